What follows belongs to an exercise in optimizing a design on an open flow for small area; a production flow would make more cautious choices. The RTL was checked by simulation tests, not by an equivalence proof against the original design. Order is by start time. A run may have started before the one above it ended, and the first run may already hold edits. Not every run is shown, and edits may drop behaviour that the tests do not exercise.

### flow/constraint.sdc
create_clock -name core_clock -period 10.0 [get_ports {clk_50}]
set_input_delay 2.0000 -clock core_clock [delete_from_list [all_inputs] [get_ports {clk_50}]]
set_output_delay 2.0000 -clock core_clock [all_outputs]
set_load 0.01 [all_outputs]
### flow/config.mk
export PLATFORM = sky130hd
export DESIGN_NAME = BreakoutControl
export DESIGN_NICKNAME = BreakoutControl
export VERILOG_FILES = /design/flow/design.v
export SDC_FILE = /design/flow/constraint.sdc
export NUM_CORES = 4
export LEC_CHECK = 0
export CAP_MARGIN = 20
export CORE_MARGIN = 2
export CORE_UTILIZATION = 40
export SLEW_MARGIN = 20
### flow/design.v
module Block(clk, en, rst, start, ballx, bally, x, y, hitx, topbotcol, LRcol);
input clk, en, rst, start;
input [9:0] ballx, bally, x, y;
output reg hitx, topbotcol, LRcol;
reg [3:0] S, NS;
parameter
Start = 4'd0,
init = 4'd1,
display = 4'd2,
hit = 4'd3,
tb = 4'd4,
lr = 4'd5;
always@(posedge clk or negedge rst)
begin
    if(rst == 1'b0)
        S <= Start;
    else if(en)
        S <= NS;
end
always@(*)
case(S)
    Start:
        NS = init;
    init:
        NS = display;
    display:
        if((ballx > x && ballx < x + 40 && bally == y) || (ballx > x && ballx < x + 40 && bally == y + 20))
            NS = tb;
        else if((bally > y && bally < y + 20 && (ballx == x || ballx == x + 1)) || (bally > y && bally < y + 20 && (ballx == x + 40 || ballx == x + 39)))
            NS = lr;
		  else
			   NS = display;
	 lr:
		NS = hit;
	 tb:
	   NS = hit;
    hit:
        NS = hit;
    default:
        NS = S;
endcase
always@(posedge clk or negedge rst)
begin
    if(rst == 1'b0)
    begin
        hitx <= 1'b0;
        topbotcol <= 1'b0;
        LRcol <= 1'b0;
    end
    else if(en)
    begin
        case(S)
            init:
				begin
                hitx <= 1'b0;
                topbotcol <= 1'b0;
                LRcol <= 1'b0;
				end
            display:
				begin
					 begin
                    hitx <= 1'b0;
					 end
				end
				tb:
				begin
                   topbotcol <= 1'b1;
                   hitx <= 1'b1;
				end
				lr:
				begin
                   LRcol <= 1'b1;
                   hitx <= 1'b1;
				end
            hit:
				begin
                topbotcol <= 1'b0;
                LRcol <= 1'b0;
                hitx <= 1'd1;
				end
        endcase
    end
end
endmodule
module Ballmove(rst, clk, clk60, start, topbotcol, LRcol, topbotcol2, LRcol2, topbotcol3, LRcol3, topbotcol4, LRcol4, topbotcol5, LRcol5, topbotcol6, LRcol6, topbotcol7, LRcol7, topbotcol8, LRcol8, topbotcol9, LRcol9, topbotcol10, LRcol10, topbotcol11, LRcol11, topbotcol12, LRcol12, topbotcol13, LRcol13, topbotcol14, LRcol14, topbotcol15, LRcol15, topbotcol16, LRcol16, ceilingcol, walcol, padcol, padAng, ballx, bally, L);
input rst, clk, clk60, start,topbotcol, LRcol, topbotcol2, LRcol2, topbotcol3, LRcol3, topbotcol4, LRcol4, topbotcol5, LRcol5, topbotcol6, LRcol6, topbotcol7, LRcol7, topbotcol8, LRcol8, topbotcol9, LRcol9, topbotcol10, LRcol10, topbotcol11, LRcol11, topbotcol12, LRcol12, topbotcol13, LRcol13, topbotcol14, LRcol14, topbotcol15, LRcol15, topbotcol16, LRcol16, padcol, ceilingcol, walcol;
input [2:0] padAng;
output reg [9:0] ballx, bally;
output reg L;
reg [3:0] S, NS;
reg [2:0] movex, movey;
reg UD;
reg [2:0] LR;
parameter
Start = 4'd0,
Startpos = 4'd1,
Startmove = 4'd2,
Move = 4'd3,
SwitchL = 4'd4,
SwitchR = 4'd8,
Switchy = 4'd5,
Padcol = 4'd6,
Done = 4'd7,
Startx = 10'd160,
Starty = 10'd100;
always@(posedge clk or negedge rst)
begin
    if(rst == 1'b0)
        S <= Start;
    else if(clk60)
        S <= NS;
end
always@(*)
begin
    case(S)
        Start:
            NS = Startpos;
        Startpos:
         if(start == 1'b0)
				NS = Startmove;
			else
				NS = Startpos;
		Startmove:
			NS = Move;
		Move:
			if(topbotcol == 1'b1 || topbotcol2 == 1'b1 || topbotcol3 == 1'b1 || topbotcol4 == 1'b1 || topbotcol5 == 1'b1 || topbotcol6 == 1'b1 || topbotcol7 == 1'b1 || topbotcol8 == 1'b1 || topbotcol9 == 1'b1 || topbotcol10 == 1'b1 || topbotcol11 == 1'b1 || topbotcol12 == 1'b1 || topbotcol13 == 1'b1 || topbotcol14 == 1'b1 || topbotcol15 == 1'b1 || topbotcol16 == 1'b1)
				NS = Switchy;
			else
			if(bally == 10'd1)
				NS = Switchy;
			else
			if(ballx == 10'd2)
				NS = SwitchL;
			else
			if(ballx == 10'd1)
				NS = SwitchL;
			else
			if(ballx == 10'd318)
				NS = SwitchR;
			else
			if(ballx == 10'd319)
				NS = SwitchR;
			else
			if(LRcol == 1'b1 || LRcol2 == 1'b1 || LRcol3 == 1'b1 || LRcol4 == 1'b1 || LRcol5 == 1'b1 || LRcol6 == 1'b1 || LRcol7 == 1'b1 || LRcol8 == 1'b1 || LRcol9 == 1'b1 || LRcol10 == 1'b1 || LRcol11 == 1'b1 || LRcol12 == 1'b1 || LRcol13 == 1'b1 || LRcol14 == 1'b1 || LRcol15 == 1'b1 || LRcol16 == 1'b1)
				NS = SwitchL;
			else
			if(padcol == 1'b1)
				NS = Padcol;
			else
			if(bally == 240)
				NS = Done;
			else
				NS = Move;
		Switchy:
			NS = Move;
		SwitchL:
			NS = Move;
		SwitchR:
			NS = Move;
		Padcol:
			NS = Move;
		Done:
			NS = Done;
		default:
			NS = S;
	endcase
end
always@(posedge clk or negedge rst)
begin
	if(rst == 1'b0)
	begin
		ballx <= 10'd160;
		bally <= 10'd100;
		UD <= 1'b0;
		LR <= 3'd0;
		L <= 1'b0;
		movex <= 3'd0;
		movey <= 3'd0;
	end
	else if(clk60)
	begin
		case(S)
			Start: 
			begin
				ballx <= 10'd160;
				bally <= 10'd100;
			end
			Startmove:
			begin
				movex <= 3'd0;
				movey <= 3'd1;
			end
			Move:
			begin
			if(UD == 1'b0 && LR == 3'd0)
			begin
				ballx <= ballx;
				bally <= bally + 1;
			end
			else if(UD == 1'b0 && LR == 3'd1)
			begin
				ballx <= ballx - 1;
				bally <= bally + 1;
			end
			else if(UD == 1'b0 && LR == 3'd2)
			begin
				ballx <= ballx - 2;
				bally <= bally + 1;
			end
			else if(UD == 1'b0 && LR == 3'd3)
			begin
				ballx <= ballx + 1;
				bally <= bally + 1;
			end
			else if(UD == 1'b0 && LR == 3'd4)
			begin
				ballx <= ballx + 2;
				bally <= bally + 1;
			end
			else if(UD == 1'b1 && LR == 3'd0)
			begin
				ballx <= ballx;
				bally <= bally - 1;
			end
			else if(UD == 1'b1 && LR == 3'd1)
			begin
				ballx <= ballx - 1;
				bally <= bally - 1;
			end
			else if(UD == 1'b1 && LR == 3'd2)
			begin
				ballx <= ballx - 2;
				bally <= bally - 1;
			end
			else if(UD == 1'b1 && LR == 3'd3)
			begin
				ballx <= ballx + 1;
				bally <= bally - 1;
			end
			else if(UD == 1'b1 && LR == 3'd4)
			begin
				ballx <= ballx + 2;
				bally <= bally - 1;
			end
			else
			begin
				bally <= ballx;
				bally <= bally;
			end
			end
			Switchy:
			begin
				if(UD == 1'b1)
				begin
					bally <= bally + 2;
					UD <= 1'b0;
				end
				else
				begin
					bally <= bally - 2;
					UD <= 1'b1;
				end
			end
			SwitchL:
			begin
				if(LR == 3'd1)
				begin
					ballx <= ballx + 2;
					LR <= 3'd3;
				end
				else if(LR == 3'd2)
				begin
					ballx <= ballx + 3;
					LR <= 3'd4;
				end
				else
				begin
					LR <= LR;
				end
			end
			SwitchR:
			begin
				if(LR == 3'd3)
				begin
					ballx <= ballx - 2;
					LR <= 3'd1;
				end
				else if(LR == 3'd4)
				begin
					ballx <= ballx - 3;
					LR <= 3'd2;
				end
				else
				begin
					LR <= LR;
				end
			end
			Padcol:
			begin
				bally <= bally - 1;
				UD <= 1'b1;
				case(padAng)
					3'd0:
					begin
						LR <= 3'd2;
					end
					3'd1:
					begin
						LR <= 3'd1;
					end
					3'd2:
					begin
						LR <= 3'd0;
					end
					3'd3:
					begin
						LR <= 3'd3;
					end
					3'd4:
					begin
						LR <= 3'd4;
					end
				endcase
			end
			Done:
			begin
				L <= 1'b1;
			end
		endcase
	end
end
endmodule
module Paddlemove(rst, clk, clk60, L, R, start, ballx, bally, padx, pady, Padcol, PadAng);
input rst, clk, clk60, L, R, start;
input [9:0] ballx, bally;
output reg Padcol;
output reg [2:0] PadAng;
output reg [9:0] padx, pady;
reg [3:0] S,NS;
parameter
PadW = 8'd80,
PadH = 5'd20,
PadStartX = 10'd100,
PadStartY = 10'd200,
ScreenW = 10'd320,
ScreenH = 10'd240,
Start = 4'd0,
Wait = 4'd1,
MoveL = 4'd2,
MoveR = 4'd3;
always@(posedge clk or negedge rst)
begin
    if(rst == 1'b0)
        S <= Start;
    else if(clk60)
        S <= NS;
end
always@(*)
    case(S)
        Start:
            if(start == 1'b0)
                NS = Wait;
            else
                NS = Start;
        Wait:
            if(L == 1'b0)
                NS = MoveL;
            else
            if(R == 1'b0)
                NS = MoveR;
            else
            if(L^~R == 1'b0)
                NS = Wait;
            else
                NS = Wait;
        MoveL:
            if(L == 1'b0)
                NS = MoveL;
            else
                NS = Wait;
        MoveR:
            if(R == 1'b0)
                NS = MoveR;
            else
                NS = Wait;
        default:
            NS = S;
    endcase
always@(posedge clk or negedge rst)
begin
    if(rst == 1'b0)
    begin
        padx <= PadStartX;
        pady <= PadStartY;
        Padcol <= 1'b0;
        PadAng <= 3'd0;
    end
    else if(clk60)
    begin
        case(S)
            Wait:
				begin
                if(ballx > padx && ballx < padx + 17 && bally == pady)
					 begin
                    Padcol <= 1'b1;
                    PadAng <= 3'd0;
					 end
                else
                if(ballx > padx + 16 && ballx < padx + 33 && bally == pady)
					 begin
                    Padcol <= 1'b1;
                    PadAng <= 3'd1;
					 end
                else
                if(ballx > padx + 32 && ballx < padx + 49 && bally == pady)
					 begin
                    Padcol <= 1'b1;
                    PadAng <= 3'd2;
					 end
                else
                if(ballx > padx + 48 && ballx < padx + 65 && bally == pady)
					 begin
                    Padcol <= 1'b1;
                    PadAng <= 3'd3;
					 end
                else
                if(ballx > padx + 64 && ballx < padx + 80 && bally == pady)
					 begin
                    Padcol <= 1'b1;
                    PadAng <= 3'd4;
					 end
                else
					 begin
                    padx <= padx;
                    Padcol <= 1'b0;
					 end
            end
            MoveL:
				begin
                if(ballx > padx && ballx < padx + 17 && bally == pady)
					 begin
                    Padcol <= 1'b1;
                    PadAng <= 3'd0;
					 end
                else
                if(ballx > padx + 16 && ballx < padx + 33 && bally == pady)
					 begin
                    Padcol <= 1'b1;
                    PadAng <= 3'd1;
					 end
                else
                if(ballx > padx + 32 && ballx < padx + 49 && bally == pady)
					 begin
                    Padcol <= 1'b1;
                    PadAng <= 3'd2;
					 end
                else
                if(ballx > padx + 48 && ballx < padx + 65 && bally == pady)
					 begin
                    Padcol <= 1'b1;
                    PadAng <= 3'd3;
					 end
                else
                if(ballx > padx + 64 && ballx < padx + 80 && bally == pady)
					 begin
                    Padcol <= 1'b1;
                    PadAng <= 3'd4;
					 end
                else
                if(padx == 10'd0)
					 begin
                    padx <= padx;
					 end
                else
					 begin
                    padx <= padx - 1;
                    Padcol <= 1'b0;
					 end
				end
            MoveR:
				begin
                if(ballx > padx && ballx < padx + 17 && bally == pady)
					 begin
                    Padcol <= 1'b1;
                    PadAng <= 3'd0;
					 end
                else
                if(ballx > padx + 16 && ballx < padx + 33 && bally == pady)
					 begin
                    Padcol <= 1'b1;
                    PadAng <= 3'd1;
					 end
                else
                if(ballx > padx + 32 && ballx < padx + 49 && bally == pady)
					 begin
                    Padcol <= 1'b1;
                    PadAng <= 3'd2;
					 end
                else
                if(ballx > padx + 48 && ballx < padx + 65 && bally == pady)
					 begin
                    Padcol <= 1'b1;
                    PadAng <= 3'd3;
					 end
                else
                if(ballx > padx + 64 && ballx < padx + 80 && bally == pady)
					 begin
                    Padcol <= 1'b1;
                    PadAng <= 3'd4;
					 end
                else
                if(padx == 10'd240)
					 begin
                    padx <= padx;
					 end
                else
					 begin
                    padx <= padx + 1;
                    Padcol <= 1'b0;
					 end
				end
            endcase
		end
	end
endmodule
module Display(clk, rst, x, y, ballx, bally, paddlex, paddley, block1x, block1y, block2x, block2y, block3x, block3y, block4x, block4y, block5x, block5y, block6x, block6y, block7x, block7y, block8x, block8y, block9x, block9y, block10x, block10y, block11x, block11y, block12x, block12y, block13x, block13y, block14x, block14y, block15x, block15y, block16x, block16y, hit1, hit2, hit3, hit4, hit5, hit6, hit7, hit8, hit9, hit10, hit11, hit12, hit13, hit14, hit15, hit16, start, done, L, W, color);
input clk, rst, start, hit1, hit2, hit3, hit4, hit5, hit6, hit7, hit8, hit9, hit10, hit11, hit12, hit13, hit14, hit15, hit16, done, W, L;
input [9:0] x, y, ballx, bally, paddlex, paddley, block1x, block1y, block2x, block2y, block3x, block3y, block4x, block4y, block5x, block5y, block6x, block6y, block7x, block7y, block8x, block8y, block9x, block9y, block10x, block10y, block11x, block11y, block12x, block12y, block13x, block13y, block14x, block14y, block15x, block15y, block16x, block16y;
output reg [2:0] color;
reg [8:0] shift;
reg [7:0] S, NS;
parameter
Start = 8'd0,
xypos = 8'd1,
black = 8'd2,
colour = 8'd3,
white = 8'd4,
Begin = 8'd5,
Win = 8'd6,
Loss = 8'd7;
always@(posedge clk or negedge rst)
begin
	if(rst == 1'b0)
		S<= Start;
	else 
		S<= NS;
end
always@(*)
begin
case(S)
	Start:
		if(start == 1'b0)
			NS = xypos;
		else
			NS = Start;
	xypos:
		if((x > paddlex && x < paddlex + 80 && y < paddley + 10 && y > paddley) || (x > ballx - 2 && x < ballx + 2 && y > bally - 2 && y < bally + 2) && L == 1'b0 && W == 1'b0)
			NS = black;
		else if(x > block1x && x < block1x + 40 && y > block1y && y < block1y + 20 && hit1 == 1'b0 && L == 1'b0 && W == 1'b0)
			NS = colour;
		else if(x > block2x && x < block2x + 40 && y > block2y && y < block2y + 20 && hit2 == 1'b0 && L == 1'b0 && W == 1'b0)
			NS = colour;
		else if(x > block3x && x < block3x + 40 && y > block3y && y < block3y + 20 && hit3 == 1'b0 && L == 1'b0 && W == 1'b0)
			NS = colour;
		else if(x > block4x && x < block4x + 40 && y > block4y && y < block4y + 20 && hit4 == 1'b0 && L == 1'b0 && W == 1'b0)
			NS = colour;
		else if(x > block5x && x < block5x + 40 && y > block5y && y < block5y + 20 && hit5 == 1'b0 && L == 1'b0 && W == 1'b0)
			NS = colour;
		else if(x > block6x && x < block6x + 40 && y > block6y && y < block6y + 20 && hit6 == 1'b0 && L == 1'b0 && W == 1'b0)
			NS = colour;
		else if(x > block7x && x < block7x + 40 && y > block7y && y < block7y + 20 && hit7 == 1'b0 && L == 1'b0 && W == 1'b0)
			NS = colour;
		else if(x > block8x && x < block8x + 40 && y > block8y && y < block8y + 20 && hit8 == 1'b0 && L == 1'b0 && W == 1'b0)
			NS = colour;
		else if(x > block9x && x < block9x + 40 && y > block9y && y < block9y + 20 && hit9 == 1'b0 && L == 1'b0 && W == 1'b0)
			NS = colour;
		else if(x > block10x && x < block10x + 40 && y > block10y && y < block10y + 20 && hit10 == 1'b0 && L == 1'b0 && W == 1'b0)
			NS = colour;
		else if(x > block11x && x < block11x + 40 && y > block11y && y < block11y + 20 && hit11 == 1'b0 && L == 1'b0 && W == 1'b0)
			NS = colour;
		else if(x > block12x && x < block12x + 40 && y > block12y && y < block12y + 20 && hit12 == 1'b0 && L == 1'b0 && W == 1'b0)
			NS = colour;
		else if(x > block13x && x < block13x + 40 && y > block13y && y < block13y + 20 && hit13 == 1'b0 && L == 1'b0 && W == 1'b0)
			NS = colour;
		else if(x > block14x && x < block14x + 40 && y > block14y && y < block14y + 20 && hit14 == 1'b0 && L == 1'b0 && W == 1'b0)
			NS = colour;
		else if(x > block15x && x < block15x + 40 && y > block15y && y < block15y + 20 && hit15 == 1'b0 && L == 1'b0 && W == 1'b0)
			NS = colour;
		else if(x > block16x && x < block16x + 40 && y > block16y && y < block16y + 20 && hit16 == 1'b0 && L == 1'b0 && W == 1'b0)
			NS = colour;
		else if(L == 1'b1)
			NS = Loss;
		else if(W == 1'b1)
			NS = Win;
		else 
			NS = white;
	black:
		NS = xypos;
	colour:
		NS = xypos;
	white:
		NS = xypos;
	Win:
		NS = xypos;
	Loss:
		NS = xypos;
	default:
		NS = S;
endcase
end
always@(posedge clk or negedge rst)
begin
	if(rst == 1'b0)
	begin
		color <= 3'b111;
	end
	else
	begin
		case (S)
			Start:
			begin
			color <= 3'b000;
			end
			black:
			begin
			color <= 3'b001;
			end
			colour:
			begin
			color <= 3'b010;
			end
			white:
			begin
			color <= 3'b011;
			end
			Win:
			begin
			color <= 3'b100;
			end
			Loss:
			begin
			color <= 3'b101;
			end
			default:
			begin
			color <= 3'b111;
			end
		endcase
	end
end
endmodule
module BreakoutControl(clk_50, strt, rst, L, R, tick, color, pix_x, pix_y, ball_x, ball_y, pad_x, bricks, win, lose);
input clk_50;
input strt, rst, L, R;
input tick;
output [2:0] color;
output [8:0] pix_x;
output [7:0] pix_y;
output [9:0] ball_x;
output [9:0] ball_y;
output [9:0] pad_x;
output [15:0] bricks;
output win, lose;
parameter 
Start = 4'd0,
Play = 4'd1,
Win = 4'd2,
Lose = 4'd3,
block1x = 10'd1,
block1y = 10'd50,
block2x = 10'd41,
block2y = 10'd50,
block3x = 10'd81,
block3y = 10'd50,
block4x = 10'd121,
block4y = 10'd50,
block5x = 10'd161,
block5y = 10'd50,
block6x = 10'd201,
block6y = 10'd50,
block7x = 10'd241,
block7y = 10'd50,
block8x = 10'd281,
block8y = 10'd50,
block9x = 10'd1,
block9y = 10'd19,
block10x = 10'd41,
block10y = 10'd19,
block11x = 10'd81,
block11y = 10'd19,
block12x = 10'd121,
block12y = 10'd19,
block13x = 10'd161,
block13y = 10'd19,
block14x = 10'd201,
block14y = 10'd19,
block15x = 10'd241,
block15y = 10'd19,
block16x = 10'd281,
block16y = 10'd19;
wire [2:0] color;
reg [3:0] S,NS;
reg W, done, start_state, ph25; 
reg [9:0] x, y;
wire [9:0] ballx, bally, padx, pady;
wire [2:0] PadAng;
wire padcol, topbotcol, LRcol, topbotcol2, LRcol2, topbotcol3, LRcol3, topbotcol4, LRcol4, topbotcol5, LRcol5, topbotcol6, LRcol6, topbotcol7, LRcol7, topbotcol8, LRcol8, topbotcol9, LRcol9, topbotcol10, LRcol10, topbotcol11, LRcol11, topbotcol12, LRcol12, topbotcol13, LRcol13, topbotcol14, LRcol14, topbotcol15, LRcol15, topbotcol16, LRcol16, ceilingcol, walcol, Lo;
wire Hit1, Hit2, Hit3, Hit4, Hit5, Hit6, Hit7, Hit8, Hit9, Hit10, Hit11, Hit12, Hit13, Hit14, Hit15, Hit16;
wire clk60;
assign clk60 = tick;
Paddlemove pad(rst, clk_50, clk60, L, R, strt, ballx, bally, padx, pady, padcol, PadAng);
Block blk1(clk_50, clk60, rst, strt, ballx, bally, block1x, block1y, Hit1, topbotcol, LRcol);
Block blk2(clk_50, clk60, rst, strt, ballx, bally, block2x, block2y, Hit2, topbotcol2, LRcol2);
Block blk3(clk_50, clk60, rst, strt, ballx, bally, block3x, block3y, Hit3, topbotcol3, LRcol3);
Block blk4(clk_50, clk60, rst, strt, ballx, bally, block4x, block4y, Hit4, topbotcol4, LRcol4);
Block blk5(clk_50, clk60, rst, strt, ballx, bally, block5x, block5y, Hit5, topbotcol5, LRcol5);
Block blk6(clk_50, clk60, rst, strt, ballx, bally, block6x, block6y, Hit6, topbotcol6, LRcol6);
Block blk7(clk_50, clk60, rst, strt, ballx, bally, block7x, block7y, Hit7, topbotcol7, LRcol7);
Block blk8(clk_50, clk60, rst, strt, ballx, bally, block8x, block8y, Hit8, topbotcol8, LRcol8);
Block blk9(clk_50, clk60, rst, strt, ballx, bally, block9x, block9y, Hit9, topbotcol9, LRcol9);
Block blk10(clk_50, clk60, rst, strt, ballx, bally, block10x, block10y, Hit10, topbotcol10, LRcol10);
Block blk11(clk_50, clk60, rst, strt, ballx, bally, block11x, block11y, Hit11, topbotcol11, LRcol11);
Block blk12(clk_50, clk60, rst, strt, ballx, bally, block12x, block12y, Hit12, topbotcol12, LRcol12);
Block blk13(clk_50, clk60, rst, strt, ballx, bally, block13x, block13y, Hit13, topbotcol13, LRcol13);
Block blk14(clk_50, clk60, rst, strt, ballx, bally, block14x, block14y, Hit14, topbotcol14, LRcol14);
Block blk15(clk_50, clk60, rst, strt, ballx, bally, block15x, block15y, Hit15, topbotcol15, LRcol15);
Block blk16(clk_50, clk60, rst, strt, ballx, bally, block16x, block16y, Hit16, topbotcol16, LRcol16);
Ballmove ball(rst, clk_50, clk60, strt, topbotcol, LRcol, topbotcol2, LRcol2, topbotcol3, LRcol3, topbotcol4, LRcol4, topbotcol5, LRcol5, topbotcol6, LRcol6, topbotcol7, LRcol7, topbotcol8, LRcol8, topbotcol9, LRcol9, topbotcol10, LRcol10, topbotcol11, LRcol11, topbotcol12, LRcol12, topbotcol13, LRcol13, topbotcol14, LRcol14, topbotcol15, LRcol15, topbotcol16, LRcol16, ceilingcol, walcol, padcol, PadAng, ballx, bally, Lo);
Display dis(clk_50, rst, x, y, ballx, bally, padx, pady, block1x, block1y, block2x, block2y, block3x, block3y, block4x, block4y, block5x, block5y, block6x, block6y, block7x, block7y, block8x, block8y, block9x, block9y, block10x, block10y, block11x, block11y, block12x, block12y, block13x, block13y, block14x, block14y, block15x, block15y, block16x, block16y, Hit1, Hit2, Hit3, Hit4, Hit5, Hit6, Hit7, Hit8, Hit9, Hit10, Hit11, Hit12, Hit13, Hit14, Hit15, Hit16, strt, done, Lo, W, color);
assign pix_x = x[8:0];
assign pix_y = y[7:0];
assign ball_x = ballx;
assign ball_y = bally;
assign pad_x = padx;
assign bricks = {Hit16, Hit15, Hit14, Hit13, Hit12, Hit11, Hit10, Hit9, Hit8, Hit7, Hit6, Hit5, Hit4, Hit3, Hit2, Hit1};
assign win = W;
assign lose = Lo;
always @(posedge clk_50 or negedge rst) begin
	if (rst == 1'b0) begin
		ph25 <= 0;
	end else begin
		ph25 <= ~ph25;
	end
end
always @(posedge clk_50 or negedge rst) begin
	if (rst == 1'b0) begin
		x <= 0;
		y <= 0;
	end else if (ph25 == 1'b0) begin
		if (x == 10'd320) begin
			x <= 0;
			if (y == 10'd240) begin
				y <= 0;
			end else begin
				y <= y + 10'd1;
			end
		end else begin
			x <= x + 10'd1;
		end
	end
end
always@(posedge clk_50 or negedge rst)
begin
	if(rst == 1'b0)
		S<= Start;
	else 
		S<= NS;
end
always@(*)
begin
case(S)
	Start:
		if(strt == 1'b0)
			NS = Play;
		else 
			NS = Start;
	Play:
		if(Hit1 == 1'b1 && Hit2 == 1'b1 && Hit3 == 1'b1 && Hit4 == 1'b1 && Hit5 == 1'b1 && Hit6 == 1'b1 && Hit7 == 1'b1 && Hit8 == 1'b1 && Hit9 == 1'b1 && Hit10 == 1'b1 && Hit11 == 1'b1 && Hit12 == 1'b1 && Hit13 == 1'b1 && Hit14 == 1'b1 && Hit15 == 1'b1 && Hit16 == 1'b1)
			NS = Win;
		else 
			if(Lo == 1'b1)
				NS = Lose;
			else
			NS = Play;
	Win:
		NS = Win;
	Lose: 
		NS = Lose;
	default:
		NS = S;
endcase
end
always@(posedge clk_50 or negedge rst)
begin
	if(rst == 1'b0)
	begin 
		done <= 1'b0;
		W <= 1'b0;
		start_state <= 1'b1;
	end
	else 
	begin
		case (S)
			Start:
			begin
				done <= 1'b0;
				W <= 1'b0;
			end
			Win:
			begin
				W <= 1'b1;
			end
		endcase
	end
end
endmodule	
### flow/run.sh
#!/bin/bash
# synth_recipe.tcl (not shown) runs the flow's synth.tcl, then flattens the netlist and writes it again
# the make line also repeats each setting of config.mk as NAME=value (left out here)
make -C /OpenROAD-flow-scripts/flow DESIGN_CONFIG=/design/flow/config.mk WORK_HOME=/design/flow/orfs CLKGATE_MAP_FILE= SYNTH_SCRIPT=/design/flow/synth_recipe.tcl finish
==> results of run 1 <==
## worst min-delay path by stage
stage	to	cells past startpoint	start
finish	S[1]$_DFFE_PN0P_	2	S[1]$_DFFE_PN0P_
global route	S[1]$_DFFE_PN0P_	2	S[1]$_DFFE_PN0P_
CTS	S[1]$_DFFE_PN0P_	2	S[1]$_DFFE_PN0P_
detailed placement	S[1]$_DFFE_PN0P_	2	S[1]$_DFFE_PN0P_
global placement	S[1]$_DFFE_PN0P_	2	S[1]$_DFFE_PN0P_
floorplan	S[1]$_DFFE_PN0P_	2	S[1]$_DFFE_PN0P_
## flip-flops by register name, summed over array words and instances (netlist names), 4 cells and up
signal and count:
ball.S 4, ball.ballx 10, ball.bally 10, pad.padx 10, x 10, y 10
## per-layer routing
metal | vias to the layer above | track usage
met4 | 0 | 0.117
met5 | - | 0
li1 | 7471 | -
met3 | 121 | 0.0350
met1 | 7775 | 0.347
met2 | 671 | 0.417
## worst max-delay path: cells and delay by family, from the launching register on
kind | cells | cell delay (ns)
AOI/OAI and AO/OA | 4 | 0.65
xor gates and xnor gates | 1 | 0.26
adders and majority gates | 2 | 0.73
and+or+nand+nor | 5 | 1.55
buffers and inverters | 2 | 0.63
DFF | 1 | 0.68
## area by class of cell
| class | count | share of cell area |
|---|---|---|
| multi-input combinational | 1647 | 0.617 |
| sequential | 171 | 0.242 |
| clock inverter | 11 | 0.00833 |
| clock buffer | 21 | 0.0266 |
| inverter | 92 | 0.0195 |
| timing repair buffer | 91 | 0.0490 |
| tap | 525 | 0.0371 |
## placed cells by master (no fill, tap or decap), types with 23 or more instances in the layout
cell / count
nor4_1: 34
a22oi_1: 33
xor2_1: 28
nor2b_1: 31
o21ai_0: 156
inv_1: 87
o22ai_1: 23
nor3_1: 61
nand2b_1: 33
ha_1: 157
a31oi_1: 36
a21oi_1: 133
xnor2_1: 95
nand2_1: 196
nand4_1: 36
clkdlybuf4s50_1: 71
nand3_1: 57
nor2_1: 175
dfrtp_1: 160
## cell families (layout without fill, tap and decap cells)
family,after synthesis,in the layout
AOI/OAI and AO/OA,610,610
xor gates and xnor gates,123,123
adders and majority gates,158,158
buffers and inverters,232,215
DFF,171,171
muxes,16,16
and+or+nand+nor,740,740
## stage by stage
step           hold slack (ns)  utilization
3_5_place_dp             0.485        0.428
3_3_place_gp             0.458        0.428
2_1_floorplan            0.449            -
6_report                 0.497        0.444
4_1_cts                  0.502        0.444
5_1_grt                  0.525        0.444
==> results.yml, run 1 <==
synthesis:
  ys_warn_count: 5
  synth_edf_count: 0
  synth_cell_types: 89
  synthXorXnorAreaFrac: 0.0664
  synth_compound_gate_area_share: 0.245
  yosysMostFrequentCell: "nand2_1"
  synth_fa_ha_area_frac: 0.122
  seq_area_frac_synth: 0.265
  synth.cell_area_sq_um: 16200
  postSynthAreaPerCell_sq_um: 7.91
  synth_top_area_frac: 0.247
  synth-main-ff-cell: "dfrtp_1"
  synth.area.mux_share: 0.0101
  yosysTopAreaCell: "dfrtp_1"
  synth-simple-area-share: 0.229
  synth-seq-cells: 171
  async_flop_share: 1.00
  synth_top_family_by_area: "compound AO/OA/AOI/OAI gates"
  ys_top_cells_by_count: "nand2_1 (196), nor2_1 (175), dfrtp_1 (160)"
  synth.area.top_cells: "dfrtp_1 (25%), ha_1 (12%), xnor2_1 (5.1%), o21ai_0 (4.8%), nand2_1 (4.5%)"
  syn_inst: 2050
route:
  highest_layer: "met4"
  avgViaCountPerCell: 6.27
  route.met2.wl_microns: 24900
  firstDrtPassIters: 5
  ant_nets: 0
  route.met3.wl_microns: 3510
  met1_length_microns: 24200
  drc: 0
  routed_wl_microns: 54800
  vias: 16000
  drt_iter0_drc: 1308
  wl_per_cell_microns: 21.4
cts:
  worstSkewPairLatency_ns: 0.47
  hold_buffers: 0
  clockBufferDepth: 2
  cts_setup_buffers: 0
  clock-sinks: 171
  clkTransAtPathRegs_ns: 0.08
  cts-root-buf: "clkbuf_16"
  h-tree-depth: 4
  cts_tree: "done"
  ctsResizeCount: 0
  cts_made_buffers: 17
placement:
  gp_congestion: 0.973
  dp_cells: 2526
  io_buffers: 73
  place_area_sq_um: 17100
  dp_hpwl_microns: 39800
  place_ws_ns: 5.24
worst_setup_path:
  reg2regPathDepth: 14
  r2r_slack_ns: 5.35
  timing.rr.start: "ball.ballx[1]$_DFFE_PN0P_"
  max_stage_delay_ns: 0.68
  cp.required_ns: 10.33
  r2r-end: "dis.S[1]$_DFFE_PN0P_"
  cp_slowest_cell: "dfrtp_1"
  crit_chain: "inv_1, ha_1, nor3b_1, nand3_1, xnor2_1, inv_1, ha_1, a211oi_1, a22oi_1, o2111ai_1, nor4_1, and4_1, nor4b_1, a211oi_1"
  critPathLaunchType: "register"
  critical_path_class: "reg2reg"
  startpoint: "ball.ballx[1]$_DFFE_PN0P_"
  worstPathMaxFanout: 16
  cp.arrival_ns: 4.98
  critPathCapture: "dis.S[1]$_DFFE_PN0P_"
  cp-end-kind: "register"
die:
  num_rows: 73
  design.core.area_sq_um: 39900
  die_h_microns: 205
  io_pins: 74
  start_util: 0.406
  die-area_sq_um: 42200
  die_x_microns: 205
global_route:
  grt_max_degree: 126
  grt_first_pass_wirelength_microns: 85400
  track_usage: 0.259
  antenna_found_initial: 0
  grt-ovfl-total: 0
  grt_pass1_vias: 15000
worst_hold_path:
  hold_path.class: "reg2reg"
timing:
  maxSlewViolCount: 0
  final-hold-violation-count: 0
  tightest_slew_ns: 1.11
  period_share: 0.465
  fin_tns_setup_ns: 0
  relSlewSlack: 0.263
  clock_skew_ns: 0.0177
  rsz0062_at_grt: "no"
  fmax_ghz: 0.215
  setup_ws_ns: 5.35
  post-route-min-period_ns: 4.65
  setup_viol: 0
final_layout:
  final_nets: 2184
  antenna_cells: 0
  nFillCells: 3960
  final_area_sq_um: 17700
  regArea_sq_um: 4290
  layout.cells.non_filler: 2558
  multiInputGateArea_sq_um: 10900
  drive_above_1_share: 0.0482
  areaGrowthSynthToFinish_pct: 9.21
outcome:
  status: "no timing/DRC/antenna violations"
run:
  drv_cap: 0
Power of run 1 is not shown: the default activity estimate is doubtful for this run.
==> run 2, diff against run 1 <==
==> flow/design.v (replaced) <==
module BreakoutControl(clk_50, strt, rst, L, R, tick, color, pix_x, pix_y, ball_x, ball_y, pad_x, bricks, win, lose);
input clk_50;
input strt, rst, L, R;
input tick;
output reg [2:0] color;
output [8:0] pix_x;
output [7:0] pix_y;
output [9:0] ball_x;
output [9:0] ball_y;
output [9:0] pad_x;
output [15:0] bricks;
output win, lose;
reg ph25;
reg [8:0] x;    
reg [7:0] y;    
always @(posedge clk_50 or negedge rst)
	if (!rst) begin
		ph25 <= 1'b0;
		x <= 9'd0;
		y <= 8'd0;
	end else begin
		ph25 <= ~ph25;
		if (!ph25) begin
			if (x[8] & x[6]) begin             
				x <= 9'd0;
				y <= (&y[7:4]) ? 8'd0 : y + 8'd1;  
			end else
				x <= x + 9'd1;
		end
	end
localparam BS_START = 4'd0, BS_POS = 4'd1, BS_SMOVE = 4'd2, BS_MOVE = 4'd3,
           BS_SWY = 4'd4, BS_SWL = 4'd5, BS_SWR = 4'd6, BS_PAD = 4'd7, BS_DONE = 4'd8;
reg [3:0] bs;
reg [9:0] bx, by;
reg ud;            
reg [2:0] dx;      
reg lo;
reg [15:0] hit, pend;
reg tbp, lrp, tbc, lrc;
reg [1:0] ps;
reg [7:0] px;      
reg pcol;
reg [2:0] pang;
always @(posedge clk_50 or negedge rst)
	if (!rst) bs <= BS_START;
	else if (tick)
		case (bs)
			BS_START: bs <= BS_POS;
			BS_POS:   if (!strt) bs <= BS_SMOVE;
			BS_SMOVE: bs <= BS_MOVE;
			BS_MOVE:
				if (tbc || by == 10'd1) bs <= BS_SWY;
				else if (bx == 10'd2 || bx == 10'd1) bs <= BS_SWL;
				else if (bx == 10'd318 || bx == 10'd319) bs <= BS_SWR;
				else if (lrc) bs <= BS_SWL;
				else if (pcol) bs <= BS_PAD;
				else if (by == 10'd240) bs <= BS_DONE;
			BS_SWY, BS_SWL, BS_SWR, BS_PAD: bs <= BS_MOVE;
			default: bs <= bs;
		endcase
wire mv  = bs == BS_MOVE;
wire swl = bs == BS_SWL && dx[2];
wire swr = bs == BS_SWR && !dx[2] && dx != 3'd0;
wire [3:0] xd = mv ? {dx[2], dx} : swl ? 4'd1 - {dx[2], dx} : swr ? 4'hf - {dx[2], dx} : 4'd0;
wire [2:0] yd = mv ? (ud ? 3'b111 : 3'b001) : bs == BS_SWY ? (ud ? 3'b010 : 3'b110) : bs == BS_PAD ? 3'b111 : 3'b000;
always @(posedge clk_50 or negedge rst)
	if (!rst) begin
		bx <= 10'd160;
		by <= 10'd100;
		ud <= 1'b0;
		dx <= 3'd0;
		lo <= 1'b0;
	end else if (tick) begin
		bx <= bx + {{6{xd[3]}}, xd};
		by <= by + {{7{yd[2]}}, yd};
		if (bs == BS_SWY) ud <= ~ud;
		if (bs == BS_PAD) ud <= 1'b1;
		if (swl || swr) dx <= -dx;
		if (bs == BS_PAD) dx <= pang - 3'd2;
		if (bs == BS_DONE) lo <= 1'b1;
	end
wire [10:0] pe = {1'b0, bx} + {3'b111, ~px};         
wire coll = by == 10'd200 && !pe[10] && pe[9:0] <= 10'd78;
always @(posedge clk_50 or negedge rst)
	if (!rst) ps <= 2'd0;
	else if (tick)
		case (ps)
			2'd0: if (!strt) ps <= 2'd1;
			2'd1: if (!L) ps <= 2'd2; else if (!R) ps <= 2'd3;
			2'd2: if (L) ps <= 2'd1;
			2'd3: if (R) ps <= 2'd1;
		endcase
always @(posedge clk_50 or negedge rst)
	if (!rst) begin
		px <= 8'd100;
		pcol <= 1'b0;
		pang <= 3'd0;
	end else if (tick && ps != 2'd0) begin
		if (coll) begin
			pcol <= 1'b1;
			pang <= pe[6:4];
		end else if (ps == 2'd1)
			pcol <= 1'b0;
		else if (ps == 2'd2 && px != 8'd0) begin
			px <= px - 8'd1;
			pcol <= 1'b0;
		end else if (ps == 2'd3 && px != 8'd240) begin
			px <= px + 8'd1;
			pcol <= 1'b0;
		end
	end
wire row1tb = by == 10'd50 || by == 10'd70;
wire row1lr = by > 10'd50 && by < 10'd70;
wire row2tb = by == 10'd19 || by == 10'd39;
wire row2lr = by > 10'd19 && by < 10'd39;
reg [7:0] coltb, collr;
integer k;
always @(*)
	for (k = 0; k < 8; k = k + 1) begin
		coltb[k] = bx > 1 + 40 * k && bx < 41 + 40 * k;
		collr[k] = bx == 1 + 40 * k || bx == 2 + 40 * k || bx == 40 + 40 * k || bx == 41 + 40 * k;
	end
wire [15:0] tbdet = {coltb & {8{row2tb}}, coltb & {8{row1tb}}};
wire [15:0] lrdet = {collr & {8{row2lr}}, collr & {8{row1lr}}};
wire [15:0] live = ~hit & ~pend;
always @(posedge clk_50 or negedge rst)
	if (!rst) begin
		hit <= 16'd0;
		pend <= 16'd0;
		tbp <= 1'b0;
		lrp <= 1'b0;
		tbc <= 1'b0;
		lrc <= 1'b0;
	end else if (tick) begin
		hit <= hit | pend;
		pend <= (tbdet | lrdet) & live;
		tbp <= |(tbdet & live);
		lrp <= |(lrdet & live);
		tbc <= tbp;
		lrc <= lrp;
	end
reg [2:0] ds;      
reg wst, lst, W;
wire started = ds != 3'd0;
always @(posedge clk_50 or negedge rst)
	if (!rst) begin
		wst <= 1'b0;
		lst <= 1'b0;
		W <= 1'b0;
	end else begin
		if (started && !wst && !lst) begin
			if (&hit) wst <= 1'b1;
			else if (lo) lst <= 1'b1;
		end
		W <= wst;
	end
wire over = lo | W;
wire [10:0] qe = {2'b0, x} + {3'b111, ~px};          
wire padpix = !qe[10] && qe[9:0] <= 10'd78 && y > 8'd200 && y < 8'd210;
wire [10:0] bxd = {2'b0, x} + 11'd1 - {1'b0, bx};
wire [10:0] byd = {3'b0, y} + 11'd1 - {1'b0, by};
wire ballpix = bx[9:1] != 9'd0 && by[9:1] != 9'd0 && bxd <= 11'd2 && byd <= 11'd2;
reg [7:0] colx;
always @(*)
	for (k = 0; k < 8; k = k + 1)
		colx[k] = x > 1 + 40 * k && x < 41 + 40 * k;
wire r1 = y > 8'd50 && y < 8'd70;
wire r2 = y > 8'd19 && y < 8'd39;
wire blkpix = (r1 && |(colx & ~hit[7:0])) || (r2 && |(colx & ~hit[15:8]));
wire [2:0] cls = (padpix || (ballpix && !over)) ? 3'd1 :
                 (blkpix && !over) ? 3'd2 :
                 lo ? 3'd5 : W ? 3'd4 : 3'd3;
always @(posedge clk_50 or negedge rst)
	if (!rst) begin
		ds <= 3'd0;
		color <= 3'b111;
	end else begin
		color <= ds;
		case (ds)
			3'd0: if (!strt) ds <= 3'd7;
			3'd7: ds <= cls;
			3'd6: ds <= ds;
			default: ds <= 3'd7;
		endcase
	end
assign pix_x = x;
assign pix_y = y;
assign ball_x = bx;
assign ball_y = by;
assign pad_x = {2'b00, px};
assign bricks = hit;
assign win = W;
assign lose = lo;
endmodule
==> results.yml, run 2 <==
route:
  wl_per_cell_microns: 18.4
  vias: 8200
  drt_iter0_drc: 524
  ant_nets: 0
  firstDrtPassIters: 5
  routed_wl_microns: 25700
  avgViaCountPerCell: 5.85
  drc: 0
timing:
  setup_viol: 0
  maxSlewViolCount: 0
  clock_skew_ns: 0.0100
  tightest_slew_ns: 1.01
  rsz0062_at_grt: "no"
  period_share: 0.424
  post-route-min-period_ns: 4.24
  fin_tns_setup_ns: 0
  relSlewSlack: 0.326
  final-hold-violation-count: 0
  fmax_ghz: 0.236
final_layout:
  reg_top3: "hit: 16 flops, pend: 16 flops"
  drive_above_1_share: 0.0491
  areaGrowthSynthToFinish_pct: 13.8
  final_cell_mix: "nor2_1 (103), dfrtp_1 (95), ha_1 (85), nand2_1 (75)"
  regArea_sq_um: 2670
  antenna_cells: 0
  multiInputGateArea_sq_um: 5780
  layout_commonest_cell: "nor2_1"
  final_nets: 1214
  nFillCells: 2183
placement:
  gp_congestion: 0.881
  dp_hpwl_microns: 19300
  io_buffers: 71
cts:
  cts-root-buf: "clkbuf_16"
  cts_made_buffers: 9
  h-tree-depth: 3
  clock-sinks: 106
  cts_setup_buffers: 0
  worstSkewPairLatency_ns: 0.36
  hold_buffers: 0
  ctsResizeCount: 0
  clockBufferDepth: 2
  cts_tree: "done"
  clkTransAtPathRegs_ns: 0.07
worst_hold_path:
  hold_path_end: "W$_DFF_PN0_"
  whs_path_depth: 0
  hold_start: "wst$_DFFE_PN0P_"
  hold_path.class: "reg2reg"
die:
  num_rows: 54
  die_x_microns: 153
  start_util: 0.408
  io_pins: 74
  die_h_microns: 153
  die-area_sq_um: 23500
  design.core.area_sq_um: 21800
global_route:
  grt-ovfl-total: 0
  antenna_found_initial: 0
  grtUsageMet2: 0.352
  grt_pass1_vias: 7748
  met3_usage: 0.0360
  grt_first_pass_wirelength_microns: 41900
  met1_usage: 0.315
  grt_max_degree: 61
  track_usage: 0.221
  top_usage_layer: "met2"
synthesis:
  syn_inst: 1070
  ys_top_cells_by_count: "nor2_1 (103), dfrtp_1 (95), ha_1 (85)"
  postSynthAreaPerCell_sq_um: 8.32
  synth-seq-cells: 106
  synth_cell_types: 83
  synth_edf_count: 0
  synth.cell_area_sq_um: 8900
  synth_top_area_frac: 0.267
  async_flop_share: 1.00
  synth-main-ff-cell: "dfrtp_1"
  seq_area_frac_synth: 0.299
  ys_warn_count: 1
  yosysTopAreaCell: "dfrtp_1"
  synth.area.top_cells: "dfrtp_1 (27%), ha_1 (12%), nor2_1 (4.3%), a21oi_1 (3.9%), o21ai_0 (3.5%)"
  yosysMostFrequentCell: "nor2_1"
worst_setup_path:
  cp-end-kind: "register"
  cp.arrival_ns: 4.48
  critical_path_class: "reg2reg"
  reg2regPathDepth: 15
  timing.rr.start: "dx[1]$_DFFE_PN0P_"
  critPathLaunchType: "register"
  worstPathMaxFanout: 7
  r2r_slack_ns: 5.76
  cp.required_ns: 10.23
  r2r-end: "bx[9]$_DFFE_PN0P_"
run:
  drv_cap: 0
outcome:
  status: "no timing/DRC/antenna violations"
## run 2: cell types whose count changed in the layout (fill, tap and decap cells not counted), moves of 22 or more
cell	before	now
xnor2_1	95	35
nand3_1	57	31
nor2_1	175	103
a31oi_1	36	12
nor2b_1	31	9
ha_1	157	85
a22oi_1	33	1
a21oi_1	133	69
nand2_1	196	75
dfrtp_1	160	95
nor4_1	34	12
o21ai_0	156	62
## run 2: cell families after synthesis
kind of cell             after synthesis  synth area share
AO/OA/AOI/OAI                        312             0.232
XOR/XNOR                              51            0.0502
adder cells (fa/ha/maj)               92             0.135
buffers and inverters                116            0.0517
flip-flops                           106             0.299
multiplexers                          13            0.0159
other                                  1          0.000421
AND/OR/NAND/NOR                      379             0.215
## run 2: stage by stage
step / cells / setup slack, ns / instance area (sq um) / util / hold WS, ns
after floorplan: 1071 / 6.23 / 8910 / - / 0.376
after global placement: 1385 / 5.86 / 9820 / 0.450 / 0.410
after detailed placement: 1385 / 5.73 / 9820 / 0.450 / 0.406
after CTS: 1401 / 5.72 / 10100 / 0.464 / 0.432
after global routing: 1401 / 5.39 / 10100 / 0.464 / 0.449
final: 1401 / 5.76 / 10100 / 0.464 / 0.431
## run 2: worst max path at each step
stage / start / end / slack, ns / cells after the start
after floorplan: dx[1]$_DFFE_PN0P_ / bx[9]$_DFFE_PN0P_ / 6.23 / 15
after global placement: dx[1]$_DFFE_PN0P_ / bx[9]$_DFFE_PN0P_ / 5.86 / 15
after detailed placement: dx[1]$_DFFE_PN0P_ / bx[9]$_DFFE_PN0P_ / 5.73 / 15
after CTS: dx[1]$_DFFE_PN0P_ / bx[9]$_DFFE_PN0P_ / 5.72 / 15
after global routing: dx[1]$_DFFE_PN0P_ / bx[9]$_DFFE_PN0P_ / 5.39 / 15
final: dx[1]$_DFFE_PN0P_ / bx[9]$_DFFE_PN0P_ / 5.76 / 15
## run 2: layer usage
| layer | routed length, microns | vias to the layer above |
|---|---|---|
| met1 | 12100 | 3935 |
| li1 | - | 4037 |
| met5 | 0 | - |
| met2 | 11900 | 201 |
| met3 | 1280 | 27 |
| met4 | 384 | 0 |
## run 2: layout make-up
type,instances,area share
repair buffers,78,0.0746
well taps,280,0.0346
inverters,72,0.0267
clock inverters,6,0.00815
flip-flops and latches,106,0.263
clock buffers,10,0.0226
multi-input cells,849,0.570
## run 2: worst max-delay path: stages, from the launching register on
cell	delay, ns
dfrtp_1	0.41
inv_1	0.06
ha_1	0.18
ha_1	0.18
nor3_1	0.25
a21oi_1	0.14
o32ai_1	0.84
ha_1	0.44
and3_1	0.20
a221o_1	0.34
o41a_1	0.35
a21o_1	0.18
a21oi_1	0.17
xnor2_1	0.13
nand2_1	0.08
xnor2_1	0.16
Power of run 2 is not shown: the default activity estimate is doubtful for this run.
==> run 3, diff against run 2 <==
--- a/flow/design.v
+++ b/flow/design.v
@@ -10,9 +10,37 @@
 output [9:0] pad_x;
 output [15:0] bricks;
 output win, lose;
+function [10:0] radd;
+	input [10:0] a;
+	input [10:0] b;
+	input cin;
+	integer i;
+	reg c;
+	begin
+		c = cin;
+		for (i = 0; i < 11; i = i + 1) begin
+			radd[i] = a[i] ^ b[i] ^ c;
+			c = (a[i] & b[i]) | (c & (a[i] | b[i]));
+		end
+	end
+endfunction
+function ge;
+	input [10:0] v;
+	input [10:0] c;
+	integer i;
+	reg r;
+	begin
+		r = 1'b1;
+		for (i = 0; i < 11; i = i + 1)
+			r = c[i] ? (v[i] & r) : (v[i] | r);
+		ge = r;
+	end
+endfunction
 reg ph25;
 reg [8:0] x;    
 reg [7:0] y;    
+wire [10:0] xinc = radd({2'b0, x}, 11'd0, 1'b1);
+wire [10:0] yinc = radd({3'b0, y}, 11'd0, 1'b1);
 always @(posedge clk_50 or negedge rst)
 	if (!rst) begin
 		ph25 <= 1'b0;
@@ -23,9 +51,9 @@
 		if (!ph25) begin
 			if (x[8] & x[6]) begin             
 				x <= 9'd0;
-				y <= (&y[7:4]) ? 8'd0 : y + 8'd1;  
+				y <= (&y[7:4]) ? 8'd0 : yinc[7:0];  
 			end else
-				x <= x + 9'd1;
+				x <= xinc[8:0];
 		end
 	end
 localparam BS_START = 4'd0, BS_POS = 4'd1, BS_SMOVE = 4'd2, BS_MOVE = 4'd3,
@@ -61,8 +89,10 @@
 wire mv  = bs == BS_MOVE;
 wire swl = bs == BS_SWL && dx[2];
 wire swr = bs == BS_SWR && !dx[2] && dx != 3'd0;
-wire [3:0] xd = mv ? {dx[2], dx} : swl ? 4'd1 - {dx[2], dx} : swr ? 4'hf - {dx[2], dx} : 4'd0;
+wire [3:0] xd = mv ? {dx[2], dx} : swl ? {3'b001, ~dx[0]} : swr ? {2'b11, dx[0], ~dx[0]} : 4'd0;
 wire [2:0] yd = mv ? (ud ? 3'b111 : 3'b001) : bs == BS_SWY ? (ud ? 3'b010 : 3'b110) : bs == BS_PAD ? 3'b111 : 3'b000;
+wire [10:0] bxn = radd({1'b0, bx}, {{7{xd[3]}}, xd}, 1'b0);
+wire [10:0] byn = radd({1'b0, by}, {{8{yd[2]}}, yd}, 1'b0);
 always @(posedge clk_50 or negedge rst)
 	if (!rst) begin
 		bx <= 10'd160;
@@ -71,16 +101,17 @@
 		dx <= 3'd0;
 		lo <= 1'b0;
 	end else if (tick) begin
-		bx <= bx + {{6{xd[3]}}, xd};
-		by <= by + {{7{yd[2]}}, yd};
+		bx <= bxn[9:0];
+		by <= byn[9:0];
 		if (bs == BS_SWY) ud <= ~ud;
 		if (bs == BS_PAD) ud <= 1'b1;
-		if (swl || swr) dx <= -dx;
+		if (swl || swr) dx <= {~dx[2], dx[1] ^ dx[0], dx[0]};  
 		if (bs == BS_PAD) dx <= pang - 3'd2;
 		if (bs == BS_DONE) lo <= 1'b1;
 	end
-wire [10:0] pe = {1'b0, bx} + {3'b111, ~px};         
-wire coll = by == 10'd200 && !pe[10] && pe[9:0] <= 10'd78;
+wire [10:0] pe = radd({1'b0, bx}, {3'b111, ~px}, 1'b0);    
+wire coll = by == 10'd200 && !pe[10] && !ge(pe, 11'd79);
+wire [10:0] pxn = radd({3'b0, px}, {3'b0, {7{~ps[0]}}, 1'b1}, 1'b0);  
 always @(posedge clk_50 or negedge rst)
 	if (!rst) ps <= 2'd0;
 	else if (tick)
@@ -101,23 +132,22 @@
 			pang <= pe[6:4];
 		end else if (ps == 2'd1)
 			pcol <= 1'b0;
-		else if (ps == 2'd2 && px != 8'd0) begin
-			px <= px - 8'd1;
+		else if (ps == 2'd2 ? px != 8'd0 : px != 8'd240) begin
+			px <= pxn[7:0];
 			pcol <= 1'b0;
-		end else if (ps == 2'd3 && px != 8'd240) begin
-			px <= px + 8'd1;
-			pcol <= 1'b0;
-		end
-	end
+		end
+	end
+wire [10:0] bx11 = {1'b0, bx};
+wire [10:0] by11 = {1'b0, by};
 wire row1tb = by == 10'd50 || by == 10'd70;
-wire row1lr = by > 10'd50 && by < 10'd70;
+wire row1lr = ge(by11, 51) && !ge(by11, 70);
 wire row2tb = by == 10'd19 || by == 10'd39;
-wire row2lr = by > 10'd19 && by < 10'd39;
+wire row2lr = ge(by11, 20) && !ge(by11, 39);
 reg [7:0] coltb, collr;
 integer k;
 always @(*)
 	for (k = 0; k < 8; k = k + 1) begin
-		coltb[k] = bx > 1 + 40 * k && bx < 41 + 40 * k;
+		coltb[k] = ge(bx11, 2 + 40 * k) && !ge(bx11, 41 + 40 * k);
 		collr[k] = bx == 1 + 40 * k || bx == 2 + 40 * k || bx == 40 + 40 * k || bx == 41 + 40 * k;
 	end
 wire [15:0] tbdet = {coltb & {8{row2tb}}, coltb & {8{row1tb}}};
@@ -155,17 +185,21 @@
 		W <= wst;
 	end
 wire over = lo | W;
-wire [10:0] qe = {2'b0, x} + {3'b111, ~px};          
-wire padpix = !qe[10] && qe[9:0] <= 10'd78 && y > 8'd200 && y < 8'd210;
-wire [10:0] bxd = {2'b0, x} + 11'd1 - {1'b0, bx};
-wire [10:0] byd = {3'b0, y} + 11'd1 - {1'b0, by};
-wire ballpix = bx[9:1] != 9'd0 && by[9:1] != 9'd0 && bxd <= 11'd2 && byd <= 11'd2;
+wire [10:0] x11 = {2'b0, x};
+wire [10:0] qe = radd(x11, {3'b111, ~px}, 1'b0);           
+wire padpix = !qe[10] && !ge(qe, 11'd79) && ge({3'b0, y}, 201) && !ge({3'b0, y}, 210);
+wire [10:0] bxd = radd(bx11, ~x11, 1'b1);                  
+wire [10:0] byd = radd(by11, ~{3'b0, y}, 1'b1);            
+wire ballpix = bx[9:1] != 9'd0 && by[9:1] != 9'd0 &&
+               (bxd == 11'd0 || bxd == 11'd1 || bxd == 11'h7ff) &&
+               (byd == 11'd0 || byd == 11'd1 || byd == 11'h7ff);
 reg [7:0] colx;
 always @(*)
 	for (k = 0; k < 8; k = k + 1)
-		colx[k] = x > 1 + 40 * k && x < 41 + 40 * k;
-wire r1 = y > 8'd50 && y < 8'd70;
-wire r2 = y > 8'd19 && y < 8'd39;
+		colx[k] = ge(x11, 2 + 40 * k) && !ge(x11, 41 + 40 * k);
+wire [10:0] y11 = {3'b0, y};
+wire r1 = ge(y11, 51) && !ge(y11, 70);
+wire r2 = ge(y11, 20) && !ge(y11, 39);
 wire blkpix = (r1 && |(colx & ~hit[7:0])) || (r2 && |(colx & ~hit[15:8]));
 wire [2:0] cls = (padpix || (ballpix && !over)) ? 3'd1 :
                  (blkpix && !over) ? 3'd2 :
==> results.yml, run 3 <==
outcome:
  status: "no timing/DRC/antenna violations"
route:
  drt_iter0_drc: 689
  firstDrtPassIters: 6
  ant_nets: 0
  avgViaCountPerCell: 5.70
  wl_per_cell_microns: 19.2
  drc: 0
  vias: 6738
  routed_wl_microns: 22700
cts:
  hold_buffers: 0
  clock-sinks: 106
  cts_setup_buffers: 0
  clockBufferDepth: 2
  cts-root-buf: "clkbuf_16"
  h-tree-depth: 3
  worstSkewPairLatency_ns: 0.36
  cts_tree: "done"
  clkTransAtPathRegs_ns: 0.07
  cts_made_buffers: 9
  ctsResizeCount: 0
worst_setup_path:
  worstPathMaxFanout: 8
  startpoint: "bx[0]$_DFFE_PN0P_"
  critical_path_class: "reg2reg"
  critPathLaunchType: "register"
  cp.required_ns: 10.26
  timing.rr.start: "bx[0]$_DFFE_PN0P_"
  cp-end-kind: "register"
  cp.arrival_ns: 5.55
global_route:
  grt_max_degree: 67
  grt-ovfl-total: 0
  antenna_found_initial: 0
  grt_pass1_vias: 6432
  track_usage: 0.220
  grt_first_pass_wirelength_microns: 36800
synthesis:
  ys_warn_count: 1
  synth_cell_types: 92
  yosysMostFrequentCell: "dfrtp_1"
  ys_top_cells_by_count: "dfrtp_1 (95), inv_1 (92), nand2_1 (80)"
  syn_inst: 866
  synth-main-ff-cell: "dfrtp_1"
  synth.cell_area_sq_um: 8000
  synth_edf_count: 0
  synth.area.top_cells: "dfrtp_1 (30%), fa_1 (13%), ha_1 (5.3%), inv_1 (4.3%), nand2_1 (3.8%)"
  postSynthAreaPerCell_sq_um: 9.23
  yosysTopAreaCell: "dfrtp_1"
  seq_area_frac_synth: 0.333
  synth_top_area_frac: 0.297
  synth-seq-cells: 106
  async_flop_share: 1.00
die:
  io_pins: 74
  num_rows: 51
  design.core.area_sq_um: 19500
  die-area_sq_um: 21100
  die_h_microns: 145
  start_util: 0.409
  die_x_microns: 145
final_layout:
  layout.cells.non_filler: 1182
  final_cell_mix: "dfrtp_1 (95), inv_1 (92), nand2_1 (80), clkdlybuf4s50_1 (69), nor2_1 (59)"
  antenna_cells: 0
  layout_commonest_cell: "dfrtp_1"
  areaGrowthSynthToFinish_pct: 14.7
  final_nets: 1003
  reg_top3: "hit: 16 flops, pend: 16 flops"
  drive_above_1_share: 0.0720
  nFillCells: 1873
timing:
  rsz0062_at_grt: "no"
  post-route-min-period_ns: 5.29
  hold_ws_ns: 0.418
  relSlewSlack: 0.280
  period_share: 0.529
  maxSlewViolCount: 0
  setup_viol: 0
  final-hold-violation-count: 0
  fin_tns_setup_ns: 0
  tightest_slew_ns: 1.07
  fmax_ghz: 0.189
  clock_skew_ns: 0.0122
worst_hold_path:
  hold_path.class: "reg2reg"
  hold_start: "wst$_DFFE_PN0P_"
placement:
  io_buffers: 71
  dp_cells: 1166
  gp_congestion: 0.904
  dp_hpwl_microns: 17000
run:
  drv_cap: 0
==> run 3: final timing paths <==
kind | slack, ns | end | cells past startpoint
max | 4.71 | ds[0]$_DFFE_PN0P_ | 19
min | 0.42 | W$_DFF_PN0_ | 0
max reg2reg | 4.71 | ds[0]$_DFFE_PN0P_ | 19
min reg2reg | 0.42 | W$_DFF_PN0_ | 0
max in group asynchronous | 7.10 | px[3]$_DFFE_PN0P_ | 2
min in group asynchronous | 1.62 | y[6]$_DFFE_PN0P_ | 1
==> run 3: final cells by class <==
type                       count  area [sq um]  area share
multi-input combinational    625          4780       0.521
sequential                   106          2670       0.291
timing repair buffer          77           748      0.0816
inverter                      93           349      0.0381
tap                          265           332      0.0361
clock buffer                  10           229      0.0250
clock inverter                 6          66.3     0.00723
==> run 3: metal layers <==
layer | routed length, microns | global-route usage
met4 | 421 | 0.0632
met3 | 1570 | 0.0411
met2 | 10400 | 0.343
met1 | 10300 | 0.316
met5 | 0 | 0
==> run 3: per-stage QoR <==
step                area, sq um   util  setup slack (ns)
finish                     9170  0.470              4.71
global route               9170  0.470              4.45
CTS                        9170  0.470              4.84
detailed placement         8880  0.455              4.87
global placement           8880  0.455              4.88
floorplan                  8000      -              5.37
==> run 3: kinds of logic after synthesis <==
logic type | synth area share
AOI/OAI and AO/OA | 0.183
xor gates and xnor gates | 0.00986
adders and majority gates | 0.181
buffers and inverters | 0.0695
DFF | 0.333
muxes | 0.0150
other | 0.000469
and+or+nand+nor | 0.207
==> run 3: critical path: stages (launching register included) <==
cell	delay (ns)
dfrtp_1	0.50
inv_1	0.16
ha_1	0.17
fa_1	0.16
inv_1	0.05
fa_1	0.38
fa_1	0.39
fa_1	0.39
fa_1	0.39
fa_1	0.37
inv_1	0.08
fa_1	0.18
fa_1	0.16
ha_1	0.11
or4b_1	0.42
nor4_1	0.70
o22ai_1	0.21
o211ai_1	0.23
a21oi_1	0.09
o41ai_1	0.06
Power of run 3 is not shown: the default activity estimate is doubtful for this run.
==> run 4, diff against run 3 <==
--- a/flow/design.v
+++ b/flow/design.v
@@ -63,7 +63,7 @@
 reg ud;            
 reg [2:0] dx;      
 reg lo;
-reg [15:0] hit, pend;
+reg [15:0] hit;
 reg tbp, lrp, tbc, lrc;
 reg [1:0] ps;
 reg [7:0] px;      
@@ -86,11 +86,13 @@
 			BS_SWY, BS_SWL, BS_SWR, BS_PAD: bs <= BS_MOVE;
 			default: bs <= bs;
 		endcase
-wire mv  = bs == BS_MOVE;
-wire swl = bs == BS_SWL && dx[2];
-wire swr = bs == BS_SWR && !dx[2] && dx != 3'd0;
+wire mv  = tick && bs == BS_MOVE;
+wire swy = tick && bs == BS_SWY;
+wire bpad = tick && bs == BS_PAD;
+wire swl = tick && bs == BS_SWL && dx[2];
+wire swr = tick && bs == BS_SWR && !dx[2] && dx != 3'd0;
 wire [3:0] xd = mv ? {dx[2], dx} : swl ? {3'b001, ~dx[0]} : swr ? {2'b11, dx[0], ~dx[0]} : 4'd0;
-wire [2:0] yd = mv ? (ud ? 3'b111 : 3'b001) : bs == BS_SWY ? (ud ? 3'b010 : 3'b110) : bs == BS_PAD ? 3'b111 : 3'b000;
+wire [2:0] yd = mv ? (ud ? 3'b111 : 3'b001) : swy ? (ud ? 3'b010 : 3'b110) : bpad ? 3'b111 : 3'b000;
 wire [10:0] bxn = radd({1'b0, bx}, {{7{xd[3]}}, xd}, 1'b0);
 wire [10:0] byn = radd({1'b0, by}, {{8{yd[2]}}, yd}, 1'b0);
 always @(posedge clk_50 or negedge rst)
@@ -100,18 +102,19 @@
 		ud <= 1'b0;
 		dx <= 3'd0;
 		lo <= 1'b0;
-	end else if (tick) begin
+	end else begin
 		bx <= bxn[9:0];
 		by <= byn[9:0];
-		if (bs == BS_SWY) ud <= ~ud;
-		if (bs == BS_PAD) ud <= 1'b1;
+		if (swy) ud <= ~ud;
+		if (bpad) ud <= 1'b1;
 		if (swl || swr) dx <= {~dx[2], dx[1] ^ dx[0], dx[0]};  
-		if (bs == BS_PAD) dx <= pang - 3'd2;
-		if (bs == BS_DONE) lo <= 1'b1;
+		if (bpad) dx <= pang - 3'd2;
+		if (tick && bs == BS_DONE) lo <= 1'b1;
 	end
 wire [10:0] pe = radd({1'b0, bx}, {3'b111, ~px}, 1'b0);    
 wire coll = by == 10'd200 && !pe[10] && !ge(pe, 11'd79);
-wire [10:0] pxn = radd({3'b0, px}, {3'b0, {7{~ps[0]}}, 1'b1}, 1'b0);  
+wire pmv = tick && ps[1] && !coll && (ps[0] ? px != 8'd240 : px != 8'd0);
+wire [10:0] pxn = radd({3'b0, px}, {3'b0, {7{pmv & ~ps[0]}}, pmv}, 1'b0);  
 always @(posedge clk_50 or negedge rst)
 	if (!rst) ps <= 2'd0;
 	else if (tick)
@@ -123,7 +126,6 @@
 		endcase
 always @(posedge clk_50 or negedge rst)
 	if (!rst) begin
-		px <= 8'd100;
 		pcol <= 1'b0;
 		pang <= 3'd0;
 	end else if (tick && ps != 2'd0) begin
@@ -132,40 +134,61 @@
 			pang <= pe[6:4];
 		end else if (ps == 2'd1)
 			pcol <= 1'b0;
-		else if (ps == 2'd2 ? px != 8'd0 : px != 8'd240) begin
-			px <= pxn[7:0];
+		else if (pmv)
 			pcol <= 1'b0;
-		end
-	end
+	end
+always @(posedge clk_50 or negedge rst)
+	if (!rst)
+		px <= 8'd100;
+	else
+		px <= pxn[7:0];
+reg pv, prow, ptwo;
+reg [2:0] pk;
 wire [10:0] bx11 = {1'b0, bx};
 wire [10:0] by11 = {1'b0, by};
 wire row1tb = by == 10'd50 || by == 10'd70;
 wire row1lr = ge(by11, 51) && !ge(by11, 70);
 wire row2tb = by == 10'd19 || by == 10'd39;
 wire row2lr = ge(by11, 20) && !ge(by11, 39);
-reg [7:0] coltb, collr;
+wire rowtb = row1tb | row2tb;
+wire rowlr = row1lr | row2lr;
+wire row = row2tb | row2lr;            
+wire g41 = ge(bx11, 41), g81 = ge(bx11, 81), g121 = ge(bx11, 121), g161 = ge(bx11, 161),
+     g201 = ge(bx11, 201), g241 = ge(bx11, 241), g281 = ge(bx11, 281);
+wire [2:0] K = {g161, (g81 & ~g161) | g241, (g41 & ~g81) | (g121 & ~g161) | (g201 & ~g241) | g281};
+wire two = bx == 10'd41 || bx == 10'd81 || bx == 10'd121 || bx == 10'd161 || bx == 10'd201 || bx == 10'd241 || bx == 10'd281;
+wire e2 = bx == 10'd2 || bx == 10'd42 || bx == 10'd82 || bx == 10'd122 || bx == 10'd162 || bx == 10'd202 || bx == 10'd242 || bx == 10'd282;
+wire e40 = bx == 10'd40 || bx == 10'd80 || bx == 10'd120 || bx == 10'd160 || bx == 10'd200 || bx == 10'd240 || bx == 10'd280 || bx == 10'd320;
+wire tbd = rowtb && ge(bx11, 2) && !ge(bx11, 321) && !two;
+wire lrd = rowlr && (bx == 10'd1 || bx == 10'd321 || two || e2 || e40);
+reg [15:0] pdec;
 integer k;
 always @(*)
-	for (k = 0; k < 8; k = k + 1) begin
-		coltb[k] = ge(bx11, 2 + 40 * k) && !ge(bx11, 41 + 40 * k);
-		collr[k] = bx == 1 + 40 * k || bx == 2 + 40 * k || bx == 40 + 40 * k || bx == 41 + 40 * k;
-	end
-wire [15:0] tbdet = {coltb & {8{row2tb}}, coltb & {8{row1tb}}};
-wire [15:0] lrdet = {collr & {8{row2lr}}, collr & {8{row1lr}}};
-wire [15:0] live = ~hit & ~pend;
+	for (k = 0; k < 16; k = k + 1)
+		pdec[k] = pv && prow == k[3] && (pk == k[2:0] || (ptwo && pk == k[2:0] + 3'd1));
+wire [15:0] live = ~hit & ~pdec;
+wire [7:0] lrow = row ? live[15:8] : live[7:0];
+wire liveA = lrow[K];
+wire liveB = lrow[K - 3'd1];
 always @(posedge clk_50 or negedge rst)
 	if (!rst) begin
 		hit <= 16'd0;
-		pend <= 16'd0;
+		pv <= 1'b0;
+		prow <= 1'b0;
+		ptwo <= 1'b0;
+		pk <= 3'd0;
 		tbp <= 1'b0;
 		lrp <= 1'b0;
 		tbc <= 1'b0;
 		lrc <= 1'b0;
 	end else if (tick) begin
-		hit <= hit | pend;
-		pend <= (tbdet | lrdet) & live;
-		tbp <= |(tbdet & live);
-		lrp <= |(lrdet & live);
+		hit <= hit | pdec;
+		pv <= tbd | lrd;
+		prow <= row;
+		pk <= K;
+		ptwo <= lrd & two;
+		tbp <= tbd & liveA;
+		lrp <= lrd & (liveA | (two & liveB));
 		tbc <= tbp;
 		lrc <= lrp;
 	end
==> results.yml, run 4 <==
final_layout:
  layout_commonest_cell: "dfrtp_1"
  final_cell_mix: "dfrtp_1 (85), clkdlybuf4s50_1 (70), inv_1 (67), nor2_1 (55)"
  regMostFlops: "hit"
  final_nets: 855
  areaGrowthSynthToFinish_pct: 16.5
  reg_top3: "hit: 16 flops, bx: 10 flops, by: 10 flops"
  nFillCells: 1650
  antenna_cells: 0
  largest_reg_flops: 16
  final_area_sq_um: 8130
  drive_above_1_share: 0.0753
  fin_util: 0.473
global_route:
  antenna_found_initial: 0
  track_usage: 0.210
  grt_pass1_vias: 5627
  grt_max_degree: 66
  grt-ovfl-total: 0
  grt_first_pass_wirelength_microns: 30000
synthesis:
  yosysMostFrequentCell: "dfrtp_1"
  postSynthAreaPerCell_sq_um: 9.86
  synth.area.top_cells: "dfrtp_1 (30%), fa_1 (15%), ha_1 (5.9%), dfstp_2 (4.1%), inv_1 (3.6%)"
  async_flop_share: 1.00
  syn_inst: 708
  synth_edf_count: 0
  ys_warn_count: 1
  yosysTopAreaCell: "dfrtp_1"
  synth.cell_area_sq_um: 6980
  synth-seq-cells: 96
  synth_cell_types: 79
  seq_area_frac_synth: 0.346
  synth_top_area_frac: 0.305
  ys_top_cells_by_count: "dfrtp_1 (85), inv_1 (67), nor2_1 (55)"
  synth-main-ff-cell: "dfrtp_1"
timing:
  period_share: 0.737
  relSlewSlack: 0.438
  post-route-min-period_ns: 7.37
  tightest_slew_ns: 0.843
  fmax_ghz: 0.136
  clock_skew_ns: 0.0107
  setup_viol: 0
  final-hold-violation-count: 0
  setup_ws_ns: 2.63
  maxSlewViolCount: 0
  fin_tns_setup_ns: 0
  rsz0062_at_grt: "no"
route:
  drt_iter0_drc: 493
  avgViaCountPerCell: 5.74
  wl_per_cell_microns: 18.6
  vias: 5711
  drc: 0
  routed_wl_microns: 18500
  ant_nets: 0
  firstDrtPassIters: 5
die:
  die-area_sq_um: 18500
  die_x_microns: 136
  die_h_microns: 136
  design.core.area_sq_um: 17200
  num_rows: 48
  start_util: 0.406
  io_pins: 74
cts:
  hold_buffers: 0
  cts-root-buf: "clkbuf_16"
  worstSkewPairLatency_ns: 0.35
  cts_setup_buffers: 0
  cts_tree: "done"
  clock-sinks: 96
  ctsResizeCount: 0
  clockBufferDepth: 2
  cts_made_buffers: 9
  clkTransAtPathRegs_ns: 0.07
  h-tree-depth: 3
worst_setup_path:
  path_buf_inv: 5
  cp.required_ns: 10.22
  cp_slowest_cell: "dfrtp_1"
  cpLargestDelayFamily: "adder cells"
  critPathLaunchType: "register"
  critical_path_class: "reg2reg"
  worstPathMaxFanout: 11
  critPathMostFrequentCell: "fa_1"
  max_stage_delay_ns: 0.54
  cp.arrival_ns: 7.59
  cp-end-kind: "register"
placement:
  gp_congestion: 0.863
  dp_hpwl_microns: 13900
  place_ws_ns: 2.60
  io_buffers: 71
  place_area_sq_um: 7860
run:
  drv_cap: 0
worst_hold_path:
  hold_path.class: "reg2reg"
outcome:
  status: "no timing/DRC/antenna violations"
[run 4: changes by cell type after synthesis, sizes merged, moves of 10 or more]
cell / before / now
nand2: 80 / 52
a21oi: 41 / 25
a21o: 13 / 2
o21bai: 3 / 18
nor3: 27 / 13
dfrtp: 95 / 85
inv: 93 / 68
buf: 22 / 8
[run 4: cell type report]
type,instances,area [sq um],area share
flip-flops and latches,96,2420,0.297
repair buffers,73,723,0.0889
inverters,68,255,0.0314
well taps,225,282,0.0346
clock inverters,6,46.3,0.00569
multi-input cells,517,4180,0.514
clock buffers,10,229,0.0282
[run 4: cell families after synthesis]
logic type      synth area share
simple gates               0.184
compound gates             0.164
flops                      0.346
buf+inv                   0.0556
fa+ha+maj                  0.205
mux                       0.0319
xor+xnor                  0.0125
other cells             0.000537
[run 4: final timing paths]
check / from / to / slack [ns] / cells past startpoint
min in group asynchronous: rst / y[5]$_DFFE_PN0P_ / 1.57 / 1
worst max-delay path: bx[0]$_DFF_PN0_ / px[7]$_DFF_PN0_ / 2.63 / 26
worst min register to register: wst$_DFFE_PN0P_ / W$_DFF_PN0_ / 0.42 / 0
max in group asynchronous: rst / pang[2]$_DFFE_PN0P_ / 7.24 / 2
worst max register to register: bx[0]$_DFF_PN0_ / px[7]$_DFF_PN0_ / 2.63 / 26
worst min-delay path: wst$_DFFE_PN0P_ / W$_DFF_PN0_ / 0.42 / 0
[run 4: per-layer routing]
metal | track usage | vias to the layer above | wire (microns)
li1 | - | 2648 | -
met3 | 0.0332 | 21 | 944
met1 | 0.289 | 2875 | 8330
met2 | 0.344 | 167 | 9010
met5 | 0 | - | 0
met4 | 0.0584 | 0 | 232
[run 4: worst register-to-register path: stages (launching register included)]
cell and delay, ns:
dfrtp_1 0.54, ha_1 0.30, fa_1 0.38, fa_1 0.40
fa_1 0.40, fa_1 0.37, inv_1 0.07, fa_1 0.18
fa_1 0.16, inv_1 0.05, fa_1 0.36, inv_1 0.07
ha_1 0.14, ha_1 0.23, nand4b_1 0.11, nor4_1 0.12
nor4_1 0.53, inv_1 0.34, fa_1 0.48, fa_1 0.39
fa_1 0.40, fa_1 0.41, fa_1 0.37, inv_1 0.08
fa_1 0.18, xnor2_1 0.13, xnor2_1 0.08
[run 4: stage by stage]
stage          hold WS, ns  std cells
2_1_floorplan        0.376        709
3_3_place_gp         0.391        979
3_5_place_dp         0.398        979
4_1_cts              0.414        995
5_1_grt              0.435        995
6_report             0.417        995
Power of run 4 is not shown: the default activity estimate is doubtful for this run.
==> run 5, diff against run 4 <==
--- a/flow/config.mk
+++ b/flow/config.mk
@@ -8,4 +8,5 @@
 export CAP_MARGIN = 20
 export CORE_MARGIN = 2
 export CORE_UTILIZATION = 40
+export CTS_BUF_LIST = sky130_fd_sc_hd__clkbuf_8
 export SLEW_MARGIN = 20
==> results.yml, run 5 <==
synthesis:
  async_flop_share: 1.00
  synth_cell_types: 79
  yosysTopAreaCell: "dfrtp_1"
  ys_top_cells_by_count: "dfrtp_1 (85), inv_1 (67), nor2_1 (55)"
  synth.area.top_cells: "dfrtp_1 (30%), fa_1 (15%), ha_1 (5.9%), dfstp_2 (4.1%), inv_1 (3.6%)"
  synth_edf_count: 0
  synth_top_area_frac: 0.305
  seq_area_frac_synth: 0.346
  postSynthAreaPerCell_sq_um: 9.86
  synth.cell_area_sq_um: 6980
  yosysMostFrequentCell: "dfrtp_1"
  ys_warn_count: 1
  synth-seq-cells: 96
  syn_inst: 708
  synth-main-ff-cell: "dfrtp_1"
run:
  drv_cap: 0
worst_hold_path:
  hold_start: "wst$_DFFE_PN0P_"
  hold_path_end: "W$_DFF_PN0_"
  whs_path_depth: 0
  hold_path.class: "reg2reg"
die:
  start_util: 0.406
  die_x_microns: 136
  io_pins: 74
  design.core.area_sq_um: 17200
  die-area_sq_um: 18500
  num_rows: 48
  die_h_microns: 136
worst_setup_path:
  r2r-end: "px[7]$_DFF_PN0_"
  cp.required_ns: 10.27
  r2r_slack_ns: 2.64
  worstPathMaxFanout: 11
  cp.arrival_ns: 7.62
  startpoint: "bx[0]$_DFF_PN0_"
  reg2regPathDepth: 26
  critPathLaunchType: "register"
  cp-end-kind: "register"
  critical_path_class: "reg2reg"
  timing.rr.start: "bx[0]$_DFF_PN0_"
timing:
  period_share: 0.736
  fin_tns_setup_ns: 0
  fmax_ghz: 0.136
  tightest_slew_ns: 0.851
  maxSlewViolCount: 0
  clock_skew_ns: 0.0156
  rsz0062_at_grt: "no"
  final-hold-violation-count: 0
  relSlewSlack: 0.433
  post-route-min-period_ns: 7.36
  setup_viol: 0
cts:
  h-tree-depth: 3
  clkTransAtPathRegs_ns: 0.11
  cts_tree: "done"
  clock-sinks: 96
  cts_made_buffers: 9
  ctsResizeCount: 0
  hold_buffers: 0
  worstSkewPairLatency_ns: 0.39
  clockBufferDepth: 2
  cts_setup_buffers: 0
  cts-root-buf: "clkbuf_8"
final_layout:
  layout_commonest_cell: "dfrtp_1"
  largest_reg_flops: 16
  final_nets: 855
  nFillCells: 1667
  regMostFlops: "hit"
  drive_above_1_share: 0.0753
  areaGrowthSynthToFinish_pct: 15.0
  antenna_cells: 0
  reg_top3: "hit: 16 flops, bx: 10 flops, by: 10 flops"
  final_cell_mix: "dfrtp_1 (85), clkdlybuf4s50_1 (70), inv_1 (68), nor2_1 (55)"
route:
  ant_nets: 0
  avgViaCountPerCell: 5.74
  drc: 0
  wl_per_cell_microns: 18.6
  routed_wl_microns: 18500
  vias: 5716
  firstDrtPassIters: 6
  drt_iter0_drc: 487
global_route:
  grt_first_pass_wirelength_microns: 30100
  grt-ovfl-total: 0
  met1_usage: 0.292
  grt_pass1_vias: 5632
  grt_max_degree: 66
  met3_usage: 0.0276
  grtUsageMet2: 0.343
  top_usage_layer: "met2"
  track_usage: 0.210
  antenna_found_initial: 0
placement:
  dp_hpwl_microns: 13900
  io_buffers: 71
  gp_congestion: 0.863
outcome:
  status: "no timing/DRC/antenna violations"
-- run 5: critical path: stages, from the launching register on --
cell and delay, ns:
dfrtp_1 0.55, ha_1 0.29, fa_1 0.38, fa_1 0.39
fa_1 0.39, fa_1 0.37, inv_1 0.07, fa_1 0.18
fa_1 0.16, inv_1 0.05, fa_1 0.36, inv_1 0.07
ha_1 0.14, ha_1 0.22, nand4b_1 0.11, nor4_1 0.12
nor4_1 0.53, inv_1 0.33, fa_1 0.48, fa_1 0.39
fa_1 0.40, fa_1 0.41, fa_1 0.37, inv_1 0.08
fa_1 0.18, xnor2_1 0.13, xnor2_1 0.08
-- run 5: metrics by stage --
stage	setup slack, ns	util	std cells	cell area [sq um]	hold slack (ns)
final	2.64	0.468	995	8030	0.424
after CTS	2.61	0.468	995	8030	0.422
after detailed placement	2.60	0.457	979	7860	0.398
after floorplan	3.22	-	709	6990	0.376
after global placement	2.82	0.457	979	7860	0.391
after global routing	2.23	0.468	995	8030	0.441
-- run 5: worst max-delay path by stage --
stage,end,cells after the start
detailed placement,px[7]$_DFF_PN0_,26
global placement,px[7]$_DFF_PN0_,26
finish,px[7]$_DFF_PN0_,26
floorplan,px[7]$_DFF_PN0_,27
CTS,px[7]$_DFF_PN0_,26
global route,px[7]$_DFF_PN0_,26
-- run 5: logic make-up (layout without fill, tap and decap cells) --
| family | count (synthesis) | after routing | synth area share |
|---|---|---|---|
| buf+inv | 96 | 157 | 0.0556 |
| other cells | 1 | 2 | 0.000537 |
| xor+xnor | 10 | 10 | 0.0125 |
| compound gates | 165 | 165 | 0.164 |
| mux | 19 | 19 | 0.0319 |
| fa+ha+maj | 84 | 84 | 0.205 |
| flops | 96 | 96 | 0.346 |
| simple gates | 237 | 237 | 0.184 |
-- run 5: routing by layer --
layer | share of wire | up-vias
met5 | 0 | -
met4 | 0.015 | 0
met3 | 0.054 | 23
met2 | 0.48 | 180
met1 | 0.45 | 2861
li1 | - | 2652
-- run 5: final cells by class --
class                      instances  area [sq um]  area share
inverter                          68           255      0.0318
tap                              225           282      0.0351
clock inverter                     7          50.0     0.00623
timing repair buffer              73           723      0.0900
sequential                        96          2420       0.301
multi-input combinational        517          4180       0.521
clock buffer                       9           124      0.0154
Power of run 5 is not shown: the default activity estimate is doubtful for this run.
==> run 6, diff against run 5 <==
==> flow/flow/run.sh (new file) <==
#!/bin/bash
set -euo pipefail
export BUFFER_PORTS_ARGS="-buffer_cell sky130_fd_sc_hd__buf_1"
bash standard.sh > standard.log 2>&1
==> flow/standard.sh (new file) <==
#!/bin/bash
# synth_recipe.tcl (not shown) runs the flow's synth.tcl, then flattens the netlist and writes it again
# the make line also repeats each setting of config.mk as NAME=value (left out here)
make -C /OpenROAD-flow-scripts/flow DESIGN_CONFIG=/design/flow/config.mk WORK_HOME=/design/flow/orfs CLKGATE_MAP_FILE= SYNTH_SCRIPT=/design/flow/synth_recipe.tcl "${@:-finish}"
--- a/flow/config.mk
+++ b/flow/config.mk
@@ -8,5 +8,4 @@
 export CAP_MARGIN = 20
 export CORE_MARGIN = 2
 export CORE_UTILIZATION = 40
-export CTS_BUF_LIST = sky130_fd_sc_hd__clkbuf_8
 export SLEW_MARGIN = 20
removed: flow/run.sh
==> results.yml, run 6 <==
worst_setup_path:
  cpLargestDelayFamily: "adder cells"
  critPathLaunchType: "register"
  path_buf_inv: 5
  critPathMostFrequentCell: "fa_1"
  cp-end-kind: "register"
  worstPathMaxFanout: 11
  cp.arrival_ns: 7.65
  cp_slowest_cell: "nor4_1"
  max_stage_delay_ns: 0.58
  critical_path_class: "reg2reg"
  cp.required_ns: 10.21
die:
  num_rows: 48
  start_util: 0.406
  io_pins: 74
  die_x_microns: 136
  design.core.area_sq_um: 17200
  die-area_sq_um: 18500
  die_h_microns: 136
route:
  vias: 5684
  drt_iter0_drc: 387
  avgViaCountPerCell: 5.71
  wl_per_cell_microns: 18.0
  ant_nets: 0
  routed_wl_microns: 17900
  firstDrtPassIters: 6
  drc: 0
final_layout:
  final_nets: 855
  multiInputGateArea_sq_um: 4180
  reg_top3: "hit: 16 flops, bx: 10 flops, by: 10 flops"
  layout.cells.non_filler: 996
  final_cell_mix: "dfrtp_1 (85), buf_1 (70), inv_1 (67), nor2_1 (55)"
  regMostFlops: "hit"
  regArea_sq_um: 2420
  nFillCells: 1669
  areaGrowthSynthToFinish_pct: 11.1
  layout_commonest_cell: "dfrtp_1"
  drive_above_1_share: 0.0766
  largest_reg_flops: 16
cts:
  h-tree-depth: 3
  cts-root-buf: "clkbuf_16"
  clock-sinks: 96
  worstSkewPairLatency_ns: 0.35
  hold_buffers: 0
  ctsResizeCount: 0
  cts_tree: "done"
  cts_made_buffers: 9
  clkTransAtPathRegs_ns: 0.07
  cts_setup_buffers: 0
  clockBufferDepth: 2
synthesis:
  yosysTopAreaCell: "dfrtp_1"
  synth_cell_types: 79
  ys_top_cells_by_count: "dfrtp_1 (85), inv_1 (67), nor2_1 (55)"
  synth_edf_count: 0
  synth-main-ff-cell: "dfrtp_1"
  synth_top_area_frac: 0.305
  synth-seq-cells: 96
  synth.area.top_cells: "dfrtp_1 (30%), fa_1 (15%), ha_1 (5.9%), dfstp_2 (4.1%), inv_1 (3.6%)"
  yosysMostFrequentCell: "dfrtp_1"
  synth.cell_area_sq_um: 6980
  seq_area_frac_synth: 0.346
  postSynthAreaPerCell_sq_um: 9.86
  async_flop_share: 1.00
  syn_inst: 708
  ys_warn_count: 1
timing:
  fin_tns_setup_ns: 0
  relSlewSlack: 0.495
  post-route-min-period_ns: 7.44
  tightest_slew_ns: 0.758
  period_share: 0.744
  setup_viol: 0
  maxSlewViolCount: 0
  clock_skew_ns: 0.00747
  rsz0062_at_grt: "no"
  final-hold-violation-count: 0
  fmax_ghz: 0.134
placement:
  gp_congestion: 0.873
  dp_hpwl_microns: 13600
  io_buffers: 71
  dp_cells: 979
global_route:
  grt_pass1_vias: 5658
  grt_max_degree: 79
  grtUsageMet2: 0.329
  grt-ovfl-total: 0
  top_usage_layer: "met2"
  track_usage: 0.203
  antenna_found_initial: 1
  met1_usage: 0.281
  grt_first_pass_wirelength_microns: 29400
  met3_usage: 0.0324
worst_hold_path:
  hold_path.class: "reg2reg"
outcome:
  status: "no timing/DRC/antenna violations"
run:
  drv_cap: 0
run 6: per-stage QoR:
| step | hold slack (ns) | setup WS [ns] | cell area [sq um] | util |
|---|---|---|---|---|
| final | 0.414 | 2.56 | 7750 | 0.451 |
| after global routing | 0.442 | 2.04 | 7750 | 0.451 |
| after CTS | 0.419 | 2.56 | 7750 | 0.451 |
| after detailed placement | 0.403 | 2.57 | 7420 | 0.432 |
| after global placement | 0.388 | 2.81 | 7420 | 0.432 |
| after floorplan | 0.376 | 3.22 | 6990 | - |
run 6: worst paths after layout:
kind,depth (start not counted),from,to,slack (ns)
setup / recovery,26,bx[0]$_DFF_PN0_,px[7]$_DFF_PN0_,2.56
hold / removal,0,wst$_DFFE_PN0P_,W$_DFF_PN0_,0.41
setup reg to reg,26,bx[0]$_DFF_PN0_,px[7]$_DFF_PN0_,2.56
hold reg to reg,0,wst$_DFFE_PN0P_,W$_DFF_PN0_,0.41
max in group asynchronous,2,rst,pang[0]$_DFFE_PN0P_,7.47
min in group asynchronous,1,rst,y[2]$_DFFE_PN0P_,1.54
run 6: worst register-to-register path, delay by kind of cell, from the launching register on:
family                   cells  cell delay, ns
XOR/XNOR                     2            0.21
buffers and inverters        5            0.63
AND/OR/NAND/NOR              3            0.78
flip-flops                   1            0.54
adder cells (fa/ha/maj)     16            5.12
run 6: cell type report:
type                            count  share of cell area
Timing Repair Buffer               73              0.0373
Tap cell                          225              0.0363
Inverter                           68              0.0329
Clock buffer                       10              0.0308
Antenna cell                        1            0.000323
Sequential cell                    96               0.312
Clock inverter                      6              0.0116
Multi-Input combinational cell    517               0.539
run 6: cell families (layout without fill, tap and decap cells):
family | count (synthesis) | in the layout | synth area share
fa+ha+maj | 84 | 84 | 0.205
buf+inv | 96 | 157 | 0.0556
xor+xnor | 10 | 10 | 0.0125
compound gates | 165 | 165 | 0.164
flops | 96 | 96 | 0.346
other cells | 1 | 3 | 0.000537
mux | 19 | 19 | 0.0319
simple gates | 237 | 237 | 0.184
run 6: metal layers:
layer,vias up,share of wire
li1,2645,-
met4,0,0.013
met1,2847,0.46
met5,-,0
met2,169,0.47
met3,23,0.053
Power of run 6 is not shown: the default activity estimate is doubtful for this run.
==> run 7, diff against run 6 <==
==> flow/flow/run.sh (replaced) <==
#!/bin/bash
set -euo pipefail
export BUFFER_PORTS_ARGS="-buffer_cell sky130_fd_sc_hd__buf_1"
export CTS_ARGS="-sink_clustering_enable -repair_clock_nets -dont_use_dummy_load -buf_list sky130_fd_sc_hd__clkbuf_8"
bash standard.sh > standard.log 2>&1
==> results.yml, run 7 <==
synthesis:
  synth_fa_ha_area_frac: 0.205
  seq_area_frac_synth: 0.346
  synth_compound_gate_area_share: 0.164
  synth_top_area_frac: 0.305
  syn_inst: 708
  yosysTopAreaCell: "dfrtp_1"
  synth_top_family_by_area: "adder cells"
  synth-main-ff-cell: "dfrtp_1"
  synth_edf_count: 0
  postSynthAreaPerCell_sq_um: 9.86
  async_flop_share: 1.00
  ys_warn_count: 1
  synth-seq-cells: 96
  synth_cell_types: 79
  synth.cell_area_sq_um: 6980
  synth.area.top_cells: "dfrtp_1 (30%), fa_1 (15%), ha_1 (5.9%), dfstp_2 (4.1%), inv_1 (3.6%)"
  synthXorXnorAreaFrac: 0.0125
  yosysMostFrequentCell: "dfrtp_1"
  synth-simple-area-share: 0.184
  ys_top_cells_by_count: "dfrtp_1 (85), inv_1 (67), nor2_1 (55)"
  synth.area.mux_share: 0.0319
final_layout:
  final_cell_mix: "dfrtp_1 (85), buf_1 (70), inv_1 (67), nor2_1 (55)"
  regMostFlops: "hit"
  areaGrowthSynthToFinish_pct: 8.14
  reg_top3: "hit: 16 flops, bx: 10 flops, by: 10 flops"
  layout_commonest_cell: "dfrtp_1"
  largest_reg_flops: 16
  nFillCells: 1693
  drive_above_1_share: 0.0682
  final_nets: 855
cts:
  hold_buffers: 0
  cts_tree: "done"
  worstSkewPairLatency_ns: 0.39
  ctsResizeCount: 0
  cts_setup_buffers: 0
  cts-root-buf: "clkbuf_8"
  clkTransAtPathRegs_ns: 0.09
  clock-sinks: 96
  clockBufferDepth: 2
  h-tree-depth: 3
  cts_made_buffers: 9
route:
  routed_wl_microns: 17900
  drc: 0
  avgViaCountPerCell: 5.75
  firstDrtPassIters: 5
  drt_iter0_drc: 464
  vias: 5685
  wl_per_cell_microns: 18.1
  ant_nets: 0
timing:
  maxSlewViolCount: 0
  clock_skew_ns: 0.0264
  relSlewSlack: 0.476
  setup_ws_ns: 2.57
  final-hold-violation-count: 0
  period_share: 0.743
  rsz0062_at_grt: "no"
  fin_tns_setup_ns: 0
  post-route-min-period_ns: 7.43
  tightest_slew_ns: 0.785
  setup_viol: 0
  fmax_ghz: 0.135
placement:
  gp_congestion: 0.873
  io_buffers: 71
  place_ws_ns: 2.57
  dp_hpwl_microns: 13600
global_route:
  grt_pass1_vias: 5636
  track_usage: 0.204
  grt-ovfl-total: 0
  grt_first_pass_wirelength_microns: 29300
  antenna_found_initial: 1
  grt_max_degree: 79
die:
  die_x_microns: 136
  die-area_sq_um: 18500
  design.core.area_sq_um: 17200
  num_rows: 48
  io_pins: 74
  die_h_microns: 136
  start_util: 0.406
run:
  drv_cap: 0
worst_setup_path:
  critPathMostFrequentCell: "fa_1"
  cp.arrival_ns: 7.66
  cp.required_ns: 10.23
  reg2regPathDepth: 26
  cp_slowest_cell: "nor4_1"
  r2r-end: "px[7]$_DFF_PN0_"
  r2r_slack_ns: 2.57
  cp-end-kind: "register"
  critPathLaunchType: "register"
  max_stage_delay_ns: 0.57
  worstPathMaxFanout: 11
  timing.rr.start: "bx[0]$_DFF_PN0_"
  critical_path_class: "reg2reg"
worst_hold_path:
  whs_path_depth: 0
  hold_path_end: "W$_DFF_PN0_"
  hold_path.class: "reg2reg"
  hold_start: "wst$_DFFE_PN0P_"
outcome:
  status: "no timing/DRC/antenna violations"
-- run 7: layout make-up --
cell class | count | area, sq um | share of cell area
multi-input cells | 517 | 4180 | 0.554
flip-flops and latches | 96 | 2420 | 0.320
repair buffers | 73 | 289 | 0.0383
well taps | 225 | 282 | 0.0373
inverters | 68 | 255 | 0.0338
clock buffers | 9 | 124 | 0.0164
diodes | 1 | 2.50 | 0.000331
-- run 7: layer usage --
| layer | vias up | wire length [microns] | global-route usage | part of all wire |
|---|---|---|---|---|
| li1 | 2634 | - | - | - |
| met1 | 2846 | 8140 | 0.281 | 0.45 |
| met2 | 178 | 8420 | 0.325 | 0.47 |
| met3 | 27 | 1040 | 0.0328 | 0.058 |
| met4 | 0 | 330 | 0.0718 | 0.018 |
| met5 | - | 0 | 0 | 0 |
-- run 7: kinds of logic after synthesis --
group / count (synthesis)
AO/OA/AOI/OAI: 165
XOR/XNOR: 10
adder cells (fa/ha/maj): 84
buffers and inverters: 96
flip-flops: 96
multiplexers: 19
other: 1
AND/OR/NAND/NOR: 237
-- run 7: worst max-delay path: cells and delay by family (launching register included) --
| family | cells | cell delay (ns) |
|---|---|---|
| xor gates and xnor gates | 2 | 0.21 |
| adders and majority gates | 16 | 5.11 |
| buffers and inverters | 5 | 0.63 |
| DFF | 1 | 0.55 |
| and+or+nand+nor | 3 | 0.77 |
-- run 7: worst max path at each step --
stage / cells after the start / slack, ns / endpoint / from
after floorplan: 27 / 3.22 / px[7]$_DFF_PN0_ / px[0]$_DFF_PN0_
after global placement: 26 / 2.81 / px[7]$_DFF_PN0_ / bx[0]$_DFF_PN0_
after detailed placement: 26 / 2.57 / px[7]$_DFF_PN0_ / bx[0]$_DFF_PN0_
after CTS: 26 / 2.56 / px[7]$_DFF_PN0_ / bx[0]$_DFF_PN0_
after global routing: 26 / 2.03 / px[7]$_DFF_PN0_ / bx[0]$_DFF_PN0_
final: 26 / 2.57 / px[7]$_DFF_PN0_ / bx[0]$_DFF_PN0_
-- run 7: stage by stage --
| stage | area, sq um | util | instances | hold WS [ns] |
|---|---|---|---|---|
| 3_5_place_dp | 7420 | 0.432 | 979 | 0.403 |
| 5_1_grt | 7550 | 0.439 | 988 | 0.449 |
| 6_report | 7550 | 0.440 | 989 | 0.422 |
| 3_3_place_gp | 7420 | 0.432 | 979 | 0.388 |
| 2_1_floorplan | 6990 | - | 709 | 0.376 |
| 4_1_cts | 7540 | 0.439 | 988 | 0.425 |
Power of run 7 is not shown: the default activity estimate is doubtful for this run.
==> run 8, diff against run 7 <==
==> flow/flow/run.sh (replaced) <==
#!/bin/bash
set -euo pipefail
export BUFFER_PORTS_ARGS="-buffer_cell sky130_fd_sc_hd__buf_1"
export CTS_ARGS="-sink_clustering_enable -repair_clock_nets -dont_use_dummy_load -buf_list sky130_fd_sc_hd__clkbuf_8 -sink_clustering_size 20 -sink_clustering_max_diameter 100"
bash standard.sh > standard.log 2>&1
==> results.yml, run 8 <==
die:
  io_pins: 74
  die_x_microns: 136
  die-area_sq_um: 18500
  design.core.area_sq_um: 17200
  start_util: 0.406
  num_rows: 48
  die_h_microns: 136
timing:
  relSlewSlack: 0.476
  maxSlewViolCount: 0
  fin_tns_setup_ns: 0
  period_share: 0.743
  fmax_ghz: 0.135
  post-route-min-period_ns: 7.43
  rsz0062_at_grt: "no"
  tightest_slew_ns: 0.785
  final-hold-violation-count: 0
  setup_viol: 0
  clock_skew_ns: 0.0264
worst_hold_path:
  whs_path_depth: 0
  hold_start: "wst$_DFFE_PN0P_"
  hold_path_end: "W$_DFF_PN0_"
  hold_path.class: "reg2reg"
worst_setup_path:
  critical_path_class: "reg2reg"
  cp.required_ns: 10.23
  worstPathMaxFanout: 11
  cp-end-kind: "register"
  critPathLaunchType: "register"
  cp.arrival_ns: 7.66
  r2r-end: "px[7]$_DFF_PN0_"
  timing.rr.start: "bx[0]$_DFF_PN0_"
  r2r_slack_ns: 2.57
  reg2regPathDepth: 26
  startpoint: "bx[0]$_DFF_PN0_"
final_layout:
  drive_above_1_share: 0.0682
  nFillCells: 1693
  layout_commonest_cell: "dfrtp_1"
  final_nets: 855
  regMostFlops: "hit"
  areaGrowthSynthToFinish_pct: 8.14
  fin_util: 0.440
  largest_reg_flops: 16
  reg_top3: "hit: 16 flops, bx: 10 flops, by: 10 flops"
  final_cell_mix: "dfrtp_1 (85), buf_1 (70), inv_1 (67), nor2_1 (55)"
global_route:
  grt-ovfl-total: 0
  grt_first_pass_wirelength_microns: 29300
  track_usage: 0.204
  antenna_found_initial: 1
  grt_max_degree: 79
  grt_pass1_vias: 5636
cts:
  worstSkewPairLatency_ns: 0.39
  clock-sinks: 96
  hold_buffers: 0
  ctsResizeCount: 0
  clkTransAtPathRegs_ns: 0.09
  cts_tree: "done"
  h-tree-depth: 3
  cts_made_buffers: 9
  cts_setup_buffers: 0
  clockBufferDepth: 2
  cts-root-buf: "clkbuf_8"
synthesis:
  postSynthAreaPerCell_sq_um: 9.86
  synth_cell_types: 79
  yosysTopAreaCell: "dfrtp_1"
  synth-simple-area-share: 0.184
  synthXorXnorAreaFrac: 0.0125
  synth.area.mux_share: 0.0319
  synth-main-ff-cell: "dfrtp_1"
  synth_compound_gate_area_share: 0.164
  syn_inst: 708
  ys_top_cells_by_count: "dfrtp_1 (85), inv_1 (67), nor2_1 (55)"
  synth_top_family_by_area: "adder cells"
  synth_top_area_frac: 0.305
  synth.area.top_cells: "dfrtp_1 (30%), fa_1 (15%), ha_1 (5.9%), dfstp_2 (4.1%), inv_1 (3.6%)"
  synth-seq-cells: 96
  ys_warn_count: 1
  synth_fa_ha_area_frac: 0.205
  synth_edf_count: 0
  yosysMostFrequentCell: "dfrtp_1"
  seq_area_frac_synth: 0.346
  synth.cell_area_sq_um: 6980
  async_flop_share: 1.00
route:
  firstDrtPassIters: 5
  wl_per_cell_microns: 18.1
  vias: 5685
  avgViaCountPerCell: 5.75
  drt_iter0_drc: 464
  drc: 0
  ant_nets: 0
  routed_wl_microns: 17900
placement:
  gp_congestion: 0.873
  dp_hpwl_microns: 13600
  io_buffers: 71
outcome:
  status: "no timing/DRC/antenna violations"
run:
  drv_cap: 0
## run 8: worst max-delay path by stage
stage,to,slack [ns],cells after the start
after floorplan,px[7]$_DFF_PN0_,3.22,27
after global placement,px[7]$_DFF_PN0_,2.81,26
after detailed placement,px[7]$_DFF_PN0_,2.57,26
after CTS,px[7]$_DFF_PN0_,2.56,26
after global routing,px[7]$_DFF_PN0_,2.03,26
final,px[7]$_DFF_PN0_,2.57,26
## run 8: layout make-up
| class | instances | area [sq um] | area share |
|---|---|---|---|
| inverters | 68 | 255 | 0.0338 |
| diodes | 1 | 2.50 | 0.000331 |
| flip-flops and latches | 96 | 2420 | 0.320 |
| clock buffers | 9 | 124 | 0.0164 |
| multi-input cells | 517 | 4180 | 0.554 |
| well taps | 225 | 282 | 0.0373 |
| repair buffers | 73 | 289 | 0.0383 |
## run 8: worst max-delay path: stages (launching register included)
cell      delay [ns]
dfrtp_1         0.55
ha_1            0.29
fa_1            0.38
fa_1            0.39
fa_1            0.40
fa_1            0.39
inv_1           0.08
fa_1            0.18
fa_1            0.16
inv_1           0.05
fa_1            0.36
inv_1           0.07
ha_1            0.13
ha_1            0.22
nand4b_1        0.09
nor4_1          0.11
nor4_1          0.57
inv_1           0.34
fa_1            0.49
fa_1            0.39
fa_1            0.39
fa_1            0.39
fa_1            0.37
inv_1           0.09
fa_1            0.18
xnor2_1         0.13
xnor2_1         0.08
## run 8: through the flow
stage          setup slack, ns  cell area (sq um)  hold slack, ns  cells
2_1_floorplan             3.22               6990           0.376    709
3_3_place_gp              2.81               7420           0.388    979
3_5_place_dp              2.57               7420           0.403    979
4_1_cts                   2.56               7540           0.425    988
5_1_grt                   2.03               7550           0.449    988
6_report                  2.57               7550           0.422    989
## run 8: per-layer routing
layer | global-route usage | vias to the layer above | share of wire
met5 | 0 | - | 0
met4 | 0.0718 | 0 | 0.018
met3 | 0.0328 | 27 | 0.058
met2 | 0.325 | 178 | 0.47
met1 | 0.281 | 2846 | 0.45
li1 | - | 2634 | -
## run 8: logic make-up (layout without fill, tap and decap cells)
group | count (synthesis) | after routing
AO/OA/AOI/OAI | 165 | 165
multiplexers | 19 | 19
buffers and inverters | 96 | 150
other | 1 | 3
AND/OR/NAND/NOR | 237 | 237
flip-flops | 96 | 96
adder cells (fa/ha/maj) | 84 | 84
XOR/XNOR | 10 | 10
Power of run 8 is not shown: the default activity estimate is doubtful for this run.
==> run 9, diff against run 8 <==
--- a/flow/design.v
+++ b/flow/design.v
@@ -57,12 +57,12 @@
 		end
 	end
 localparam BS_START = 4'd0, BS_POS = 4'd1, BS_SMOVE = 4'd2, BS_MOVE = 4'd3,
-           BS_SWY = 4'd4, BS_SWL = 4'd5, BS_SWR = 4'd6, BS_PAD = 4'd7, BS_DONE = 4'd8;
+           BS_SWY = 4'd4, BS_SWL = 4'd5, BS_SWR = 4'd6, BS_PAD = 4'd7, BS_DONE = 4'd8,
+           BS_LOST = 4'd9;    
 reg [3:0] bs;
 reg [9:0] bx, by;
 reg ud;            
 reg [2:0] dx;      
-reg lo;
 reg [15:0] hit;
 reg tbp, lrp, tbc, lrc;
 reg [1:0] ps;
@@ -84,8 +84,10 @@
 				else if (pcol) bs <= BS_PAD;
 				else if (by == 10'd240) bs <= BS_DONE;
 			BS_SWY, BS_SWL, BS_SWR, BS_PAD: bs <= BS_MOVE;
+			BS_DONE: bs <= BS_LOST;
 			default: bs <= bs;
 		endcase
+wire lo = bs == BS_LOST;
 wire mv  = tick && bs == BS_MOVE;
 wire swy = tick && bs == BS_SWY;
 wire bpad = tick && bs == BS_PAD;
@@ -101,7 +103,6 @@
 		by <= 10'd100;
 		ud <= 1'b0;
 		dx <= 3'd0;
-		lo <= 1'b0;
 	end else begin
 		bx <= bxn[9:0];
 		by <= byn[9:0];
@@ -109,10 +110,9 @@
 		if (bpad) ud <= 1'b1;
 		if (swl || swr) dx <= {~dx[2], dx[1] ^ dx[0], dx[0]};  
 		if (bpad) dx <= pang - 3'd2;
-		if (tick && bs == BS_DONE) lo <= 1'b1;
-	end
-wire [10:0] pe = radd({1'b0, bx}, {3'b111, ~px}, 1'b0);    
-wire coll = by == 10'd200 && !pe[10] && !ge(pe, 11'd79);
+	end
+wire [10:0] pe = radd({2'b0, bx[8:0]}, {2'b11, 1'b1, ~px}, 1'b0);
+wire coll = by == 10'd200 && !bx[9] && !pe[9] && !ge({2'b0, pe[8:0]}, 11'd79);
 wire pmv = tick && ps[1] && !coll && (ps[0] ? px != 8'd240 : px != 8'd0);
 wire [10:0] pxn = radd({3'b0, px}, {3'b0, {7{pmv & ~ps[0]}}, pmv}, 1'b0);  
 always @(posedge clk_50 or negedge rst)
@@ -142,7 +142,7 @@
 		px <= 8'd100;
 	else
 		px <= pxn[7:0];
-reg pv, prow, ptwo;
+reg prow, ptwo;
 reg [2:0] pk;
 wire [10:0] bx11 = {1'b0, bx};
 wire [10:0] by11 = {1'b0, by};
@@ -165,7 +165,7 @@
 integer k;
 always @(*)
 	for (k = 0; k < 16; k = k + 1)
-		pdec[k] = pv && prow == k[3] && (pk == k[2:0] || (ptwo && pk == k[2:0] + 3'd1));
+		pdec[k] = (tbp | lrp) && prow == k[3] && (pk == k[2:0] || (ptwo && pk == k[2:0] + 3'd1));
 wire [15:0] live = ~hit & ~pdec;
 wire [7:0] lrow = row ? live[15:8] : live[7:0];
 wire liveA = lrow[K];
@@ -173,7 +173,6 @@
 always @(posedge clk_50 or negedge rst)
 	if (!rst) begin
 		hit <= 16'd0;
-		pv <= 1'b0;
 		prow <= 1'b0;
 		ptwo <= 1'b0;
 		pk <= 3'd0;
@@ -183,7 +182,6 @@
 		lrc <= 1'b0;
 	end else if (tick) begin
 		hit <= hit | pdec;
-		pv <= tbd | lrd;
 		prow <= row;
 		pk <= K;
 		ptwo <= lrd & two;
@@ -193,19 +191,18 @@
 		lrc <= lrp;
 	end
 reg [2:0] ds;      
-reg wst, lst, W;
+reg [1:0] gs;      
+wire W = gs == 2'd3;
 wire started = ds != 3'd0;
 always @(posedge clk_50 or negedge rst)
 	if (!rst) begin
-		wst <= 1'b0;
-		lst <= 1'b0;
-		W <= 1'b0;
-	end else begin
-		if (started && !wst && !lst) begin
-			if (&hit) wst <= 1'b1;
-			else if (lo) lst <= 1'b1;
-		end
-		W <= wst;
+		gs <= 2'd0;
+	end else begin
+		if (started && gs == 2'd0) begin
+			if (&hit) gs <= 2'd1;
+			else if (lo) gs <= 2'd2;
+		end else if (gs == 2'd1)
+			gs <= 2'd3;
 	end
 wire over = lo | W;
 wire [10:0] x11 = {2'b0, x};
==> flow/flow/run.sh (replaced) <==
#!/bin/bash
set -euo pipefail
export BUFFER_PORTS_ARGS="-buffer_cell sky130_fd_sc_hd__buf_1"
export CTS_ARGS="-sink_clustering_enable -repair_clock_nets -dont_use_dummy_load -buf_list sky130_fd_sc_hd__clkbuf_8"
bash standard.sh > standard.log 2>&1
==> results.yml, run 9 <==
outcome:
  status: "no timing/DRC/antenna violations"
worst_setup_path:
  r2r_slack_ns: 3.15
  cp-end-kind: "register"
  critPathLaunchType: "register"
  worstPathMaxFanout: 11
  critical_path_class: "reg2reg"
  cp.required_ns: 10.25
  reg2regPathDepth: 24
  cp.arrival_ns: 7.10
  r2r-end: "px[7]$_DFF_PN0_"
  timing.rr.start: "bx[0]$_DFF_PN0_"
cts:
  cts_made_buffers: 9
  hold_buffers: 0
  clock-sinks: 93
  cts_setup_buffers: 0
  clockBufferDepth: 2
  cts_tree: "done"
  cts-root-buf: "clkbuf_8"
  clkTransAtPathRegs_ns: 0.10
  ctsResizeCount: 0
  h-tree-depth: 3
  worstSkewPairLatency_ns: 0.39
route:
  wl_per_cell_microns: 18.0
  routed_wl_microns: 17300
  vias: 5514
  drc: 0
  drt_iter0_drc: 465
  avgViaCountPerCell: 5.73
  ant_nets: 0
  firstDrtPassIters: 6
synthesis:
  synth.cell_area_sq_um: 6750
  yosysMostFrequentCell: "dfrtp_1"
  synth.area.top_cells: "dfrtp_1 (30%), fa_1 (15%), ha_1 (5.9%), dfstp_2 (4.3%), inv_1 (3.8%)"
  synth_cell_types: 72
  synth_edf_count: 0
  ys_top_cells_by_count: "dfrtp_1 (82), inv_1 (69), nand2_1 (62)"
  seq_area_frac_synth: 0.347
  yosysTopAreaCell: "dfrtp_1"
  synth_top_area_frac: 0.304
  async_flop_share: 1.00
  synth-main-ff-cell: "dfrtp_1"
  ys_warn_count: 1
  synth-seq-cells: 93
  postSynthAreaPerCell_sq_um: 9.86
  syn_inst: 685
die:
  die-area_sq_um: 17900
  num_rows: 47
  design.core.area_sq_um: 16500
  die_h_microns: 134
  io_pins: 74
  die_x_microns: 134
  start_util: 0.409
final_layout:
  regMostFlops: "hit"
  final_nets: 833
  areaGrowthSynthToFinish_pct: 8.49
  layout_commonest_cell: "dfrtp_1"
  antenna_cells: 0
  final_cell_mix: "dfrtp_1 (82), buf_1 (70), inv_1 (69), nand2_1 (62), fa_1 (51)"
  reg_top3: "hit: 16 flops, bx: 10 flops, by: 10 flops"
  drive_above_1_share: 0.0606
  largest_reg_flops: 16
global_route:
  track_usage: 0.203
  grt_first_pass_wirelength_microns: 28500
  grt-ovfl-total: 0
  antenna_found_initial: 0
  grt_max_degree: 53
  grt_pass1_vias: 5348
worst_hold_path:
  hold_start: "ds[0]$_DFFE_PN0P_"
  hold_path.class: "reg2reg"
  hold_path_end: "color[0]$_DFF_PN1_"
  whs_path_depth: 0
timing:
  final-hold-violation-count: 0
  rsz0062_at_grt: "no"
  fmax_ghz: 0.146
  tightest_slew_ns: 0.832
  setup_viol: 0
  fin_tns_setup_ns: 0
  relSlewSlack: 0.446
  period_share: 0.685
  post-route-min-period_ns: 6.85
  clock_skew_ns: 0.0302
  maxSlewViolCount: 0
placement:
  gp_congestion: 0.905
  dp_hpwl_microns: 13400
  io_buffers: 71
run:
  drv_cap: 0
## run 9: cell count changes after synthesis, sizes merged, moves of 4 or more
cell,delta
nor2,-17
nand2,+10
nand3,-9
o31ai,+8
nand4,-7
clkbuf,-5
nor2b,-5
o211ai,-5
nor3,+4
o21ai,-4
or4,+4
## run 9: stage by stage
step	std cells	hold slack [ns]	instance area, sq um	worst slack, ns	util
2_1_floorplan	686	0.396	6760	3.69	-
3_3_place_gp	953	0.415	7200	3.38	0.436
3_5_place_dp	953	0.420	7200	3.18	0.436
4_1_cts	962	0.434	7330	3.15	0.443
5_1_grt	962	0.460	7330	2.81	0.443
6_report	962	0.436	7330	3.15	0.443
## run 9: cells by family (layout without fill, tap and decap cells)
group                    count (synthesis)  in the layout  synth area share
flip-flops                              93             93             0.347
other                                    1              2          0.000555
AO/OA/AOI/OAI                          165            165             0.170
XOR/XNOR                                12             12            0.0183
multiplexers                            17             17            0.0298
buffers and inverters                   95            151            0.0565
AND/OR/NAND/NOR                        219            219             0.168
adder cells (fa/ha/maj)                 83             83             0.210
## run 9: how the worst max path moves through the flow
stage,start,to,slack [ns],cells after the start
after CTS,bx[0]$_DFF_PN0_,px[7]$_DFF_PN0_,3.15,24
after floorplan,px[0]$_DFF_PN0_,px[7]$_DFF_PN0_,3.69,25
after detailed placement,bx[0]$_DFF_PN0_,px[7]$_DFF_PN0_,3.18,24
final,bx[0]$_DFF_PN0_,px[7]$_DFF_PN0_,3.15,24
after global routing,bx[0]$_DFF_PN0_,px[7]$_DFF_PN0_,2.81,24
after global placement,bx[0]$_DFF_PN0_,px[7]$_DFF_PN0_,3.38,24
## run 9: worst max-delay path, stage by stage, from the launching register on
cell	delay, ns
dfrtp_1	0.51
ha_1	0.27
fa_1	0.38
fa_1	0.40
fa_1	0.40
fa_1	0.36
inv_1	0.08
fa_1	0.18
fa_1	0.18
fa_1	0.41
nand2_1	0.08
nor3_1	0.04
nand3_1	0.12
nor3_1	0.07
nor3_1	0.41
inv_1	0.29
fa_1	0.48
fa_1	0.41
fa_1	0.40
fa_1	0.40
fa_1	0.38
inv_1	0.08
fa_1	0.18
xnor2_1	0.13
xnor2_1	0.08
## run 9: area by class of cell
class	count	area (sq um)
Inverter	69	259
Multi-Input combinational cell	498	4040
Fill cell	1583	9200
Clock buffer	9	124
Tap cell	220	275
Sequential cell	93	2340
Timing Repair Buffer	73	285
## run 9: metal layers
metal	vias up	part of all wire	GRT usage
met5	-	0	0
li1	2557	-	-
met2	209	0.47	0.324
met1	2718	0.45	0.283
met3	30	0.061	0.0389
met4	0	0.019	0.0567
Power of run 9 is not shown: the default activity estimate is doubtful for this run.
==> run 10, diff against run 9 <==
==> flow/run.sh (new file) <==
#!/bin/bash
# synth_recipe.tcl (not shown) runs the flow's synth.tcl, then flattens the netlist and writes it again
# the make line also repeats each setting of config.mk as NAME=value (left out here)
make -C /OpenROAD-flow-scripts/flow DESIGN_CONFIG=/design/flow/config.mk WORK_HOME=/design/flow/orfs CLKGATE_MAP_FILE= SYNTH_SCRIPT=/design/flow/synth_recipe.tcl finish
removed: flow/flow/run.sh
removed: flow/standard.sh
==> results.yml, run 10 <==
synthesis:
  synth_top_family_by_area: "adder cells"
  synth_compound_gate_area_share: 0.170
  ys_top_cells_by_count: "dfrtp_1 (82), inv_1 (69), nand2_1 (62)"
  synth-seq-cells: 93
  ys_warn_count: 1
  synth.area.mux_share: 0.0298
  synth_edf_count: 0
  synth-main-ff-cell: "dfrtp_1"
  synth.area.top_cells: "dfrtp_1 (30%), fa_1 (15%), ha_1 (5.9%), dfstp_2 (4.3%), inv_1 (3.8%)"
  synth.cell_area_sq_um: 6750
  synthXorXnorAreaFrac: 0.0183
  seq_area_frac_synth: 0.347
  synth_top_area_frac: 0.304
  synth_fa_ha_area_frac: 0.210
  postSynthAreaPerCell_sq_um: 9.86
  yosysMostFrequentCell: "dfrtp_1"
  synth_cell_types: 72
  syn_inst: 685
  yosysTopAreaCell: "dfrtp_1"
  async_flop_share: 1.00
  synth-simple-area-share: 0.168
cts:
  clockBufferDepth: 2
  ctsResizeCount: 0
  h-tree-depth: 3
  cts_made_buffers: 9
  cts-root-buf: "clkbuf_16"
  clkTransAtPathRegs_ns: 0.07
  cts_setup_buffers: 0
  worstSkewPairLatency_ns: 0.35
  hold_buffers: 0
  cts_tree: "done"
  clock-sinks: 93
placement:
  dp_hpwl_microns: 13400
  gp_congestion: 0.907
  place_area_sq_um: 7640
  io_buffers: 71
route:
  drt_iter0_drc: 526
  firstDrtPassIters: 5
  vias: 5462
  wl_per_cell_microns: 18.3
  drc: 0
  ant_nets: 0
  routed_wl_microns: 17800
  avgViaCountPerCell: 5.64
worst_setup_path:
  max_stage_delay_ns: 0.53
  crit_chain: "ha_1, fa_1, fa_1, fa_1, fa_1, inv_1, fa_1, fa_1, fa_1, nand2_1, nor3_1, nand3_1, nor3_1, nor3_1, inv_1, fa_1, fa_1, fa_1, fa_1, fa_1, inv_1, fa_1, xnor2_1, xnor2_1"
  cp-end-kind: "register"
  worstPathMaxFanout: 11
  cp.arrival_ns: 7.08
  critPathMostFrequentCell: "fa_1"
  path_buf_inv: 3
  cp.required_ns: 10.23
  cpLargestDelayFamily: "adder cells"
  critPathLaunchType: "register"
  cp_slowest_cell: "dfrtp_1"
  critical_path_class: "reg2reg"
timing:
  tightest_slew_ns: 0.947
  rsz0062_at_grt: "no"
  relSlewSlack: 0.368
  fin_tns_setup_ns: 0
  final-hold-violation-count: 0
  period_share: 0.685
  post-route-min-period_ns: 6.85
  fmax_ghz: 0.146
  setup_viol: 0
  maxSlewViolCount: 0
  clock_skew_ns: 0.00574
global_route:
  grt_pass1_vias: 5417
  antenna_found_initial: 0
  grt-ovfl-total: 0
  grt_first_pass_wirelength_microns: 29200
  grt_max_degree: 75
  track_usage: 0.207
final_layout:
  final_nets: 833
  regMostFlops: "hit"
  nFillCells: 1561
  antenna_cells: 0
  final_area_sq_um: 7920
  largest_reg_flops: 16
  final_cell_mix: "dfrtp_1 (82), clkdlybuf4s50_1 (70), inv_1 (69), nand2_1 (62), fa_1 (51)"
  layout_commonest_cell: "dfrtp_1"
  reg_top3: "hit: 16 flops, bx: 10 flops, by: 10 flops"
  drive_above_1_share: 0.0681
  areaGrowthSynthToFinish_pct: 17.3
die:
  start_util: 0.409
  die-area_sq_um: 17900
  io_pins: 74
  num_rows: 47
  die_x_microns: 134
  design.core.area_sq_um: 16500
  die_h_microns: 134
outcome:
  status: "no timing/DRC/antenna violations"
run:
  drv_cap: 0
worst_hold_path:
  hold_path.class: "reg2reg"
[run 10: cell count changes in the layout (fill, tap and decap cells not counted), moves of 2 or more]
| cell | delta |
|---|---|
| buf_1 | -70 |
| clkdlybuf4s50_1 | +70 |
| clkbuf_16 | +9 |
| clkbuf_8 | -8 |
| clkinv_2 | +2 |
[run 10: per-layer routing]
layer  vias to the layer above  track usage  wire length (microns)
met3                        29       0.0287                    901
met1                      2685        0.293                   8230
met5                         -            0                      0
met4                         0       0.0727                    307
li1                       2574            -                      -
met2                       174        0.329                   8330
[run 10: kinds of logic (layout without fill, tap and decap cells)]
logic type / after synthesis / count (layout)
buffers and inverters: 95 / 158
adder cells (fa/ha/maj): 83 / 83
other: 1 / 2
multiplexers: 17 / 17
AND/OR/NAND/NOR: 219 / 219
flip-flops: 93 / 93
XOR/XNOR: 12 / 12
AO/OA/AOI/OAI: 165 / 165
[run 10: area by class of cell]
cell class	instances	area [sq um]	share of cell area
repair buffers	73	723	0.0913
flip-flops and latches	93	2340	0.296
clock buffers	11	243	0.0307
multi-input cells	498	4040	0.510
well taps	220	275	0.0348
clock inverters	5	35.0	0.00442
inverters	69	259	0.0327
[run 10: per-stage QoR]
step | worst slack, ns | cells | hold WS [ns] | util
floorplan | 3.69 | 686 | 0.396 | -
global placement | 2.97 | 953 | 0.415 | 0.462
detailed placement | 2.81 | 953 | 0.415 | 0.462
CTS | 3.11 | 969 | 0.425 | 0.479
global route | 2.74 | 969 | 0.449 | 0.479
finish | 3.15 | 969 | 0.429 | 0.479
[run 10: worst paths after layout]
| kind | start | to | slack [ns] | cells past startpoint |
|---|---|---|---|---|
| min in group asynchronous | rst | y[2]$_DFFE_PN0P_ | 1.52 | 1 |
| setup / recovery | bx[0]$_DFF_PN0_ | px[7]$_DFF_PN0_ | 3.15 | 24 |
| max in group asynchronous | rst | bs[1]$_DFFE_PN0P_ | 7.25 | 2 |
| setup reg to reg | bx[0]$_DFF_PN0_ | px[7]$_DFF_PN0_ | 3.15 | 24 |
| hold reg to reg | ds[0]$_DFFE_PN0P_ | color[0]$_DFF_PN1_ | 0.43 | 0 |
| hold / removal | ds[0]$_DFFE_PN0P_ | color[0]$_DFF_PN1_ | 0.43 | 0 |
Power of run 10 is not shown: the default activity estimate is doubtful for this run.
==> run 11, diff against run 10 <==
==> flow/flow/run.sh (new file) <==
#!/bin/bash
# The standard layout (standard.sh) with three changes:
#  - after the standard synthesis, ABC maps the logic between the registers
#    again, for area; the registers and tie cells stay exactly as synthesised
#    (same cells, same instance names);
#  - every port gets the smallest buffer;
#  - the clock tree is built from clkbuf_8 without dummy loads.
# Each tool writes its full output to a log file here.
set -euo pipefail
here=$(pwd)
export BUFFER_PORTS_ARGS="-buffer_cell sky130_fd_sc_hd__buf_1"
export CTS_ARGS="-sink_clustering_enable -repair_clock_nets -dont_use_dummy_load -buf_list sky130_fd_sc_hd__clkbuf_8"

bash standard.sh synth > synth.log 2>&1

res=orfs/results/$FLOW_PLATFORM/BreakoutControl/base
pv() { make -s -C "$FLOW_HOME" DESIGN_CONFIG="$here/config.mk" WORK_HOME="$here/orfs" "print-$1" | sed "s/^$1: //"; }
lib=$(pv LIB_FILES)
du=""
for c in $(pv DONT_USE_CELLS); do du="$du -dont_use $c"; done
cp "$res/1_2_yosys.v" "$here/synth_standard.v"

# black-box models of the flip-flops and tie cells, so that they stay as they are
cat > stubs.ys <<EOS
read_liberty -lib -ignore_miss_func $lib
write_verilog -blackboxes $here/cells_bb.v
EOS
yosys -s stubs.ys > stubs.log 2>&1
awk '/^module /{keep=($2 ~ /^sky130_fd_sc_hd__(df|conb_1)/)} keep{print} /^endmodule/{keep=0}' cells_bb.v > keep_bb.v

# every other cell is read as its logic function, flattened and mapped again
cat > remap.ys <<EOS
read_verilog -lib $here/keep_bb.v
read_liberty -ignore_miss_func -ignore_redef $lib
read_verilog $here/synth_standard.v
hierarchy -top $FLOW_TOP
flatten
rename -hide w:*.*
delete t:\$scopeinfo
opt -purge
abc -liberty $lib $du -script $here/flow/remap.abc
opt_clean -purge
hilomap -singleton -hicell sky130_fd_sc_hd__conb_1 HI -locell sky130_fd_sc_hd__conb_1 LO
splitnets
opt_clean -purge
write_verilog -noattr -noexpr -nohex -nodec $here/synth_remap0.v
EOS
yosys -s remap.ys > remap.log 2>&1

python3 flow/fixnets.py synth_remap0.v synth_remap1.v > fixnets.log 2>&1

cat > finish.ys <<EOS
read_liberty -lib -ignore_miss_func $lib
read_verilog $here/synth_remap1.v
hierarchy -top $FLOW_TOP
opt_clean -purge
insbuf -buf sky130_fd_sc_hd__buf_4 A X
check -assert
tee -o $here/remap_stat.txt stat -liberty $lib
write_verilog -noattr -noexpr -nohex -nodec $here/synth_remap.v
EOS
yosys -s finish.ys > finish.log 2>&1

cp "$here/synth_remap.v" "$res/1_2_yosys.v"
rm -f "$res/1_synth.odb" "$res/1_synth.sdc"
bash standard.sh > layout.log 2>&1
==> flow/flow/fixnets.py (new file) <==
#!/usr/bin/env python3
"""Join output ports to the nets that drive them in a flat gate netlist.

Yosys leaves assigns such as  assign {y[2], y[0]} = {_12_, _40_};  when a port
bit is driven through an internal net. For each assigned port bit whose net is
a private 1-bit net used by no other assigned port bit, the net is renamed to
the port bit everywhere and the assign is dropped. Assigns left over are
written one bit per line (insbuf then buffers them).
usage: fixnets.py in.v out.v
"""
import re
import sys

src = open(sys.argv[1]).read()

def bits(expr):
    expr = expr.strip()
    if expr.startswith('{'):
        expr = expr[1:-1]
    out = []
    for item in [t.strip() for t in expr.split(',')]:
        m = re.fullmatch(r'(\\?\S+?)\s*\[(\d+):(\d+)\]', item)
        if m:
            hi, lo = int(m.group(2)), int(m.group(3))
            step = -1 if hi >= lo else 1
            out += ['%s[%d]' % (m.group(1), i) for i in range(hi, lo + step, step)]
        else:
            out.append(item)
    return out

pairs = []
def grab(m):
    l, r = bits(m.group(1)), bits(m.group(2))
    assert len(l) == len(r), m.group(0)
    pairs.extend(zip(l, r))
    return ''
body = re.sub(r'^\s*assign\s+(.*?)\s*=\s*(.*?);\s*$', grab, src, flags=re.M)

use = {}
for l, r in pairs:
    use[r] = use.get(r, 0) + 1
rename = {}
left = []
for l, r in pairs:
    if re.fullmatch(r'_\d+_', r) and use[r] == 1 and re.fullmatch(r'\w+\[\d+\]', l):
        rename[r] = l
    else:
        left.append((l, r))

def sub(m):
    n = m.group(0)
    return rename.get(n, n)
body = re.sub(r'(?<![\w$\\])_\d+_(?![\w$])', sub, body)
# drop the declarations of the renamed nets (they now read "wire port[i];")
body = re.sub(r'^\s*wire\s+\w+\[\d+\]\s*;\s*\n', '', body, flags=re.M)
extra = ''.join('  assign %s = %s;\n' % (l, r) for l, r in left)
body = re.sub(r'^endmodule', extra + 'endmodule', body, count=1, flags=re.M)
open(sys.argv[2], 'w').write(body)
print('joined %d port bits, left %d assigns' % (len(rename), len(left)))
==> flow/flow/remap.abc (new file) <==
strash
dc2
dch -f
map -a
topo
strash
dc2
dch -f
map -a
topo
==> flow/standard.sh (new file) <==
#!/bin/bash
# synth_recipe.tcl (not shown) runs the flow's synth.tcl, then flattens the netlist and writes it again
# the make line also repeats each setting of config.mk as NAME=value (left out here)
make -C /OpenROAD-flow-scripts/flow DESIGN_CONFIG=/design/flow/config.mk WORK_HOME=/design/flow/orfs CLKGATE_MAP_FILE= SYNTH_SCRIPT=/design/flow/synth_recipe.tcl "${@:-finish}"
removed: flow/run.sh
==> results.yml, run 11 <==
cts:
  clkTransAtPathRegs_ns: 0.09
  h-tree-depth: 3
  clock-sinks: 93
  hold_buffers: 0
  ctsResizeCount: 0
  cts_tree: "done"
  clockBufferDepth: 2
  cts_setup_buffers: 0
  cts_made_buffers: 9
  worstSkewPairLatency_ns: 0.38
  cts-root-buf: "clkbuf_8"
run:
  drv_cap: 0
worst_hold_path:
  whs_path_depth: 0
  hold_path_end: "color[2]$_DFF_PN1_"
  hold_path.class: "reg2reg"
  hold_start: "ds[2]$_DFFE_PN0P_"
final_layout:
  layout.cells.non_filler: 1250
  regMostFlops: "hit"
  antenna_cells: 0
  reg_top3: "hit: 16 flops, bx: 10 flops, by: 10 flops"
  layout_commonest_cell: "nor2_1"
  drive_above_1_share: 0.0290
  multiInputGateArea_sq_um: 3600
  final_area_sq_um: 7130
  final_nets: 1042
  final_cell_mix: "nor2_1 (190), nand2_1 (183), clkinv_1 (133), o21ai_0 (84), dfrtp_1 (82)"
  nFillCells: 1694
  regArea_sq_um: 2340
  largest_reg_flops: 16
  areaGrowthSynthToFinish_pct: 10.6
placement:
  gp_congestion: 0.911
  dp_hpwl_microns: 15500
  io_buffers: 71
  place_area_sq_um: 7010
  dp_cells: 1241
timing:
  tightest_slew_ns: 0.825
  final-hold-violation-count: 0
  fin_tns_setup_ns: 0
  maxSlewViolCount: 0
  relSlewSlack: 0.450
  rsz0062_at_grt: "no"
  fmax_ghz: 0.176
  period_share: 0.570
  setup_viol: 0
  clock_skew_ns: 0.0313
  post-route-min-period_ns: 5.70
route:
  avgViaCountPerCell: 5.48
  wl_per_cell_microns: 15.8
  drc: 0
  drt_iter0_drc: 462
  vias: 6853
  ant_nets: 0
  routed_wl_microns: 19700
  firstDrtPassIters: 6
synthesis:
  synth.cell_area_sq_um: 6450
  syn_inst: 952
  ys_warn_count: 1
  postSynthAreaPerCell_sq_um: 6.77
global_route:
  track_usage: 0.240
  grt_first_pass_wirelength_microns: 32100
  grt-ovfl-total: 0
  antenna_found_initial: 0
  grt_pass1_vias: 6379
  grt_max_degree: 69
worst_setup_path:
  reg2regPathDepth: 27
  cp-end-kind: "register"
  critPathLaunchType: "input pin"
  r2r_slack_ns: 5.07
  cp.required_ns: 10.26
  r2r-end: "px[7]$_DFF_PN0_"
  cp.arrival_ns: 5.96
  timing.rr.start: "bx[0]$_DFF_PN0_"
  worstPathMaxFanout: 14
  critical_path_class: "in2reg"
die:
  die_x_microns: 131
  start_util: 0.407
  die-area_sq_um: 17200
  die_h_microns: 131
  num_rows: 46
  design.core.area_sq_um: 15800
  io_pins: 74
outcome:
  status: "no timing/DRC/antenna violations"
[run 11: critical path, stage by stage]
cell and delay (ns):
buf_1 0.07, buf_4 0.20, clkinv_1 0.30, nor2_1 0.18
clkinv_1 0.10, nor2_1 0.19, nand2_1 0.17, nand3_1 0.14
nand2_1 0.09, a21oi_1 0.46, clkinv_1 0.36, nor2_1 0.22
clkinv_1 0.09, a21oi_1 0.26, o21ai_0 0.15, nor2_1 0.13
nor2_1 0.08, nor2_1 0.19, nand2_1 0.07, nand2_1 0.09
nand2_1 0.07, a21oi_1 0.12, nand2_1 0.08, xnor2_1 0.12
[run 11: cell type report]
type                            count  share of cell area
Multi-Input combinational cell    725               0.505
Sequential cell                    93               0.328
Inverter                          133              0.0700
Timing Repair Buffer               74              0.0411
Tap cell                          216              0.0379
Clock buffer                        9              0.0174
[run 11: per-layer routing]
metal  track usage  part of all wire  vias to the layer above
li1              -                 -                     3392
met3        0.0403             0.057                       37
met2         0.383              0.45                      251
met5             0                 0                        -
met4        0.0932             0.024                        0
met1         0.326              0.47                     3173
[run 11: worst max-delay path by stage]
stage                     startpoint         endpoint  slack (ns)  cells past startpoint
after global placement          tick  by[9]$_DFF_PN0_        4.08                     24
final                           tick  by[9]$_DFF_PN0_        4.30                     24
after floorplan                 tick  by[9]$_DFF_PN0_        4.93                     22
after global routing            tick  by[9]$_DFF_PN0_        3.61                     24
after CTS                       tick  by[9]$_DFF_PN0_        4.37                     24
after detailed placement        tick  by[9]$_DFF_PN0_        3.99                     24
[run 11: per-stage QoR]
step	hold WS (ns)	setup WS, ns	util
final	0.413	4.30	0.450
after global routing	0.437	3.61	0.450
after CTS	0.417	4.37	0.450
after detailed placement	0.404	3.99	0.443
after global placement	0.400	4.08	0.443
after floorplan	0.375	4.93	-
Power of run 11 is not shown: the default activity estimate is doubtful for this run.
==> run 12, diff against run 11 <==
--- a/flow/flow/run.sh
+++ b/flow/flow/run.sh
@@ -1,8 +1,9 @@
 #!/bin/bash
 # The standard layout (standard.sh) with three changes:
-#  - after the standard synthesis, ABC maps the logic between the registers
-#    again, for area; the registers and tie cells stay exactly as synthesised
-#    (same cells, same instance names);
+#  - after the standard synthesis, ABC optimises the logic between the
+#    registers again (deepsyn) and maps it for area (amap); the registers and
+#    tie cells stay exactly as synthesised (same cells, same instance names).
+#    If that step fails, the standard netlist is laid out instead;
 #  - every port gets the smallest buffer;
 #  - the clock tree is built from clkbuf_8 without dummy loads.
 # Each tool writes its full output to a log file here.
@@ -45,9 +46,9 @@
 opt_clean -purge
 write_verilog -noattr -noexpr -nohex -nodec $here/synth_remap0.v
 EOS
-yosys -s remap.ys > remap.log 2>&1
+yosys -s remap.ys > remap.log 2>&1 || true
 
-python3 flow/fixnets.py synth_remap0.v synth_remap1.v > fixnets.log 2>&1
+python3 flow/fixnets.py synth_remap0.v synth_remap1.v > fixnets.log 2>&1 || true
 
 cat > finish.ys <<EOS
 read_liberty -lib -ignore_miss_func $lib
@@ -59,8 +60,16 @@
 tee -o $here/remap_stat.txt stat -liberty $lib
 write_verilog -noattr -noexpr -nohex -nodec $here/synth_remap.v
 EOS
-yosys -s finish.ys > finish.log 2>&1
+rm -f synth_remap.v
+yosys -s finish.ys > finish.log 2>&1 || rm -f synth_remap.v
 
-cp "$here/synth_remap.v" "$res/1_2_yosys.v"
+# use the new netlist only if it has exactly the standard netlist's registers
+regs() { grep -oE '^ *sky130_fd_sc_hd__df[a-z0-9_]+ +[^ ]+' "$1" | sed 's/^ *//' | sort; }
+if [[ -s synth_remap.v ]] && [[ "$(regs synth_remap.v)" == "$(regs synth_standard.v)" ]]; then
+  cp "$here/synth_remap.v" "$res/1_2_yosys.v"
+  echo "laying out the remapped netlist" > choice.log
+else
+  echo "remap failed; laying out the standard netlist" > choice.log
+fi
 rm -f "$res/1_synth.odb" "$res/1_synth.sdc"
 bash standard.sh > layout.log 2>&1
==> flow/flow/remap.abc (replaced) <==
strash
&get -n
&deepsyn -T 120
&put
strash
dc2
dch -f
amap
topo
strash
dc2
dch -f
amap
topo
strash
dc2
dch -f
amap
topo
==> results.yml, run 12 <==
outcome:
  status: "no timing/DRC/antenna violations"
cts:
  hold_buffers: 0
  worstSkewPairLatency_ns: 0.38
  cts_tree: "done"
  cts_made_buffers: 9
  cts_setup_buffers: 0
  clkTransAtPathRegs_ns: 0.09
  cts-root-buf: "clkbuf_8"
  clockBufferDepth: 2
  h-tree-depth: 3
  clock-sinks: 93
  ctsResizeCount: 0
placement:
  gp_congestion: 0.936
  io_buffers: 71
  dp_hpwl_microns: 14200
worst_setup_path:
  r2r-end: "tbp$_DFFE_PN0P_"
  cpLargestDelayFamily: "compound AO/OA/AOI/OAI gates"
  cp.depth: 22
  max_stage_delay_ns: 0.44
  path_buf_inv: 4
  critical_path_class: "in2reg"
  cp_slowest_cell: "clkinv_1"
  cp-end-kind: "register"
  reg2regPathDepth: 16
  critPathLaunchType: "input pin"
  crit_chain: "buf_1, clkinv_1, nor2_1, nand2_1, clkinv_1, o211ai_1, a22oi_1, o21a_1, a21oi_1, nor2_1, nor2_1, o21ai_0, a21oi_1, nand2_1, o21ai_0, nand2_1, nor2_1, o22ai_1, clkinv_1, o21ai_0, nor2_1, o21ai_0"
  timing.rr.start: "by[8]$_DFF_PN0_"
  startpoint: "tick"
  worstPathMaxFanout: 12
  cp.arrival_ns: 5.73
  critPathCapture: "bx[7]$_DFF_PN1_"
  cp.required_ns: 10.30
  critPathMostFrequentCell: "nor2_1"
  r2r_slack_ns: 5.33
global_route:
  grt_first_pass_wirelength_microns: 31000
  grt-ovfl-total: 0
  grt_pass1_vias: 5841
  antenna_found_initial: 0
  track_usage: 0.243
  grt_max_degree: 65
route:
  firstDrtPassIters: 5
  avgViaCountPerCell: 5.90
  drt_iter0_drc: 614
  wl_per_cell_microns: 17.4
  drc: 0
  vias: 6300
  routed_wl_microns: 18600
  ant_nets: 0
final_layout:
  areaGrowthSynthToFinish_pct: 10.9
  antenna_cells: 0
  regMostFlops: "hit"
  final_cell_mix: "nor2_1 (155), clkinv_1 (120), dfrtp_1 (82), o21ai_0 (81), buf_1 (70)"
  drive_above_1_share: 0.0283
  layout_commonest_cell: "nor2_1"
  final_nets: 891
  reg_top3: "hit: 16 flops, bx: 10 flops, by: 10 flops"
  largest_reg_flops: 16
synthesis:
  ys_warn_count: 1
  synth.cell_area_sq_um: 5900
  syn_inst: 801
  postSynthAreaPerCell_sq_um: 7.37
timing:
  hold_ws_ns: 0.414
  final-hold-violation-count: 0
  period_share: 0.544
  rsz0062_at_grt: "no"
  tightest_slew_ns: 1.04
  setup_viol: 0
  fmax_ghz: 0.184
  relSlewSlack: 0.289
  post-route-min-period_ns: 5.44
  maxSlewViolCount: 0
  clock_skew_ns: 0.0200
  fin_tns_setup_ns: 0
die:
  die_h_microns: 125
  design.core.area_sq_um: 14500
  start_util: 0.407
  die-area_sq_um: 15700
  io_pins: 74
  num_rows: 44
  die_x_microns: 125
worst_hold_path:
  whs_path_depth: 0
  hold_path.class: "reg2reg"
run:
  drv_cap: 0
-- run 12: cell types whose count changed in the layout (fill, tap and decap cells not counted), moves of 11 or more --
cell      delta
xnor2_1     -13
clkinv_1    -13
xor2_1      -30
nand3_1     -17
nor2_1      -35
o221ai_1    +11
nand2_1    -116
o22ai_1     +30
-- run 12: how the worst min path moves through the flow --
stage                      startpoint                  to  slack [ns]
floorplan           ds[2]$_DFFE_PN0P_  color[2]$_DFF_PN1_        0.37
global placement    ds[2]$_DFFE_PN0P_  color[2]$_DFF_PN1_        0.40
detailed placement  ds[2]$_DFFE_PN0P_  color[2]$_DFF_PN1_        0.38
CTS                 ds[2]$_DFFE_PN0P_  color[2]$_DFF_PN1_        0.41
global route        ds[1]$_DFFE_PN0P_  color[1]$_DFF_PN1_        0.44
finish              ds[2]$_DFFE_PN0P_  color[2]$_DFF_PN1_        0.41
-- run 12: worst register-to-register path, delay by kind of cell, from the launching register on --
kind / cells / cell delay [ns]
flops: 1 / 0.44
simple gates: 5 / 1.38
compound gates: 8 / 1.76
buf+inv: 3 / 0.96
-- run 12: stage by stage --
stage / setup WS [ns] / cell area (sq um) / std cells / utilization
floorplan: 5.36 / 5900 / 802 / -
global placement: 4.33 / 6410 / 1058 / 0.443
detailed placement: 4.18 / 6410 / 1058 / 0.443
CTS: 4.58 / 6540 / 1067 / 0.451
global route: 4.00 / 6540 / 1067 / 0.452
finish: 4.56 / 6540 / 1067 / 0.452
-- run 12: cell type report --
cell class | instances | area [sq um]
sequential | 93 | 2340
inverter | 120 | 450
timing repair buffer | 74 | 293
fill | 1511 | 7940
tap | 184 | 230
clock buffer | 9 | 124
multi-input combinational | 587 | 3100
-- run 12: layer usage --
layer | global-route usage | wire length [microns] | share of wire
met5 | 0 | 0 | 0
met4 | 0.0654 | 489 | 0.026
met1 | 0.359 | 8860 | 0.48
met3 | 0.0608 | 1230 | 0.066
met2 | 0.355 | 8030 | 0.43
Power of run 12 is not shown: the default activity estimate is doubtful for this run.
==> run 13, diff against run 12 <==
==> flow/flow/run.sh (replaced) <==
#!/bin/bash
set -euo pipefail
export BUFFER_PORTS_ARGS="-buffer_cell sky130_fd_sc_hd__buf_1"
export CTS_ARGS="-sink_clustering_enable -repair_clock_nets -dont_use_dummy_load -buf_list sky130_fd_sc_hd__clkbuf_8 -sink_clustering_size 30 -sink_clustering_max_diameter 400"
bash standard.sh > standard.log 2>&1
removed: flow/flow/fixnets.py
removed: flow/flow/remap.abc
==> results.yml, run 13 <==
placement:
  dp_hpwl_microns: 13400
  io_buffers: 71
  gp_congestion: 0.905
worst_setup_path:
  worstPathMaxFanout: 11
  cp-end-kind: "register"
  cp.required_ns: 10.25
  critical_path_class: "reg2reg"
  critPathLaunchType: "register"
  cp.arrival_ns: 7.10
route:
  firstDrtPassIters: 6
  wl_per_cell_microns: 18.0
  drc: 0
  routed_wl_microns: 17300
  vias: 5514
  avgViaCountPerCell: 5.73
  drt_iter0_drc: 465
  ant_nets: 0
final_layout:
  final_nets: 833
  layout_commonest_cell: "dfrtp_1"
  drive_above_1_share: 0.0606
  antenna_cells: 0
  regMostFlops: "hit"
  nFillCells: 1583
  regArea_sq_um: 2340
  largest_reg_flops: 16
  areaGrowthSynthToFinish_pct: 8.49
  reg_top3: "hit: 16 flops, bx: 10 flops, by: 10 flops"
  fin_util: 0.443
  multiInputGateArea_sq_um: 4040
  final_cell_mix: "dfrtp_1 (82), buf_1 (70), inv_1 (69), nand2_1 (62), fa_1 (51)"
cts:
  cts-root-buf: "clkbuf_8"
  cts_made_buffers: 9
  clkTransAtPathRegs_ns: 0.10
  cts_tree: "done"
  hold_buffers: 0
  worstSkewPairLatency_ns: 0.39
  cts_setup_buffers: 0
  h-tree-depth: 3
  ctsResizeCount: 0
  clock-sinks: 93
  clockBufferDepth: 2
timing:
  relSlewSlack: 0.446
  fin_tns_setup_ns: 0
  rsz0062_at_grt: "no"
  post-route-min-period_ns: 6.85
  period_share: 0.685
  maxSlewViolCount: 0
  final-hold-violation-count: 0
  tightest_slew_ns: 0.832
  clock_skew_ns: 0.0302
  hold_ws_ns: 0.436
  setup_viol: 0
  fmax_ghz: 0.146
die:
  die-area_sq_um: 17900
  die_h_microns: 134
  design.core.area_sq_um: 16500
  io_pins: 74
  die_x_microns: 134
  start_util: 0.409
  num_rows: 47
synthesis:
  synth-seq-cells: 93
  postSynthAreaPerCell_sq_um: 9.86
  synth_edf_count: 0
  ys_top_cells_by_count: "dfrtp_1 (82), inv_1 (69), nand2_1 (62)"
  synth_cell_types: 72
  syn_inst: 685
  synth.cell_area_sq_um: 6750
  synth-main-ff-cell: "dfrtp_1"
  async_flop_share: 1.00
  synth_top_area_frac: 0.304
  synth.area.top_cells: "dfrtp_1 (30%), fa_1 (15%), ha_1 (5.9%), dfstp_2 (4.3%), inv_1 (3.8%)"
  yosysTopAreaCell: "dfrtp_1"
  ys_warn_count: 1
  seq_area_frac_synth: 0.347
  yosysMostFrequentCell: "dfrtp_1"
global_route:
  antenna_found_initial: 0
  grt-ovfl-total: 0
  grt_first_pass_wirelength_microns: 28500
  grt_pass1_vias: 5348
  grt_max_degree: 53
  track_usage: 0.203
outcome:
  status: "no timing/DRC/antenna violations"
worst_hold_path:
  hold_path.class: "reg2reg"
run:
  drv_cap: 0
-- run 13: metal layers --
layer / routed length, microns / share of wire / global-route usage
met5: 0 / 0 / 0
met4: 327 / 0.019 / 0.0567
met1: 7730 / 0.45 / 0.283
met2: 8230 / 0.47 / 0.324
met3: 1060 / 0.061 / 0.0389
-- run 13: worst paths after layout --
kind                       slack [ns]            endpoint  cells after the start              start
setup / recovery                 3.15     px[7]$_DFF_PN0_                     24    bx[0]$_DFF_PN0_
hold / removal                   0.44  color[0]$_DFF_PN1_                      0  ds[0]$_DFFE_PN0P_
setup reg to reg                 3.15     px[7]$_DFF_PN0_                     24    bx[0]$_DFF_PN0_
hold reg to reg                  0.44  color[0]$_DFF_PN1_                      0  ds[0]$_DFFE_PN0P_
max in group asynchronous        7.27   bs[2]$_DFFE_PN0P_                      2                rst
min in group asynchronous        1.62    y[7]$_DFFE_PN0P_                      1                rst
-- run 13: stage by stage --
step	area, sq um	instances	worst slack (ns)
3_3_place_gp	7200	953	3.38
5_1_grt	7330	962	2.81
6_report	7330	962	3.15
2_1_floorplan	6760	686	3.69
3_5_place_dp	7200	953	3.18
4_1_cts	7330	962	3.15
-- run 13: final cells by class --
class                           instances  area share
Timing Repair Buffer                   73      0.0389
Inverter                               69      0.0354
Multi-Input combinational cell        498       0.552
Clock buffer                            9      0.0169
Tap cell                              220      0.0376
Sequential cell                        93       0.320
-- run 13: kinds of logic (layout without fill, tap and decap cells) --
| group | count (synthesis) | count (layout) | share of synthesized area |
|---|---|---|---|
| and+or+nand+nor | 219 | 219 | 0.168 |
| AOI/OAI and AO/OA | 165 | 165 | 0.170 |
| buffers and inverters | 95 | 151 | 0.0565 |
| DFF | 93 | 93 | 0.347 |
| adders and majority gates | 83 | 83 | 0.210 |
| muxes | 17 | 17 | 0.0298 |
| xor gates and xnor gates | 12 | 12 | 0.0183 |
| other | 1 | 2 | 0.000555 |
-- run 13: critical path, stage by stage, from the launching register on --
cell and delay, ns:
dfrtp_1 0.51, ha_1 0.27, fa_1 0.38, fa_1 0.40
fa_1 0.40, fa_1 0.36, inv_1 0.08, fa_1 0.18
fa_1 0.18, fa_1 0.41, nand2_1 0.08, nor3_1 0.04
nand3_1 0.12, nor3_1 0.07, nor3_1 0.41, inv_1 0.29
fa_1 0.48, fa_1 0.41, fa_1 0.40, fa_1 0.40
fa_1 0.38, inv_1 0.08, fa_1 0.18, xnor2_1 0.13
xnor2_1 0.08
Power of run 13 is not shown: the default activity estimate is doubtful for this run.
==> run 14, diff against run 13 <==
--- a/flow/design.v
+++ b/flow/design.v
@@ -2,7 +2,7 @@
 input clk_50;
 input strt, rst, L, R;
 input tick;
-output reg [2:0] color;
+output [2:0] color;
 output [8:0] pix_x;
 output [7:0] pix_y;
 output [9:0] ball_x;
@@ -190,10 +190,11 @@
 		tbc <= tbp;
 		lrc <= lrp;
 	end
-reg [2:0] ds;      
+reg st, dp;
+reg [2:0] dc;
 reg [1:0] gs;      
 wire W = gs == 2'd3;
-wire started = ds != 3'd0;
+wire started = st;
 always @(posedge clk_50 or negedge rst)
 	if (!rst) begin
 		gs <= 2'd0;
@@ -226,17 +227,20 @@
                  lo ? 3'd5 : W ? 3'd4 : 3'd3;
 always @(posedge clk_50 or negedge rst)
 	if (!rst) begin
-		ds <= 3'd0;
-		color <= 3'b111;
-	end else begin
-		color <= ds;
-		case (ds)
-			3'd0: if (!strt) ds <= 3'd7;
-			3'd7: ds <= cls;
-			3'd6: ds <= ds;
-			default: ds <= 3'd7;
-		endcase
-	end
+		st <= 1'b0;
+		dp <= 1'b0;
+		dc <= 3'b111;
+	end else if (!st) begin
+		dc <= 3'd0;
+		if (!strt) begin
+			st <= 1'b1;
+			dp <= 1'b1;
+		end
+	end else begin
+		dp <= ~dp;
+		if (dp) dc <= cls;
+	end
+assign color = (st && !dp) ? 3'b111 : dc;
 assign pix_x = x;
 assign pix_y = y;
 assign ball_x = bx;
==> flow/flow/run.sh: back to that of run 12 <==
==> flow/flow/fixnets.py (new file) <==
#!/usr/bin/env python3
"""Join output ports to the nets that drive them in a flat gate netlist.

Yosys leaves assigns such as  assign {y[2], y[0]} = {_12_, _40_};  when a port
bit is driven through an internal net. For each assigned port bit whose net is
a private 1-bit net used by no other assigned port bit, the net is renamed to
the port bit everywhere and the assign is dropped. Assigns left over are
written one bit per line (insbuf then buffers them).
usage: fixnets.py in.v out.v
"""
import re
import sys

src = open(sys.argv[1]).read()

def bits(expr):
    expr = expr.strip()
    if expr.startswith('{'):
        expr = expr[1:-1]
    out = []
    for item in [t.strip() for t in expr.split(',')]:
        m = re.fullmatch(r'(\\?\S+?)\s*\[(\d+):(\d+)\]', item)
        if m:
            hi, lo = int(m.group(2)), int(m.group(3))
            step = -1 if hi >= lo else 1
            out += ['%s[%d]' % (m.group(1), i) for i in range(hi, lo + step, step)]
        else:
            out.append(item)
    return out

pairs = []
def grab(m):
    l, r = bits(m.group(1)), bits(m.group(2))
    assert len(l) == len(r), m.group(0)
    pairs.extend(zip(l, r))
    return ''
body = re.sub(r'^\s*assign\s+(.*?)\s*=\s*(.*?);\s*$', grab, src, flags=re.M)

use = {}
for l, r in pairs:
    use[r] = use.get(r, 0) + 1
rename = {}
left = []
for l, r in pairs:
    if re.fullmatch(r'_\d+_', r) and use[r] == 1 and re.fullmatch(r'\w+\[\d+\]', l):
        rename[r] = l
    else:
        left.append((l, r))

def sub(m):
    n = m.group(0)
    return rename.get(n, n)
body = re.sub(r'(?<![\w$\\])_\d+_(?![\w$])', sub, body)
# drop the declarations of the renamed nets (they now read "wire port[i];")
body = re.sub(r'^\s*wire\s+\w+\[\d+\]\s*;\s*\n', '', body, flags=re.M)
extra = ''.join('  assign %s = %s;\n' % (l, r) for l, r in left)
body = re.sub(r'^endmodule', extra + 'endmodule', body, count=1, flags=re.M)
open(sys.argv[2], 'w').write(body)
print('joined %d port bits, left %d assigns' % (len(rename), len(left)))
==> flow/flow/remap.abc (new file) <==
strash
&get -n
&deepsyn -T 120
&put
strash
dc2
dch -f
amap
topo
strash
dc2
dch -f
amap
topo
strash
dc2
dch -f
amap
topo
==> results.yml, run 14 <==
final_layout:
  final_cell_mix: "nor2_1 (178), clkinv_1 (121), dfrtp_1 (81), o21ai_0 (70), buf_1 (70)"
  layout_commonest_cell: "nor2_1"
  nFillCells: 1566
  regArea_sq_um: 2320
  drive_above_1_share: 0.0291
  areaGrowthSynthToFinish_pct: 11.0
  regMostFlops: "hit"
  final_nets: 900
  fin_util: 0.453
  largest_reg_flops: 16
  reg_top3: "hit: 16 flops, bx: 10 flops, by: 10 flops"
  multiInputGateArea_sq_um: 3120
  antenna_cells: 0
global_route:
  grt_max_degree: 51
  grt-ovfl-total: 0
  antenna_found_initial: 0
  grt_first_pass_wirelength_microns: 29400
  grt_pass1_vias: 5610
  track_usage: 0.233
timing:
  clock_skew_ns: 0.0262
  period_share: 0.639
  setup_viol: 0
  rsz0062_at_grt: "no"
  fmax_ghz: 0.157
  fin_tns_setup_ns: 0
  tightest_slew_ns: 0.802
  post-route-min-period_ns: 6.39
  relSlewSlack: 0.461
  final-hold-violation-count: 0
  maxSlewViolCount: 0
die:
  die_x_microns: 126
  die_h_microns: 126
  design.core.area_sq_um: 14500
  start_util: 0.408
  num_rows: 44
  io_pins: 74
  die-area_sq_um: 15800
worst_setup_path:
  cp-end-kind: "register"
  cp.arrival_ns: 6.65
  worstPathMaxFanout: 12
  critical_path_class: "in2reg"
  cp.required_ns: 10.26
  critPathLaunchType: "input pin"
route:
  routed_wl_microns: 18300
  vias: 6267
  firstDrtPassIters: 5
  wl_per_cell_microns: 17.0
  ant_nets: 0
  drc: 0
  avgViaCountPerCell: 5.82
  drt_iter0_drc: 734
cts:
  cts_made_buffers: 9
  hold_buffers: 0
  worstSkewPairLatency_ns: 0.39
  cts-root-buf: "clkbuf_8"
  cts_tree: "done"
  cts_setup_buffers: 0
  clock-sinks: 92
  h-tree-depth: 3
  clockBufferDepth: 2
  clkTransAtPathRegs_ns: 0.08
  ctsResizeCount: 0
synthesis:
  postSynthAreaPerCell_sq_um: 7.31
  synth.cell_area_sq_um: 5910
  syn_inst: 808
  ys_warn_count: 1
run:
  drv_cap: 0
worst_hold_path:
  hold_path.class: "reg2reg"
placement:
  dp_hpwl_microns: 14000
  io_buffers: 71
  gp_congestion: 0.957
outcome:
  status: "no timing/DRC/antenna violations"
## run 14: per-stage QoR
stage	setup slack (ns)	hold WS, ns	area [sq um]	std cells
floorplan	4.63	0.451	5910	809
global placement	3.37	0.473	6430	1067
detailed placement	3.23	0.480	6430	1067
CTS	3.63	0.499	6560	1076
global route	2.83	0.518	6560	1076
finish	3.61	0.498	6560	1076
## run 14: per-layer routing
metal  track usage  part of all wire  vias to the layer above
met4        0.0680             0.013                        0
met5             0                 0                        -
li1              -                 -                     3080
met1         0.335              0.46                     2945
met2         0.360              0.46                      225
met3        0.0402             0.068                       17
## run 14: critical path, cell delays in order
cell,delay [ns]
buf_1,0.45
clkinv_1,0.50
nor2_1,0.27
clkinv_1,0.11
nor2_1,0.22
clkinv_1,0.13
nor3_1,0.31
nor2_1,0.11
nor2_1,0.17
nor2_1,0.08
o21ai_0,0.28
a22oi_1,0.17
nor2_1,0.19
nor2_1,0.09
a21oi_1,0.24
and3_1,0.22
o22ai_1,0.09
clkinv_1,0.09
o21ai_0,0.11
clkinv_1,0.08
nand2_1,0.07
clkinv_1,0.07
o21ai_0,0.12
nor2_1,0.18
o221ai_1,0.16
nor2_1,0.12
a21oi_1,0.05
## run 14: worst paths after layout
| check | from | endpoint | slack, ns | depth (start not counted) |
|---|---|---|---|---|
| setup / recovery | tick | bx[9]$_DFF_PN0_ | 3.61 | 27 |
| setup reg to reg | bx[4]$_DFF_PN0_ | lrp$_DFFE_PN0P_ | 5.43 | 19 |
| hold reg to reg | ph25$_DFF_PN0_ | ph25$_DFF_PN0_ | 0.50 | 1 |
| max in group asynchronous | rst | bx[6]$_DFF_PN0_ | 7.25 | 2 |
| hold / removal | ph25$_DFF_PN0_ | ph25$_DFF_PN0_ | 0.50 | 1 |
| min in group asynchronous | rst | dp$_DFFE_PN0P_ | 1.64 | 1 |
## run 14: cell type report
cell class | count | share of cell area
flip-flops and latches | 92 | 0.353
repair buffers | 76 | 0.0469
inverters | 121 | 0.0693
clock buffers | 9 | 0.0189
multi-input cells | 594 | 0.477
well taps | 184 | 0.0351
Power of run 14 is not shown: the default activity estimate is doubtful for this run.
==> run 15, diff against run 14 <==
==> flow/flow/run.sh (replaced) <==
#!/bin/bash
# The standard layout (standard.sh) with three changes:
#  - after the standard synthesis, ABC optimises the logic between the
#    registers again (deepsyn, four seeds in parallel) and maps it for area
#    (amap); the smallest result is laid out. The registers and tie cells stay
#    exactly as synthesised (same cells, same instance names). If that step
#    fails, the standard netlist is laid out instead;
#  - every port gets the smallest buffer;
#  - the clock tree is built from clkbuf_8 without dummy loads.
# Each tool writes its full output to a log file here.
set -euo pipefail
here=$(pwd)
export BUFFER_PORTS_ARGS="-buffer_cell sky130_fd_sc_hd__buf_1"
export CTS_ARGS="-sink_clustering_enable -repair_clock_nets -dont_use_dummy_load -buf_list sky130_fd_sc_hd__clkbuf_8"
DEEPSYN_SECONDS=240

bash standard.sh synth > synth.log 2>&1

res=orfs/results/$FLOW_PLATFORM/BreakoutControl/base
pv() { make -s -C "$FLOW_HOME" DESIGN_CONFIG="$here/config.mk" WORK_HOME="$here/orfs" "print-$1" | sed "s/^$1: //"; }
lib=$(pv LIB_FILES)
du=""
for c in $(pv DONT_USE_CELLS); do du="$du -dont_use $c"; done
cp "$res/1_2_yosys.v" "$here/synth_standard.v"

# black-box models of the flip-flops and tie cells, so that they stay as they are
cat > stubs.ys <<EOS
read_liberty -lib -ignore_miss_func $lib
write_verilog -blackboxes $here/cells_bb.v
EOS
yosys -s stubs.ys > stubs.log 2>&1
awk '/^module /{keep=($2 ~ /^sky130_fd_sc_hd__(df|conb_1)/)} keep{print} /^endmodule/{keep=0}' cells_bb.v > keep_bb.v

remap() {
  local s=$1
  sed "s/@T@/$DEEPSYN_SECONDS/; s/@S@/$s/" flow/remap.abc > remap_$s.abc
  # every other cell is read as its logic function, flattened and mapped again
  cat > remap_$s.ys <<EOS
read_verilog -lib $here/keep_bb.v
read_liberty -ignore_miss_func -ignore_redef $lib
read_verilog $here/synth_standard.v
hierarchy -top $FLOW_TOP
flatten
rename -hide w:*.*
delete t:\$scopeinfo
opt -purge
abc -liberty $lib $du -script $here/remap_$s.abc
opt_clean -purge
hilomap -singleton -hicell sky130_fd_sc_hd__conb_1 HI -locell sky130_fd_sc_hd__conb_1 LO
splitnets
opt_clean -purge
write_verilog -noattr -noexpr -nohex -nodec $here/remap0_$s.v
EOS
  yosys -s remap_$s.ys > remap_$s.log 2>&1 || return 0
  python3 flow/fixnets.py remap0_$s.v remap1_$s.v > fixnets_$s.log 2>&1 || return 0
  cat > finish_$s.ys <<EOS
read_liberty -lib -ignore_miss_func $lib
read_verilog $here/remap1_$s.v
hierarchy -top $FLOW_TOP
opt_clean -purge
insbuf -buf sky130_fd_sc_hd__buf_4 A X
check -assert
tee -o $here/remap_stat_$s.txt stat -liberty $lib
write_verilog -noattr -noexpr -nohex -nodec $here/remap_$s.v
EOS
  yosys -s finish_$s.ys > finish_$s.log 2>&1 || rm -f remap_$s.v
}
for s in 1 2 3 4; do remap $s & done
wait

# lay out the smallest new netlist that has exactly the standard netlist's registers
regs() { grep -oE '^ *sky130_fd_sc_hd__df[a-z0-9_]+ +[^ ]+' "$1" | sed 's/^ *//' | sort; }
best=""
bestarea=""
for s in 1 2 3 4; do
  [[ -s remap_$s.v && -s remap_stat_$s.txt ]] || continue
  [[ "$(regs remap_$s.v)" == "$(regs synth_standard.v)" ]] || continue
  a=$(grep "Chip area" remap_stat_$s.txt | awk '{print $NF}')
  if [[ -z "$best" ]] || awk "BEGIN{exit !($a < $bestarea)}"; then best=$s; bestarea=$a; fi
done
if [[ -n "$best" ]]; then
  cp "$here/remap_$best.v" "$here/synth_remap.v"
  cp "$here/synth_remap.v" "$res/1_2_yosys.v"
  echo "laying out the remapped netlist of seed $best (area $bestarea)" > choice.log
else
  echo "remap failed; laying out the standard netlist" > choice.log
fi
rm -f "$res/1_synth.odb" "$res/1_synth.sdc"
bash standard.sh > layout.log 2>&1
==> flow/flow/remap.abc (replaced) <==
strash
&get -n
&deepsyn -T @T@ -S @S@
&put
strash
dc2
dch -f
amap
topo
strash
dc2
dch -f
amap
topo
strash
dc2
dch -f
amap
topo
==> results.yml, run 15 <==
worst_setup_path:
  max_stage_delay_ns: 0.53
  cpLargestDelayFamily: "buffers and inverters"
  crit_chain: "buf_1, clkinv_1, nor2_1, nand2_1, nor2_1, clkinv_1, nor2_1, clkinv_1, o22ai_1, nand2_1, o21ai_0, a21oi_1, nor2_1, o22ai_1, a21oi_1, clkinv_1, nor2_1, o21ai_0, clkinv_1, o21ai_0, nand2_1, o21ai_0"
  critical_path_class: "in2reg"
  timing.rr.start: "bx[5]$_DFF_PN1_"
  cp_slowest_cell: "buf_1"
  path_buf_inv: 6
  cp-end-kind: "register"
  startpoint: "tick"
  cp.arrival_ns: 5.87
  critPathLaunchType: "input pin"
  worstPathMaxFanout: 15
  cp.required_ns: 10.24
die:
  die-area_sq_um: 15500
  design.core.area_sq_um: 14400
  die_x_microns: 125
  num_rows: 44
  io_pins: 74
  die_h_microns: 125
  start_util: 0.405
run:
  drv_cap: 0
final_layout:
  nFillCells: 1503
  final_nets: 885
  antenna_cells: 0
  reg_top3: "hit: 16 flops, bx: 10 flops, by: 10 flops"
  final_cell_mix: "nor2_1 (183), clkinv_1 (113), dfrtp_1 (81), buf_1 (70), o21ai_0 (69)"
  regMostFlops: "hit"
  largest_reg_flops: 16
  final_area_sq_um: 6460
  areaGrowthSynthToFinish_pct: 11.2
  fin_util: 0.450
  layout_commonest_cell: "nor2_1"
  drive_above_1_share: 0.0296
cts:
  clockBufferDepth: 2
  cts_made_buffers: 9
  cts-root-buf: "clkbuf_8"
  cts_tree: "done"
  h-tree-depth: 3
  cts_setup_buffers: 0
  ctsResizeCount: 0
  hold_buffers: 0
  worstSkewPairLatency_ns: 0.38
  clkTransAtPathRegs_ns: 0.09
  clock-sinks: 92
synthesis:
  postSynthAreaPerCell_sq_um: 7.33
  synth.cell_area_sq_um: 5810
  ys_warn_count: 1
  syn_inst: 793
timing:
  fin_tns_setup_ns: 0
  post-route-min-period_ns: 5.63
  relSlewSlack: 0.265
  final-hold-violation-count: 0
  clock_skew_ns: 0.0303
  period_share: 0.563
  setup_viol: 0
  rsz0062_at_grt: "no"
  tightest_slew_ns: 1.07
  maxSlewViolCount: 0
  hold_ws_ns: 0.493
  fmax_ghz: 0.178
global_route:
  grt_max_degree: 49
  met1_usage: 0.344
  grt_first_pass_wirelength_microns: 29900
  grt_pass1_vias: 5636
  grtUsageMet2: 0.368
  grt-ovfl-total: 0
  top_usage_layer: "met2"
  antenna_found_initial: 0
  met3_usage: 0.0305
  track_usage: 0.237
worst_hold_path:
  hold_start: "dc[2]$_DFFE_PN1N_"
  hold_path.class: "reg2reg"
route:
  vias: 6074
  drc: 0
  wl_per_cell_microns: 17.0
  firstDrtPassIters: 6
  drt_iter0_drc: 523
  avgViaCountPerCell: 5.72
  routed_wl_microns: 18100
  ant_nets: 0
placement:
  dp_hpwl_microns: 13900
  place_area_sq_um: 6340
  gp_congestion: 0.933
  io_buffers: 71
outcome:
  status: "no timing/DRC/antenna violations"
[run 15: metrics by stage]
stage | setup WS (ns) | cells
after CTS | 4.44 | 1061
after global placement | 4.17 | 1052
after global routing | 3.87 | 1061
after floorplan | 5.23 | 794
final | 4.37 | 1061
after detailed placement | 4.07 | 1052
[run 15: path summary, 6_finish.rpt]
check | to | slack (ns) | cells past startpoint
max in group asynchronous | by[3]$_DFF_PN0_ | 7.28 | 2
min in group asynchronous | hit[5]$_DFFE_PN0P_ | 1.67 | 1
worst max-delay path | bx[9]$_DFF_PN0_ | 4.37 | 22
worst min-delay path | dc[2]$_DFFE_PN1N_ | 0.49 | 2
worst min register to register | dc[2]$_DFFE_PN1N_ | 0.49 | 2
worst max register to register | lrp$_DFFE_PN0P_ | 5.10 | 18
[run 15: cell type report]
cell class              count  area, sq um  area share
clock buffers               9          124      0.0192
inverters                 113          424      0.0656
multi-input cells         587         3060       0.474
flip-flops and latches     92         2320       0.358
well taps                 184          230      0.0356
repair buffers             76          308      0.0476
[run 15: per-layer routing]
layer	share of wire	wire [microns]	vias to the layer above
li1	-	-	3022
met5	0	0	-
met4	0.019	348	0
met1	0.47	8520	2820
met3	0.053	964	31
met2	0.46	8260	201
[run 15: worst min-delay path, cell delays in order (launching register included)]
cell	delay [ns]
dfstp_2	0.37
clkinv_1	0.05
o32ai_1	0.07
Power of run 15 is not shown: the default activity estimate is doubtful for this run.
==> run 16, diff against run 15 <==
--- a/flow/design.v
+++ b/flow/design.v
@@ -161,11 +161,16 @@
 wire e40 = bx == 10'd40 || bx == 10'd80 || bx == 10'd120 || bx == 10'd160 || bx == 10'd200 || bx == 10'd240 || bx == 10'd280 || bx == 10'd320;
 wire tbd = rowtb && ge(bx11, 2) && !ge(bx11, 321) && !two;
 wire lrd = rowlr && (bx == 10'd1 || bx == 10'd321 || two || e2 || e40);
-reg [15:0] pdec;
-integer k;
-always @(*)
-	for (k = 0; k < 16; k = k + 1)
-		pdec[k] = (tbp | lrp) && prow == k[3] && (pk == k[2:0] || (ptwo && pk == k[2:0] + 3'd1));
+wire [15:0] pdec;
+genvar k;
+generate
+	for (k = 0; k < 16; k = k + 1) begin : g_pdec
+		localparam [0:0] KR = k / 8;
+		localparam [2:0] KC = k % 8;
+		localparam [2:0] KN = (k + 1) % 8;
+		assign pdec[k] = (tbp | lrp) && prow == KR && (pk == KC || (ptwo && pk == KN));
+	end
+endgenerate
 wire [15:0] live = ~hit & ~pdec;
 wire [7:0] lrow = row ? live[15:8] : live[7:0];
 wire liveA = lrow[K];
@@ -214,10 +219,12 @@
 wire ballpix = bx[9:1] != 9'd0 && by[9:1] != 9'd0 &&
                (bxd == 11'd0 || bxd == 11'd1 || bxd == 11'h7ff) &&
                (byd == 11'd0 || byd == 11'd1 || byd == 11'h7ff);
-reg [7:0] colx;
-always @(*)
-	for (k = 0; k < 8; k = k + 1)
-		colx[k] = ge(x11, 2 + 40 * k) && !ge(x11, 41 + 40 * k);
+wire [7:0] colx;
+generate
+	for (k = 0; k < 8; k = k + 1) begin : g_colx
+		assign colx[k] = ge(x11, 2 + 40 * k) && !ge(x11, 41 + 40 * k);
+	end
+endgenerate
 wire [10:0] y11 = {3'b0, y};
 wire r1 = ge(y11, 51) && !ge(y11, 70);
 wire r2 = ge(y11, 20) && !ge(y11, 39);
==> results.yml, run 16 <==
outcome:
  status: "no timing/DRC/antenna violations"
synthesis:
  synth.cell_area_sq_um: 5820
  ys_warn_count: 1
  syn_inst: 796
  postSynthAreaPerCell_sq_um: 7.31
timing:
  period_share: 0.638
  tightest_slew_ns: 0.903
  post-route-min-period_ns: 6.38
  clock_skew_ns: 0.0167
  final-hold-violation-count: 0
  maxSlewViolCount: 0
  setup_viol: 0
  setup_ws_ns: 3.62
  relSlewSlack: 0.392
  fmax_ghz: 0.157
  rsz0062_at_grt: "no"
  fin_tns_setup_ns: 0
final_layout:
  final_nets: 887
  reg_top3: "hit: 16 flops, bx: 10 flops, by: 10 flops"
  areaGrowthSynthToFinish_pct: 11.1
  layout_commonest_cell: "nor2_1"
  multiInputGateArea_sq_um: 3050
  regArea_sq_um: 2320
  drive_above_1_share: 0.0284
  fin_util: 0.450
  antenna_cells: 0
  final_cell_mix: "nor2_1 (175), clkinv_1 (117), o21ai_0 (84), dfrtp_1 (81), buf_1 (70)"
  final_area_sq_um: 6460
  nFillCells: 1486
  largest_reg_flops: 16
  regMostFlops: "hit"
route:
  drt_iter0_drc: 495
  vias: 6181
  drc: 0
  wl_per_cell_microns: 17.8
  ant_nets: 0
  routed_wl_microns: 18900
  firstDrtPassIters: 5
  avgViaCountPerCell: 5.81
worst_setup_path:
  r2r_slack_ns: 5.77
  cp_slowest_cell: "clkinv_1"
  cp.depth: 22
  cp.arrival_ns: 6.64
  path_buf_inv: 5
  crit_chain: "buf_1, clkinv_1, nor3_1, nand3_1, o21ai_0, o22ai_1, nor2_1, clkinv_1, a22oi_1, nand2_1, o21ai_0, clkinv_1, nor3_1, o22ai_1, nor2_1, o21ai_0, nor2_1, clkinv_1, nor3_1, o221ai_1, nor2_1, a21oi_1"
  timing.rr.start: "bs[2]$_DFFE_PN0P_"
  max_stage_delay_ns: 0.53
  critPathLaunchType: "input pin"
  reg2regPathDepth: 21
  cp-end-kind: "register"
  startpoint: "tick"
  cp.required_ns: 10.27
  worstPathMaxFanout: 14
  critical_path_class: "in2reg"
  r2r-end: "bx[9]$_DFF_PN0_"
  cpLargestDelayFamily: "simple AND/OR/NAND/NOR gates"
cts:
  cts_tree: "done"
  cts_made_buffers: 9
  cts_setup_buffers: 0
  clockBufferDepth: 2
  worstSkewPairLatency_ns: 0.38
  h-tree-depth: 3
  clkTransAtPathRegs_ns: 0.09
  cts-root-buf: "clkbuf_8"
  hold_buffers: 0
  clock-sinks: 92
  ctsResizeCount: 0
die:
  design.core.area_sq_um: 14400
  io_pins: 74
  start_util: 0.405
  die_x_microns: 125
  die-area_sq_um: 15500
  die_h_microns: 125
  num_rows: 44
global_route:
  track_usage: 0.245
  grt-ovfl-total: 0
  grt_pass1_vias: 5848
  antenna_found_initial: 0
  grt_first_pass_wirelength_microns: 30600
  grt_max_degree: 50
worst_hold_path:
  hold_path.class: "reg2reg"
  hold_start: "dc[2]$_DFFE_PN1N_"
  whs_path_depth: 2
  hold_path_end: "dc[2]$_DFFE_PN1N_"
placement:
  place_area_sq_um: 6340
  dp_hpwl_microns: 14200
  place_ws_ns: 3.32
  io_buffers: 71
  gp_congestion: 0.936
run:
  drv_cap: 0
-- run 16: worst register-to-register path, cell delays in order (launching register included) --
cell and delay [ns]:
dfrtp_1 0.41, clkinv_1 0.15, nor3_1 0.28, nand3_1 0.15, o21ai_0 0.35, o22ai_1 0.16, nor2_1 0.20, clkinv_1 0.12
a22oi_1 0.22, nand2_1 0.10, o21ai_0 0.18, clkinv_1 0.18, nor3_1 0.23, o22ai_1 0.14, nor2_1 0.18, o21ai_0 0.17
nor2_1 0.18, clkinv_1 0.10, nor3_1 0.25, o221ai_1 0.21, nor2_1 0.12, a21oi_1 0.05
-- run 16: how the worst max path moves through the flow --
stage | end | slack (ns)
2_1_floorplan | bx[9]$_DFF_PN0_ | 4.60
5_1_grt | bx[9]$_DFF_PN0_ | 3.00
3_5_place_dp | bx[9]$_DFF_PN0_ | 3.32
6_report | bx[9]$_DFF_PN0_ | 3.62
4_1_cts | bx[9]$_DFF_PN0_ | 3.72
3_3_place_gp | bx[9]$_DFF_PN0_ | 3.46
-- run 16: through the flow --
stage | hold slack, ns | cells
6_report | 0.484 | 1063
5_1_grt | 0.500 | 1063
2_1_floorplan | 0.450 | 797
3_5_place_dp | 0.474 | 1054
3_3_place_gp | 0.473 | 1054
4_1_cts | 0.489 | 1063
-- run 16: cell type report --
class | count | area share
clock buffer | 9 | 0.0192
tap | 184 | 0.0356
timing repair buffer | 75 | 0.0465
inverter | 117 | 0.0680
multi-input combinational | 586 | 0.472
sequential | 92 | 0.358
-- run 16: metal layers --
layer	up-vias	part of all wire	track usage	wire (microns)
met5	-	0	0	0
met4	0	0.016	0.0780	303
met3	21	0.067	0.0296	1260
met2	257	0.46	0.392	8660
met1	2884	0.46	0.345	8660
li1	3019	-	-	-
Power of run 16 is not shown: the default activity estimate is doubtful for this run.
==> run 17, diff against run 16 <==
--- a/flow/design.v
+++ b/flow/design.v
@@ -197,18 +197,14 @@
 	end
 reg st, dp;
 reg [2:0] dc;
-reg [1:0] gs;      
-wire W = gs == 2'd3;
-wire started = st;
-always @(posedge clk_50 or negedge rst)
-	if (!rst) begin
-		gs <= 2'd0;
-	end else begin
-		if (started && gs == 2'd0) begin
-			if (&hit) gs <= 2'd1;
-			else if (lo) gs <= 2'd2;
-		end else if (gs == 2'd1)
-			gs <= 2'd3;
+reg wst, W;
+always @(posedge clk_50 or negedge rst)
+	if (!rst) begin
+		wst <= 1'b0;
+		W <= 1'b0;
+	end else begin
+		wst <= &hit;
+		W <= wst;
 	end
 wire over = lo | W;
 wire [10:0] x11 = {2'b0, x};
--- a/flow/flow/run.sh
+++ b/flow/flow/run.sh
@@ -65,14 +65,14 @@
 EOS
   yosys -s finish_$s.ys > finish_$s.log 2>&1 || rm -f remap_$s.v
 }
-for s in 1 2 3 4; do remap $s & done
+for s in 1 6 7 8; do remap $s & done
 wait
 
 # lay out the smallest new netlist that has exactly the standard netlist's registers
 regs() { grep -oE '^ *sky130_fd_sc_hd__df[a-z0-9_]+ +[^ ]+' "$1" | sed 's/^ *//' | sort; }
 best=""
 bestarea=""
-for s in 1 2 3 4; do
+for s in 1 6 7 8; do
   [[ -s remap_$s.v && -s remap_stat_$s.txt ]] || continue
   [[ "$(regs remap_$s.v)" == "$(regs synth_standard.v)" ]] || continue
   a=$(grep "Chip area" remap_stat_$s.txt | awk '{print $NF}')
--- a/flow/flow/fixnets.py
+++ b/flow/flow/fixnets.py
@@ -13,6 +13,12 @@
 
 src = open(sys.argv[1]).read()
 
+# declared vector ranges, to expand a whole vector named without a range
+ranges = {}
+for m in re.finditer(r'^\s*(?:input|output|inout|wire|reg)\s*\[(\d+):(\d+)\]\s*([^;]+);', src, re.M):
+    for name in m.group(3).split(','):
+        ranges[name.strip()] = (int(m.group(1)), int(m.group(2)))
+
 def bits(expr):
     expr = expr.strip()
     if expr.startswith('{'):
@@ -21,11 +27,14 @@
     for item in [t.strip() for t in expr.split(',')]:
         m = re.fullmatch(r'(\\?\S+?)\s*\[(\d+):(\d+)\]', item)
         if m:
-            hi, lo = int(m.group(2)), int(m.group(3))
-            step = -1 if hi >= lo else 1
-            out += ['%s[%d]' % (m.group(1), i) for i in range(hi, lo + step, step)]
+            name, hi, lo = m.group(1), int(m.group(2)), int(m.group(3))
+        elif item in ranges:
+            name, (hi, lo) = item, ranges[item]
         else:
             out.append(item)
+            continue
+        step = -1 if hi >= lo else 1
+        out += ['%s[%d]' % (name, i) for i in range(hi, lo + step, step)]
     return out
 
 pairs = []
==> results.yml, run 17 <==
outcome:
  status: "no timing/DRC/antenna violations"
die:
  die_x_microns: 125
  io_pins: 74
  start_util: 0.406
  die-area_sq_um: 15500
  num_rows: 44
  die_h_microns: 125
  design.core.area_sq_um: 14400
route:
  highest_layer: "met4"
  avgViaCountPerCell: 5.83
  routed_wl_microns: 18800
  drt_iter0_drc: 551
  firstDrtPassIters: 5
  route.met2.wl_microns: 8440
  drc: 0
  met1_length_microns: 8600
  vias: 6152
  route.met3.wl_microns: 1170
  ant_nets: 0
  wl_per_cell_microns: 17.8
timing:
  period_share: 0.594
  fmax_ghz: 0.168
  fin_tns_setup_ns: 0
  setup_viol: 0
  final-hold-violation-count: 0
  relSlewSlack: 0.445
  clock_skew_ns: 0.0346
  rsz0062_at_grt: "no"
  maxSlewViolCount: 0
  post-route-min-period_ns: 5.94
  tightest_slew_ns: 0.830
cts:
  cts_setup_buffers: 0
  cts_tree: "done"
  ctsResizeCount: 0
  cts-root-buf: "clkbuf_8"
  cts_made_buffers: 9
  h-tree-depth: 3
  hold_buffers: 0
  worstSkewPairLatency_ns: 0.39
  clock-sinks: 92
  clockBufferDepth: 2
  clkTransAtPathRegs_ns: 0.08
final_layout:
  largest_reg_flops: 16
  layout_commonest_cell: "nor2_1"
  reg_top3: "hit: 16 flops, bx: 10 flops, by: 10 flops"
  antenna_cells: 0
  final_area_sq_um: 6470
  final_cell_mix: "nor2_1 (167), clkinv_1 (109), dfrtp_1 (81), buf_1 (70), o21ai_0 (69)"
  nFillCells: 1512
  areaGrowthSynthToFinish_pct: 11.1
  regMostFlops: "hit"
  final_nets: 880
  drive_above_1_share: 0.0287
global_route:
  antenna_found_initial: 0
  grt_max_degree: 79
  grt_pass1_vias: 5709
  grt-ovfl-total: 0
  grt_first_pass_wirelength_microns: 30700
  track_usage: 0.246
worst_setup_path:
  timing.rr.start: "bx[2]$_DFF_PN0_"
  cp-end-kind: "register"
  r2r_slack_ns: 5.89
  critical_path_class: "in2reg"
  worstPathMaxFanout: 13
  cp.arrival_ns: 6.23
  startpoint: "tick"
  critPathLaunchType: "input pin"
  cp.required_ns: 10.29
placement:
  gp_congestion: 0.948
  place_area_sq_um: 6350
  io_buffers: 71
  dp_hpwl_microns: 14200
synthesis:
  synth.cell_area_sq_um: 5830
  postSynthAreaPerCell_sq_um: 7.39
  ys_warn_count: 1
  syn_inst: 789
worst_hold_path:
  hold_start: "wst$_DFF_PN0_"
  hold_path.class: "reg2reg"
run:
  drv_cap: 0
==> run 17: cell type report <==
class                      instances  area [sq um]  share of cell area
clock buffer                       9           124              0.0191
inverter                         109           409              0.0632
tap                              184           230              0.0356
sequential                        92          2320               0.358
timing repair buffer              75           304              0.0470
multi-input combinational        587          3090               0.477
==> run 17: final timing paths <==
kind | to | cells past startpoint
min | W$_DFF_PN0_ | 0
min reg2reg | W$_DFF_PN0_ | 0
max in group asynchronous | hit[2]$_DFFE_PN0P_ | 2
min in group asynchronous | by[9]$_DFF_PN0_ | 1
max | bx[9]$_DFF_PN0_ | 21
max reg2reg | px[7]$_DFF_PN0_ | 21
==> run 17: critical path, cell delays in order <==
cell	delay (ns)
buf_1	0.42
clkinv_1	0.46
nor2_1	0.29
nand2_1	0.13
a2111oi_1	0.68
nor2_1	0.22
a21oi_1	0.19
o21ai_0	0.18
nor3_1	0.28
o22ai_1	0.14
clkinv_1	0.09
o21ai_0	0.11
clkinv_1	0.09
o221ai_1	0.15
nor2_1	0.19
clkinv_1	0.10
nor2_1	0.15
clkinv_1	0.11
nor2_1	0.12
nand2_1	0.06
o21ai_0	0.07
==> run 17: per-layer routing <==
metal | up-vias | GRT usage
met4 | 0 | 0.102
met1 | 2860 | 0.347
li1 | 3033 | -
met2 | 229 | 0.378
met3 | 30 | 0.0387
met5 | - | 0
==> run 17: through the flow <==
stage          hold WS (ns)  std cells  worst slack, ns  utilization
2_1_floorplan         0.331        790             4.86            -
3_3_place_gp          0.336       1047             3.78        0.442
3_5_place_dp          0.336       1047             3.52        0.442
4_1_cts               0.356       1056             3.92        0.450
5_1_grt               0.362       1056             3.59        0.451
6_report              0.360       1056             4.06        0.451
Power of run 17 is not shown: the default activity estimate is doubtful for this run.
==> run 18, diff against run 17 <==
--- a/flow/design.v
+++ b/flow/design.v
@@ -210,11 +210,10 @@
 wire [10:0] x11 = {2'b0, x};
 wire [10:0] qe = radd(x11, {3'b111, ~px}, 1'b0);           
 wire padpix = !qe[10] && !ge(qe, 11'd79) && ge({3'b0, y}, 201) && !ge({3'b0, y}, 210);
-wire [10:0] bxd = radd(bx11, ~x11, 1'b1);                  
-wire [10:0] byd = radd(by11, ~{3'b0, y}, 1'b1);            
+wire [10:0] bxd = radd(xinc, ~bx11, 1'b1);                 
+wire [10:0] byd = radd(yinc, ~by11, 1'b1);                 
 wire ballpix = bx[9:1] != 9'd0 && by[9:1] != 9'd0 &&
-               (bxd == 11'd0 || bxd == 11'd1 || bxd == 11'h7ff) &&
-               (byd == 11'd0 || byd == 11'd1 || byd == 11'h7ff);
+               bxd[10:2] == 9'd0 && bxd[1:0] != 2'd3 && byd[10:2] == 9'd0 && byd[1:0] != 2'd3;
 wire [7:0] colx;
 generate
 	for (k = 0; k < 8; k = k + 1) begin : g_colx
==> results.yml, run 18 <==
die:
  die_h_microns: 124
  design.core.area_sq_um: 14400
  die_x_microns: 124
  io_pins: 74
  die-area_sq_um: 15500
  start_util: 0.404
  num_rows: 44
timing:
  maxSlewViolCount: 0
  setup_viol: 0
  tightest_slew_ns: 0.894
  post-route-min-period_ns: 5.63
  relSlewSlack: 0.399
  final-hold-violation-count: 0
  fin_tns_setup_ns: 0
  rsz0062_at_grt: "no"
  hold_ws_ns: 0.352
  fmax_ghz: 0.178
  period_share: 0.563
  clock_skew_ns: 0.0267
placement:
  io_buffers: 71
  dp_hpwl_microns: 13800
  gp_congestion: 0.958
final_layout:
  antenna_cells: 0
  drive_above_1_share: 0.0252
  final_nets: 880
  layout_commonest_cell: "nor2_1"
  final_cell_mix: "nor2_1 (173), clkinv_1 (112), dfrtp_1 (81), o21ai_0 (78), buf_1 (70)"
  largest_reg_flops: 16
  regMostFlops: "hit"
  areaGrowthSynthToFinish_pct: 10.7
  reg_top3: "hit: 16 flops, bx: 10 flops, by: 10 flops"
worst_setup_path:
  cp_slowest_cell: "buf_1"
  startpoint: "tick"
  critPathLaunchType: "input pin"
  path_buf_inv: 3
  critPathMostFrequentCell: "o21ai_0"
  timing.rr.start: "bx[1]$_DFF_PN0_"
  cp-end-kind: "register"
  crit_chain: "buf_1, nand2_1, nor2_1, clkinv_1, o21ai_0, o21ai_0, o21ai_0, o21ai_0, nor2_1, a22oi_1, nand2_1, o221ai_1, or3_1, nor3_1, o22ai_1, clkinv_1, o21ai_0, nor2_1, o21ai_0, nand2_1, o21ai_0"
  r2r_slack_ns: 5.94
  critical_path_class: "in2reg"
  worstPathMaxFanout: 16
  cp.arrival_ns: 5.88
  cpLargestDelayFamily: "simple AND/OR/NAND/NOR gates"
  max_stage_delay_ns: 0.59
  cp.required_ns: 10.25
synthesis:
  ys_warn_count: 1
  syn_inst: 792
  synth.cell_area_sq_um: 5800
  postSynthAreaPerCell_sq_um: 7.33
route:
  avgViaCountPerCell: 5.88
  drc: 0
  routed_wl_microns: 18300
  ant_nets: 0
  met1_length_microns: 8380
  route.met2.wl_microns: 8160
  drt_iter0_drc: 540
  vias: 6211
  highest_layer: "met4"
  route.met3.wl_microns: 1160
  wl_per_cell_microns: 17.3
  firstDrtPassIters: 5
worst_hold_path:
  hold_path.class: "reg2reg"
  hold_start: "wst$_DFF_PN0_"
global_route:
  grt-ovfl-total: 0
  track_usage: 0.241
  grt_max_degree: 63
  antenna_found_initial: 0
  grt_first_pass_wirelength_microns: 30100
  grt_pass1_vias: 5643
cts:
  ctsResizeCount: 0
  cts-root-buf: "clkbuf_8"
  h-tree-depth: 3
  clockBufferDepth: 2
  cts_made_buffers: 9
  clkTransAtPathRegs_ns: 0.08
  cts_setup_buffers: 0
  clock-sinks: 92
  hold_buffers: 0
  worstSkewPairLatency_ns: 0.39
  cts_tree: "done"
outcome:
  status: "no timing/DRC/antenna violations"
run:
  drv_cap: 0
[run 18: area by class of cell]
class                           count  area, sq um
Fill cell                        1555         7950
Multi-Input combinational cell    587         3060
Sequential cell                    92         2320
Inverter                          112          420
Timing Repair Buffer               72          278
Tap cell                          184          230
Clock buffer                        9          124
[run 18: final timing paths]
path,endpoint,cells past startpoint
min in group asynchronous,hit[13]$_DFFE_PN0P_,1
worst min-delay path,W$_DFF_PN0_,0
worst max-delay path,bx[9]$_DFF_PN0_,21
worst max register to register,lrp$_DFFE_PN0P_,14
worst min register to register,W$_DFF_PN0_,0
max in group asynchronous,y[0]$_DFFE_PN0P_,2
[run 18: through the flow]
stage          cells  area (sq um)   util  worst slack (ns)
2_1_floorplan    793          5810      -              5.20
3_3_place_gp    1047          6300  0.438              4.25
3_5_place_dp    1047          6300  0.438              4.06
4_1_cts         1056          6420  0.447              4.45
5_1_grt         1056          6420  0.447              3.68
6_report        1056          6420  0.447              4.37
[run 18: worst reg2reg max path, cell delays in order (launching register included)]
cell and delay (ns):
dfrtp_1 0.56, nor2_1 0.30, nand2_1 0.14, o21a_1 0.20, nor4_1 0.66, clkinv_1 0.30, o21ai_0 0.28, clkinv_1 0.17
a21oi_1 0.26, clkinv_1 0.12, nor2_1 0.11, a31oi_1 0.06, o21ai_0 0.38, o311ai_0 0.29, o221ai_1 0.13
[run 18: layer usage]
metal	track usage	vias up
li1	-	3004
met1	0.345	2921
met2	0.366	246
met3	0.0348	40
met4	0.101	0
met5	0	-
Power of run 18 is not shown: the default activity estimate is doubtful for this run.
==> run 19, diff against run 18 <==
--- a/flow/flow/run.sh
+++ b/flow/flow/run.sh
@@ -1,7 +1,7 @@
 #!/bin/bash
 # The standard layout (standard.sh) with three changes:
 #  - after the standard synthesis, ABC optimises the logic between the
-#    registers again (deepsyn, four seeds in parallel) and maps it for area
+#    registers again (deepsyn, eight seeds, four at a time) and maps it for area
 #    (amap); the smallest result is laid out. The registers and tie cells stay
 #    exactly as synthesised (same cells, same instance names). If that step
 #    fails, the standard netlist is laid out instead;
@@ -12,7 +12,7 @@
 here=$(pwd)
 export BUFFER_PORTS_ARGS="-buffer_cell sky130_fd_sc_hd__buf_1"
 export CTS_ARGS="-sink_clustering_enable -repair_clock_nets -dont_use_dummy_load -buf_list sky130_fd_sc_hd__clkbuf_8"
-DEEPSYN_SECONDS=240
+DEEPSYN_SECONDS=200
 
 bash standard.sh synth > synth.log 2>&1
 
@@ -65,14 +65,16 @@
 EOS
   yosys -s finish_$s.ys > finish_$s.log 2>&1 || rm -f remap_$s.v
 }
-for s in 1 6 7 8; do remap $s & done
+for s in 1 2 3 4; do remap $s & done
+wait
+for s in 5 6 7 8; do remap $s & done
 wait
 
 # lay out the smallest new netlist that has exactly the standard netlist's registers
 regs() { grep -oE '^ *sky130_fd_sc_hd__df[a-z0-9_]+ +[^ ]+' "$1" | sed 's/^ *//' | sort; }
 best=""
 bestarea=""
-for s in 1 6 7 8; do
+for s in 1 2 3 4 5 6 7 8; do
   [[ -s remap_$s.v && -s remap_stat_$s.txt ]] || continue
   [[ "$(regs remap_$s.v)" == "$(regs synth_standard.v)" ]] || continue
   a=$(grep "Chip area" remap_stat_$s.txt | awk '{print $NF}')
==> results.yml, run 19 <==
outcome:
  status: "no timing/DRC/antenna violations"
route:
  vias: 6211
  drc: 0
  wl_per_cell_microns: 17.3
  routed_wl_microns: 18300
  ant_nets: 0
  firstDrtPassIters: 5
  drt_iter0_drc: 540
  avgViaCountPerCell: 5.88
placement:
  dp_hpwl_microns: 13800
  dp_cells: 1047
  gp_congestion: 0.958
  place_ws_ns: 4.06
  io_buffers: 71
global_route:
  grt_pass1_vias: 5643
  grt_max_degree: 63
  track_usage: 0.241
  grt_first_pass_wirelength_microns: 30100
  antenna_found_initial: 0
  grt-ovfl-total: 0
timing:
  hold_ws_ns: 0.352
  setup_viol: 0
  setup_ws_ns: 4.37
  period_share: 0.563
  rsz0062_at_grt: "no"
  clock_skew_ns: 0.0267
  fin_tns_setup_ns: 0
  post-route-min-period_ns: 5.63
  tightest_slew_ns: 0.894
  fmax_ghz: 0.178
  final-hold-violation-count: 0
  relSlewSlack: 0.399
  maxSlewViolCount: 0
cts:
  h-tree-depth: 3
  hold_buffers: 0
  cts_tree: "done"
  clkTransAtPathRegs_ns: 0.08
  cts-root-buf: "clkbuf_8"
  ctsResizeCount: 0
  cts_made_buffers: 9
  clock-sinks: 92
  cts_setup_buffers: 0
  worstSkewPairLatency_ns: 0.39
  clockBufferDepth: 2
run:
  drv_cap: 0
final_layout:
  reg_top3: "hit: 16 flops, bx: 10 flops, by: 10 flops"
  layout_commonest_cell: "nor2_1"
  nFillCells: 1555
  final_cell_mix: "nor2_1 (173), clkinv_1 (112), dfrtp_1 (81), o21ai_0 (78), buf_1 (70)"
  largest_reg_flops: 16
  drive_above_1_share: 0.0252
  regMostFlops: "hit"
  layout.cells.non_filler: 1056
  areaGrowthSynthToFinish_pct: 10.7
  antenna_cells: 0
  final_nets: 880
die:
  num_rows: 44
  io_pins: 74
  start_util: 0.404
  die_x_microns: 124
  die-area_sq_um: 15500
  design.core.area_sq_um: 14400
  die_h_microns: 124
synthesis:
  postSynthAreaPerCell_sq_um: 7.33
  ys_warn_count: 1
  syn_inst: 792
  synth.cell_area_sq_um: 5800
worst_setup_path:
  r2r_slack_ns: 5.94
  cp.required_ns: 10.25
  worstPathMaxFanout: 16
  critPathLaunchType: "input pin"
  cp-end-kind: "register"
  critical_path_class: "in2reg"
  cp.arrival_ns: 5.88
worst_hold_path:
  hold_path.class: "reg2reg"
run 19: cell counts in the layout (fill, tap and decap cells not counted):
No cell type changed its count.
run 19: worst paths after layout:
path | start | end | depth (start not counted)
setup / recovery | tick | bx[9]$_DFF_PN0_ | 21
hold / removal | wst$_DFF_PN0_ | W$_DFF_PN0_ | 0
setup reg to reg | bx[1]$_DFF_PN0_ | lrp$_DFFE_PN0P_ | 14
hold reg to reg | wst$_DFF_PN0_ | W$_DFF_PN0_ | 0
max in group asynchronous | rst | y[0]$_DFFE_PN0P_ | 2
min in group asynchronous | rst | hit[13]$_DFFE_PN0P_ | 1
run 19: routing by layer:
| layer | vias to the layer above | global-route usage | wire (microns) |
|---|---|---|---|
| met5 | - | 0 | 0 |
| met4 | 0 | 0.101 | 590 |
| met3 | 40 | 0.0348 | 1160 |
| met2 | 246 | 0.366 | 8160 |
| met1 | 2921 | 0.345 | 8380 |
| li1 | 3004 | - | - |
run 19: final cells by class:
cell class | instances | area [sq um] | share of cell area
tap | 184 | 230 | 0.0358
clock buffer | 9 | 124 | 0.0193
multi-input combinational | 587 | 3060 | 0.476
timing repair buffer | 72 | 278 | 0.0432
sequential | 92 | 2320 | 0.361
inverter | 112 | 420 | 0.0654
run 19: through the flow:
| stage | instance area [sq um] | util |
|---|---|---|
| 4_1_cts | 6420 | 0.447 |
| 3_5_place_dp | 6300 | 0.438 |
| 6_report | 6420 | 0.447 |
| 2_1_floorplan | 5810 | - |
| 5_1_grt | 6420 | 0.447 |
| 3_3_place_gp | 6300 | 0.438 |
run 19: worst max-delay path, stage by stage:
cell and delay [ns]:
buf_1 0.59, nand2_1 0.16, nor2_1 0.22, clkinv_1 0.11
o21ai_0 0.21, o21ai_0 0.13, o21ai_0 0.19, o21ai_0 0.14
nor2_1 0.19, a22oi_1 0.14, nand2_1 0.13, o221ai_1 0.15
or3_1 0.44, nor3_1 0.25, o22ai_1 0.14, clkinv_1 0.07
o21ai_0 0.13, nor2_1 0.18, o21ai_0 0.13, nand2_1 0.08
o21ai_0 0.09
Power of run 19 is not shown: the default activity estimate is doubtful for this run.
==> run 20, diff against run 19 <==
--- a/flow/design.v
+++ b/flow/design.v
@@ -217,13 +217,14 @@
 wire [7:0] colx;
 generate
 	for (k = 0; k < 8; k = k + 1) begin : g_colx
-		assign colx[k] = ge(x11, 2 + 40 * k) && !ge(x11, 41 + 40 * k);
+		assign colx[k] = ge(x11, 2 + 40 * k) && (k == 7 || !ge(x11, 41 + 40 * k));
 	end
 endgenerate
 wire [10:0] y11 = {3'b0, y};
 wire r1 = ge(y11, 51) && !ge(y11, 70);
 wire r2 = ge(y11, 20) && !ge(y11, 39);
-wire blkpix = (r1 && |(colx & ~hit[7:0])) || (r2 && |(colx & ~hit[15:8]));
+wire [7:0] hrow = r2 ? hit[15:8] : hit[7:0];
+wire blkpix = (r1 || r2) && |(colx & ~hrow);
 wire [2:0] cls = (padpix || (ballpix && !over)) ? 3'd1 :
                  (blkpix && !over) ? 3'd2 :
                  lo ? 3'd5 : W ? 3'd4 : 3'd3;
--- a/flow/flow/run.sh
+++ b/flow/flow/run.sh
@@ -1,7 +1,7 @@
 #!/bin/bash
 # The standard layout (standard.sh) with three changes:
 #  - after the standard synthesis, ABC optimises the logic between the
-#    registers again (deepsyn, eight seeds, four at a time) and maps it for area
+#    registers again (deepsyn, four seeds in parallel) and maps it for area
 #    (amap); the smallest result is laid out. The registers and tie cells stay
 #    exactly as synthesised (same cells, same instance names). If that step
 #    fails, the standard netlist is laid out instead;
@@ -12,7 +12,7 @@
 here=$(pwd)
 export BUFFER_PORTS_ARGS="-buffer_cell sky130_fd_sc_hd__buf_1"
 export CTS_ARGS="-sink_clustering_enable -repair_clock_nets -dont_use_dummy_load -buf_list sky130_fd_sc_hd__clkbuf_8"
-DEEPSYN_SECONDS=200
+DEEPSYN_SECONDS=240
 
 bash standard.sh synth > synth.log 2>&1
 
@@ -65,16 +65,14 @@
 EOS
   yosys -s finish_$s.ys > finish_$s.log 2>&1 || rm -f remap_$s.v
 }
-for s in 1 2 3 4; do remap $s & done
-wait
-for s in 5 6 7 8; do remap $s & done
+for s in 1 6 7 8; do remap $s & done
 wait
 
 # lay out the smallest new netlist that has exactly the standard netlist's registers
 regs() { grep -oE '^ *sky130_fd_sc_hd__df[a-z0-9_]+ +[^ ]+' "$1" | sed 's/^ *//' | sort; }
 best=""
 bestarea=""
-for s in 1 2 3 4 5 6 7 8; do
+for s in 1 6 7 8; do
   [[ -s remap_$s.v && -s remap_stat_$s.txt ]] || continue
   [[ "$(regs remap_$s.v)" == "$(regs synth_standard.v)" ]] || continue
   a=$(grep "Chip area" remap_stat_$s.txt | awk '{print $NF}')
==> results.yml, run 20 <==
outcome:
  status: "no timing/DRC/antenna violations"
synthesis:
  synth.cell_area_sq_um: 5770
  postSynthAreaPerCell_sq_um: 7.36
  syn_inst: 784
  ys_warn_count: 1
worst_setup_path:
  reg2regPathDepth: 24
  cp.arrival_ns: 6.18
  path_buf_inv: 6
  cp_slowest_cell: "or2_0"
  cp-end-kind: "register"
  cp.required_ns: 10.25
  startpoint: "tick"
  max_stage_delay_ns: 0.35
  timing.rr.start: "bx[2]$_DFF_PN0_"
  critPathLaunchType: "input pin"
  cpLargestDelayFamily: "compound AO/OA/AOI/OAI gates"
  worstPathMaxFanout: 14
  cp.depth: 26
  critPathCapture: "bx[9]$_DFF_PN0_"
  r2r_slack_ns: 5.67
  critPathMostFrequentCell: "a21oi_1"
  r2r-end: "px[7]$_DFF_PN0_"
  critical_path_class: "in2reg"
global_route:
  met1_usage: 0.356
  grt-ovfl-total: 0
  track_usage: 0.248
  grt_pass1_vias: 5411
  met3_usage: 0.0348
  antenna_found_initial: 0
  grt_max_degree: 52
  grt_first_pass_wirelength_microns: 29000
  grtUsageMet2: 0.381
  top_usage_layer: "met2"
die:
  start_util: 0.413
  die_x_microns: 124
  num_rows: 43
  io_pins: 74
  design.core.area_sq_um: 14000
  die-area_sq_um: 15400
  die_h_microns: 124
final_layout:
  final_area_sq_um: 6410
  antenna_cells: 0
  reg_top3: "hit: 16 flops, bx: 10 flops, by: 10 flops"
  regMostFlops: "hit"
  largest_reg_flops: 16
  areaGrowthSynthToFinish_pct: 11.1
  final_nets: 875
  final_cell_mix: "nor2_1 (169), clkinv_1 (114), dfrtp_1 (81), o21ai_0 (71), buf_1 (70)"
  layout_commonest_cell: "nor2_1"
  drive_above_1_share: 0.0288
timing:
  tightest_slew_ns: 0.866
  relSlewSlack: 0.418
  rsz0062_at_grt: "no"
  fmax_ghz: 0.169
  setup_viol: 0
  period_share: 0.593
  post-route-min-period_ns: 5.93
  maxSlewViolCount: 0
  fin_tns_setup_ns: 0
  clock_skew_ns: 0.0320
  final-hold-violation-count: 0
cts:
  ctsResizeCount: 0
  cts-root-buf: "clkbuf_8"
  clock-sinks: 92
  worstSkewPairLatency_ns: 0.39
  clockBufferDepth: 2
  h-tree-depth: 3
  hold_buffers: 0
  cts_tree: "done"
  cts_setup_buffers: 0
  clkTransAtPathRegs_ns: 0.08
  cts_made_buffers: 9
route:
  ant_nets: 0
  vias: 6195
  avgViaCountPerCell: 5.92
  drt_iter0_drc: 645
  firstDrtPassIters: 7
  wl_per_cell_microns: 17.7
  routed_wl_microns: 18500
  drc: 0
run:
  drv_cap: 0
placement:
  dp_hpwl_microns: 14300
  place_area_sq_um: 6290
  gp_congestion: 0.907
  io_buffers: 71
worst_hold_path:
  hold_path.class: "reg2reg"
[run 20: cell type report]
cell class                      instances  area (sq um)
Timing Repair Buffer                   75           300
Clock buffer                            9           124
Tap cell                              180           225
Sequential cell                        92          2320
Fill cell                            1496          7580
Multi-Input combinational cell        577          3020
Inverter                              114           428
[run 20: how the worst min path moves through the flow]
stage	cells after the start	to	from	slack [ns]
5_1_grt	0	W$_DFF_PN0_	wst$_DFF_PN0_	0.38
3_3_place_gp	0	W$_DFF_PN0_	wst$_DFF_PN0_	0.34
4_1_cts	0	W$_DFF_PN0_	wst$_DFF_PN0_	0.37
6_report	0	W$_DFF_PN0_	wst$_DFF_PN0_	0.36
2_1_floorplan	0	W$_DFF_PN0_	wst$_DFF_PN0_	0.33
3_5_place_dp	0	W$_DFF_PN0_	wst$_DFF_PN0_	0.35
[run 20: through the flow]
| step | worst slack, ns | instances | util | hold WS, ns |
|---|---|---|---|---|
| after floorplan | 4.65 | 785 | - | 0.331 |
| after global placement | 3.88 | 1038 | 0.449 | 0.340 |
| after detailed placement | 3.70 | 1038 | 0.449 | 0.345 |
| after CTS | 4.11 | 1047 | 0.458 | 0.365 |
| after global routing | 3.42 | 1047 | 0.458 | 0.375 |
| final | 4.07 | 1047 | 0.458 | 0.361 |
[run 20: per-layer routing]
layer | vias to the layer above | part of all wire | wire [microns]
met2 | 236 | 0.45 | 8380
met1 | 2932 | 0.46 | 8580
met3 | 31 | 0.062 | 1150
met4 | 0 | 0.023 | 418
li1 | 2996 | - | -
met5 | - | 0 | 0
[run 20: worst reg2reg max path, cell delays in order, from the launching register on]
cell and delay, ns:
dfrtp_1 0.58, clkinv_1 0.34, a221oi_1 0.46, clkinv_1 0.11, o22ai_1 0.20, nand2_1 0.12, o21a_1 0.15, o22ai_1 0.15
o21ai_0 0.19, a31oi_1 0.18, nor3_1 0.06, o21ai_0 0.14, nand2_1 0.13, clkinv_1 0.10, o221ai_1 0.16, nor2_1 0.18
clkinv_1 0.11, nor2_1 0.18, o221ai_1 0.16, clkinv_1 0.08, o21ai_0 0.11, clkinv_1 0.07, o21ai_0 0.10, nor2_1 0.10
a21oi_1 0.05
Power of run 20 is not shown: the default activity estimate is doubtful for this run.

-- what the ideal ports hide --
Ports are ideal in the flow. The routed layouts listed here were re-timed in OpenROAD.
Step 1 sets driving cells, clkbuf_16 on the clock port and buf_2 on the other inputs (assumed; they add their load-dependent delay and slew).
Step 2 also shifts input and output timing later by t, the mid clock arrival at the registers, as if the neighbouring blocks saw the same clock.
Slacks: ideal ports / drivers / drivers and shift; pairs: ideal ports / drivers.
run | t (ns) | slack for setup (ns) | latest minus earliest clock arrival (ns)
run 1 | 0.518 | 5.350 / 5.350 / 5.350 | 0.017 / 0.018
run 2 | 0.409 | 5.758 / 5.758 / 5.758 | 0.010 / 0.010
run 3 | 0.404 | 4.708 / 4.708 / 4.708 | 0.012 / 0.013
run 4 | 0.390 | 2.631 / 2.631 / 2.631 | 0.011 / 0.011
run 5 | 0.422 | 2.644 / 2.644 / 2.644 | 0.016 / 0.016
run 6 | 0.388 | 2.562 / 2.562 / 2.562 | 0.008 / 0.008
run 7 | 0.412 | 2.574 / 2.574 / 2.574 | 0.026 / 0.026
run 8 | 0.412 | 2.574 / 2.574 / 2.574 | 0.026 / 0.026
run 9 | 0.408 | 3.145 / 3.145 / 3.145 | 0.031 / 0.030
run 10 | 0.395 | 3.146 / 3.146 / 2.793 | 0.007 / 0.007
run 11 | 0.406 | 4.304 / 4.317 / 3.911 | 0.032 / 0.032
run 12 | 0.407 | 4.563 / 4.573 / 4.166 | 0.022 / 0.022
run 13 | 0.408 | 3.145 / 3.145 / 3.145 | 0.031 / 0.030
run 14 | 0.406 | 3.614 / 3.622 / 3.216 | 0.027 / 0.026
run 15 | 0.406 | 4.369 / 4.380 / 3.974 | 0.030 / 0.030
run 16 | 0.410 | 3.625 / 3.634 / 3.223 | 0.017 / 0.017
run 17 | 0.412 | 4.062 / 4.059 / 3.647 | 0.035 / 0.035
run 18 | 0.415 | 4.367 / 4.374 / 3.959 | 0.030 / 0.030
run 19 | 0.415 | 4.367 / 4.374 / 3.959 | 0.030 / 0.030
run 20 | 0.412 | 4.065 / 4.081 / 3.669 | 0.032 / 0.033
After both steps every run listed still meets setup and hold. For run 17, which loses most, drivers alone change the setup slack by -0.003 ns; drivers and shift together by -0.415 ns.
